Context: an optimization exercise on an open-source flow, tuned for small area, a short achievable clock period and few clock cycles per item. The choices shown serve that exercise and are no tape-out recipe. Where RTL was checked, it was by simulation tests only, not by an equivalence proof against the original. Order is by start time. A run may have started before the one above it ended, and the first run may already hold edits. Some runs may be left out. An edit can pass the tests and still lose a function that they never use. The RTL of runs 1 to 4, 6, 9, 22 and 23 was laid out without a check of its function.

$ cat design/flow/config.mk
export PLATFORM = sky130hd
export DESIGN_NAME = unsigned_to_bcd
export DESIGN_NICKNAME = unsigned_to_bcd
export VERILOG_FILES = /design/flow/design.v
export SDC_FILE = /design/flow/constraint.sdc
export NUM_CORES = 4
export LEC_CHECK = 0
export CAP_MARGIN = 20
export CORE_MARGIN = 2
export CORE_UTILIZATION = 40
export SLEW_MARGIN = 20
$ cat design/flow/constraint.sdc
create_clock -name core_clock -period 5.0 [get_ports {clk}]
set_input_delay 1.0000 -clock core_clock [delete_from_list [all_inputs] [get_ports {clk}]]
set_output_delay 1.0000 -clock core_clock [all_outputs]
set_load 0.01 [all_outputs]
$ cat design/flow/design.v
module unsigned_to_bcd (
        input  logic clk,             
        input  logic reset,           
        input  logic trigger,         
        input  logic [31:0] in,       
        output logic idle,       
        output logic [31:0] bcd  
    );
	localparam S_IDLE  = 'b001;
	localparam S_SHIFT = 'b010;
	localparam S_ADD3  = 'b100;
	logic [2:0] state, state_next;  
	logic [31:0] shift, shift_next;
	logic [31:0] bcd_next;
	localparam COUNTER_MAX = 32;
	logic [5:0] counter, counter_next;  
	always_comb begin
		state_next = state;
		shift_next = shift;
		bcd_next = bcd;
		counter_next = counter;
		idle = 1'b0;  
		case (state)
		S_IDLE: begin
			counter_next = 'd1;
			shift_next = 'd0;
			idle = 1'b1;
			if (trigger) begin
				state_next = S_SHIFT;
			end
		end
		S_ADD3: begin
			if (shift[31:28] >= 5)
				shift_next[31:28] = shift[31:28] + 4'd3;
			if (shift[27:24] >= 5)
				shift_next[27:24] = shift[27:24] + 4'd3;
			if (shift[23:20] >= 5)
				shift_next[23:20] = shift[23:20] + 4'd3;
			if (shift[19:16] >= 5)
				shift_next[19:16] = shift[19:16] + 4'd3;
			if (shift[15:12] >= 5)
				shift_next[15:12] = shift[15:12] + 4'd3;
			if (shift[11:8] >= 5)
				shift_next[11:8] = shift[11:8] + 4'd3;
			if (shift[7:4] >= 5)
				shift_next[7:4] = shift[7:4] + 4'd3;
			if (shift[3:0] >= 5)
				shift_next[3:0] = shift[3:0] + 4'd3;
			state_next = S_SHIFT;
		end
		S_SHIFT: begin
			shift_next = {shift[30:0], in[COUNTER_MAX - counter_next]};
			if (counter == COUNTER_MAX) begin
				bcd_next = shift_next;
				state_next = S_IDLE;
			end else
				state_next = S_ADD3;
			counter_next = counter + 'd1;
		end
		default: begin
			state_next = S_IDLE;
		end
		endcase
	end
	always_ff @(posedge clk) begin
		if (reset) begin
			state   <= S_IDLE;
			shift   <= 'd0;
			bcd     <= 'd0;
			counter <= 'd1;
		end else begin
			state   <= state_next;
			shift   <= shift_next;
			bcd     <= bcd_next;
			counter <= counter_next;
		end
	end
endmodule
$ cat design/flow/run.sh
#!/bin/bash
# synth_recipe.tcl (not shown) runs the flow's synth.tcl, then flattens the netlist and writes it again
# the make line also repeats each setting of config.mk as NAME=value (left out here)
make -C /OpenROAD-flow-scripts/flow DESIGN_CONFIG=/design/flow/config.mk WORK_HOME=/design/flow/orfs CLKGATE_MAP_FILE= SYNTH_SCRIPT=/design/flow/synth_recipe.tcl finish
==> impl_metrics.toml, run 1 <==
[outcome]
outcome = "complete, no violations"

[clock_network]
cts_sinks = 73
cts_hold_buf = 0
clk-insertion-delay-late_ns = 0.35
ctsResizeCount = 0
postCtsSetupBuffers = 0
clock_path_buffers = 2
cts_root_buf = "clkbuf_8"
clk_pin_slew_worst_paths_ns = 0.08
cts_tree = "yes"
htreeDepth = 3
cts_buffers = 9

[placement]
gp_congestion = 0.817
placed_area_um2 = 5060
placed_cells = 736
port-buffer-count = 67
post-dp-hpwl_mm = 7.09

[setup_path]
crit_path_end_kind = "output pin"
path_cells = "nand2b_1 > or2_4 > inv_2 > clkdlybuf4s50_1"
crit_path_max_incr_delay_ns = 0.59
cp.arrival_ns = 2.21
crit_fanout = 11
worst-setup-path-type = "reg -> out"
start_kind = "flop"
r2r_cells = 7
worstPathRequired_ns = 4.00
cp.buffers_inverters = 2
r2r_setup_slack_ns = 2.18
cp_top_family = "buffers and inverters"
r2r_start = "counter[0]"
crit_slowest_cell = "dfxtp_1"
r2r_end = "bcd[0]"

[sta]
tightest_slew_ns = 1.00
rsz0062_at_grt = "no"
min_period_ns = 3.21
finalMaxSlewViolations = 0
final.setup.tns_ns = 0
fmax_mhz = 312
setup_viol = 0
final.setup_skew_ns = 0.0114
hold_viol = 0
period_share_pct = 64.2
relSlewSlack_pct = 33.1

[routing]
vias = 4062
firstDrtPassIters = 4
drtAntennaViolNets = 0
wirelength_mm = 10.8
drt-initial-drc-count = 194
drc_errors = 0
wl_per_cell_um = 14.3
vias_per_cell = 5.39

[logic_synthesis]
synth_adder_area_share_pct = 5.13
synth_enable_flop_cells = 0
synth_top_family_by_area = "compound AO/OA/AOI/OAI gates"
seq_area_frac_synth_pct = 33.3
synth-xor-area-share_pct = 0
postSynthAreaPerCell_um2 = 7.79
synthMuxAreaShare_pct = 8.39
synth_compound_area_share_pct = 23.2
async_flop_share_pct = 0
synth_cell_types = 59
yosys_warnings = 1
synth-main-ff-cell = "dfxtp_1"
synth_top_area_share_pct = 33.3
mappedNetlistArea_um2 = 4390
synth_top_area_cell = "dfxtp_1"
ys_seq_elements = 73
synth-simple-area-share_pct = 22.6
synth_area_leaders = "dfxtp_1 33%, a21oi_1 8.6%, nand2_1 8.5%"
netlist_instances = 563

[final_layout]
fin_cells = 753
final_cell_mix = "99 x nand2_1, 75 x a21oi_1, 73 x dfxtp_1"
syn_to_final_growth_pct = 20.4
final_nets = 661
design_area_um2 = 5280
mostFrequentLayoutCell = "nand2_1"
drive_gt1_share_pct = 8.65
utilization_pct = 48.9
n_antenna_cell = 0

[global_routing]
antenna_found_initial = 0
grt_start_max_net_pins = 41
grt_usage_pct = 18.8
first_global_vias = 3858
grt_pass1_wl_mm = 18.0
grt_remaining_overflow = 0

[die]
die_area_um2 = 11800
die_x_um = 109
core_area_um2 = 10800
ios = 68
initial_utilization_pct = 40.6
die_h_um = 109
rows = 38

[worst_hold_path]
hold_path_depth = 2
hold_end = "bcd[28]"
hp-start = "bcd[28]"
hold_class = "reg -> reg"

[run]
drv_cap = 0
-- cell usage after synthesis (all sizes together), types with 2 or more instances --
library cell / count
nor2b: 4
nor3: 22
nor2: 55
o21bai: 2
ha: 18
a31oi: 2
a21oi: 83
buf: 18
nand4: 2
mux2i: 12
dfxtp: 73
a211oi: 10
nand2b: 6
o22ai: 3
or3b: 3
inv: 32
mux4: 10
a311oi: 7
nand3: 3
nand3b: 3
mux2: 2
nor3b: 3
clkbuf: 19
o31ai: 3
nand2: 99
o21ai: 29
a22oi: 2
o211a: 6
or2: 4
and3: 4
o21a: 9
-- stage by stage --
step           hold slack [ns]  setup WS, ns
6_report                 0.454          1.79
5_1_grt                  0.470          1.66
4_1_cts                  0.457          1.77
3_5_place_dp             0.447          2.15
3_3_place_gp             0.445          1.99
2_1_floorplan            0.464          2.49
-- how the worst max path moves through the flow --
| stage | startpoint | to | slack (ns) | depth (start not counted) |
|---|---|---|---|---|
| final | state[0] | idle | 1.79 | 4 |
| after global placement | counter[0] | bcd[4] | 1.99 | 8 |
| after CTS | state[0] | idle | 1.77 | 4 |
| after detailed placement | counter[0] | bcd[0] | 2.15 | 7 |
| after global routing | state[0] | idle | 1.66 | 4 |
| after floorplan | counter[0] | shift[0] | 2.49 | 11 |
-- logic make-up (layout without fill, tap and decap cells) --
| family | count (synthesis) | in the layout |
|---|---|---|
| compound gates | 164 | 164 |
| fa+ha+maj | 18 | 18 |
| buf+inv | 69 | 119 |
| flops | 73 | 73 |
| mux | 24 | 24 |
| simple gates | 215 | 215 |
-- state kept, by name, summed over array words and instances, names as in the netlist --
signal	count
bcd	32
counter	6
shift	32
state	3
-- routing by layer --
metal | track usage, % | part of all wire, %
met2 | 32.0 | 49
met1 | 23.6 | 46
met5 | 0 | 0
met4 | 6.32 | 1.1
met3 | 4.24 | 4.1
-- worst min-delay path, cell delays in order, from the launching register on --
cell and delay (ns):
dfxtp_1 0.31, nand2_1 0.05, a21oi_1 0.05
-- final cells by class --
cell class / count / area, µm²
clock buffers: 14 / 173
clock inverters: 2 / 35.0
fillers: 1073 / 5510
inverters: 32 / 120
multi-input cells: 421 / 2610
flip-flops and latches: 73 / 1460
well taps: 140 / 175
repair buffers: 71 / 703
Power of run 1 is not shown: the default activity estimate is doubtful for this run.
==> run 2: changes to the inputs <==
==> design/flow/design.v (replaced) <==
module unsigned_to_bcd (
        input  logic clk,
        input  logic reset,           
        input  logic trigger,         
        input  logic [31:0] in,       
        output logic idle,            
        output logic [31:0] bcd       
    );
	localparam int K  = 4;                  
	localparam int L  = 4;                  
	localparam int NS = (32 - L) / K;       
	localparam int CW = $clog2(NS + 1);     
	function automatic logic [3:0] dd_cell(input logic [3:0] s);
		logic c, m2, m1, m0;
		c  = s[3] | (s[2] & (s[1] | s[0]));
		m2 = (s[2] & ~s[1] & ~s[0]) | (s[3] & s[0]);
		m1 = (s[1] & (~s[2] | s[0])) | (s[3] & ~s[0]);
		m0 = (~s[3] & ~s[2] & s[0]) | (s[2] & s[1] & ~s[0]) | (s[3] & ~s[0]);
		dd_cell = {c, m2, m1, m0};
	endfunction
	function automatic logic [31:0] dd_steps(input logic [31:0] a, input logic [K-1:0] b);
		logic [31:0] r;
		logic [3:0]  t;
		logic [8:0]  cy;
		r = a;
		for (int j = K - 1; j >= 0; j--) begin
			cy[0] = b[j];
			for (int d = 0; d < 8; d++) begin
				t = dd_cell(r[4*d +: 4]);
				cy[d+1] = t[3];
				r[4*d +: 4] = {t[2:0], cy[d]};
			end
		end
		dd_steps = r;
	endfunction
	logic [31:0]   acc;
	logic [K-1:0]  chunk;
	logic [CW-1:0] cnt;
	logic          idle_q;
	logic          go;
	assign idle = idle_q;
	assign bcd  = acc;
	assign go   = trigger & idle_q;
	logic [K-1:0] chunk_sel;
	always_comb begin
		chunk_sel = in[31 - L -: K];
		for (int j = 0; j < NS; j++)
			if (cnt == CW'(j)) chunk_sel = in[31 - L - K*j -: K];
	end
	logic [31:0] load_val;
	always_comb begin
		logic [K-1:0] top;
		top = '0;
		top[L-1:0] = in[31 -: L];
		load_val = dd_steps(32'd0, top);
	end
	always_ff @(posedge clk) begin
		chunk <= chunk_sel;
		if (go)
			acc <= load_val;
		else if (!idle_q)
			acc <= dd_steps(acc, chunk);
		if (reset) begin
			idle_q <= 1'b1;
			cnt    <= '0;
		end else if (go) begin
			idle_q <= 1'b0;
			cnt    <= CW'(1);
		end else if (!idle_q) begin
			if (cnt == CW'(NS)) begin
				idle_q <= 1'b1;
				cnt    <= '0;
			end else
				cnt <= cnt + CW'(1);
		end
	end
endmodule
==> run 2 against run 1 <==
Against the previous run: still clean on timing, DRC and antenna; fmax shrank 4.6%; final cell count rose by 38%; wire length up 57%; sequential share of layout area down 15 points; first-iteration DRC count rose to 4.3 times the previous value; via count is 64% higher; clock skew down 0.0076 ns; non-clock buffer count fell by 1; critical path type is now reg -> reg.
==> impl_metrics.toml, run 2 <==
[outcome]
outcome = "complete, no violations"

[logic_synthesis]
synth-main-ff-cell = "dfxtp_1"
postSynthAreaPerCell_um2 = 6.80
synth-simple-area-share_pct = 29.1
ys_seq_elements = 40
synth_top_area_share_pct = 12.1
synth_compound_area_share_pct = 43.5
synthMuxAreaShare_pct = 2.37
async_flop_share_pct = 0
synth_cell_types = 88
seq_area_frac_synth_pct = 14.7
yosys_warnings = 1
mappedNetlistArea_um2 = 5810
synth_area_leaders = "dfxtp_1 12%, o21ai_0 5.5%, a21oi_1 5.2%"
synth_top_family_by_area = "compound AO/OA/AOI/OAI gates"
netlist_instances = 854
synth-xor-area-share_pct = 1.06
synth_top_area_cell = "dfxtp_1"
yosysMostFrequentCell = "nor2_1"
synth_adder_area_share_pct = 1.47
synth_commonest_cells = "73 x nor2_1, 71 x nand2_1, 64 x o21ai_0"
synth_enable_flop_cells = 5

[routing]
drc_errors = 0
firstDrtPassIters = 7
vias_per_cell = 6.42
wirelength_mm = 17.0
drtAntennaViolNets = 0
drt-initial-drc-count = 842
wl_per_cell_um = 16.4
vias = 6654

[die]
ios = 68
initial_utilization_pct = 40.4
die_h_um = 124
die_area_um2 = 15500
die_x_um = 124
core_area_um2 = 14400
rows = 44

[sta]
setup_viol = 0
period_share_pct = 67.3
final.setup.tns_ns = 0
tightest_slew_ns = 0.967
rsz0062_at_grt = "no"
finalMaxSlewViolations = 0
fmax_mhz = 297
min_period_ns = 3.36
final.setup_skew_ns = 0.00384
relSlewSlack_pct = 35.5
hold_viol = 0

[global_routing]
grt_remaining_overflow = 0
antenna_found_initial = 0
grt_usage_pct = 21.2
first_global_vias = 5838
grt_pass1_wl_mm = 29.1
grt_start_max_net_pins = 32

[placement]
gp_congestion = 0.867
port-buffer-count = 67
post-dp-hpwl_mm = 12.0

[setup_path]
path_cells = "nor2b_1 > a311oi_2 > and2_1 > nor3_1 > a311o_1 > o32ai_2 > or4b_1 > o221ai_1"
r2r_cells = 8
crit_path_end_kind = "flop"
crit_slowest_cell = "dfxtp_1"
start_kind = "flop"
crit_fanout = 30
cp.arrival_ns = 3.57
worst-setup-path-type = "reg -> reg"
worstPathRequired_ns = 5.20
crit_path_max_incr_delay_ns = 0.96

[final_layout]
mostFrequentLayoutCell = "nor2_1"
drive_gt1_share_pct = 4.93
final_nets = 892
largest_register_ff_count = 32
syn_to_final_growth_pct = 13.0
n_antenna_cell = 0
final_cell_mix = "73 x nor2_1, 71 x nand2_1, 67 x clkdlybuf4s50_1"
regMostFlops = "acc"
top_regs = "acc: 32 flops, chunk: 4 flops, cnt: 3 flops"

[clock_network]
cts_buffers = 5
htreeDepth = 2
clock_path_buffers = 2
cts_root_buf = "clkbuf_16"
ctsResizeCount = 0
postCtsSetupBuffers = 0
clk_pin_slew_worst_paths_ns = 0.06
cts_sinks = 40
clk-insertion-delay-late_ns = 0.28
cts_tree = "yes"
cts_hold_buf = 0

[run]
drv_cap = 0

[worst_hold_path]
hold_class = "reg -> reg"
hold_path_depth = 1
-- run 2: cell count changes in the layout (fill, tap and decap cells not counted), sizes merged, moves of 10 or more --
cell / before / now
o21ai: 29 / 73
dfxtp: 73 / 35
nand3: 3 / 36
nand2: 99 / 72
o211ai: 0 / 25
a21oi: 83 / 60
nor2: 55 / 73
a22oi: 2 / 17
a31oi: 2 / 17
nor2b: 4 / 19
ha: 18 / 6
mux4: 10 / 0
o221ai: 0 / 10
o311ai: 0 / 10
-- run 2: cell type report --
cell class	count	area (µm²)
Tap cell	184	230
Sequential cell	40	851
Timing Repair Buffer	70	693
Clock buffer	5	125
Clock inverter	3	37.5
Fill cell	1484	7810
Inverter	32	120
Multi-Input combinational cell	702	4500
-- run 2: path summary, 6_finish.rpt --
path	endpoint	slack (ns)	start
max reg2reg	acc[19]	1.64	acc[15]
max	acc[19]	1.64	acc[15]
min reg2reg	acc[0]	0.53	chunk[0]
min	acc[0]	0.53	chunk[0]
-- run 2: kinds of logic (layout without fill, tap and decap cells) --
logic type / count (synthesis) / count (layout)
muxes: 13 / 13
xor gates and xnor gates: 7 / 7
buffers and inverters: 112 / 110
and+or+nand+nor: 322 / 322
AOI/OAI and AO/OA: 353 / 353
adders and majority gates: 7 / 7
DFF: 40 / 40
-- run 2: routing by layer --
metal / GRT usage [%] / up-vias / share of wire (%)
li1: - / 3317 / -
met1: 32.4 / 3101 / 49
met2: 32.9 / 224 / 45
met3: 2.28 / 12 / 5.4
met4: 2.71 / 0 / 0.58
met5: 0 / - / 0
-- run 2: critical path: cells and delay by family, from the launching register on --
family | cells | cell delay [ns]
compound gates | 4 | 1.18
simple gates | 4 | 1.15
flops | 1 | 0.96
-- run 2: through the flow --
| stage | utilization, % | instance area [µm²] | std cells | hold WS [ns] | setup slack, ns |
|---|---|---|---|---|---|
| 2_1_floorplan | - | 5810 | 854 | 0.508 | 2.48 |
| 3_3_place_gp | 44.5 | 6390 | 1028 | 0.520 | 1.85 |
| 3_5_place_dp | 44.5 | 6390 | 1028 | 0.522 | 1.74 |
| 4_1_cts | 45.6 | 6560 | 1036 | 0.536 | 1.72 |
| 6_report | 45.6 | 6560 | 1036 | 0.534 | 1.64 |
| 5_1_grt | 45.6 | 6560 | 1036 | 0.553 | 1.38 |
Power of run 2 is not shown: the default activity estimate is doubtful for this run.
==> run 3: changes to the inputs <==
--- a/design/flow/config.mk
+++ b/design/flow/config.mk
@@ -5,6 +5,7 @@
 export SDC_FILE = /design/flow/constraint.sdc
 export NUM_CORES = 4
 export LEC_CHECK = 0
+export ABC_AREA = 1
 export CAP_MARGIN = 20
 export CORE_MARGIN = 2
 export CORE_UTILIZATION = 40
==> run 3 against run 2 <==
Against the previous run: global-route usage is 1.7 points lower; flip-flop and latch count stayed put; final cell count is 9.7% lower; fmax is 32% higher; critical path depth is 5 lower; setup slack better by 0.81 ns; wire length is 38% lower; synthesized cell count is 14% lower; design area is 26% lower; sequential share of layout area is 4.5 points higher; register-to-register slack better by 0.97 ns; non-clock buffer count is 3 lower; critical endpoint is now acc[3].
==> impl_metrics.toml, run 3 <==
[outcome]
outcome = "complete, no violations"

[logic_synthesis]
postSynthAreaPerCell_um2 = 5.42
netlist_instances = 733
yosysMostFrequentCell = "nand2_1"
synth_cell_types = 32
synth_enable_flop_cells = 5
synth_commonest_cells = "284 x nand2_1, 99 x nand3_1, 83 x nor2_1"
seq_area_frac_synth_pct = 21.4
synth-main-ff-cell = "dfxtp_1"
mappedNetlistArea_um2 = 3980
synth_top_area_cell = "nand2_1"
async_flop_share_pct = 0
synth_top_area_share_pct = 26.8
yosys_warnings = 1
ys_seq_elements = 40
synth_area_leaders = "nand2_1 27%, dfxtp_1 18%, nand3_1 12%"

[final_layout]
largest_register_ff_count = 32
mostFrequentLayoutCell = "nand2_1"
final_nets = 843
design_area_um2 = 4870
final_cell_mix = "284 x nand2_1, 99 x nand3_1, 82 x nor2_1"
top_regs = "acc: 32 flops, chunk: 4 flops, cnt: 3 flops"
regMostFlops = "acc"
n_antenna_cell = 0
syn_to_final_growth_pct = 22.6
drive_gt1_share_pct = 5.24

[clock_network]
cts_buffers = 5
cts_sinks = 40
cts_tree = "yes"
htreeDepth = 2
clock_path_buffers = 2
postCtsSetupBuffers = 0
cts_root_buf = "clkbuf_8"
clk-insertion-delay-late_ns = 0.29
clk_pin_slew_worst_paths_ns = 0.08
cts_hold_buf = 0
ctsResizeCount = 0

[placement]
gp_congestion = 0.839
port-buffer-count = 67
place_ws_ns = 1.65
post-dp-hpwl_mm = 8.61
placed_area_um2 = 4790

[global_routing]
grt_usage_pct = 19.5
grt_remaining_overflow = 0
first_global_vias = 4150
grt_start_max_net_pins = 31
grt_use_met3_pct = 2.52
use_met2_pct = 34.7
grt-busiest-layer = "met2"
antenna_found_initial = 0
grt_pass1_wl_mm = 18.1
grtUsageMet1_pct = 25.2

[sta]
rsz0062_at_grt = "no"
min_period_ns = 2.55
tightest_slew_ns = 0.876
final.setup_skew_ns = 0.00558
timing.final.ws_setup_ns = 2.45
finalMaxSlewViolations = 0
hold_slack_ns = 0.502
setup_viol = 0
relSlewSlack_pct = 41.5
fmax_mhz = 392
final.setup.tns_ns = 0
period_share_pct = 51.0
hold_viol = 0

[worst_hold_path]
hold_class = "reg -> reg"

[run]
drv_cap = 0

[setup_path]
crit_fanout = 18
cp.arrival_ns = 2.49
start_kind = "input pin"
worst-setup-path-type = "in -> reg"
worstPathRequired_ns = 4.93
crit_path_end_kind = "flop"

[routing]
drc_errors = 0
drt-initial-drc-count = 188
wl_per_cell_um = 11.3
wirelength_mm = 10.6
vias = 4670
firstDrtPassIters = 4
drtAntennaViolNets = 0
vias_per_cell = 4.99

[die]
die_h_um = 104
rows = 36
die_x_um = 104
initial_utilization_pct = 40.9
ios = 68
die_area_um2 = 10800
core_area_um2 = 9730
==> run 3: kinds of logic (layout without fill, tap and decap cells) <==
group	Yosys count	count (layout)	synth area share (%)
flops	40	40	21.4
simple gates	491	491	51.6
compound gates	107	107	16.7
fa+ha+maj	6	6	1.89
buf+inv	89	158	8.44
==> run 3: critical path, cell delays in order <==
cell             delay [ns]
clkdlybuf4s50_1        0.46
nor2_2                 0.55
inv_1                  0.47
==> run 3: path summary, 6_finish.rpt <==
kind / startpoint / to / slack [ns] / cells past startpoint
setup / recovery: trigger / acc[3] / 2.45 / 3
hold / removal: acc[31] / acc[31] / 0.50 / 2
setup reg to reg: idle_q / acc[3] / 2.61 / 3
hold reg to reg: acc[31] / acc[31] / 0.50 / 2
==> run 3: per-stage QoR <==
| step | instances | utilization [%] |
|---|---|---|
| final | 935 | 50.1 |
| after CTS | 935 | 50.1 |
| after global placement | 928 | 49.3 |
| after global routing | 935 | 50.1 |
| after detailed placement | 928 | 49.3 |
| after floorplan | 733 | - |
==> run 3: layer usage <==
metal	vias up	share of wire [%]
li1	2528	-
met1	2045	49
met2	88	47
met3	9	3.7
met4	0	0.95
met5	-	0
==> run 3: final cells by class <==
cell class                 count  area (µm²)
sequential                    40         851
fill                        1085        4850
clock inverter                 2        11.3
tap                          133         166
timing repair buffer          67         671
inverter                      84         315
multi-input combinational    604        2790
clock buffer                   5        68.8
Power of run 3 is not shown: the default activity estimate is doubtful for this run.
==> run 4: changes to the inputs <==
==> design/flow/flow/run.sh (new file) <==
#!/bin/bash
# Standard ORFS layout, with plain buffers (instead of the default delay
# buffers) on the input and output ports.
export BUFFER_PORTS_ARGS="-buffer_cell sky130_fd_sc_hd__buf_2"
bash standard.sh > standard.log 2>&1
==> design/flow/standard.sh (new file) <==
#!/bin/bash
# synth_recipe.tcl (not shown) runs the flow's synth.tcl, then flattens the netlist and writes it again
# the make line also repeats each setting of config.mk as NAME=value (left out here)
make -C /OpenROAD-flow-scripts/flow DESIGN_CONFIG=/design/flow/config.mk WORK_HOME=/design/flow/orfs CLKGATE_MAP_FILE= SYNTH_SCRIPT=/design/flow/synth_recipe.tcl "${@:-finish}"
--- a/design/flow/config.mk
+++ b/design/flow/config.mk
@@ -9,4 +9,5 @@
 export CAP_MARGIN = 20
 export CORE_MARGIN = 2
 export CORE_UTILIZATION = 40
+export SETUP_SLACK_MARGIN = 3.2
 export SLEW_MARGIN = 20
removed: design/flow/run.sh
==> run 4 against run 3 <==
Against the previous run: still clean; via count grew 12%; hold slack gained 0.0035 ns; sequential share of layout area shrank 2.0 points; wire length increased by 23%; utilization up 13 points; global-route usage increased by 1.6 points; clock skew barely moved; fmax increased by 28%.
==> impl_metrics.toml, run 4 <==
[logic_synthesis]
ys_seq_elements = 40
synth_top_area_cell = "nand2_1"
yosys_warnings = 1
synth_enable_flop_cells = 5
async_flop_share_pct = 0
netlist_instances = 733
mappedNetlistArea_um2 = 3980
yosysMostFrequentCell = "nand2_1"
synth_top_area_share_pct = 26.8
seq_area_frac_synth_pct = 21.4
synth_cell_types = 32
synth-main-ff-cell = "dfxtp_1"
postSynthAreaPerCell_um2 = 5.42
synth_commonest_cells = "284 x nand2_1, 99 x nand3_1, 83 x nor2_1"
synth_area_leaders = "nand2_1 27%, dfxtp_1 18%, nand3_1 12%"

[sta]
relSlewSlack_pct = 58.6
fmax_mhz = 501
period_share_pct = 39.9
setup_viol = 0
rsz0062_at_grt = "yes"
final.setup_skew_ns = 0.00510
final.setup.tns_ns = 0
min_period_ns = 2.00
finalMaxSlewViolations = 0
tightest_slew_ns = 0.617
hold_viol = 0

[global_routing]
first_global_vias = 4570
grt_start_max_net_pins = 18
grt_pass1_wl_mm = 19.5
grt_usage_pct = 21.1
grt_remaining_overflow = 0
antenna_found_initial = 0

[routing]
drtAntennaViolNets = 0
vias_per_cell = 5.26
wl_per_cell_um = 13.1
drc_errors = 0
wirelength_mm = 13.0
drt-initial-drc-count = 238
vias = 5248
firstDrtPassIters = 6

[setup_path]
r2r_start = "acc[0]"
crit_path_end_kind = "output pin"
start_kind = "flop"
r2r_setup_slack_ns = 3.01
worst-setup-path-type = "reg -> out"
crit_fanout = 2
path_cells = "buf_4 > buf_6"
cp.buffers_inverters = 2
crit_path_max_incr_delay_ns = 0.43
cp.arrival_ns = 1.00
worstPathRequired_ns = 4.00
r2r_end = "acc[1]"
cp_top_family = "flip-flops"
crit_slowest_cell = "edfxtp_1"
r2r_cells = 13

[placement]
port-buffer-count = 67
post-dp-hpwl_mm = 8.39
gp_congestion = 0.863

[final_layout]
drive_gt1_share_pct = 45.7
syn_to_final_growth_pct = 54.9
multi_input_area_um2 = 3590
n_antenna_cell = 0
final_nets = 904
largest_register_ff_count = 32
final_cell_mix = "202 x nand2_1, 70 x nand3_1, 68 x nand2_2"
mostFrequentLayoutCell = "nand2_1"
utilization_pct = 63.3
top_regs = "acc: 32 flops, chunk: 4 flops, cnt: 3 flops"
regMostFlops = "acc"
ff_latch_area_um2 = 951
nFillCells = 887

[worst_hold_path]
hold_class = "reg -> reg"
hold_end = "acc[24]"
hold_path_depth = 2
hp-start = "acc[24]"

[die]
die_h_um = 104
initial_utilization_pct = 40.9
die_area_um2 = 10800
core_area_um2 = 9730
die_x_um = 104
ios = 68
rows = 36

[clock_network]
cts_sinks = 40
clk-insertion-delay-late_ns = 0.30
clk_pin_slew_worst_paths_ns = 0.08
htreeDepth = 2
cts_buffers = 5
clock_path_buffers = 2
cts_tree = "yes"
cts_root_buf = "clkbuf_8"

[outcome]
outcome = "complete, no violations"

[run]
drv_cap = 0
==> run 4: cell counts after synthesis <==
No cell type changed its count.
==> run 4: metrics by stage <==
step,setup WS [ns],instance area [µm²],hold slack [ns],std cells
finish,3.00,6160,0.506,997
global placement,2.49,4460,0.501,928
detailed placement,2.45,4460,0.498,928
global route,2.91,6160,0.534,997
floorplan,3.21,3980,0.476,733
CTS,3.05,5150,0.502,970
==> run 4: cell families (layout without fill, tap and decap cells) <==
group	count (synthesis)	count (layout)	synth area share, %
buffers and inverters	89	220	8.44
DFF	40	40	21.4
AOI/OAI and AO/OA	107	107	16.7
adders and majority gates	6	6	1.89
and+or+nand+nor	491	491	51.6
==> run 4: per-layer routing <==
metal / GRT usage [%] / share of wire [%]
met1: 27.8 / 44
met2: 37.1 / 51
met3: 2.64 / 3.9
met4: 4.25 / 1.0
met5: 0 / 0
==> run 4: worst max-delay path by stage <==
stage,startpoint,end,slack [ns],depth (start not counted)
6_report,acc[0],bcd[0],3.00,2
5_1_grt,acc[0],acc[4],2.91,13
4_1_cts,acc[1],bcd[1],3.05,1
3_5_place_dp,trigger,acc[2],2.45,3
3_3_place_gp,trigger,acc[1],2.49,3
2_1_floorplan,acc[0],acc[1],3.21,14
==> run 4: area by class of cell <==
| type | count | area share (%) |
|---|---|---|
| clock buffer | 6 | 1.34 |
| multi-input combinational | 604 | 58.4 |
| timing repair inverter | 1 | 0.0813 |
| tap | 133 | 2.70 |
| clock inverter | 2 | 0.223 |
| timing repair buffer | 127 | 16.4 |
| inverter | 84 | 5.49 |
| sequential | 40 | 15.4 |
==> run 4: timing repair <==
item,in CTS,in global routing
setup buffers,33,27
resized for setup,120,236
hold buffers,0,0
setup endpoints to repair,70,63
pin swaps,29,72
hold endpoints to repair,0,0
gates cloned,1,0
==> run 4: worst reg2reg max path, cell delays in order, from the launching register on <==
cell      delay [ns]
edfxtp_1        0.43
buf_6           0.16
nand2_2         0.07
inv_2           0.04
a21oi_4         0.19
nor2_2          0.08
nor2_2          0.18
nand2_2         0.11
o21ai_4         0.20
nor2_1          0.07
nand2_1         0.05
nand3_1         0.07
nand2_1         0.07
inv_1           0.04
Power of run 4 is not shown: the default activity estimate is doubtful for this run.
==> run 5: changes to the inputs <==
==> design/flow/design.v (replaced) <==
module dd_cell (
        input  logic [3:0] s,
        output logic       c,
        output logic [2:0] m
    );
	assign c    = s[3] | (s[2] & (s[1] | s[0]));
	assign m[2] = (s[2] & ~s[1] & ~s[0]) | (s[3] & s[0]);
	assign m[1] = (s[1] & (~s[2] | s[0])) | (s[3] & ~s[0]);
	assign m[0] = (~s[3] & ~s[2] & s[0]) | (s[2] & s[1] & ~s[0]) | (s[3] & ~s[0]);
endmodule
module acc_bit (
        input  logic a,       
        input  logic st,      
        input  logic hold,    
        input  logic busy,    
        output logic d
    );
	assign d = (a & hold) | (st & busy);
endmodule
module unsigned_to_bcd (
        input  logic clk,
        input  logic reset,           
        input  logic trigger,         
        input  logic [31:0] in,       
        output logic idle,            
        output logic [31:0] bcd       
    );
	localparam int K  = 4;                  
	localparam int L  = 4;                  
	localparam int NS = (32 - L) / K;       
	localparam int CW = 3;                  
	logic [31:0]   acc;
	logic [K-1:0]  chunk;
	logic [CW-1:0] cnt;
	logic          idle_q;
	assign idle = idle_q;
	assign bcd  = acc;
	logic go, hold, busy;
	assign go   = trigger & idle_q;
	assign hold = idle_q & ~trigger;
	assign busy = ~idle_q;
	logic [3:0] s  [0:K][0:7];
	logic       cy [0:K-1][0:7];
	logic [2:0] mm [0:K-1][0:7];
	for (genvar d = 0; d < 8; d++) begin : g_in
		assign s[0][d] = acc[4*d +: 4];
	end
	for (genvar j = 0; j < K; j++) begin : g_step
		for (genvar d = 0; d < 8; d++) begin : g_dig
			dd_cell u_cell (.s(s[j][d]), .c(cy[j][d]), .m(mm[j][d]));
			if (d == 0) begin : g_lsd
				assign s[j+1][d] = {mm[j][d], chunk[K-1-j]};
			end else begin : g_msd
				assign s[j+1][d] = {mm[j][d], cy[j][d-1]};
			end
		end
	end
	logic [31:0] st;
	for (genvar d = 0; d < 8; d++) begin : g_st
		assign st[4*d +: 4] = s[K][d];
	end
	logic       ld_c;
	logic [2:0] ld_m;
	dd_cell u_load (.s({1'b0, in[31:29]}), .c(ld_c), .m(ld_m));
	logic [7:0] ld;
	assign ld = {3'b000, ld_c, ld_m, in[28]};
	logic [31:0] acc_d;
	for (genvar b = 0; b < 32; b++) begin : g_acc
		logic t;
		acc_bit u_bit (.a(acc[b]), .st(st[b]), .hold(hold), .busy(busy), .d(t));
		if (b < 8) begin : g_ld
			assign acc_d[b] = t | (go & ld[b]);
		end else begin : g_nold
			assign acc_d[b] = t;
		end
	end
	logic [K-1:0] chunk_sel;
	always_comb begin
		chunk_sel = in[K-1:0];
		for (int j = 0; j < NS; j++)
			if (cnt == CW'(j)) chunk_sel = in[31 - L - K*j -: K];
	end
	always_ff @(posedge clk) begin
		acc   <= acc_d;
		chunk <= chunk_sel;
		if (reset) begin
			idle_q <= 1'b1;
			cnt    <= '0;
		end else begin
			if (go)
				idle_q <= 1'b0;
			else if (busy && cnt == CW'(NS))
				idle_q <= 1'b1;
			if (go || busy)
				cnt <= (cnt == CW'(NS)) ? '0 : cnt + CW'(1);
		end
	end
endmodule
--- a/design/flow/config.mk
+++ b/design/flow/config.mk
@@ -9,5 +9,6 @@
 export CAP_MARGIN = 20
 export CORE_MARGIN = 2
 export CORE_UTILIZATION = 40
-export SETUP_SLACK_MARGIN = 3.2
 export SLEW_MARGIN = 20
+export SYNTH_HIERARCHICAL = 1
+export SYNTH_MINIMUM_KEEP_SIZE = 0
==> run 5 against run 4 <==
Against the previous run: still clean; hold slack better by 0.0041 ns; first-iteration DRC count is 46% lower; synthesized cell count is 2.7% lower; area after synthesis is 5.9% lower; wire length is 28% lower; die area is 5.7% lower; critical path depth is 2 higher; flip-flop and latch count stayed put.
==> impl_metrics.toml, run 5 <==
[outcome]
outcome = "complete, no violations"

[sta]
finalMaxSlewViolations = 0
fmax_mhz = 447
hold_viol = 0
relSlewSlack_pct = 33.0
rsz0062_at_grt = "no"
final.setup_skew_ns = 0.00788
tightest_slew_ns = 1.00
period_share_pct = 44.7
setup_viol = 0
min_period_ns = 2.24
final.setup.tns_ns = 0

[die]
ios = 68
die_area_um2 = 10100
initial_utilization_pct = 40.9
core_area_um2 = 9150
die_x_um = 101
die_h_um = 101
rows = 35

[global_routing]
antenna_found_initial = 0
grt_remaining_overflow = 0
first_global_vias = 3786
use_met2_pct = 32.2
grt_pass1_wl_mm = 15.9
grtUsageMet1_pct = 24.7
grt_use_met3_pct = 2.70
grt_usage_pct = 18.6
grt-busiest-layer = "met2"
grt_start_max_net_pins = 38

[final_layout]
mostFrequentLayoutCell = "nand2_1"
n_antenna_cell = 0
regMostFlops = "acc"
syn_to_final_growth_pct = 16.2
multi_input_area_um2 = 2620
ff_latch_area_um2 = 801
final_nets = 831
top_regs = "acc: 32 flops, chunk: 4 flops, cnt: 3 flops"
final_cell_mix = "336 x nand2_1, 73 x nand3_1, 67 x buf_2"
nFillCells = 1005
drive_gt1_share_pct = 19.5
largest_register_ff_count = 32

[logic_synthesis]
netlist_instances = 713
yosys_warnings = 11
mappedNetlistArea_um2 = 3740
postSynthAreaPerCell_um2 = 5.25

[clock_network]
clock_path_buffers = 2
postCtsSetupBuffers = 0
cts_hold_buf = 0
cts_root_buf = "clkbuf_8"
cts_buffers = 5
htreeDepth = 2
ctsResizeCount = 0
clk_pin_slew_worst_paths_ns = 0.08
cts_tree = "yes"
clk-insertion-delay-late_ns = 0.29
cts_sinks = 40

[setup_path]
crit_slowest_cell = "nor2_4"
crit_path_end_kind = "flop"
path_cells = "inv_1 > nor2_4 > inv_1 > a211oi_1"
worstPathRequired_ns = 5.21
cp.arrival_ns = 2.45
start_kind = "flop"
cp_common_cell = "inv_1"
crit_path_max_incr_delay_ns = 0.81
crit_fanout = 37
r2r_setup_slack_ns = 2.76
worst-setup-path-type = "reg -> reg"

[routing]
drc_errors = 0
vias = 4433
firstDrtPassIters = 4
vias_per_cell = 4.91
wirelength_mm = 9.33
drt-initial-drc-count = 129
wl_per_cell_um = 10.3
drtAntennaViolNets = 0

[placement]
gp_congestion = 0.823
post-dp-hpwl_mm = 7.56
port-buffer-count = 67

[worst_hold_path]
hold_class = "reg -> reg"

[run]
drv_cap = 0
## run 5: cell types whose count changed in the layout (fill, tap and decap cells not counted), moves of 13 or more
cell | previous run | this run
nand2_4 | 15 | 2
nand3_2 | 26 | 0
nand2_2 | 68 | 33
buf_2 | 38 | 67
buf_4 | 49 | 0
dfxtp_1 | 7 | 40
nor2_2 | 28 | 0
dfxtp_4 | 26 | 0
buf_6 | 40 | 0
nand2_1 | 202 | 336
## run 5: worst max-delay path: cells and delay by family, from the launching register on
| kind | cells | cell delay (ns) |
|---|---|---|
| simple gates | 1 | 0.81 |
| compound gates | 1 | 0.23 |
| flops | 1 | 0.45 |
| buf+inv | 2 | 0.65 |
## run 5: cell type report
class / count / share of cell area, %
flip-flops and latches: 40 / 18.4
well taps: 111 / 3.20
inverters: 87 / 7.57
repair buffers: 67 / 7.71
clock buffers: 6 / 1.90
clock inverters: 2 / 0.892
multi-input cells: 589 / 60.3
## run 5: worst paths after layout
kind              startpoint       to  cells past startpoint
hold reg to reg      acc[29]  acc[29]                      2
setup reg to reg      idle_q   cnt[2]                      4
setup / recovery      idle_q   cnt[2]                      4
hold / removal       acc[29]  acc[29]                      2
## run 5: layer usage
layer | up-vias | routed length (µm)
li1 | 2382 | -
met1 | 1974 | 4460
met2 | 70 | 4490
met3 | 7 | 332
met4 | 0 | 57
met5 | - | 0
## run 5: per-stage QoR
stage	instances	hold slack, ns	worst slack (ns)	utilization [%]	area (µm²)
after floorplan	716	0.480	3.16	-	3750
after global placement	894	0.501	2.73	46.2	4230
after detailed placement	894	0.503	2.69	46.2	4230
after CTS	902	0.520	2.74	47.5	4350
after global routing	902	0.549	2.49	47.5	4350
final	902	0.510	2.76	47.5	4350
Testbench counts for the RTL of run 5, summed over its fixed seeds: cycles 128,008, items 16,000.
Power of run 5 is not shown: the default activity estimate is doubtful for this run.
==> run 6: changes to the inputs <==
--- a/design/flow/design.v
+++ b/design/flow/design.v
@@ -25,10 +25,10 @@
         output logic idle,            
         output logic [31:0] bcd       
     );
-	localparam int K  = 4;                  
-	localparam int L  = 4;                  
+	localparam int K  = 3;                  
+	localparam int L  = 5;                  
 	localparam int NS = (32 - L) / K;       
-	localparam int CW = 3;                  
+	localparam int CW = 4;                  
 	logic [31:0]   acc;
 	logic [K-1:0]  chunk;
 	logic [CW-1:0] cnt;
@@ -59,11 +59,20 @@
 	for (genvar d = 0; d < 8; d++) begin : g_st
 		assign st[4*d +: 4] = s[K][d];
 	end
-	logic       ld_c;
-	logic [2:0] ld_m;
-	dd_cell u_load (.s({1'b0, in[31:29]}), .c(ld_c), .m(ld_m));
+	logic [3:0] ld_s [3:L];
+	logic       ld_c [3:L-1];
+	logic [2:0] ld_m [3:L-1];
+	assign ld_s[3] = {1'b0, in[31:29]};
+	for (genvar j = 3; j < L; j++) begin : g_ld
+		dd_cell u_load (.s(ld_s[j]), .c(ld_c[j]), .m(ld_m[j]));
+		assign ld_s[j+1] = {ld_m[j], in[31-j]};
+	end
 	logic [7:0] ld;
-	assign ld = {3'b000, ld_c, ld_m, in[28]};
+	always_comb begin
+		ld = {4'b0000, ld_s[L]};
+		for (int j = 3; j < L; j++)
+			ld[4 + L - 1 - j] = ld_c[j];
+	end
 	logic [31:0] acc_d;
 	for (genvar b = 0; b < 32; b++) begin : g_acc
 		logic t;
==> run 6 against run 5 <==
Against the previous run: count of clock-buffer cells in the layout fell by 1; die area down 12%; critical path depth is 2 higher; first-iteration DRC count up 10%; highest routed layer unchanged; still clean; fmax up 4.7%.
==> impl_metrics.toml, run 6 <==
[routing]
firstDrtPassIters = 4
vias_per_cell = 4.79
drt-initial-drc-count = 142
drtAntennaViolNets = 0
wl_per_cell_um = 9.71
drc_errors = 0
wirelength_mm = 7.71
vias = 3803

[logic_synthesis]
mappedNetlistArea_um2 = 3260
postSynthAreaPerCell_um2 = 5.32
yosys_warnings = 15
netlist_instances = 613

[clock_network]
clock_path_buffers = 2
postCtsSetupBuffers = 0
clk_pin_slew_worst_paths_ns = 0.09
ctsResizeCount = 0
htreeDepth = 2
clk-insertion-delay-late_ns = 0.30
cts_sinks = 40
cts_buffers = 5
cts_tree = "yes"
cts_root_buf = "clkbuf_8"
cts_hold_buf = 0

[sta]
fmax_mhz = 468
hold_viol = 0
rsz0062_at_grt = "no"
finalMaxSlewViolations = 0
min_period_ns = 2.14
tightest_slew_ns = 0.688
period_share_pct = 42.7
final.setup_skew_ns = 0.00882
final.setup.tns_ns = 0
relSlewSlack_pct = 54.1
setup_viol = 0

[placement]
port-buffer-count = 67
gp_congestion = 0.815
post-dp-hpwl_mm = 6.06

[die]
initial_utilization_pct = 41.8
die_area_um2 = 8900
rows = 32
die_h_um = 94.3
die_x_um = 94.3
ios = 68
core_area_um2 = 7810

[worst_hold_path]
hold_class = "reg -> reg"
hp-start = "acc[31]"

[outcome]
outcome = "complete, no violations"

[global_routing]
grt_remaining_overflow = 0
grt_start_max_net_pins = 35
grt_usage_pct = 18.4
antenna_found_initial = 0
grt_pass1_wl_mm = 13.8
first_global_vias = 3384

[setup_path]
startpoint = "idle_q"
crit_fanout = 21
start_kind = "flop"
cp.arrival_ns = 2.39
worstPathRequired_ns = 5.25
r2r_start = "idle_q"
crit_path_end_kind = "flop"
worst-setup-path-type = "reg -> reg"

[final_layout]
largest_register_ff_count = 32
top_regs = "acc: 32 flops, cnt: 4 flops, chunk: 3 flops"
syn_to_final_growth_pct = 18.4
regMostFlops = "acc"
nFillCells = 836
mostFrequentLayoutCell = "nand2_1"
final_cell_mix = "292 x nand2_1, 71 x nand3_1, 67 x buf_2"
final_nets = 726
drive_gt1_share_pct = 21.5
n_antenna_cell = 0

[run]
drv_cap = 0
## run 6: metal layers
layer	vias to the layer above	track usage (%)	wire length [µm]	part of all wire (%)
li1	2081	-	-	-
met1	1653	22.8	3770	49
met2	63	33.6	3600	47
met3	6	2.97	282	3.7
met4	0	3.38	50	0.65
met5	-	0	0	0
## run 6: per-stage QoR
stage	area [µm²]	cells	utilization (%)	setup slack (ns)	hold WS (ns)
finish	3860	794	49.5	2.86	0.513
global route	3860	794	49.5	2.63	0.549
CTS	3850	793	49.3	2.57	0.512
detailed placement	3730	785	47.8	2.60	0.495
global placement	3730	785	47.8	2.65	0.493
floorplan	3270	616	-	2.77	0.480
## run 6: final cells by class
| class | count | area, µm² | area share [%] |
|---|---|---|---|
| Clock buffer | 5 | 68.8 | 1.78 |
| Clock inverter | 3 | 46.3 | 1.20 |
| Inverter | 72 | 270 | 6.99 |
| Multi-Input combinational cell | 503 | 2190 | 56.7 |
| Sequential cell | 40 | 801 | 20.7 |
| Tap cell | 102 | 128 | 3.30 |
| Timing Repair Buffer | 69 | 358 | 9.26 |
## run 6: critical path: stages (launching register included)
cell and delay [ns]:
dfxtp_1 0.49, inv_1 0.34, nor2_2 0.64, buf_4 0.37, nand2_1 0.08, nand2_1 0.07
a31o_2 0.09
## run 6: final timing paths
check / end / slack, ns / cells after the start
setup reg to reg: acc[2] / 2.86 / 6
hold reg to reg: acc[31] / 0.51 / 2
setup / recovery: acc[2] / 2.86 / 6
hold / removal: acc[31] / 0.51 / 2
Power of run 6 is not shown: the default activity estimate is doubtful for this run.
==> run 7: changes to the inputs <==
--- a/design/flow/design.v
+++ b/design/flow/design.v
@@ -25,10 +25,10 @@
         output logic idle,            
         output logic [31:0] bcd       
     );
-	localparam int K  = 3;                  
-	localparam int L  = 5;                  
+	localparam int K  = 4;                  
+	localparam int L  = 4;                  
 	localparam int NS = (32 - L) / K;       
-	localparam int CW = 4;                  
+	localparam int CW = 3;                  
 	logic [31:0]   acc;
 	logic [K-1:0]  chunk;
 	logic [CW-1:0] cnt;
@@ -59,20 +59,11 @@
 	for (genvar d = 0; d < 8; d++) begin : g_st
 		assign st[4*d +: 4] = s[K][d];
 	end
-	logic [3:0] ld_s [3:L];
-	logic       ld_c [3:L-1];
-	logic [2:0] ld_m [3:L-1];
-	assign ld_s[3] = {1'b0, in[31:29]};
-	for (genvar j = 3; j < L; j++) begin : g_ld
-		dd_cell u_load (.s(ld_s[j]), .c(ld_c[j]), .m(ld_m[j]));
-		assign ld_s[j+1] = {ld_m[j], in[31-j]};
-	end
+	logic       ld_c;
+	logic [2:0] ld_m;
+	dd_cell u_load (.s({1'b0, in[31:29]}), .c(ld_c), .m(ld_m));
 	logic [7:0] ld;
-	always_comb begin
-		ld = {4'b0000, ld_s[L]};
-		for (int j = 3; j < L; j++)
-			ld[4 + L - 1 - j] = ld_c[j];
-	end
+	assign ld = {3'b000, ld_c, ld_m, in[28]};
 	logic [31:0] acc_d;
 	for (genvar b = 0; b < 32; b++) begin : g_acc
 		logic t;
--- a/design/flow/config.mk
+++ b/design/flow/config.mk
@@ -9,6 +9,7 @@
 export CAP_MARGIN = 20
 export CORE_MARGIN = 2
 export CORE_UTILIZATION = 40
+export SETUP_SLACK_MARGIN = 2.7
 export SLEW_MARGIN = 20
 export SYNTH_HIERARCHICAL = 1
 export SYNTH_MINIMUM_KEEP_SIZE = 0
==> run 7 against run 6 <==
Against the previous run: still clean; utilization fell by 1.8 points; setup slack improved by 0.038 ns; final cell count rose by 14%; via count rose by 16%; first-iteration DRC count rose by 15%; clock skew rose by 0.0016 ns; synthesized cell count rose by 16%.
==> impl_metrics.toml, run 7 <==
[placement]
placed_cells = 894
placed_area_um2 = 4230
gp_congestion = 0.823
post-dp-hpwl_mm = 7.56
port-buffer-count = 67

[clock_network]
clk-insertion-delay-late_ns = 0.29
cts_tree = "yes"
clk_pin_slew_worst_paths_ns = 0.08
cts_sinks = 40
cts_buffers = 5
htreeDepth = 2
cts_root_buf = "clkbuf_8"
clock_path_buffers = 2
cts_hold_buf = 0

[routing]
vias_per_cell = 4.89
drt-initial-drc-count = 163
firstDrtPassIters = 5
drc_errors = 0
vias = 4417
drtAntennaViolNets = 0
wirelength_mm = 9.47
wl_per_cell_um = 10.5

[final_layout]
syn_to_final_growth_pct = 16.6
final_cell_mix = "336 x nand2_1, 73 x nand3_1, 67 x buf_2"
ff_latch_area_um2 = 802
drive_gt1_share_pct = 19.9
final_nets = 832
top_regs = "acc: 32 flops, chunk: 4 flops, cnt: 3 flops"
design_area_um2 = 4360
nFillCells = 1006
n_antenna_cell = 0
fin_cells = 903
multi_input_area_um2 = 2640
mostFrequentLayoutCell = "nand2_1"
largest_register_ff_count = 32
regMostFlops = "acc"

[setup_path]
startpoint = "idle_q"
worstPathRequired_ns = 5.24
cp.arrival_ns = 2.33
r2r_cells = 4
r2r_start = "idle_q"
start_kind = "flop"
crit_fanout = 35
worst-setup-path-type = "reg -> reg"
crit_path_end_kind = "flop"

[sta]
finalMaxSlewViolations = 0
tightest_slew_ns = 1.07
final.setup_skew_ns = 0.0104
rsz0062_at_grt = "no"
final.setup.tns_ns = 0
relSlewSlack_pct = 28.5
min_period_ns = 2.10
fmax_mhz = 477
setup_viol = 0
hold_viol = 0
period_share_pct = 41.9

[logic_synthesis]
postSynthAreaPerCell_um2 = 5.25
mappedNetlistArea_um2 = 3740
netlist_instances = 713
yosys_warnings = 11

[global_routing]
first_global_vias = 3786
antenna_found_initial = 0
grt_start_max_net_pins = 38
grt_usage_pct = 18.6
grt_remaining_overflow = 0
grt_pass1_wl_mm = 15.9

[die]
rows = 35
die_h_um = 101
ios = 68
initial_utilization_pct = 40.9
die_area_um2 = 10100
die_x_um = 101
core_area_um2 = 9150

[run]
drv_cap = 0

[outcome]
outcome = "complete, no violations"

[worst_hold_path]
hold_class = "reg -> reg"
hold_path_depth = 2
hp-start = "acc[29]"
-- run 7: metrics by stage --
stage          util [%]  hold WS (ns)  setup slack (ns)
2_1_floorplan         -         0.480              3.16
3_3_place_gp       46.2         0.501              2.73
3_5_place_dp       46.2         0.503              2.69
4_1_cts            47.5         0.520              2.74
5_1_grt            47.7         0.549              2.72
6_report           47.7         0.510              2.90
-- run 7: path summary, 6_finish.rpt --
kind         endpoint  slack [ns]
max           acc[26]        2.90
min           acc[29]        0.51
max reg2reg   acc[26]        2.90
min reg2reg   acc[29]        0.51
-- run 7: layer usage --
layer	global-route usage [%]	up-vias	part of all wire (%)
li1	-	2388	-
met1	24.7	1964	48
met2	32.2	58	47
met3	2.70	7	3.9
met4	4.00	0	0.60
met5	0	-	0
-- run 7: worst max-delay path: stages, from the launching register on --
cell	delay (ns)
dfxtp_1	0.45
inv_1	0.52
nor2_2	0.85
nand2_1	0.12
nand2_1	0.10
-- run 7: timing repair --
action	4_1_cts	5_1_grt
endpoints found under the setup margin	0	16
gates resized for setup	0	3
buffers inserted	0	0
-- run 7: layout make-up --
class	instances	share of cell area, %
Clock inverter	2	0.889
Inverter	87	7.54
Timing Repair Buffer	67	7.69
Multi-Input combinational cell	590	60.4
Sequential cell	40	18.4
Clock buffer	6	1.89
Tap cell	111	3.18
Testbench counts for the RTL of run 7, summed over its fixed seeds: cycles 128,008, items 16,000.
Power of run 7 is not shown: the default activity estimate is doubtful for this run.
==> run 8: changes to the inputs <==
--- a/design/flow/config.mk
+++ b/design/flow/config.mk
@@ -9,7 +9,7 @@
 export CAP_MARGIN = 20
 export CORE_MARGIN = 2
 export CORE_UTILIZATION = 40
-export SETUP_SLACK_MARGIN = 2.7
+export SETUP_SLACK_MARGIN = 2.9
 export SLEW_MARGIN = 20
 export SYNTH_HIERARCHICAL = 1
 export SYNTH_MINIMUM_KEEP_SIZE = 0
==> run 8 against run 7 <==
Against the previous run: final cell count grew 0.44%; die area is the same; via count grew 1.5%; clock skew shrank 0.0033 ns; register-to-register slack gained 0.20 ns; setup slack gained 0.068 ns; flip-flop and latch count is the same; first-iteration DRC count shrank 20%; synthesized cell count is the same; hold slack lost 0.015 ns; fmax grew 3.4%; critical path depth shrank 3; largest cell class unchanged; highest routed layer unchanged.
==> impl_metrics.toml, run 8 <==
[setup_path]
cp.depth = 1
worstPathRequired_ns = 4.00
cp_top_family = "flip-flops"
r2r_cells = 13
start_kind = "flop"
path_cells = "buf_2"
cp.buffers_inverters = 1
cp.arrival_ns = 1.03
crit_slowest_cell = "dfxtp_1"
crit_path_max_incr_delay_ns = 0.52
crit_path_end_kind = "output pin"
worst-setup-path-type = "reg -> out"
crit_fanout = 8

[routing]
drt-initial-drc-count = 131
wirelength_mm = 9.69
drtAntennaViolNets = 0
vias = 4482
vias_per_cell = 4.94
wl_per_cell_um = 10.7
firstDrtPassIters = 4
drc_errors = 0

[clock_network]
htreeDepth = 2
cts_tree = "yes"
cts_root_buf = "clkbuf_8"
cts_buffers = 5
clk-insertion-delay-late_ns = 0.29
clock_path_buffers = 2
cts_sinks = 40
clk_pin_slew_worst_paths_ns = 0.08

[sta]
setup_viol = 0
fmax_mhz = 493
final.setup.tns_ns = 0
final.setup_skew_ns = 0.00710
relSlewSlack_pct = 56.6
period_share_pct = 40.6
rsz0062_at_grt = "yes"
min_period_ns = 2.03
hold_viol = 0
finalMaxSlewViolations = 0
tightest_slew_ns = 0.647

[die]
rows = 35
die_x_um = 101
core_area_um2 = 9150
die_h_um = 101
initial_utilization_pct = 40.9
die_area_um2 = 10100
ios = 68

[final_layout]
syn_to_final_growth_pct = 20.0
ff_latch_area_um2 = 828
mostFrequentLayoutCell = "nand2_1"
top_regs = "acc: 32 flops, chunk: 4 flops, cnt: 3 flops"
fin_cells = 907
drive_gt1_share_pct = 24.5
largest_register_ff_count = 32
final_cell_mix = "336 x nand2_1, 72 x nand3_1, 67 x buf_2"
multi_input_area_um2 = 2690
final_nets = 836
n_antenna_cell = 0
regMostFlops = "acc"
nFillCells = 994

[logic_synthesis]
yosys_warnings = 11
mappedNetlistArea_um2 = 3740
netlist_instances = 713
postSynthAreaPerCell_um2 = 5.25

[placement]
gp_congestion = 0.823
port-buffer-count = 67
placed_cells = 894
post-dp-hpwl_mm = 7.56

[global_routing]
grt_usage_pct = 18.9
antenna_found_initial = 0
grt_remaining_overflow = 0
first_global_vias = 3812
grt_start_max_net_pins = 36
grt_pass1_wl_mm = 16.1

[outcome]
outcome = "complete, no violations"

[worst_hold_path]
hold_class = "reg -> reg"
hold_path_depth = 2

[run]
drv_cap = 0
run 8: cell type report:
cell class	count	share of cell area [%]
inverters	87	7.42
flip-flops and latches	40	18.5
repair buffers	70	8.25
clock inverters	2	0.864
multi-input cells	590	60.0
clock buffers	6	1.84
well taps	111	3.10
repair inverters	1	0.112
run 8: path summary, 6_finish.rpt:
path                            startpoint  endpoint  slack [ns]
worst max-delay path                idle_q      idle        2.97
worst min register to register     acc[27]   acc[27]        0.50
worst min-delay path               acc[27]   acc[27]        0.50
worst max register to register     acc[12]   acc[17]        3.10
run 8: layer usage:
layer	vias up	part of all wire [%]	track usage, %	wire length (µm)
met3	10	3.5	2.70	337
met1	2014	48	25.0	4630
met4	0	0.95	4.43	92
li1	2401	-	-	-
met5	-	0	0	0
met2	57	48	32.5	4640
run 8: timing repair:
item,4_1_cts,5_1_grt
cloned,1,1
setup buffers,0,3
setup endpoints to repair,9,36
hold buffers,0,0
hold endpoints to repair,0,0
resized for setup,1,41
pin swaps,1,1
run 8: metrics by stage:
stage                     area, µm²  hold WS (ns)  setup slack, ns  util, %
after floorplan                3750         0.480             3.16        -
after global placement         4230         0.501             2.73     46.2
after detailed placement       4230         0.503             2.69     46.2
after CTS                      4350         0.520             2.93     47.6
after global routing           4490         0.515             2.87     49.0
final                          4490         0.495             2.97     49.0
run 8: worst register-to-register path: cells and delay by family, from the launching register on:
| kind | cells | cell delay (ns) |
|---|---|---|
| simple gates | 9 | 0.78 |
| compound gates | 2 | 0.47 |
| buf+inv | 2 | 0.16 |
| flops | 1 | 0.39 |
Power of run 8 is not shown: the default activity estimate is doubtful for this run.
==> run 9: changes to the inputs <==
--- a/design/flow/design.v
+++ b/design/flow/design.v
@@ -25,10 +25,10 @@
         output logic idle,            
         output logic [31:0] bcd       
     );
-	localparam int K  = 4;                  
-	localparam int L  = 4;                  
+	localparam int K  = 3;                  
+	localparam int L  = 5;                  
 	localparam int NS = (32 - L) / K;       
-	localparam int CW = 3;                  
+	localparam int CW = 4;                  
 	logic [31:0]   acc;
 	logic [K-1:0]  chunk;
 	logic [CW-1:0] cnt;
@@ -59,11 +59,20 @@
 	for (genvar d = 0; d < 8; d++) begin : g_st
 		assign st[4*d +: 4] = s[K][d];
 	end
-	logic       ld_c;
-	logic [2:0] ld_m;
-	dd_cell u_load (.s({1'b0, in[31:29]}), .c(ld_c), .m(ld_m));
+	logic [3:0] ld_s [3:L];
+	logic       ld_c [3:L-1];
+	logic [2:0] ld_m [3:L-1];
+	assign ld_s[3] = {1'b0, in[31:29]};
+	for (genvar j = 3; j < L; j++) begin : g_ld
+		dd_cell u_load (.s(ld_s[j]), .c(ld_c[j]), .m(ld_m[j]));
+		assign ld_s[j+1] = {ld_m[j], in[31-j]};
+	end
 	logic [7:0] ld;
-	assign ld = {3'b000, ld_c, ld_m, in[28]};
+	always_comb begin
+		ld = {4'b0000, ld_s[L]};
+		for (int j = 3; j < L; j++)
+			ld[4 + L - 1 - j] = ld_c[j];
+	end
 	logic [31:0] acc_d;
 	for (genvar b = 0; b < 32; b++) begin : g_acc
 		logic t;
--- a/design/flow/config.mk
+++ b/design/flow/config.mk
@@ -9,7 +9,7 @@
 export CAP_MARGIN = 20
 export CORE_MARGIN = 2
 export CORE_UTILIZATION = 40
-export SETUP_SLACK_MARGIN = 2.9
+export SETUP_SLACK_MARGIN = 3.0
 export SLEW_MARGIN = 20
 export SYNTH_HIERARCHICAL = 1
 export SYNTH_MINIMUM_KEEP_SIZE = 0
==> run 9 against run 8 <==
Against the previous run: synthesized cell count down 14%; wire length shrank 19%; critical endpoint is now bcd[24]; fmax increased by 5.3%; flip-flop and latch count is the same; highest routed layer unchanged; die area down 12%; critical path type unchanged; register-to-register slack better by 0.16 ns; largest cell class unchanged.
==> impl_metrics.toml, run 9 <==
[outcome]
outcome = "complete, no violations"

[sta]
final.setup.tns_ns = 0
rsz0062_at_grt = "no"
period_share_pct = 38.5
final.setup_skew_ns = 0.00676
hold_viol = 0
finalMaxSlewViolations = 0
min_period_ns = 1.93
relSlewSlack_pct = 59.0
tightest_slew_ns = 0.614
fmax_mhz = 519
timing.final.ws_setup_ns = 3.07
setup_viol = 0

[final_layout]
mostFrequentLayoutCell = "nand2_1"
final_nets = 729
n_antenna_cell = 0
nFillCells = 834
largest_register_ff_count = 32
utilization_pct = 50.1
drive_gt1_share_pct = 22.2
regMostFlops = "acc"
final_cell_mix = "292 x nand2_1, 71 x nand3_1, 67 x buf_2"
design_area_um2 = 3910
syn_to_final_growth_pct = 19.9
top_regs = "acc: 32 flops, cnt: 4 flops, chunk: 3 flops"

[logic_synthesis]
mappedNetlistArea_um2 = 3260
netlist_instances = 613
postSynthAreaPerCell_um2 = 5.32
yosys_warnings = 15

[clock_network]
clk_pin_slew_worst_paths_ns = 0.08
cts_buffers = 5
cts_hold_buf = 0
clock_path_buffers = 2
htreeDepth = 2
cts_root_buf = "clkbuf_8"
clk-insertion-delay-late_ns = 0.29
cts_sinks = 40
cts_tree = "yes"

[setup_path]
worstPathRequired_ns = 4.00
crit_slowest_cell = "dfxtp_1"
cp.buffers_inverters = 1
start_kind = "flop"
cp_top_family = "flip-flops"
worst-setup-path-type = "reg -> out"
path_cells = "buf_2"
crit_path_max_incr_delay_ns = 0.46
crit_fanout = 6
cp.arrival_ns = 0.93
crit_path_end_kind = "output pin"

[routing]
firstDrtPassIters = 5
drtAntennaViolNets = 0
wl_per_cell_um = 9.88
vias = 3898
drt-initial-drc-count = 162
wirelength_mm = 7.88
drc_errors = 0
vias_per_cell = 4.89

[die]
core_area_um2 = 7810
ios = 68
initial_utilization_pct = 41.8
rows = 32
die_area_um2 = 8900
die_x_um = 94.3
die_h_um = 94.3

[placement]
gp_congestion = 0.793
port-buffer-count = 67
placed_area_um2 = 3730
place_ws_ns = 2.55
post-dp-hpwl_mm = 6.02

[global_routing]
grt_pass1_wl_mm = 13.9
grt_remaining_overflow = 0
grt_usage_pct = 18.6
use_met2_pct = 34.3
grtUsageMet1_pct = 22.6
grt-busiest-layer = "met2"
grt_start_max_net_pins = 36
first_global_vias = 3437
antenna_found_initial = 0
grt_use_met3_pct = 3.77

[worst_hold_path]
hold_class = "reg -> reg"

[run]
drv_cap = 0
run 9: final timing paths:
kind                start  endpoint  slack, ns  depth (start not counted)
hold / removal    acc[31]   acc[31]       0.51                          2
setup reg to reg   acc[0]    acc[1]       3.26                         12
hold reg to reg   acc[31]   acc[31]       0.51                          2
setup / recovery  acc[24]   bcd[24]       3.07                          1
run 9: metal layers:
metal	up-vias	wire (µm)
li1	2095	-
met1	1713	3670
met2	83	3840
met3	7	320
met4	0	53
met5	-	0
run 9: area by class of cell:
class                   count  area (µm²)  area share [%]
clock buffers               7        96.3            2.46
clock inverters             1        30.0           0.768
inverters                  72         270            6.91
multi-input cells         504        2210            56.4
flip-flops and latches     40         802            20.5
well taps                 102         128            3.26
repair buffers             71         378            9.66
run 9: timing repair:
item | CTS | global route
setup buffers | 4 | 0
pin swaps | 1 | 0
setup endpoints to repair | 37 | 1
gates resized for setup | 1 | 1
gates cloned | 1 | 0
run 9: worst register-to-register path: stages (launching register included):
cell and delay, ns:
dfxtp_1 0.43, inv_2 0.07, nand2_2 0.07, nand2_1 0.05, nand2_1 0.13, nand2_2 0.07
o21ai_1 0.25, nor2_1 0.09, nand2_1 0.06, nand3_1 0.07, nand2_1 0.09, nand2_1 0.06
a31o_2 0.20
run 9: per-stage QoR:
step / cells / hold slack (ns)
global route: 797 / 0.557
global placement: 784 / 0.491
detailed placement: 784 / 0.499
CTS: 797 / 0.513
floorplan: 616 / 0.480
finish: 797 / 0.512
Power of run 9 is not shown: the default activity estimate is doubtful for this run.
==> run 10: changes to the inputs <==
--- a/design/flow/design.v
+++ b/design/flow/design.v
@@ -25,10 +25,10 @@
         output logic idle,            
         output logic [31:0] bcd       
     );
-	localparam int K  = 3;                  
-	localparam int L  = 5;                  
+	localparam int K  = 4;                  
+	localparam int L  = 4;                  
 	localparam int NS = (32 - L) / K;       
-	localparam int CW = 4;                  
+	localparam int CW = 3;                  
 	logic [31:0]   acc;
 	logic [K-1:0]  chunk;
 	logic [CW-1:0] cnt;
@@ -59,20 +59,11 @@
 	for (genvar d = 0; d < 8; d++) begin : g_st
 		assign st[4*d +: 4] = s[K][d];
 	end
-	logic [3:0] ld_s [3:L];
-	logic       ld_c [3:L-1];
-	logic [2:0] ld_m [3:L-1];
-	assign ld_s[3] = {1'b0, in[31:29]};
-	for (genvar j = 3; j < L; j++) begin : g_ld
-		dd_cell u_load (.s(ld_s[j]), .c(ld_c[j]), .m(ld_m[j]));
-		assign ld_s[j+1] = {ld_m[j], in[31-j]};
-	end
+	logic       ld_c;
+	logic [2:0] ld_m;
+	dd_cell u_load (.s({1'b0, in[31:29]}), .c(ld_c), .m(ld_m));
 	logic [7:0] ld;
-	always_comb begin
-		ld = {4'b0000, ld_s[L]};
-		for (int j = 3; j < L; j++)
-			ld[4 + L - 1 - j] = ld_c[j];
-	end
+	assign ld = {3'b000, ld_c, ld_m, in[28]};
 	logic [31:0] acc_d;
 	for (genvar b = 0; b < 32; b++) begin : g_acc
 		logic t;
--- a/design/flow/config.mk
+++ b/design/flow/config.mk
@@ -9,7 +9,7 @@
 export CAP_MARGIN = 20
 export CORE_MARGIN = 2
 export CORE_UTILIZATION = 40
-export SETUP_SLACK_MARGIN = 3.0
+export SETUP_SLACK_MARGIN = 3.1
 export SLEW_MARGIN = 20
 export SYNTH_HIERARCHICAL = 1
 export SYNTH_MINIMUM_KEEP_SIZE = 0
==> run 10 against run 9 <==
Against the previous run: critical endpoint is now bcd[25]; largest cell class unchanged; sequential share of layout area is 2.4 points lower; critical path type unchanged; global-route usage is 0.50 points higher; via count is 16% higher.
==> impl_metrics.toml, run 10 <==
[final_layout]
final_cell_mix = "317 x nand2_1, 67 x buf_2, 61 x nand3_1"
largest_register_ff_count = 32
mostFrequentLayoutCell = "nand2_1"
regMostFlops = "acc"
final_nets = 839
drive_gt1_share_pct = 31.7
n_antenna_cell = 0
top_regs = "acc: 32 flops, chunk: 4 flops, cnt: 3 flops"
syn_to_final_growth_pct = 28.8

[global_routing]
grt_start_max_net_pins = 36
grt_pass1_wl_mm = 16.3
first_global_vias = 3868
grt_usage_pct = 19.1
grt_remaining_overflow = 0
antenna_found_initial = 0

[setup_path]
path_cells = "buf_2"
cp.buffers_inverters = 1
crit_path_end_kind = "output pin"
start_kind = "flop"
crit_path_max_incr_delay_ns = 0.42
worstPathRequired_ns = 4.00
crit_slowest_cell = "dfxtp_2"
worst-setup-path-type = "reg -> out"
cp_top_family = "flip-flops"
cp.arrival_ns = 0.87
crit_fanout = 6

[die]
die_x_um = 101
core_area_um2 = 9150
rows = 35
ios = 68
initial_utilization_pct = 40.9
die_h_um = 101
die_area_um2 = 10100

[routing]
wl_met2_mm = 4.94
wirelength_mm = 9.92
drt-initial-drc-count = 144
highest_layer = "met4"
firstDrtPassIters = 4
drc_errors = 0
drtAntennaViolNets = 0
wl_met1_mm = 4.59
vias_per_cell = 4.98
wl_met3_um = 297
wl_per_cell_um = 10.9
vias = 4529

[sta]
hold_slack_ns = 0.485
final.setup_skew_ns = 0.00670
final.setup.tns_ns = 0
fmax_mhz = 536
hold_viol = 0
period_share_pct = 37.3
min_period_ns = 1.87
finalMaxSlewViolations = 0
rsz0062_at_grt = "yes"
timing.final.ws_setup_ns = 3.13
setup_viol = 0

[clock_network]
clk-insertion-delay-late_ns = 0.29
cts_root_buf = "clkbuf_8"
cts_sinks = 40
cts_tree = "yes"
htreeDepth = 2
clock_path_buffers = 2
cts_buffers = 5
clk_pin_slew_worst_paths_ns = 0.08
cts_hold_buf = 0

[logic_synthesis]
mappedNetlistArea_um2 = 3740
postSynthAreaPerCell_um2 = 5.25
netlist_instances = 713
yosys_warnings = 11

[worst_hold_path]
hold_class = "reg -> reg"

[placement]
place_ws_ns = 2.69
port-buffer-count = 67
post-dp-hpwl_mm = 7.56
gp_congestion = 0.823

[outcome]
outcome = "complete, no violations"

[run]
drv_cap = 0
-- run 10: final timing paths --
path,to,slack (ns),depth (start not counted),startpoint
worst max-delay path,bcd[25],3.13,1,acc[25]
worst min-delay path,acc[29],0.48,2,acc[29]
worst max register to register,acc[24],3.23,12,acc[17]
worst min register to register,acc[29],0.48,2,acc[29]
-- run 10: area by class of cell --
class                           instances  area, µm²
Multi-Input combinational cell        590       2950
Clock inverter                          2       38.8
Inverter                               87        332
Clock buffer                            6       82.6
Tap cell                              111        139
Fill cell                             958       4330
Sequential cell                        40        872
Timing Repair Buffer                   74        408
-- run 10: metrics by stage --
step                cells  utilization [%]  cell area [µm²]
floorplan             716                -             3750
global placement      894             46.2             4230
detailed placement    894             46.2             4230
CTS                   905             48.3             4420
global route          910             52.6             4820
finish                910             52.6             4820
-- run 10: timing repair --
| item | 4_1_cts | 5_1_grt |
|---|---|---|
| setup endpoints to repair | 59 | 43 |
| gates resized for setup | 30 | 110 |
| buffers inserted | 2 | 4 |
| cloned | 1 | 0 |
| pin swaps | 1 | 16 |
-- run 10: layer usage --
layer  global-route usage [%]  vias to the layer above
li1                         -                     2417
met1                     25.0                     2048
met2                     33.2                       53
met3                     2.70                       11
met4                     4.43                        0
met5                        0                        -
Testbench counts for the RTL of run 10, summed over its fixed seeds: cycles 128,008, items 16,000.
Power of run 10 is not shown: the default activity estimate is doubtful for this run.
==> run 11: changes to the inputs <==
==> design/flow/flow/run.sh (replaced) <==
#!/bin/bash
# Standard ORFS layout with two changes to how the layout is made:
#  - plain buffers (buf_2) instead of the default delay buffers on the ports;
#  - an area-oriented ABC mapping script (flow/abc_area.script) for synthesis.
# Each tool's output goes to standard.log in this folder.
set -e
rm -rf scripts_mod
cp -r "$FLOW_HOME/scripts" scripts_mod
cp flow/abc_area.script scripts_mod/abc_area.script
export SCRIPTS_DIR="$PWD/scripts_mod"
export BUFFER_PORTS_ARGS="-buffer_cell sky130_fd_sc_hd__buf_2"
bash standard.sh > standard.log 2>&1
==> design/flow/flow/abc_area.script (new file) <==
strash
&get -n
&dch -f
&nf -R 1000
&put
--- a/design/flow/config.mk
+++ b/design/flow/config.mk
@@ -9,7 +9,7 @@
 export CAP_MARGIN = 20
 export CORE_MARGIN = 2
 export CORE_UTILIZATION = 40
-export SETUP_SLACK_MARGIN = 3.1
+export SETUP_SLACK_MARGIN = 2.9
 export SLEW_MARGIN = 20
 export SYNTH_HIERARCHICAL = 1
 export SYNTH_MINIMUM_KEEP_SIZE = 0
==> run 11 against run 10 <==
Against the previous run: design area is 2.4% lower; critical path type is now reg -> reg; synthesized cell count is 25% lower; fmax is 12% lower; wire length is 9.9% lower; area after synthesis is 8.1% lower; sequential share of layout area is 0.23 points higher.
==> impl_metrics.toml, run 11 <==
[outcome]
outcome = "complete, no violations"

[setup_path]
r2r_setup_slack_ns = 2.88
crit_path_max_incr_delay_ns = 0.36
cp.arrival_ns = 2.31
r2r_start = "acc[0]"
crit_slowest_cell = "dfxtp_4"
r2r_cells = 14
path_cells = "nand2b_4 > o211ai_1 > buf_4 > nand2_4 > nand2_4 > nor2_2 > nand2_1 > o211ai_1 > buf_4 > buf_6 > nand2_2 > nand2_1 > a22o_1 > a21o_1"
r2r_end = "acc[2]"
worstPathRequired_ns = 5.19
crit_fanout = 6
worst-setup-path-type = "reg -> reg"
crit_path_end_kind = "flop"
start_kind = "flop"

[global_routing]
grt_pass1_wl_mm = 14.0
first_global_vias = 3386
antenna_found_initial = 0
grt_remaining_overflow = 0
grt_usage_pct = 17.2
grt_start_max_net_pins = 35

[routing]
wl_per_cell_um = 11.8
drt-initial-drc-count = 114
vias_per_cell = 5.14
drc_errors = 0
firstDrtPassIters = 4
vias = 3901
wirelength_mm = 8.94
drtAntennaViolNets = 0

[final_layout]
regMostFlops = "acc"
multi_input_area_um2 = 2830
ff_latch_area_um2 = 862
drive_gt1_share_pct = 33.3
syn_to_final_growth_pct = 36.8
largest_register_ff_count = 32
mostFrequentLayoutCell = "nand2_1"
top_regs = "acc: 32 flops, chunk: 4 flops, cnt: 3 flops"
n_antenna_cell = 0
design_area_um2 = 4700
final_nets = 695
final_cell_mix = "136 x nand2_1, 72 x nand2b_1, 67 x buf_2"
nFillCells = 808

[logic_synthesis]
mappedNetlistArea_um2 = 3440
postSynthAreaPerCell_um2 = 6.41
netlist_instances = 536
yosys_warnings = 11

[sta]
finalMaxSlewViolations = 0
relSlewSlack_pct = 36.9
rsz0062_at_grt = "yes"
final.setup.tns_ns = 0
hold_slack_ns = 0.522
hold_viol = 0
setup_viol = 0
min_period_ns = 2.12
tightest_slew_ns = 0.940
period_share_pct = 42.4
final.setup_skew_ns = 0.00916
fmax_mhz = 472

[run]
drv_cap = 0

[placement]
port-buffer-count = 67
placed_area_um2 = 3920
gp_congestion = 0.845
post-dp-hpwl_mm = 6.38

[die]
die_h_um = 96.7
initial_utilization_pct = 41.6
die_x_um = 96.7
ios = 68
die_area_um2 = 9350
core_area_um2 = 8260
rows = 33

[clock_network]
clock_path_buffers = 2
clk-insertion-delay-late_ns = 0.29
cts_hold_buf = 0
cts_root_buf = "clkbuf_8"
cts_sinks = 40
clk_pin_slew_worst_paths_ns = 0.08
cts_buffers = 5
htreeDepth = 2
cts_tree = "yes"

[worst_hold_path]
hold_path_depth = 2
hp-start = "chunk[0]"
hold_class = "reg -> reg"
hold_end = "acc[0]"
run 11: stage by stage:
step	cells	worst slack, ns	utilization [%]
final	759	2.88	57.0
after detailed placement	711	2.66	47.4
after floorplan	539	2.93	-
after CTS	736	2.84	51.1
after global routing	759	2.76	57.0
after global placement	711	2.69	47.4
run 11: worst max-delay path by stage:
stage | startpoint | slack, ns | to
after floorplan | acc[0] | 2.93 | acc[3]
after global placement | trigger | 2.69 | acc[3]
after detailed placement | trigger | 2.66 | acc[1]
after CTS | acc[0] | 2.84 | acc[1]
after global routing | acc[8] | 2.76 | acc[13]
final | acc[0] | 2.88 | acc[2]
run 11: layout make-up:
class / instances / share of cell area [%]
clock inverter: 2 / 0.266
multi-input combinational: 461 / 60.2
timing repair buffer: 108 / 13.8
sequential: 40 / 18.3
inverter: 38 / 3.09
tap: 105 / 2.79
clock buffer: 5 / 1.46
run 11: per-layer routing:
metal / track usage, % / routed length (µm) / vias up / share of wire (%)
met5: 0 / 0 / - / 0
met4: 3.90 / 104 / 0 / 1.2
met3: 2.46 / 180 / 10 / 2.0
met2: 32.3 / 4620 / 34 / 52
met1: 20.6 / 4030 / 1784 / 45
li1: - / - / 2073 / -
run 11: repair_timing:
| action | 4_1_cts | 5_1_grt |
|---|---|---|
| endpoints found under the hold margin | 0 | 0 |
| resized for setup | 48 | 118 |
| pin swaps | 28 | 45 |
| buffers inserted | 18 | 23 |
| setup endpoints to repair | 31 | 36 |
run 11: worst max-delay path, delay by kind of cell, from the launching register on:
family | cells | cell delay, ns
AO/OA/AOI/OAI | 4 | 0.71
AND/OR/NAND/NOR | 7 | 0.48
buffers and inverters | 3 | 0.47
flip-flops | 1 | 0.36
Power of run 11 is not shown: the default activity estimate is doubtful for this run.
==> run 12: changes to the inputs <==
--- a/design/flow/config.mk
+++ b/design/flow/config.mk
@@ -11,5 +11,3 @@
 export CORE_UTILIZATION = 40
 export SETUP_SLACK_MARGIN = 2.9
 export SLEW_MARGIN = 20
-export SYNTH_HIERARCHICAL = 1
-export SYNTH_MINIMUM_KEEP_SIZE = 0
==> run 12 against run 11 <==
Against the previous run: hold slack worse by 0.028 ns; via count is 5.0% higher; sequential share of layout area is 1.6 points lower; global-route usage is 1.5 points higher; non-clock buffer count is 8 higher; utilization is 2.9 points higher; critical endpoint is now acc[21]; setup slack worse by 0.12 ns; still clean; wire length is 22% higher.
==> impl_metrics.toml, run 12 <==
[placement]
port-buffer-count = 67
post-dp-hpwl_mm = 6.64
gp_congestion = 0.861

[final_layout]
n_antenna_cell = 0
largest_register_ff_count = 32
syn_to_final_growth_pct = 45.6
mostFrequentLayoutCell = "buf_2"
top_regs = "acc: 32 flops, chunk: 4 flops, cnt: 3 flops"
regMostFlops = "acc"
drive_gt1_share_pct = 48.6
final_cell_mix = "67 x buf_2, 60 x nand2_1, 47 x buf_4"
nFillCells = 824
final_nets = 672

[sta]
setup_viol = 0
rsz0062_at_grt = "yes"
fmax_mhz = 448
min_period_ns = 2.23
relSlewSlack_pct = 32.8
tightest_slew_ns = 1.00
final.setup_skew_ns = 0.00441
finalMaxSlewViolations = 0
period_share_pct = 44.7
final.setup.tns_ns = 0
hold_viol = 0

[logic_synthesis]
yosys_warnings = 5
yosysMostFrequentCell = "a21oi_1"
postSynthAreaPerCell_um2 = 6.62
seq_area_frac_synth_pct = 22.4
synth_commonest_cells = "70 x a21oi_1, 65 x nand2_1, 65 x nor2_1"
synth_cell_types = 36
synth_area_leaders = "dfxtp_1 22%, a21oi_1 9.8%, o21ai_0 7.3%"
mappedNetlistArea_um2 = 3570
async_flop_share_pct = 0
synth_enable_flop_cells = 0
netlist_instances = 539
synth-main-ff-cell = "dfxtp_1"
synth_top_area_cell = "dfxtp_1"
ys_seq_elements = 40
synth_top_area_share_pct = 22.4

[global_routing]
grt_remaining_overflow = 0
grt_pass1_wl_mm = 15.5
antenna_found_initial = 0
grtUsageMet1_pct = 24.2
grt-busiest-layer = "met2"
use_met2_pct = 33.3
first_global_vias = 3531
grt_usage_pct = 18.7
grt_use_met3_pct = 2.77
grt_start_max_net_pins = 40

[die]
die_x_um = 98.5
core_area_um2 = 8680
initial_utilization_pct = 41.1
rows = 34
ios = 68
die_area_um2 = 9690
die_h_um = 98.5

[setup_path]
r2r_setup_slack_ns = 2.77
start_kind = "flop"
crit_fanout = 8
startpoint = "acc[16]"
cp.arrival_ns = 2.45
crit_path_end_kind = "flop"
r2r_start = "acc[16]"
worst-setup-path-type = "reg -> reg"
worstPathRequired_ns = 5.21
crit_path_end = "acc[21]"
r2r_cells = 12
r2r_end = "acc[21]"

[routing]
firstDrtPassIters = 6
wirelength_mm = 10.9
wl_per_cell_um = 14.7
vias = 4095
drc_errors = 0
vias_per_cell = 5.53
drt-initial-drc-count = 158
drtAntennaViolNets = 0

[clock_network]
clk_pin_slew_worst_paths_ns = 0.08
clock_path_buffers = 2
cts_root_buf = "clkbuf_8"
cts_buffers = 5
htreeDepth = 2
cts_hold_buf = 0
cts_tree = "yes"
clk-insertion-delay-late_ns = 0.29
cts_sinks = 40

[outcome]
outcome = "complete, no violations"

[worst_hold_path]
hold_class = "reg -> reg"

[run]
drv_cap = 0
## run 12: changes by cell type in the layout (fill, tap and decap cells not counted), moves of 9 or more
cell / previous run / this run
nand2_1: 136 / 60
o21ai_1: 24 / 10
o21ai_2: 19 / 8
nor2_2: 1 / 17
o211ai_1: 43 / 11
a21oi_2: 0 / 26
nor2b_2: 1 / 10
nor2_4: 0 / 10
a21oi_1: 2 / 37
nand2b_1: 72 / 17
nand2b_4: 24 / 9
a22o_1: 32 / 4
## run 12: cell families after synthesis
kind of cell | after synthesis | synth area share [%]
flip-flops | 40 | 22.4
multiplexers | 4 | 1.12
buffers and inverters | 56 | 9.26
AO/OA/AOI/OAI | 206 | 35.1
adder cells (fa/ha/maj) | 6 | 2.10
AND/OR/NAND/NOR | 227 | 30.0
## run 12: critical path, cell delays in order, from the launching register on
cell and delay (ns):
dfxtp_4 0.39, nor2_2 0.15, o21ba_4 0.17, nor2b_1 0.21, nor2b_2 0.21, a211oi_2 0.07, buf_4 0.15, buf_4 0.14
a22oi_2 0.21, nand2_1 0.11, o22ai_1 0.17, nor2_1 0.06, o21ai_0 0.12
## run 12: repair_timing
item | 4_1_cts | 5_1_grt
cloned | 0 | 2
gates resized for setup | 82 | 181
pin swaps | 15 | 48
endpoints found under the setup margin | 32 | 39
setup buffers | 18 | 29
## run 12: worst min-delay path by stage
stage	start	end	slack [ns]	depth (start not counted)
2_1_floorplan	acc[25]	acc[25]	0.47	2
3_3_place_gp	acc[14]	acc[14]	0.49	2
3_5_place_dp	acc[14]	acc[14]	0.49	2
4_1_cts	acc[14]	acc[14]	0.49	2
5_1_grt	acc[14]	acc[14]	0.52	2
6_report	acc[25]	acc[25]	0.49	2
## run 12: area by class of cell
class                      instances  area (µm²)  share of cell area [%]
clock inverter                     2        35.0                   0.674
tap                              108         135                    2.60
timing repair buffer             116         733                    14.1
multi-input combinational        444        3260                    62.7
inverter                          24        90.1                    1.73
clock buffer                       6        72.6                    1.40
sequential                        40         870                    16.7
## run 12: through the flow
step | hold WS [ns] | cell area (µm²) | cells | setup WS [ns] | util [%]
6_report | 0.494 | 5190 | 740 | 2.77 | 59.9
5_1_grt | 0.518 | 5190 | 740 | 2.65 | 59.9
4_1_cts | 0.491 | 4310 | 709 | 2.87 | 49.7
3_5_place_dp | 0.494 | 3850 | 683 | 2.58 | 44.4
3_3_place_gp | 0.493 | 3850 | 683 | 2.70 | 44.4
2_1_floorplan | 0.469 | 3610 | 539 | 2.91 | -
## run 12: per-layer routing
layer	routed length, µm	share of wire, %
met1	4940	45
met2	5600	51
met3	293	2.7
met4	46	0.42
met5	0	0
Power of run 12 is not shown: the default activity estimate is doubtful for this run.
==> run 13: changes to the inputs <==
--- a/design/flow/design.v
+++ b/design/flow/design.v
@@ -28,10 +28,9 @@
 	localparam int K  = 4;                  
 	localparam int L  = 4;                  
 	localparam int NS = (32 - L) / K;       
-	localparam int CW = 3;                  
 	logic [31:0]   acc;
 	logic [K-1:0]  chunk;
-	logic [CW-1:0] cnt;
+	logic [2:0]    cnt;             
 	logic          idle_q;
 	assign idle = idle_q;
 	assign bcd  = acc;
@@ -74,25 +73,36 @@
 			assign acc_d[b] = t;
 		end
 	end
+	localparam logic [2:0] S_IDLE = 3'b001;
+	logic [2:0] st_next;
+	logic       last;
+	assign st_next = {cnt[1:0], cnt[2] ^ cnt[1]};
+	assign last    = (cnt == S_IDLE);
 	logic [K-1:0] chunk_sel;
 	always_comb begin
-		chunk_sel = in[K-1:0];
-		for (int j = 0; j < NS; j++)
-			if (cnt == CW'(j)) chunk_sel = in[31 - L - K*j -: K];
+		case (cnt)
+			3'b001:  chunk_sel = in[27:24];
+			3'b010:  chunk_sel = in[23:20];
+			3'b101:  chunk_sel = in[19:16];
+			3'b011:  chunk_sel = in[15:12];
+			3'b111:  chunk_sel = in[11:8];
+			3'b110:  chunk_sel = in[7:4];
+			default: chunk_sel = in[3:0];
+		endcase
 	end
 	always_ff @(posedge clk) begin
 		acc   <= acc_d;
 		chunk <= chunk_sel;
 		if (reset) begin
 			idle_q <= 1'b1;
-			cnt    <= '0;
+			cnt    <= S_IDLE;
 		end else begin
 			if (go)
 				idle_q <= 1'b0;
-			else if (busy && cnt == CW'(NS))
+			else if (busy && last)
 				idle_q <= 1'b1;
-			if (go || busy)
-				cnt <= (cnt == CW'(NS)) ? '0 : cnt + CW'(1);
+			if (go || (busy && !last))
+				cnt <= st_next;
 		end
 	end
 endmodule
==> design/flow/flow/run.sh (replaced) <==
#!/bin/bash
# Standard ORFS layout, with plain buffers (instead of the default delay
# buffers) on the input and output ports.
export BUFFER_PORTS_ARGS="-buffer_cell sky130_fd_sc_hd__buf_2"
bash standard.sh > standard.log 2>&1
--- a/design/flow/config.mk
+++ b/design/flow/config.mk
@@ -9,5 +9,7 @@
 export CAP_MARGIN = 20
 export CORE_MARGIN = 2
 export CORE_UTILIZATION = 40
-export SETUP_SLACK_MARGIN = 2.9
+export SETUP_SLACK_MARGIN = 3.1
 export SLEW_MARGIN = 20
+export SYNTH_HIERARCHICAL = 1
+export SYNTH_MINIMUM_KEEP_SIZE = 0
removed: design/flow/flow/abc_area.script
==> run 13 against run 12 <==
Against the previous run: critical path type is now reg -> out; area after synthesis up 0.18%; utilization fell by 8.1 points; design area decreased by 13%; still clean on timing, DRC and antenna; fmax increased by 20%; final cell count grew 17%; hold slack worse by 0.0063 ns.
==> impl_metrics.toml, run 13 <==
[outcome]
outcome = "complete, no violations"

[sta]
setup_viol = 0
final.setup_skew_ns = 0.00452
min_period_ns = 1.86
relSlewSlack_pct = 50.5
finalMaxSlewViolations = 0
fmax_mhz = 539
rsz0062_at_grt = "yes"
tightest_slew_ns = 0.741
hold_viol = 0
final.setup.tns_ns = 0
period_share_pct = 37.1

[final_layout]
final_nets = 792
syn_to_final_growth_pct = 25.8
nFillCells = 973
drive_gt1_share_pct = 32.5
top_regs = "acc: 32 flops, chunk: 4 flops, cnt: 3 flops"
fin_cells = 865
final_cell_mix = "295 x nand2_1, 67 x buf_2, 64 x nand3_1"
mostFrequentLayoutCell = "nand2_1"
n_antenna_cell = 0
utilization_pct = 51.8
regMostFlops = "acc"
largest_register_ff_count = 32

[clock_network]
htreeDepth = 2
cts_buffers = 5
cts_root_buf = "clkbuf_8"
cts_tree = "yes"
clk-insertion-delay-late_ns = 0.29
cts_sinks = 40
clk_pin_slew_worst_paths_ns = 0.08
clock_path_buffers = 2

[setup_path]
path_cells = "buf_2"
worstPathRequired_ns = 4.00
cp.buffers_inverters = 1
worst-setup-path-type = "reg -> out"
cp_top_family = "flip-flops"
cp.arrival_ns = 0.86
r2r_setup_slack_ns = 3.23
start_kind = "flop"
crit_path_end_kind = "output pin"
crit_fanout = 6
crit_slowest_cell = "dfxtp_2"
crit_path_max_incr_delay_ns = 0.41

[die]
initial_utilization_pct = 41.2
die_x_um = 98.5
die_area_um2 = 9710
ios = 68
rows = 34
die_h_um = 98.5
core_area_um2 = 8680

[placement]
post-dp-hpwl_mm = 6.93
placed_cells = 852
port-buffer-count = 67
gp_congestion = 0.774

[logic_synthesis]
yosys_warnings = 11
mappedNetlistArea_um2 = 3570
netlist_instances = 678
postSynthAreaPerCell_um2 = 5.27

[routing]
vias = 4300
drtAntennaViolNets = 0
wl_per_cell_um = 10.9
firstDrtPassIters = 5
drc_errors = 0
drt-initial-drc-count = 137
wirelength_mm = 9.47
vias_per_cell = 4.97

[global_routing]
grt_start_max_net_pins = 36
first_global_vias = 3737
grt_pass1_wl_mm = 15.7
grt_remaining_overflow = 0
antenna_found_initial = 0
grt_usage_pct = 18.9

[run]
drv_cap = 0

[worst_hold_path]
hold_class = "reg -> reg"
[run 13: final cells by class]
type / instances / area (µm²) / area share [%]
multi-input combinational: 567 / 2740 / 61.0
sequential: 40 / 855 / 19.0
timing repair buffer: 71 / 365 / 8.13
inverter: 71 / 272 / 6.04
tap: 108 / 135 / 3.01
clock buffer: 7 / 96.3 / 2.14
clock inverter: 1 / 30.0 / 0.668
[run 13: worst paths after layout]
| check | endpoint | depth (start not counted) | start |
|---|---|---|---|
| worst max-delay path | bcd[1] | 1 | acc[1] |
| worst min register to register | acc[30] | 2 | acc[30] |
| worst max register to register | acc[5] | 13 | acc[0] |
| worst min-delay path | acc[30] | 2 | acc[30] |
[run 13: stage by stage]
stage	hold slack, ns	setup slack (ns)	cell area (µm²)
2_1_floorplan	0.467	3.22	3590
3_3_place_gp	0.477	2.91	4030
3_5_place_dp	0.496	2.88	4030
4_1_cts	0.496	3.09	4200
5_1_grt	0.508	3.06	4500
6_report	0.487	3.14	4500
[run 13: metal layers]
layer / vias up / part of all wire (%) / track usage, % / routed length, µm
li1: 2325 / - / - / -
met1: 1884 / 45 / 22.5 / 4250
met2: 84 / 50 / 35.2 / 4780
met3: 7 / 3.7 / 3.12 / 352
met4: 0 / 0.94 / 4.85 / 89
met5: - / 0 / 0 / 0
[run 13: timing repair]
action	4_1_cts	5_1_grt
buffers inserted	0	4
hold buffers	0	0
setup endpoints to repair	44	47
pin swaps	1	21
gates cloned	1	0
resized for setup	19	102
Testbench counts for the RTL of run 13, summed over its fixed seeds: cycles 128,008, items 16,000.
Power of run 13 is not shown: the default activity estimate is doubtful for this run.
==> run 14: changes to the inputs <==
--- a/design/flow/config.mk
+++ b/design/flow/config.mk
@@ -9,7 +9,7 @@
 export CAP_MARGIN = 20
 export CORE_MARGIN = 2
 export CORE_UTILIZATION = 40
-export SETUP_SLACK_MARGIN = 3.1
+export SETUP_SLACK_MARGIN = 2.9
 export SLEW_MARGIN = 20
 export SYNTH_HIERARCHICAL = 1
 export SYNTH_MINIMUM_KEEP_SIZE = 0
==> run 14 against run 13 <==
Against the previous run: area after synthesis stayed put; utilization is 3.7 points lower; clock skew is 0.0034 ns higher; first-iteration DRC count stayed put; flip-flop and latch count stayed put.
==> impl_metrics.toml, run 14 <==
[sta]
period_share_pct = 38.6
finalMaxSlewViolations = 0
setup_viol = 0
relSlewSlack_pct = 60.8
tightest_slew_ns = 0.588
final.setup_skew_ns = 0.00791
rsz0062_at_grt = "yes"
min_period_ns = 1.93
hold_viol = 0
final.setup.tns_ns = 0
fmax_mhz = 518

[clock_network]
cts_root_buf = "clkbuf_8"
ctsResizeCount = 0
cts_hold_buf = 0
cts_buffers = 5
cts_tree = "yes"
clk_pin_slew_worst_paths_ns = 0.08
postCtsSetupBuffers = 0
clk-insertion-delay-late_ns = 0.29
clock_path_buffers = 2
htreeDepth = 2
cts_sinks = 40

[setup_path]
worstPathRequired_ns = 4.00
cp.arrival_ns = 0.93
crit_slowest_cell = "dfxtp_1"
cp_top_family = "flip-flops"
cp.depth = 1
start_kind = "flop"
r2r_cells = 13
crit_fanout = 6
crit_path_end_kind = "output pin"
crit_path_max_incr_delay_ns = 0.46
worst-setup-path-type = "reg -> out"
cp.buffers_inverters = 1
path_cells = "buf_2"

[global_routing]
grt_start_max_net_pins = 35
grt_usage_pct = 18.3
grt_pass1_wl_mm = 15.4
antenna_found_initial = 0
grt_remaining_overflow = 0
first_global_vias = 3744

[final_layout]
nFillCells = 963
n_antenna_cell = 0
design_area_um2 = 4170
drive_gt1_share_pct = 23.1
regMostFlops = "acc"
mostFrequentLayoutCell = "nand2_1"
syn_to_final_growth_pct = 16.8
final_nets = 788
largest_register_ff_count = 32
top_regs = "acc: 32 flops, chunk: 4 flops, cnt: 3 flops"
final_cell_mix = "309 x nand2_1, 77 x nand3_1, 67 x buf_2"

[die]
die_x_um = 98.5
ios = 68
rows = 34
core_area_um2 = 8680
initial_utilization_pct = 41.2
die_h_um = 98.5
die_area_um2 = 9710

[routing]
drc_errors = 0
drt-initial-drc-count = 137
drtAntennaViolNets = 0
vias = 4260
wirelength_mm = 8.76
wl_per_cell_um = 10.2
firstDrtPassIters = 5
vias_per_cell = 4.95

[logic_synthesis]
postSynthAreaPerCell_um2 = 5.27
mappedNetlistArea_um2 = 3570
netlist_instances = 678
yosys_warnings = 11

[placement]
placed_area_um2 = 4030
post-dp-hpwl_mm = 6.84
gp_congestion = 0.781
port-buffer-count = 67

[worst_hold_path]
hold_class = "reg -> reg"
hold_path_depth = 2

[run]
drv_cap = 0

[outcome]
outcome = "complete, no violations"
run 14: final timing paths:
path,end,slack (ns),start
hold reg to reg,acc[15],0.49,acc[15]
setup reg to reg,acc[28],3.11,acc[24]
hold / removal,acc[15],0.49,acc[15]
setup / recovery,bcd[24],3.07,acc[24]
run 14: layout make-up:
type / instances / area (µm²) / area share (%)
Inverter: 71 / 269 / 6.44
Tap cell: 108 / 135 / 3.24
Timing Repair Buffer: 68 / 343 / 8.21
Clock buffer: 8 / 90.1 / 2.16
Multi-Input combinational cell: 566 / 2520 / 60.5
Sequential cell: 40 / 813 / 19.5
run 14: metal layers:
layer | global-route usage (%) | vias up | routed length (µm)
li1 | - | 2304 | -
met2 | 33.4 | 89 | 4230
met4 | 5.06 | 0 | 147
met3 | 2.34 | 14 | 309
met5 | 0 | - | 0
met1 | 22.4 | 1853 | 4070
run 14: per-stage QoR:
step | setup slack (ns) | hold slack (ns) | std cells | util [%]
after global routing | 2.84 | 0.518 | 861 | 48.1
after floorplan | 3.05 | 0.467 | 681 | -
final | 3.07 | 0.491 | 861 | 48.1
after CTS | 3.03 | 0.510 | 861 | 47.5
after global placement | 3.11 | 0.491 | 853 | 46.5
after detailed placement | 3.05 | 0.498 | 853 | 46.5
Power of run 14 is not shown: the default activity estimate is doubtful for this run.
==> run 15: changes to the inputs <==
--- a/design/flow/config.mk
+++ b/design/flow/config.mk
@@ -9,6 +9,9 @@
 export CAP_MARGIN = 20
 export CORE_MARGIN = 2
 export CORE_UTILIZATION = 40
+export CTS_BUF_LIST = sky130_fd_sc_hd__clkbuf_16
+export CTS_CLUSTER_DIAMETER = 500
+export CTS_CLUSTER_SIZE = 50
 export SETUP_SLACK_MARGIN = 2.9
 export SLEW_MARGIN = 20
 export SYNTH_HIERARCHICAL = 1
==> run 15 against run 14 <==
Against the previous run: still clean on timing, DRC and antenna; highest routed layer unchanged; setup slack gained 0.022 ns; count of clock-buffer cells in the layout shrank 3; via count shrank 0.61%; largest cell class unchanged; global-route usage grew 0.16 points; first-iteration DRC count shrank 2.2%; wire length grew 0.30%.
==> impl_metrics.toml, run 15 <==
[global_routing]
grt_pass1_wl_mm = 15.6
grt_usage_pct = 18.4
grt_start_max_net_pins = 35
antenna_found_initial = 0
first_global_vias = 3791
grt_remaining_overflow = 0

[die]
rows = 34
die_x_um = 98.5
ios = 68
core_area_um2 = 8680
die_area_um2 = 9710
die_h_um = 98.5
initial_utilization_pct = 41.2

[final_layout]
mostFrequentLayoutCell = "nand2_1"
top_regs = "acc: 32 flops, chunk: 4 flops, cnt: 3 flops"
final_nets = 788
drive_gt1_share_pct = 23.1
regMostFlops = "acc"
syn_to_final_growth_pct = 18.4
design_area_um2 = 4230
largest_register_ff_count = 32
n_antenna_cell = 0
nFillCells = 949
final_cell_mix = "309 x nand2_1, 77 x nand3_1, 67 x buf_2"

[setup_path]
crit_path_end_kind = "output pin"
crit_fanout = 6
r2r_cells = 13
crit_path_max_incr_delay_ns = 0.45
cp.arrival_ns = 0.91
cp_top_family = "flip-flops"
r2r_setup_slack_ns = 3.12
worst-setup-path-type = "reg -> out"
crit_slowest_cell = "dfxtp_1"
path_cells = "buf_2"
cp.depth = 1
cp.buffers_inverters = 1
start_kind = "flop"
worstPathRequired_ns = 4.00

[clock_network]
cts_sinks = 40
clk_pin_slew_worst_paths_ns = 0.06
htreeDepth = 2
clk-insertion-delay-late_ns = 0.28
cts_root_buf = "clkbuf_16"
cts_tree = "yes"
cts_hold_buf = 0
cts_buffers = 5
clock_path_buffers = 2

[sta]
hold_slack_ns = 0.493
rsz0062_at_grt = "yes"
relSlewSlack_pct = 60.2
min_period_ns = 1.91
finalMaxSlewViolations = 0
fmax_mhz = 524
setup_viol = 0
hold_viol = 0
final.setup.tns_ns = 0
tightest_slew_ns = 0.596
final.setup_skew_ns = 0.00518
period_share_pct = 38.1
timing.final.ws_setup_ns = 3.09

[placement]
placed_area_um2 = 4030
gp_congestion = 0.781
place_ws_ns = 3.05
port-buffer-count = 67
post-dp-hpwl_mm = 6.84

[logic_synthesis]
mappedNetlistArea_um2 = 3570
netlist_instances = 678
postSynthAreaPerCell_um2 = 5.27
yosys_warnings = 11

[routing]
drt-initial-drc-count = 134
wl_per_cell_um = 10.2
vias_per_cell = 4.92
vias = 4234
drtAntennaViolNets = 0
drc_errors = 0
wirelength_mm = 8.78
firstDrtPassIters = 4

[worst_hold_path]
hold_class = "reg -> reg"
hold_path_depth = 2

[outcome]
outcome = "complete, no violations"

[run]
drv_cap = 0
-- run 15: worst paths after layout --
check,from,to
hold / removal,acc[14],acc[14]
hold reg to reg,acc[14],acc[14]
setup / recovery,acc[9],bcd[9]
setup reg to reg,acc[8],acc[13]
-- run 15: cell type report --
cell class	instances	area [µm²]	share of cell area [%]
clock inverter	3	11.3	0.266
sequential	40	810	19.1
timing repair buffer	68	343	8.10
inverter	71	269	6.36
multi-input combinational	566	2540	60.0
tap	108	135	3.19
clock buffer	5	125	2.96
-- run 15: stage by stage --
step	cells	util, %
CTS	861	48.1
global placement	853	46.5
finish	861	48.8
detailed placement	853	46.5
floorplan	681	-
global route	861	48.8
-- run 15: per-layer routing --
layer  track usage, %  part of all wire, %  vias up
met5                0                    0        -
met4             4.64                  1.3        0
met3             2.55                  3.5       13
met2             34.0                   49       75
met1             22.5                   46     1842
li1                 -                    -     2304
-- run 15: repair_timing --
action,CTS,global route
setup endpoints to repair,0,27
buffers inserted,0,0
gates resized for setup,0,23
Power of run 15 is not shown: the default activity estimate is doubtful for this run.
==> run 16: changes to the inputs <==
--- a/design/flow/design.v
+++ b/design/flow/design.v
@@ -7,6 +7,24 @@
 	assign m[2] = (s[2] & ~s[1] & ~s[0]) | (s[3] & s[0]);
 	assign m[1] = (s[1] & (~s[2] | s[0])) | (s[3] & ~s[0]);
 	assign m[0] = (~s[3] & ~s[2] & s[0]) | (s[2] & s[1] & ~s[0]) | (s[3] & ~s[0]);
+endmodule
+module dd_cell_top (
+        input  logic [3:0] s,
+        output logic [2:0] m
+    );
+	assign m[2] = (s[2] & ~s[1] & ~s[0]) | (s[3] & s[0]);
+	assign m[1] = (s[1] & (~s[2] | s[0])) | (s[3] & ~s[0]);
+	assign m[0] = (~s[3] & ~s[2] & s[0]) | (s[2] & s[1] & ~s[0]) | (s[3] & ~s[0]);
+endmodule
+module dd_cell_3 (
+        input  logic [2:0] s,
+        output logic       c,
+        output logic [2:0] m
+    );
+	assign c    = s[2] & (s[1] | s[0]);
+	assign m[2] = s[2] & ~s[1] & ~s[0];
+	assign m[1] = s[1] & (~s[2] | s[0]);
+	assign m[0] = (~s[2] & s[0]) | (s[2] & s[1] & ~s[0]);
 endmodule
 module acc_bit (
         input  logic a,       
@@ -46,7 +64,12 @@
 	end
 	for (genvar j = 0; j < K; j++) begin : g_step
 		for (genvar d = 0; d < 8; d++) begin : g_dig
-			dd_cell u_cell (.s(s[j][d]), .c(cy[j][d]), .m(mm[j][d]));
+			if (d == 7) begin : g_top
+				dd_cell_top u_cell (.s(s[j][d]), .m(mm[j][d]));
+				assign cy[j][d] = 1'b0;    
+			end else begin : g_cell
+				dd_cell u_cell (.s(s[j][d]), .c(cy[j][d]), .m(mm[j][d]));
+			end
 			if (d == 0) begin : g_lsd
 				assign s[j+1][d] = {mm[j][d], chunk[K-1-j]};
 			end else begin : g_msd
@@ -60,7 +83,7 @@
 	end
 	logic       ld_c;
 	logic [2:0] ld_m;
-	dd_cell u_load (.s({1'b0, in[31:29]}), .c(ld_c), .m(ld_m));
+	dd_cell_3 u_load (.s(in[31:29]), .c(ld_c), .m(ld_m));
 	logic [7:0] ld;
 	assign ld = {3'b000, ld_c, ld_m, in[28]};
 	logic [31:0] acc_d;
==> design/flow/flow/run.sh (replaced) <==
#!/bin/bash
# Standard ORFS layout (standard.sh), except for the port buffers:
# buf_1 on the inputs and buf_2 on the outputs, instead of the default
# delay buffers. The ORFS output goes to standard.log in this folder.
export PRE_GLOBAL_PLACE_TCL="$PWD/flow/buffer_outputs.tcl"
export BUFFER_PORTS_ARGS="-inputs -buffer_cell sky130_fd_sc_hd__buf_1"
bash standard.sh > standard.log 2>&1
==> design/flow/flow/buffer_outputs.tcl (new file) <==
# Runs just before global placement's own port buffering (which is limited
# to the inputs by BUFFER_PORTS_ARGS): buffer every output port.
buffer_ports -outputs -buffer_cell sky130_fd_sc_hd__buf_2
--- a/design/flow/config.mk
+++ b/design/flow/config.mk
@@ -9,9 +9,6 @@
 export CAP_MARGIN = 20
 export CORE_MARGIN = 2
 export CORE_UTILIZATION = 40
-export CTS_BUF_LIST = sky130_fd_sc_hd__clkbuf_16
-export CTS_CLUSTER_DIAMETER = 500
-export CTS_CLUSTER_SIZE = 50
 export SETUP_SLACK_MARGIN = 2.9
 export SLEW_MARGIN = 20
 export SYNTH_HIERARCHICAL = 1
==> run 16 against run 15 <==
Against the previous run: via count is 2.8% lower; wire length rose by 1.2%; largest cell class unchanged; critical path type is now reg -> reg; non-clock buffer count fell by 33; first-iteration DRC count grew 3.0%; critical path depth is 12 higher; clock skew up 0.0042 ns; final cell count is 4.9% lower; count of clock-buffer cells in the layout up 2.
==> impl_metrics.toml, run 16 <==
[logic_synthesis]
synth_top_area_share_pct = 32.1
yosysMostFrequentCell = "nand2_1"
ys_seq_elements = 40
synth_cell_types = 21
synth_commonest_cells = "305 x nand2_1, 76 x nand3_1, 49 x nor2_1"
synth_enable_flop_cells = 0
seq_area_frac_synth_pct = 22.5
postSynthAreaPerCell_um2 = 5.31
synth_top_area_cell = "nand2_1"
mappedNetlistArea_um2 = 3570
async_flop_share_pct = 0
yosys_warnings = 12
synth-main-ff-cell = "dfxtp_1"
synth_area_leaders = "nand2_1 32%, dfxtp_1 22%, nand3_1 11%"
netlist_instances = 672

[routing]
drtAntennaViolNets = 0
wirelength_mm = 8.89
vias_per_cell = 5.02
vias = 4115
drc_errors = 0
drt-initial-drc-count = 138
wl_per_cell_um = 10.9
firstDrtPassIters = 4

[sta]
relSlewSlack_pct = 57.9
min_period_ns = 1.96
tightest_slew_ns = 0.628
fmax_mhz = 510
timing.final.ws_setup_ns = 3.04
rsz0062_at_grt = "yes"
final.setup.tns_ns = 0
hold_viol = 0
final.setup_skew_ns = 0.00941
finalMaxSlewViolations = 0
period_share_pct = 39.2
setup_viol = 0

[setup_path]
worst-setup-path-type = "reg -> reg"
r2r_setup_slack_ns = 3.04
crit_fanout = 6
crit_path_end_kind = "flop"
cp.arrival_ns = 2.14
cp_top_family = "simple AND/OR/NAND/NOR gates"
r2r_cells = 13
worstPathRequired_ns = 5.18
start_kind = "flop"
r2r_end = "acc[1]"
cp_common_cell = "nand2_1"
cp.buffers_inverters = 1
crit_slowest_cell = "dfxtp_2"
crit_path_max_incr_delay_ns = 0.37
path_cells = "inv_2 > nand2_2 > o21ai_1 > nand2_1 > nand2_1 > nand2_2 > o21ai_1 > nor2_1 > nand2_1 > nand3_1 > nand2_1 > nand2_1 > a21o_1"
r2r_start = "acc[0]"

[run]
drv_cap = 0

[global_routing]
grt_remaining_overflow = 0
grt_pass1_wl_mm = 14.8
grt_start_max_net_pins = 35
antenna_found_initial = 0
first_global_vias = 3633
grt_usage_pct = 17.7

[outcome]
outcome = "complete, no violations"

[clock_network]
cts_buffers = 5
cts_tree = "yes"
cts_hold_buf = 0
clk_pin_slew_worst_paths_ns = 0.07
htreeDepth = 2
clock_path_buffers = 2
cts_root_buf = "clkbuf_8"
cts_sinks = 40
clk-insertion-delay-late_ns = 0.29

[worst_hold_path]
hold_path_depth = 3
hold_end = "acc[0]"
hp-start = "chunk[0]"
hold_class = "reg -> reg"

[final_layout]
top_regs = "acc: 32 flops, chunk: 4 flops, cnt: 3 flops"
regMostFlops = "acc"
mostFrequentLayoutCell = "nand2_1"
n_antenna_cell = 0
final_cell_mix = "305 x nand2_1, 76 x nand3_1, 48 x nor2_1"
largest_register_ff_count = 32
final_nets = 747
drive_gt1_share_pct = 17.6
syn_to_final_growth_pct = 11.8

[die]
die_area_um2 = 9690
ios = 68
die_h_um = 98.4
rows = 34
initial_utilization_pct = 41.1
die_x_um = 98.4
core_area_um2 = 8680

[placement]
gp_congestion = 0.807
place_ws_ns = 2.98
port-buffer-count = 67
post-dp-hpwl_mm = 6.73
-- run 16: worst max-delay path by stage --
stage | from | cells past startpoint | to | slack (ns)
2_1_floorplan | trigger | 3 | cnt[2] | 3.05
3_3_place_gp | acc[2] | 12 | acc[1] | 3.03
3_5_place_dp | acc[8] | 13 | acc[13] | 2.98
4_1_cts | acc[8] | 13 | acc[13] | 2.97
5_1_grt | acc[13] | 10 | acc[28] | 2.86
6_report | acc[0] | 13 | acc[1] | 3.04
-- run 16: cell type report --
| class | instances | area [µm²] |
|---|---|---|
| fill | 959 | 4690 |
| multi-input combinational | 557 | 2510 |
| sequential | 40 | 831 |
| inverter | 71 | 273 |
| timing repair buffer | 35 | 135 |
| tap | 108 | 135 |
| clock buffer | 7 | 96.3 |
| timing repair inverter | 1 | 5.00 |
-- run 16: per-layer routing --
metal	part of all wire [%]	wire [µm]	track usage [%]	vias to the layer above
li1	-	-	-	2217
met3	5.3	475	3.33	8
met2	48	4280	33.6	99
met4	1.0	89	3.69	0
met5	0	0	0	-
met1	46	4050	20.6	1791
-- run 16: per-module statistics from Yosys, one instance, submodules excluded --
module / cells inside / flip-flops and latches / times used
dd_cell_top: 11 / 0 / 4
dd_cell: 14 / 0 / 28
dd_cell_3: 9 / 0 / 1
acc_bit: 3 / 0 / 32
unsigned_to_bcd: 131 / 40 / 1
-- run 16: cell families after synthesis --
logic type               Yosys count  synth area share (%)
buffers and inverters             75                  8.46
adder cells (fa/ha/maj)            1                 0.351
AO/OA/AOI/OAI                     71                  10.9
AND/OR/NAND/NOR                  485                  57.8
flip-flops                        40                  22.5
-- run 16: what timing repair did --
| item | CTS | global route |
|---|---|---|
| endpoints found under the setup margin | 0 | 35 |
| gates resized for setup | 0 | 39 |
| buffers inserted | 0 | 0 |
-- run 16: per-stage QoR --
step	area [µm²]	hold WS, ns	util [%]	instances
3_5_place_dp	3810	0.503	43.9	811
4_1_cts	3900	0.520	45.0	818
3_3_place_gp	3810	0.499	43.9	811
5_1_grt	3990	0.537	45.9	819
2_1_floorplan	3570	0.467	-	672
6_report	3990	0.508	45.9	819
-- run 16: worst reg2reg max path, delay by kind of cell (launching register included) --
family / cells / cell delay, ns
and+or+nand+nor: 9 / 0.76
buffers and inverters: 1 / 0.08
DFF: 1 / 0.37
AOI/OAI and AO/OA: 3 / 0.66
Testbench counts for the RTL of run 16, summed over its fixed seeds: cycles 128,008, items 16,000.
Power of run 16 is not shown: the default activity estimate is doubtful for this run.
==> run 17: changes to the inputs <==
==> design/flow/flow/run.sh (replaced) <==
#!/bin/bash
# Standard ORFS layout, with plain buffers (instead of the default delay
# buffers) on the input and output ports.
export BUFFER_PORTS_ARGS="-buffer_cell sky130_fd_sc_hd__buf_2"
bash standard.sh > standard.log 2>&1
removed: design/flow/flow/buffer_outputs.tcl
==> run 17 against run 16 <==
Against the previous run: setup slack improved by 0.049 ns; first-iteration DRC count grew 25%; wire length down 1.6%; highest routed layer unchanged; flip-flop and latch count unchanged; critical endpoint is now bcd[24]; design area rose by 4.6%; critical path type is now reg -> out; still clean.
==> impl_metrics.toml, run 17 <==
[final_layout]
nFillCells = 961
mostFrequentLayoutCell = "nand2_1"
regMostFlops = "acc"
multi_input_area_um2 = 2500
final_nets = 780
top_regs = "acc: 32 flops, chunk: 4 flops, cnt: 3 flops"
utilization_pct = 48.0
ff_latch_area_um2 = 816
final_cell_mix = "305 x nand2_1, 76 x nand3_1, 67 x buf_2"
largest_register_ff_count = 32
drive_gt1_share_pct = 24.0
syn_to_final_growth_pct = 16.9
n_antenna_cell = 0

[logic_synthesis]
synth_top_family_by_area = "simple AND/OR/NAND/NOR gates"
yosysMostFrequentCell = "nand2_1"
synth-main-ff-cell = "dfxtp_1"
synth_commonest_cells = "305 x nand2_1, 76 x nand3_1, 49 x nor2_1"
synth_top_area_share_pct = 32.1
netlist_instances = 672
synth_cell_types = 21
synth-simple-area-share_pct = 57.8
synthMuxAreaShare_pct = 0
synth_top_area_cell = "nand2_1"
seq_area_frac_synth_pct = 22.5
synth_enable_flop_cells = 0
synth_area_leaders = "nand2_1 32%, dfxtp_1 22%, nand3_1 11%"
synth_adder_area_share_pct = 0.351
synth-xor-area-share_pct = 0
mappedNetlistArea_um2 = 3570
ys_seq_elements = 40
async_flop_share_pct = 0
synth_compound_area_share_pct = 10.9
yosys_warnings = 12
postSynthAreaPerCell_um2 = 5.31

[die]
ios = 68
rows = 34
die_h_um = 98.4
die_area_um2 = 9690
initial_utilization_pct = 41.1
die_x_um = 98.4
core_area_um2 = 8680

[placement]
post-dp-hpwl_mm = 6.86
place_ws_ns = 2.99
gp_congestion = 0.803
port-buffer-count = 67

[clock_network]
cts_root_buf = "clkbuf_8"
cts_buffers = 5
clk_pin_slew_worst_paths_ns = 0.08
clk-insertion-delay-late_ns = 0.29
cts_sinks = 40
clock_path_buffers = 2
cts_tree = "yes"
cts_hold_buf = 0
htreeDepth = 2

[sta]
final.setup_skew_ns = 0.00410
period_share_pct = 38.2
hold_viol = 0
rsz0062_at_grt = "yes"
tightest_slew_ns = 0.601
timing.final.ws_setup_ns = 3.09
finalMaxSlewViolations = 0
setup_viol = 0
min_period_ns = 1.91
final.setup.tns_ns = 0
fmax_mhz = 523
relSlewSlack_pct = 59.9

[routing]
firstDrtPassIters = 5
wirelength_mm = 8.75
drtAntennaViolNets = 0
drc_errors = 0
vias = 4200
wl_per_cell_um = 10.3
drt-initial-drc-count = 173
vias_per_cell = 4.92

[setup_path]
cp_top_family = "flip-flops"
crit_fanout = 6
path_cells = "buf_2"
start_kind = "flop"
r2r_setup_slack_ns = 3.09
crit_path_max_incr_delay_ns = 0.45
worst-setup-path-type = "reg -> out"
r2r_cells = 12
cp.buffers_inverters = 1
worstPathRequired_ns = 4.00
r2r_start = "acc[6]"
r2r_end = "acc[11]"
crit_path_end_kind = "output pin"
crit_slowest_cell = "dfxtp_1"
cp.arrival_ns = 0.91

[worst_hold_path]
hold_end = "acc[15]"
hold_path_depth = 2
hold_class = "reg -> reg"
hp-start = "acc[15]"

[global_routing]
first_global_vias = 3779
grt_start_max_net_pins = 35
antenna_found_initial = 0
grt_pass1_wl_mm = 15.7
grt_usage_pct = 18.7
grt_remaining_overflow = 0

[outcome]
outcome = "complete, no violations"

[run]
drv_cap = 0
==> run 17: cell families (layout without fill, tap and decap cells) <==
kind of cell    after synthesis  count (layout)
compound gates               71              71
fa+ha+maj                     1               1
buf+inv                      75             148
flops                        40              40
simple gates                485             485
==> run 17: Yosys stat by module (local to each module, per instance) <==
module           cell area, µm²  copies in the design
dd_cell_3                  40.0                     1
unsigned_to_bcd            1280                     1
acc_bit                    11.3                    32
dd_cell                    60.1                    28
dd_cell_top                51.3                     4
==> run 17: timing repair <==
item | in CTS | in global routing
endpoints found under the setup margin | 0 | 33
resized for setup | 0 | 25
setup buffers | 0 | 1
==> run 17: per-stage QoR <==
step                instance area (µm²)  std cells  hold WS (ns)
finish                             4170        853         0.491
global route                       4170        853         0.530
CTS                                4100        852         0.506
detailed placement                 4010        844         0.496
global placement                   4010        844         0.489
floorplan                          3570        672         0.467
==> run 17: layout make-up <==
| class | count | area share (%) |
|---|---|---|
| tap | 108 | 3.24 |
| clock buffer | 8 | 2.16 |
| multi-input combinational | 557 | 60.1 |
| sequential | 40 | 19.6 |
| inverter | 71 | 6.54 |
| timing repair buffer | 69 | 8.41 |
==> run 17: layer usage <==
layer / GRT usage, % / vias up / part of all wire, %
li1: - / 2281 / -
met2: 34.0 / 90 / 48
met5: 0 / - / 0
met4: 3.27 / 0 / 0.56
met1: 23.5 / 1824 / 48
met3: 3.05 / 5 / 4.1
==> run 17: how the worst max path moves through the flow <==
| stage | startpoint | end | slack, ns | depth (start not counted) |
|---|---|---|---|---|
| global route | acc[6] | acc[11] | 2.90 | 12 |
| floorplan | trigger | cnt[2] | 3.05 | 3 |
| detailed placement | trigger | acc[0] | 2.99 | 6 |
| finish | acc[24] | bcd[24] | 3.09 | 1 |
| CTS | acc[16] | bcd[16] | 3.05 | 1 |
| global placement | trigger | acc[0] | 3.00 | 6 |
Power of run 17 is not shown: the default activity estimate is doubtful for this run.
==> run 18: changes to the inputs <==
--- a/design/flow/config.mk
+++ b/design/flow/config.mk
@@ -8,7 +8,7 @@
 export ABC_AREA = 1
 export CAP_MARGIN = 20
 export CORE_MARGIN = 2
-export CORE_UTILIZATION = 40
+export CORE_UTILIZATION = 60
 export SETUP_SLACK_MARGIN = 2.9
 export SLEW_MARGIN = 20
 export SYNTH_HIERARCHICAL = 1
==> run 18 against run 17 <==
Against the previous run: design area is 0.75% lower; setup slack got worse by 0.027 ns; utilization rose by 23 points; wire length is 2.5% lower; area after synthesis is the same; fmax decreased by 1.4%.
==> impl_metrics.toml, run 18 <==
[final_layout]
regMostFlops = "acc"
drive_gt1_share_pct = 24.1
mostFrequentLayoutCell = "nand2_1"
final_cell_mix = "305 x nand2_1, 76 x nand3_1, 67 x buf_2"
largest_register_ff_count = 32
n_antenna_cell = 0
top_regs = "acc: 32 flops, chunk: 4 flops, cnt: 3 flops"
syn_to_final_growth_pct = 16.0
final_nets = 779

[sta]
min_period_ns = 1.94
fmax_mhz = 516
final.setup_skew_ns = 0.00486
rsz0062_at_grt = "no"
period_share_pct = 38.8
tightest_slew_ns = 0.591
setup_viol = 0
finalMaxSlewViolations = 0
final.setup.tns_ns = 0
relSlewSlack_pct = 60.5
hold_viol = 0

[die]
die_x_um = 81.1
core_area_um2 = 5820
rows = 28
die_area_um2 = 6580
ios = 68
die_h_um = 81.1
initial_utilization_pct = 61.3

[outcome]
outcome = "complete, no violations"

[logic_synthesis]
synth_top_area_cell = "nand2_1"
postSynthAreaPerCell_um2 = 5.31
yosysMostFrequentCell = "nand2_1"
synth_enable_flop_cells = 0
ys_seq_elements = 40
synth_commonest_cells = "305 x nand2_1, 76 x nand3_1, 49 x nor2_1"
netlist_instances = 672
async_flop_share_pct = 0
synth_top_area_share_pct = 32.1
synth-main-ff-cell = "dfxtp_1"
yosys_warnings = 12
seq_area_frac_synth_pct = 22.5
mappedNetlistArea_um2 = 3570
synth_cell_types = 21
synth_area_leaders = "nand2_1 32%, dfxtp_1 22%, nand3_1 11%"

[routing]
firstDrtPassIters = 5
drt-initial-drc-count = 181
drc_errors = 0
wl_per_cell_um = 10.4
wirelength_mm = 8.53
vias_per_cell = 5.20
vias = 4260
drtAntennaViolNets = 0

[setup_path]
crit_fanout = 6
path_cells = "buf_2"
cp.buffers_inverters = 1
worst-setup-path-type = "reg -> out"
start_kind = "flop"
crit_path_max_incr_delay_ns = 0.46
cp_top_family = "flip-flops"
worstPathRequired_ns = 4.00
crit_slowest_cell = "dfxtp_1"
crit_path_end_kind = "output pin"
cp.arrival_ns = 0.94

[global_routing]
grt_pass1_wl_mm = 14.0
grt_remaining_overflow = 0
grt_start_max_net_pins = 35
antenna_found_initial = 0
first_global_vias = 3507
grt_usage_pct = 25.7

[clock_network]
cts_buffers = 5
cts_sinks = 40
htreeDepth = 2
cts_hold_buf = 0
postCtsSetupBuffers = 0
clk_pin_slew_worst_paths_ns = 0.08
cts_root_buf = "clkbuf_8"
clock_path_buffers = 2
cts_tree = "yes"
ctsResizeCount = 0
clk-insertion-delay-late_ns = 0.29

[placement]
post-dp-hpwl_mm = 6.57
port-buffer-count = 67
gp_congestion = 0.807

[run]
drv_cap = 0

[worst_hold_path]
hold_class = "reg -> reg"
run 18: cell counts after synthesis:
No cell type changed its count.
run 18: per-module statistics from Yosys (local to each module, per instance):
module / flip-flops and latches / times used
unsigned_to_bcd: 40 / 1
dd_cell: 0 / 28
dd_cell_top: 0 / 4
dd_cell_3: 0 / 1
acc_bit: 0 / 32
run 18: cell families (layout without fill, tap and decap cells):
kind of cell	after synthesis	after routing	synth area share, %
AND/OR/NAND/NOR	485	485	57.8
flip-flops	40	40	22.5
adder cells (fa/ha/maj)	1	1	0.351
buffers and inverters	75	147	8.46
AO/OA/AOI/OAI	71	71	10.9
run 18: final cells by class:
class | count | area (µm²)
Clock inverter | 3 | 42.5
Tap cell | 75 | 93.8
Clock buffer | 5 | 68.8
Sequential cell | 40 | 816
Fill cell | 587 | 1680
Inverter | 71 | 273
Multi-Input combinational cell | 557 | 2500
Timing Repair Buffer | 68 | 343
run 18: routing by layer:
layer	share of wire [%]	track usage [%]	up-vias
met1	45	31.9	1858
met2	49	46.5	117
met3	4.8	3.56	11
li1	-	-	2274
met5	0	0	-
met4	1.1	6.78	0
run 18: path summary, 6_finish.rpt:
kind | startpoint | to | slack (ns) | cells after the start
max | acc[27] | bcd[27] | 3.06 | 1
min | acc[6] | acc[6] | 0.50 | 2
max reg2reg | acc[0] | acc[4] | 3.08 | 14
min reg2reg | acc[6] | acc[6] | 0.50 | 2
run 18: metrics by stage:
step	utilization [%]	setup WS [ns]	area, µm²	hold WS (ns)	cells
after floorplan	-	3.05	3570	0.467	672
after global placement	68.3	3.15	3970	0.487	811
after detailed placement	68.3	3.03	3970	0.499	811
after CTS	70.2	3.01	4080	0.509	819
after global routing	71.1	2.90	4140	0.516	819
final	71.1	3.06	4140	0.498	819
Power of run 18 is not shown: the default activity estimate is doubtful for this run.
==> run 19: changes to the inputs <==
==> design/flow/flow/run.sh (replaced) <==
#!/bin/bash
# Standard ORFS layout, with plain buffers (instead of the default delay
# buffers) on the input and output ports.
export BUFFER_PORTS_ARGS="-buffer_cell sky130_fd_sc_hd__buf_1"
bash standard.sh > standard.log 2>&1
--- a/design/flow/config.mk
+++ b/design/flow/config.mk
@@ -8,7 +8,7 @@
 export ABC_AREA = 1
 export CAP_MARGIN = 20
 export CORE_MARGIN = 2
-export CORE_UTILIZATION = 60
+export CORE_UTILIZATION = 40
 export SETUP_SLACK_MARGIN = 2.9
 export SLEW_MARGIN = 20
 export SYNTH_HIERARCHICAL = 1
==> run 19 against run 18 <==
Against the previous run: critical path depth stayed put; register-to-register slack better by 0.03 ns; still clean; wire length is 2.1% higher; clock skew hardly changed; hold slack worse by 0.0037 ns; utilization is 24 points lower.
==> impl_metrics.toml, run 19 <==
[clock_network]
cts_sinks = 40
cts_tree = "yes"
clk-insertion-delay-late_ns = 0.29
clock_path_buffers = 2
clk_pin_slew_worst_paths_ns = 0.08
htreeDepth = 2
cts_root_buf = "clkbuf_8"
cts_buffers = 5

[die]
die_x_um = 98.4
core_area_um2 = 8680
initial_utilization_pct = 41.1
die_area_um2 = 9690
die_h_um = 98.4
ios = 68
rows = 34

[setup_path]
crit_path_max_incr_delay_ns = 0.45
start_kind = "flop"
cp.buffers_inverters = 1
crit_path_end_kind = "output pin"
cp.depth = 1
crit_slowest_cell = "dfxtp_1"
r2r_end = "acc[28]"
r2r_start = "acc[22]"
cp_top_family = "flip-flops"
path_cells = "buf_1"
startpoint = "acc[9]"
crit_fanout = 6
worstPathRequired_ns = 4.00
r2r_setup_slack_ns = 3.11
crit_path_end = "bcd[9]"
r2r_cells = 11
cp.arrival_ns = 0.94
worst-setup-path-type = "reg -> out"

[routing]
wirelength_mm = 8.71
firstDrtPassIters = 4
vias_per_cell = 4.92
drt-initial-drc-count = 180
wl_per_cell_um = 10.2
drc_errors = 0
drtAntennaViolNets = 0
vias = 4195

[final_layout]
final_cell_mix = "305 x nand2_1, 76 x nand3_1, 67 x buf_1"
syn_to_final_growth_pct = 15.9
largest_register_ff_count = 32
design_area_um2 = 4130
mostFrequentLayoutCell = "nand2_1"
drive_gt1_share_pct = 15.8
multi_input_area_um2 = 2510
regMostFlops = "acc"
top_regs = "acc: 32 flops, chunk: 4 flops, cnt: 3 flops"
nFillCells = 958
final_nets = 780
n_antenna_cell = 0
ff_latch_area_um2 = 817

[logic_synthesis]
synth_top_area_share_pct = 32.1
synth-main-ff-cell = "dfxtp_1"
async_flop_share_pct = 0
synth_area_leaders = "nand2_1 32%, dfxtp_1 22%, nand3_1 11%"
postSynthAreaPerCell_um2 = 5.31
synth_top_area_cell = "nand2_1"
synth_commonest_cells = "305 x nand2_1, 76 x nand3_1, 49 x nor2_1"
synth_cell_types = 21
yosys_warnings = 12
synth_enable_flop_cells = 0
ys_seq_elements = 40
yosysMostFrequentCell = "nand2_1"
mappedNetlistArea_um2 = 3570
seq_area_frac_synth_pct = 22.5
netlist_instances = 672

[global_routing]
first_global_vias = 3830
grt_pass1_wl_mm = 15.9
grt_remaining_overflow = 0
antenna_found_initial = 0
grt_start_max_net_pins = 35
grt_usage_pct = 19.1

[outcome]
outcome = "complete, no violations"

[sta]
tightest_slew_ns = 0.600
relSlewSlack_pct = 59.9
period_share_pct = 38.8
final.setup_skew_ns = 0.00482
hold_viol = 0
final.setup.tns_ns = 0
rsz0062_at_grt = "yes"
finalMaxSlewViolations = 0
min_period_ns = 1.94
setup_viol = 0
hold_slack_ns = 0.494
fmax_mhz = 516

[worst_hold_path]
hold_path_depth = 2
hold_class = "reg -> reg"

[placement]
gp_congestion = 0.811
port-buffer-count = 67
post-dp-hpwl_mm = 6.81
placed_area_um2 = 3930

[run]
drv_cap = 0
-- run 19: kinds of logic after synthesis --
group | share of synthesized area (%)
flip-flops | 22.5
AO/OA/AOI/OAI | 10.9
buffers and inverters | 8.46
adder cells (fa/ha/maj) | 0.351
AND/OR/NAND/NOR | 57.8
-- run 19: what timing repair did --
action,4_1_cts,5_1_grt
setup buffers,0,1
hold endpoints to repair,0,0
hold buffers,0,0
resized for setup,0,31
setup endpoints to repair,0,33
-- run 19: cell type report --
class	instances	area share (%)
clock buffer	7	2.33
clock inverter	1	0.727
inverter	71	6.60
multi-input combinational	557	60.9
sequential	40	19.8
tap	108	3.27
timing repair buffer	69	6.45
-- run 19: worst min-delay path by stage --
stage	startpoint	end	slack, ns
after global placement	acc[31]	acc[31]	0.50
after detailed placement	acc[31]	acc[31]	0.50
after global routing	acc[8]	acc[8]	0.52
after CTS	acc[31]	acc[31]	0.51
final	acc[6]	acc[6]	0.49
after floorplan	chunk[0]	acc[0]	0.47
-- run 19: per-module statistics from Yosys (local to each module, per instance) --
module           cells  times used
unsigned_to_bcd    131           1
dd_cell             14          28
dd_cell_top         11           4
dd_cell_3            9           1
acc_bit              3          32
-- run 19: metrics by stage --
stage	util (%)	setup WS [ns]	cells
3_3_place_gp	45.3	3.06	844
3_5_place_dp	45.3	3.08	844
2_1_floorplan	-	3.05	672
4_1_cts	46.7	3.03	852
6_report	47.6	3.06	853
5_1_grt	47.6	2.85	853
-- run 19: metal layers --
| layer | routed length [µm] | global-route usage, % | part of all wire [%] | vias to the layer above |
|---|---|---|---|---|
| li1 | - | - | - | 2291 |
| met1 | 4130 | 24.1 | 47 | 1816 |
| met2 | 4160 | 34.1 | 48 | 79 |
| met3 | 324 | 2.91 | 3.7 | 9 |
| met4 | 96 | 4.85 | 1.1 | 0 |
| met5 | 0 | 0 | 0 | - |
-- run 19: worst register-to-register path: cells and delay by family, from the launching register on --
kind	cells	cell delay [ns]
AO/OA/AOI/OAI	3	0.63
AND/OR/NAND/NOR	8	0.73
flip-flops	1	0.43
Power of run 19 is not shown: the default activity estimate is doubtful for this run.
==> run 20: changes to the inputs <==
--- a/design/flow/config.mk
+++ b/design/flow/config.mk
@@ -9,7 +9,7 @@
 export CAP_MARGIN = 20
 export CORE_MARGIN = 2
 export CORE_UTILIZATION = 40
-export SETUP_SLACK_MARGIN = 2.9
+export SETUP_SLACK_MARGIN = 3.0
 export SLEW_MARGIN = 20
 export SYNTH_HIERARCHICAL = 1
 export SYNTH_MINIMUM_KEEP_SIZE = 0
==> run 20 against run 19 <==
Against the previous run: still clean on timing, DRC and antenna; non-clock buffer count stayed put; final cell count is the same; setup slack gained 0.0087 ns; area after synthesis is the same; register-to-register slack gained 0.04 ns; synthesized cell count stayed put; global-route usage unchanged; critical path depth unchanged; hold slack got worse by 0.0024 ns; flip-flop and latch count did not move; largest cell class unchanged; highest routed layer unchanged.
==> impl_metrics.toml, run 20 <==
[setup_path]
worstPathRequired_ns = 4.00
worst-setup-path-type = "reg -> out"
start_kind = "flop"
crit_fanout = 6
crit_path_max_incr_delay_ns = 0.43
r2r_start = "acc[0]"
cp_top_family = "flip-flops"
path_cells = "buf_1"
r2r_setup_slack_ns = 3.15
cp.arrival_ns = 0.93
r2r_cells = 14
r2r_end = "acc[4]"
crit_slowest_cell = "dfxtp_1"
cp.buffers_inverters = 1
crit_path_end_kind = "output pin"

[clock_network]
cts_sinks = 40
clk_pin_slew_worst_paths_ns = 0.08
clk-insertion-delay-late_ns = 0.29
clock_path_buffers = 2
cts_root_buf = "clkbuf_8"
cts_buffers = 5
htreeDepth = 2
cts_tree = "yes"

[sta]
setup_viol = 0
period_share_pct = 38.6
final.setup.tns_ns = 0
relSlewSlack_pct = 59.5
final.setup_skew_ns = 0.00522
rsz0062_at_grt = "yes"
finalMaxSlewViolations = 0
fmax_mhz = 518
min_period_ns = 1.93
hold_viol = 0
tightest_slew_ns = 0.605

[die]
ios = 68
initial_utilization_pct = 41.1
die_h_um = 98.4
rows = 34
die_area_um2 = 9690
die_x_um = 98.4
core_area_um2 = 8680

[logic_synthesis]
synth_commonest_cells = "305 x nand2_1, 76 x nand3_1, 49 x nor2_1"
synth_cell_types = 21
synth_enable_flop_cells = 0
async_flop_share_pct = 0
synth_top_area_share_pct = 32.1
netlist_instances = 672
ys_seq_elements = 40
seq_area_frac_synth_pct = 22.5
synth_top_area_cell = "nand2_1"
yosysMostFrequentCell = "nand2_1"
synth_area_leaders = "nand2_1 32%, dfxtp_1 22%, nand3_1 11%"
postSynthAreaPerCell_um2 = 5.31
mappedNetlistArea_um2 = 3570
yosys_warnings = 12
synth-main-ff-cell = "dfxtp_1"

[run]
drv_cap = 0

[final_layout]
drive_gt1_share_pct = 19.6
top_regs = "acc: 32 flops, chunk: 4 flops, cnt: 3 flops"
n_antenna_cell = 0
final_cell_mix = "302 x nand2_1, 70 x nand3_1, 67 x buf_1"
mostFrequentLayoutCell = "nand2_1"
nFillCells = 963
regMostFlops = "acc"
syn_to_final_growth_pct = 18.3
ff_latch_area_um2 = 832
multi_input_area_um2 = 2590
largest_register_ff_count = 32
final_nets = 780

[routing]
vias_per_cell = 4.98
firstDrtPassIters = 5
wirelength_mm = 8.89
wl_per_cell_um = 10.4
drt-initial-drc-count = 208
drtAntennaViolNets = 0
vias = 4246
drc_errors = 0

[global_routing]
grt_start_max_net_pins = 35
grt_pass1_wl_mm = 15.9
grt_remaining_overflow = 0
first_global_vias = 3830
antenna_found_initial = 0
grt_usage_pct = 19.1

[worst_hold_path]
hold_path_depth = 2
hp-start = "acc[15]"
hold_class = "reg -> reg"
hold_end = "acc[15]"

[placement]
port-buffer-count = 67
post-dp-hpwl_mm = 6.81
gp_congestion = 0.811

[outcome]
outcome = "complete, no violations"
==> run 20: cell counts after synthesis <==
No cell type changed its count.
==> run 20: metrics by stage <==
| step | hold slack (ns) | setup WS (ns) | utilization, % | instances | area [µm²] |
|---|---|---|---|---|---|
| floorplan | 0.467 | 3.05 | - | 672 | 3570 |
| global placement | 0.496 | 3.06 | 45.3 | 844 | 3930 |
| detailed placement | 0.500 | 3.08 | 45.3 | 844 | 3930 |
| CTS | 0.512 | 3.03 | 46.7 | 852 | 4060 |
| global route | 0.519 | 2.96 | 48.6 | 853 | 4220 |
| finish | 0.492 | 3.07 | 48.6 | 853 | 4220 |
==> run 20: metal layers <==
metal / track usage, % / wire length, µm / up-vias
li1: - / - / 2295
met1: 24.1 / 4170 / 1858
met2: 34.1 / 4310 / 84
met3: 2.91 / 314 / 9
met4: 4.85 / 95 / 0
met5: 0 / 0 / -
==> run 20: how the worst max path moves through the flow <==
stage	startpoint	endpoint	slack [ns]	cells past startpoint
2_1_floorplan	trigger	cnt[2]	3.05	3
3_3_place_gp	trigger	acc[0]	3.06	6
3_5_place_dp	trigger	acc[0]	3.08	6
4_1_cts	acc[16]	bcd[16]	3.03	1
5_1_grt	acc[6]	acc[14]	2.96	13
6_report	acc[11]	bcd[11]	3.07	1
==> run 20: final cells by class <==
class | instances | area share, %
repair buffers | 69 | 6.32
flip-flops and latches | 40 | 19.7
clock buffers | 7 | 2.28
well taps | 108 | 3.20
clock inverters | 1 | 0.712
multi-input cells | 557 | 61.3
inverters | 71 | 6.47
==> run 20: per-module statistics from Yosys (local to each module, per instance) <==
module	cells inside	flops+latches	copies in the design	area (µm²)
acc_bit	3	0	32	11.3
dd_cell	14	0	28	60.1
dd_cell_3	9	0	1	40.0
dd_cell_top	11	0	4	51.3
unsigned_to_bcd	131	40	1	1280
==> run 20: kinds of logic (layout without fill, tap and decap cells) <==
kind of cell    Yosys count  after routing  synth area share (%)
simple gates            485            485                  57.8
compound gates           71             71                  10.9
buf+inv                  75            148                  8.46
flops                    40             40                  22.5
fa+ha+maj                 1              1                 0.351
==> run 20: timing repair <==
action	CTS	global route
gates resized for setup	0	67
endpoints found under the setup margin	0	37
buffers inserted	0	1
hold buffers	0	0
Power of run 20 is not shown: the default activity estimate is doubtful for this run.
==> run 21: changes to the inputs <==
--- a/design/flow/config.mk
+++ b/design/flow/config.mk
@@ -9,7 +9,7 @@
 export CAP_MARGIN = 20
 export CORE_MARGIN = 2
 export CORE_UTILIZATION = 40
-export SETUP_SLACK_MARGIN = 3.0
+export SETUP_SLACK_MARGIN = 2.8
 export SLEW_MARGIN = 20
 export SYNTH_HIERARCHICAL = 1
 export SYNTH_MINIMUM_KEEP_SIZE = 0
==> run 21 against run 20 <==
Against the previous run: global-route usage is the same; count of clock-buffer cells in the layout unchanged; clock skew fell by 0.0016 ns; sequential share of layout area about the same; flip-flop and latch count is the same; via count down 1.3%; area after synthesis unchanged; register-to-register slack worse by 0.12 ns; critical path depth rose by 11; utilization decreased by 1.5 points; fmax is 1.9% lower; critical endpoint is now acc[4]; highest routed layer unchanged.
==> impl_metrics.toml, run 21 <==
[logic_synthesis]
synth-main-ff-cell = "dfxtp_1"
synth_area_leaders = "nand2_1 32%, dfxtp_1 22%, nand3_1 11%"
synth_top_area_share_pct = 32.1
async_flop_share_pct = 0
yosysMostFrequentCell = "nand2_1"
postSynthAreaPerCell_um2 = 5.31
ys_seq_elements = 40
synth_top_family_by_area = "simple AND/OR/NAND/NOR gates"
synth_adder_area_share_pct = 0.351
synth-simple-area-share_pct = 57.8
synth_commonest_cells = "305 x nand2_1, 76 x nand3_1, 49 x nor2_1"
mappedNetlistArea_um2 = 3570
synth-xor-area-share_pct = 0
synth_top_area_cell = "nand2_1"
synth_compound_area_share_pct = 10.9
synth_enable_flop_cells = 0
yosys_warnings = 12
netlist_instances = 672
synthMuxAreaShare_pct = 0
seq_area_frac_synth_pct = 22.5
synth_cell_types = 21

[clock_network]
cts_buffers = 5
htreeDepth = 2
cts_tree = "yes"
clk_pin_slew_worst_paths_ns = 0.08
clock_path_buffers = 2
cts_hold_buf = 0
cts_sinks = 40
clk-insertion-delay-late_ns = 0.29
cts_root_buf = "clkbuf_8"

[setup_path]
r2r_setup_slack_ns = 3.03
start_kind = "flop"
crit_path_end = "acc[4]"
r2r_end = "acc[4]"
worstPathRequired_ns = 5.19
cp.arrival_ns = 2.16
crit_fanout = 6
r2r_cells = 12
crit_path_end_kind = "flop"
r2r_start = "acc[2]"
startpoint = "acc[2]"
worst-setup-path-type = "reg -> reg"

[die]
die_area_um2 = 9690
core_area_um2 = 8680
die_h_um = 98.4
die_x_um = 98.4
rows = 34
initial_utilization_pct = 41.1
ios = 68

[routing]
vias_per_cell = 4.92
wirelength_mm = 8.65
firstDrtPassIters = 4
drt-initial-drc-count = 196
drc_errors = 0
wl_per_cell_um = 10.2
vias = 4191
drtAntennaViolNets = 0

[sta]
fmax_mhz = 508
rsz0062_at_grt = "yes"
setup_viol = 0
finalMaxSlewViolations = 0
final.setup.tns_ns = 0
hold_viol = 0
tightest_slew_ns = 0.603
final.setup_skew_ns = 0.00362
period_share_pct = 39.4
hold_slack_ns = 0.498
min_period_ns = 1.97
relSlewSlack_pct = 59.7

[global_routing]
antenna_found_initial = 0
grt_start_max_net_pins = 35
grt_remaining_overflow = 0
first_global_vias = 3830
grt_usage_pct = 19.1
grt_pass1_wl_mm = 15.9

[final_layout]
mostFrequentLayoutCell = "nand2_1"
nFillCells = 959
syn_to_final_growth_pct = 14.7
n_antenna_cell = 0
top_regs = "acc: 32 flops, chunk: 4 flops, cnt: 3 flops"
final_nets = 779
drive_gt1_share_pct = 13.7
regMostFlops = "acc"
design_area_um2 = 4090
final_cell_mix = "305 x nand2_1, 76 x nand3_1, 67 x buf_1"
largest_register_ff_count = 32

[outcome]
outcome = "complete, no violations"

[placement]
gp_congestion = 0.811
post-dp-hpwl_mm = 6.81
port-buffer-count = 67
placed_area_um2 = 3930

[run]
drv_cap = 0

[worst_hold_path]
hold_class = "reg -> reg"
==> run 21: cell counts after synthesis <==
No cell type changed its count.
==> run 21: how the worst min path moves through the flow <==
| stage | from | to | slack [ns] | cells past startpoint |
|---|---|---|---|---|
| 2_1_floorplan | chunk[0] | acc[0] | 0.47 | 3 |
| 5_1_grt | acc[16] | acc[16] | 0.54 | 2 |
| 6_report | acc[13] | acc[13] | 0.50 | 2 |
| 4_1_cts | acc[31] | acc[31] | 0.51 | 2 |
| 3_5_place_dp | acc[31] | acc[31] | 0.50 | 2 |
| 3_3_place_gp | acc[31] | acc[31] | 0.50 | 2 |
==> run 21: area by class of cell <==
| type | count | area, µm² | area share (%) |
|---|---|---|---|
| multi-input cells | 557 | 2490 | 60.9 |
| flip-flops and latches | 40 | 806 | 19.7 |
| inverters | 71 | 273 | 6.67 |
| repair buffers | 68 | 259 | 6.33 |
| well taps | 108 | 135 | 3.30 |
| clock buffers | 7 | 96.3 | 2.35 |
| clock inverters | 1 | 30.0 | 0.734 |
==> run 21: metal layers <==
metal / up-vias / global-route usage [%] / routed length [µm] / part of all wire, %
li1: 2288 / - / - / -
met1: 1795 / 24.1 / 4030 / 47
met2: 99 / 34.1 / 4130 / 48
met3: 9 / 2.91 / 392 / 4.5
met4: 0 / 4.85 / 97 / 1.1
met5: - / 0 / 0 / 0
==> run 21: Yosys stat by module (local to each module, per instance) <==
module,cells inside,area [µm²],flip-flops and latches,times used
dd_cell_3,9,40.0,0,1
dd_cell,14,60.1,0,28
dd_cell_top,11,51.3,0,4
acc_bit,3,11.3,0,32
unsigned_to_bcd,131,1280,40,1
==> run 21: metrics by stage <==
step,worst slack (ns),cells,utilization (%)
after CTS,3.03,852,46.7
after floorplan,3.05,672,-
after global placement,3.06,844,45.3
after detailed placement,3.08,844,45.3
after global routing,2.73,852,47.1
final,3.03,852,47.1
==> run 21: cell families (layout without fill, tap and decap cells) <==
group                      Yosys count  after routing
DFF                                 40             40
AOI/OAI and AO/OA                   71             71
adders and majority gates            1              1
buffers and inverters               75            147
and+or+nand+nor                    485            485
==> run 21: what timing repair did <==
item	in CTS	in global routing
endpoints found under the hold margin	0	0
endpoints found under the setup margin	0	33
setup buffers	0	0
gates resized for setup	0	12
==> run 21: worst max-delay path, stage by stage (launching register included) <==
cell     delay (ns)
dfxtp_1        0.45
nand2_2        0.09
o21ai_1        0.26
nor2_1         0.10
nand2_1        0.07
nand3_1        0.14
nand3_1        0.12
nand3_1        0.12
o21ai_0        0.19
nand2_1        0.06
nand2_1        0.06
nand2_1        0.06
a21o_1         0.15
Power of run 21 is not shown: the default activity estimate is doubtful for this run.
==> run 22: changes to the inputs <==
--- a/design/flow/design.v
+++ b/design/flow/design.v
@@ -46,8 +46,10 @@
 	localparam int K  = 4;                  
 	localparam int L  = 4;                  
 	localparam int NS = (32 - L) / K;       
+	localparam int R  = 2;                  
 	logic [31:0]   acc;
-	logic [K-1:0]  chunk;
+	logic [K-1:R]  chunk_q;         
+	logic [K-1:0]  chunk;           
 	logic [2:0]    cnt;             
 	logic          idle_q;
 	assign idle = idle_q;
@@ -113,9 +115,22 @@
 			default: chunk_sel = in[3:0];
 		endcase
 	end
+	logic [K-1:0] chunk_cur;
+	always_comb begin
+		case (cnt)
+			3'b010:  chunk_cur = in[27:24];
+			3'b101:  chunk_cur = in[23:20];
+			3'b011:  chunk_cur = in[19:16];
+			3'b111:  chunk_cur = in[15:12];
+			3'b110:  chunk_cur = in[11:8];
+			3'b100:  chunk_cur = in[7:4];
+			default: chunk_cur = in[3:0];
+		endcase
+	end
+	assign chunk = {chunk_q, chunk_cur[R-1:0]};
 	always_ff @(posedge clk) begin
-		acc   <= acc_d;
-		chunk <= chunk_sel;
+		acc     <= acc_d;
+		chunk_q <= chunk_sel[K-1:R];
 		if (reset) begin
 			idle_q <= 1'b1;
 			cnt    <= S_IDLE;
--- a/design/flow/config.mk
+++ b/design/flow/config.mk
@@ -9,7 +9,7 @@
 export CAP_MARGIN = 20
 export CORE_MARGIN = 2
 export CORE_UTILIZATION = 40
-export SETUP_SLACK_MARGIN = 2.8
+export SETUP_SLACK_MARGIN = 2.9
 export SLEW_MARGIN = 20
 export SYNTH_HIERARCHICAL = 1
 export SYNTH_MINIMUM_KEEP_SIZE = 0
==> run 22 against run 21 <==
Against the previous run: still clean on timing, DRC and antenna; design area down 1.3%; wire length up 2.7%; hold slack about the same; final cell count up 0.23%; area after synthesis down 0.95%; first-iteration DRC count down 54%; non-clock buffer count unchanged; critical path type is now reg -> out; critical endpoint is now bcd[24]; largest cell class unchanged.
==> impl_metrics.toml, run 22 <==
[setup_path]
cp.arrival_ns = 0.95
cp.buffers_inverters = 1
cp_top_family = "flip-flops"
crit_slowest_cell = "dfxtp_1"
worst-setup-path-type = "reg -> out"
crit_path_end_kind = "output pin"
worstPathRequired_ns = 4.00
r2r_start = "acc[4]"
start_kind = "flop"
startpoint = "acc[24]"
path_cells = "buf_1"
crit_fanout = 6
crit_path_max_incr_delay_ns = 0.47

[logic_synthesis]
netlist_instances = 674
yosys_warnings = 12
synth_area_leaders = "nand2_1 33%, dfxtp_1 22%, nand3_1 10%"
yosysMostFrequentCell = "nand2_1"
synth_top_area_cell = "nand2_1"
synth-main-ff-cell = "dfxtp_1"
seq_area_frac_synth_pct = 21.5
mappedNetlistArea_um2 = 3530
postSynthAreaPerCell_um2 = 5.24
synth_top_area_share_pct = 33.4
synth_commonest_cells = "314 x nand2_1, 74 x nand3_1, 50 x nor2_1"
synth_cell_types = 23
synth_enable_flop_cells = 0
ys_seq_elements = 38
async_flop_share_pct = 0

[clock_network]
clk_pin_slew_worst_paths_ns = 0.08
clk-insertion-delay-late_ns = 0.29
cts_root_buf = "clkbuf_8"
clock_path_buffers = 2
cts_sinks = 38
cts_hold_buf = 0
cts_buffers = 5
postCtsSetupBuffers = 0
cts_tree = "yes"
htreeDepth = 2

[die]
initial_utilization_pct = 40.9
ios = 68
rows = 34
core_area_um2 = 8640
die_area_um2 = 9600
die_x_um = 98.0
die_h_um = 98.0

[sta]
fmax_mhz = 512
final.setup.tns_ns = 0
tightest_slew_ns = 0.671
hold_slack_ns = 0.499
period_share_pct = 39.1
hold_viol = 0
finalMaxSlewViolations = 0
rsz0062_at_grt = "yes"
setup_viol = 0
relSlewSlack_pct = 55.2
final.setup_skew_ns = 0.0104
min_period_ns = 1.95

[placement]
placed_area_um2 = 3890
post-dp-hpwl_mm = 6.89
gp_congestion = 0.835
port-buffer-count = 67

[run]
drv_cap = 0

[routing]
firstDrtPassIters = 4
drtAntennaViolNets = 0
wl_per_cell_um = 10.4
drt-initial-drc-count = 91
vias = 4219
vias_per_cell = 4.94
wirelength_mm = 8.89
drc_errors = 0

[global_routing]
grt_remaining_overflow = 0
antenna_found_initial = 0
grt_start_max_net_pins = 35
first_global_vias = 3612
grt_usage_pct = 18.3
grt_pass1_wl_mm = 15.4

[final_layout]
mostFrequentLayoutCell = "nand2_1"
top_regs = "acc: 32 flops, cnt: 3 flops, chunk_q: 2 flops"
final_nets = 782
n_antenna_cell = 0
drive_gt1_share_pct = 15.0
largest_register_ff_count = 32
syn_to_final_growth_pct = 14.3
final_cell_mix = "314 x nand2_1, 74 x nand3_1, 67 x buf_1"
regMostFlops = "acc"
design_area_um2 = 4040

[worst_hold_path]
hold_class = "reg -> reg"
hp-start = "acc[11]"

[outcome]
outcome = "complete, no violations"
## run 22: timing repair
action / in CTS / in global routing
resized for setup: 2 / 20
pin swaps: 0 / 1
setup endpoints to repair: 2 / 22
## run 22: Yosys stat by module, one instance, submodules excluded
module           cells inside  flip-flops and latches  area, µm²  copies in the design
dd_cell                    14                       0       60.1                    28
acc_bit                     3                       0       11.3                    32
dd_cell_3                   9                       0       40.0                     1
dd_cell_top                11                       0       51.3                     4
unsigned_to_bcd           133                      38       1240                     1
## run 22: logic make-up (layout without fill, tap and decap cells)
group                    after synthesis  count (layout)  synth area share, %
AO/OA/AOI/OAI                         72              72                 11.2
adder cells (fa/ha/maj)                2               2                0.708
buffers and inverters                 75             147                 8.64
flip-flops                            38              38                 21.5
AND/OR/NAND/NOR                      487             487                 58.0
## run 22: layer usage
metal	up-vias	track usage (%)	share of wire (%)
li1	2281	-	-
met1	1849	23.7	48
met2	83	32.9	48
met3	6	2.93	3.6
met4	0	2.24	0.54
met5	-	0	0
## run 22: through the flow
step           utilization, %  instances  setup WS (ns)
4_1_cts                  46.2        854           3.00
5_1_grt                  46.8        854           2.83
6_report                 46.8        854           3.05
2_1_floorplan               -        674           3.00
3_3_place_gp             45.1        846           2.75
3_5_place_dp             45.1        846           2.73
## run 22: final cells by class
class	instances	area (µm²)
fillers	960	4600
clock inverters	2	12.5
flip-flops and latches	38	774
well taps	108	135
repair buffers	68	259
clock buffers	6	82.6
multi-input cells	561	2510
inverters	71	269
## run 22: worst paths after layout
path	to	slack, ns	depth (start not counted)
setup / recovery	bcd[24]	3.05	1
hold / removal	acc[11]	0.50	2
setup reg to reg	acc[14]	3.07	13
hold reg to reg	acc[11]	0.50	2
Power of run 22 is not shown: the default activity estimate is doubtful for this run.
==> run 23: changes to the inputs <==
--- a/design/flow/design.v
+++ b/design/flow/design.v
@@ -46,7 +46,7 @@
 	localparam int K  = 4;                  
 	localparam int L  = 4;                  
 	localparam int NS = (32 - L) / K;       
-	localparam int R  = 2;                  
+	localparam int R  = 1;                  
 	logic [31:0]   acc;
 	logic [K-1:R]  chunk_q;         
 	logic [K-1:0]  chunk;           
==> run 23 against run 22 <==
Against the previous run: flip-flop and latch count is 1 higher; sequential share of layout area is 0.25 points higher; count of clock-buffer cells in the layout is 1 higher; design area is 0.81% higher; critical path type is now reg -> reg; largest cell class unchanged; highest routed layer unchanged.
==> impl_metrics.toml, run 23 <==
[global_routing]
grt_remaining_overflow = 0
grt_start_max_net_pins = 35
grt_usage_pct = 18.5
antenna_found_initial = 0
first_global_vias = 3833
grt_pass1_wl_mm = 15.7

[final_layout]
drive_gt1_share_pct = 14.4
largest_register_ff_count = 32
n_antenna_cell = 0
mostFrequentLayoutCell = "nand2_1"
nFillCells = 997
regMostFlops = "acc"
final_cell_mix = "314 x nand2_1, 74 x nand3_1, 67 x buf_1"
syn_to_final_growth_pct = 13.9
top_regs = "acc: 32 flops, chunk_q: 3 flops, cnt: 3 flops"
final_nets = 785

[sta]
final.setup.tns_ns = 0
relSlewSlack_pct = 31.2
tightest_slew_ns = 1.03
hold_viol = 0
hold_slack_ns = 0.495
finalMaxSlewViolations = 0
setup_viol = 0
fmax_mhz = 514
min_period_ns = 1.94
final.setup_skew_ns = 0.00535
rsz0062_at_grt = "yes"
period_share_pct = 38.9

[die]
die_area_um2 = 9710
core_area_um2 = 8680
die_x_um = 98.5
ios = 68
die_h_um = 98.5
initial_utilization_pct = 41.2
rows = 34

[clock_network]
clk-insertion-delay-late_ns = 0.29
cts_buffers = 5
ctsResizeCount = 0
postCtsSetupBuffers = 0
cts_tree = "yes"
clock_path_buffers = 2
clk_pin_slew_worst_paths_ns = 0.08
cts_root_buf = "clkbuf_8"
cts_sinks = 39
htreeDepth = 2
cts_hold_buf = 0

[logic_synthesis]
synth_top_area_cell = "nand2_1"
ys_seq_elements = 39
synth-main-ff-cell = "dfxtp_1"
synth_area_leaders = "nand2_1 33%, dfxtp_1 22%, nand3_1 10%"
synth_enable_flop_cells = 0
async_flop_share_pct = 0
synth_top_area_share_pct = 33.0
synth_commonest_cells = "314 x nand2_1, 74 x nand3_1, 52 x nor2_1"
yosys_warnings = 12
postSynthAreaPerCell_um2 = 5.28
seq_area_frac_synth_pct = 21.8
netlist_instances = 677
yosysMostFrequentCell = "nand2_1"
mappedNetlistArea_um2 = 3570
synth_cell_types = 24

[routing]
vias = 4272
drt-initial-drc-count = 237
drc_errors = 0
wirelength_mm = 8.88
drtAntennaViolNets = 0
wl_per_cell_um = 10.4
firstDrtPassIters = 5
vias_per_cell = 4.98

[setup_path]
cp_top_family = "simple AND/OR/NAND/NOR gates"
cp.buffers_inverters = 0
crit_path_end_kind = "flop"
crit_path_max_incr_delay_ns = 0.46
crit_fanout = 6
r2r_start = "acc[3]"
worst-setup-path-type = "reg -> reg"
cp.arrival_ns = 2.13
crit_slowest_cell = "dfxtp_1"
path_cells = "nor2_1 > nand2_1 > nand3_1 > nand3_1 > nand3_1 > nand3_1 > nand3_1 > o21ai_0 > nand2_1 > nand2_1 > nand2_1 > a21o_1"
start_kind = "flop"
worstPathRequired_ns = 5.18
r2r_setup_slack_ns = 3.06
cp_common_cell = "nand3_1"
r2r_cells = 12
r2r_end = "acc[4]"

[placement]
post-dp-hpwl_mm = 6.94
port-buffer-count = 67
gp_congestion = 0.816

[worst_hold_path]
hold_class = "reg -> reg"
hold_end = "acc[11]"
hold_path_depth = 2
hp-start = "acc[11]"

[outcome]
outcome = "complete, no violations"

[run]
drv_cap = 0
==> run 23: cell types whose count changed after synthesis, sizes merged <==
cell / delta
dfxtp: +1
inv: +1
nor2: +1
==> run 23: stage by stage <==
step / worst slack [ns] / cells / utilization [%] / cell area, µm²
after global routing: 2.87 / 857 / 46.9 / 4070
after CTS: 3.03 / 857 / 46.2 / 4010
final: 3.06 / 857 / 46.9 / 4070
after floorplan: 3.06 / 677 / - / 3580
after global placement: 3.10 / 849 / 45.3 / 3930
after detailed placement: 3.04 / 849 / 45.3 / 3930
==> run 23: cell families (layout without fill, tap and decap cells) <==
| kind of cell | Yosys count | after routing | share of synthesized area, % |
|---|---|---|---|
| AO/OA/AOI/OAI | 72 | 72 | 11.2 |
| adder cells (fa/ha/maj) | 2 | 2 | 0.700 |
| buffers and inverters | 76 | 148 | 8.93 |
| flip-flops | 39 | 39 | 21.8 |
| AND/OR/NAND/NOR | 488 | 488 | 57.3 |
==> run 23: routing by layer <==
layer	track usage (%)	part of all wire [%]	vias up
li1	-	-	2280
met1	23.2	46	1903
met2	33.6	49	83
met3	2.55	3.7	6
met4	4.00	0.71	0
met5	0	0	-
==> run 23: worst max-delay path by stage <==
stage	startpoint	end	slack [ns]	depth (start not counted)
2_1_floorplan	trigger	acc[3]	3.06	4
3_5_place_dp	acc[4]	acc[12]	3.04	12
4_1_cts	acc[4]	acc[12]	3.03	12
3_3_place_gp	trigger	acc[0]	3.10	6
6_report	acc[3]	acc[4]	3.06	12
5_1_grt	acc[0]	acc[4]	2.87	12
==> run 23: per-module statistics from Yosys (local to each module, per instance) <==
module | area [µm²] | flops+latches | copies in the design
dd_cell_3 | 40.0 | 0 | 1
dd_cell | 60.1 | 0 | 28
unsigned_to_bcd | 1290 | 39 | 1
acc_bit | 11.3 | 0 | 32
dd_cell_top | 51.3 | 0 | 4
==> run 23: cell type report <==
cell class | count | area [µm²] | share of cell area [%]
clock buffers | 7 | 76.3 | 1.87
clock inverters | 1 | 5.00 | 0.123
inverters | 72 | 275 | 6.76
multi-input cells | 562 | 2530 | 62.1
flip-flops and latches | 39 | 791 | 19.4
well taps | 108 | 135 | 3.32
repair buffers | 68 | 259 | 6.36
==> run 23: tightest hold or removal path: cells and delay by family, from the launching register on <==
family,cells,cell delay (ns)
flops,1,0.35
simple gates,2,0.11
Power of run 23 is not shown: the default activity estimate is doubtful for this run.

-- separate check: timing with driven ports --
The results above use ideal ports. As a check the final layouts listed here were re-extracted and re-timed, cells and wires unchanged. Step 1 sets driving cells, clkbuf_16 on the clock port and buf_2 on the other inputs (assumed; they add their load-dependent delay and slew). Step 2 adds t to the input delays and takes it off the output delays; t is the mean of the earliest and latest rising clock arrival at the registers after step 1. Input paths then give back, and output paths get back, about the clock's delay inside the block. Slacks: ideal ports / drivers / drivers and shift; pairs: ideal ports / drivers.
| run | t, ns | setup slack, ns | hold WS [ns] | latest minus earliest clock arrival (ns) |
|---|---|---|---|---|
| run 1 | 0.378 | 1.791 / 1.759 / 2.137 | 0.454 / 0.454 / 0.454 | 0.012 / 0.012 |
| run 2 | 0.314 | 1.636 / 1.636 / 1.636 | 0.534 / 0.534 / 0.534 | 0.004 / 0.004 |
| run 3 | 0.319 | 2.448 / 2.457 / 2.138 | 0.502 / 0.502 / 0.502 | 0.005 / 0.006 |
| run 4 | 0.329 | 3.004 / 2.973 / 2.978 | 0.506 / 0.506 / 0.506 | 0.005 / 0.005 |
| run 5 | 0.316 | 2.763 / 2.763 / 2.699 | 0.510 / 0.510 / 0.510 | 0.008 / 0.008 |
| run 6 | 0.322 | 2.865 / 2.865 / 2.608 | 0.513 / 0.513 / 0.513 | 0.009 / 0.009 |
| run 7 | 0.318 | 2.903 / 2.903 / 2.888 | 0.510 / 0.510 / 0.510 | 0.010 / 0.010 |
| run 8 | 0.317 | 2.971 / 2.941 / 3.095 | 0.495 / 0.495 / 0.495 | 0.007 / 0.007 |
| run 9 | 0.314 | 3.074 / 3.048 / 2.943 | 0.512 / 0.512 / 0.512 | 0.007 / 0.007 |
| run 10 | 0.318 | 3.133 / 3.103 / 3.166 | 0.485 / 0.485 / 0.485 | 0.006 / 0.007 |
| run 11 | 0.315 | 2.882 / 2.882 / 2.882 | 0.522 / 0.522 / 0.522 | 0.009 / 0.009 |
| run 12 | 0.315 | 2.767 / 2.767 / 2.724 | 0.494 / 0.494 / 0.494 | 0.004 / 0.005 |
| run 13 | 0.320 | 3.145 / 3.113 / 3.007 | 0.487 / 0.487 / 0.487 | 0.004 / 0.004 |
| run 14 | 0.314 | 3.070 / 3.042 / 3.105 | 0.491 / 0.491 / 0.491 | 0.007 / 0.008 |
| run 15 | 0.308 | 3.093 / 3.060 / 3.118 | 0.493 / 0.493 / 0.493 | 0.005 / 0.005 |
| run 16 | 0.314 | 3.040 / 3.040 / 3.040 | 0.508 / 0.508 / 0.508 | 0.009 / 0.010 |
| run 17 | 0.314 | 3.089 / 3.061 / 3.018 | 0.491 / 0.491 / 0.491 | 0.004 / 0.004 |
| run 18 | 0.318 | 3.061 / 3.034 / 3.079 | 0.498 / 0.498 / 0.498 | 0.005 / 0.005 |
| run 19 | 0.321 | 3.061 / 3.029 / 3.080 | 0.494 / 0.494 / 0.494 | 0.004 / 0.004 |
| run 20 | 0.323 | 3.070 / 3.038 / 3.082 | 0.492 / 0.492 / 0.492 | 0.005 / 0.005 |
| run 21 | 0.322 | 3.032 / 3.032 / 3.032 | 0.498 / 0.498 / 0.498 | 0.004 / 0.004 |
| run 22 | 0.315 | 3.046 / 3.020 / 2.741 | 0.499 / 0.499 / 0.499 | 0.011 / 0.010 |
| run 23 | 0.312 | 3.055 / 3.043 / 3.055 | 0.495 / 0.495 / 0.495 | 0.005 / 0.005 |
After both steps setup and hold are still met in every run listed. The setup slack of run 3, which loses most, moves by +0.009 ns with the drivers and by -0.310 ns with both steps.
